What follows belongs to an exercise in optimizing a design on an open flow for a short achievable clock period and few clock cycles; a production flow would make more cautious choices. At most, simulation tests tie the RTL to the original design; equivalence was not proved. The runs stand in the order in which they began. Some may have run side by side, so a run need not build on the results above it, and the first need not be the original design. Not every run is shown, and edits may drop behaviour that the tests do not exercise. Function not checked in run 3: the RTL went through the layout flow alone. Power figures rest on the tool's default switching activity, not on a simulated workload.

==> flow/design.v <==
module flope #(
    parameter int Width = 1
)(
    input logic clk,
    input logic en,
    input logic[Width-1:0] d,
    output logic[Width-1:0] q
);
    always_ff @(posedge clk) begin
        if (en)
            q <= d; 
    end
endmodule
module floper #(
    parameter int Width = 1,
    parameter logic[Width-1:0] ResetValue = 0
)(
    input logic clk,
    input logic reset,
    input logic en,
    input logic[Width-1:0] d,
    output logic[Width-1:0] q
);
    always_ff @(posedge clk or posedge reset) begin
        if (reset)
            q <= ResetValue;
        else if (en)
            q <= d; 
    end
endmodule
module flopr #(
    parameter int Width = 1,
    parameter logic[Width-1:0] ResetValue = 0
)(
    input logic clk,
    input logic reset,
    input logic[Width-1:0] d,
    output logic[Width-1:0] q
);
    always_ff @(posedge clk or posedge reset) begin
        if (reset)
            q <= ResetValue;
        else
            q <= d; 
    end
endmodule
module mux2 #(
    parameter int Width = 1
)(
    input logic[Width-1:0] a0,
    input logic[Width-1:0] a1,
    input logic sel,
    output logic[Width-1:0] y
);
    assign y = sel ? a1 : a0;
endmodule
module mux4 #(
    parameter int Width = 1
)(
    input logic[Width-1:0] a0,
    input logic[Width-1:0] a1,
    input logic[Width-1:0] a2,
    input logic[Width-1:0] a3,
    input logic[1:0] sel,
    output logic[Width-1:0] y
);
    always_comb
        case (sel)
            2'h0: y = a0;
            2'h1: y = a1;
            2'h2: y = a2;
            2'h3: y = a3;
        endcase
endmodule
module controller(
    input logic[6:0] opcode,
    input logic[2:0] funct3,
    input logic funct75,
    output logic[1:0] rs_valid,
    output logic rd_valid,
    output logic[2:0] imm_sel,
    output logic[1:0] src_sel,
    output logic[3:0] alsu_func,
    output logic[1:0] exec_sel,
    output logic jump_d,
    output logic[2:0] flow_ctrl,
    output logic mem_write,
    output logic mem_read,
    output logic[2:0] mem_size,
    output logic system
);
    logic is_shift;
    logic[17:0] controls;
    assign is_shift = funct3[1:0] == 2'b01;
    assign mem_write = (opcode == 7'b01_000_11);
    assign mem_read = (opcode == 7'b00_000_11);
    assign mem_size = funct3;
    assign {rs_valid, rd_valid, imm_sel, src_sel, alsu_func, exec_sel, jump_d, flow_ctrl} = controls;
    always_comb begin
        system = 0;
        case (opcode)
            7'b00_100_11:
                if (is_shift) controls = {3'b01_1,  3'b000, 2'b10, {funct75, funct3},  2'b00, 4'b0000  };
                else          controls = {3'b01_1,  3'b000, 2'b10, {1'b0, funct3},   2'b00, 4'b0000  };
            7'b01_100_11:       controls = {3'b11_1, 3'b000, 2'b00, {funct75, funct3},  2'b00, 4'b0000  };
            7'b01_101_11:      controls = {3'b00_1,   3'b010, 2'b00,  4'b0000,    2'b01,  4'b0000  };
            7'b00_101_11:    controls = {3'b00_1,   3'b010, 2'b11, 4'b0000,  2'b00, 4'b0000  };
            7'b00_000_11:     controls = {3'b01_1,  3'b000, 2'b10, 4'b0000,  2'b00, 4'b0000  };
            7'b01_000_11:    controls = {3'b11_0,  3'b001, 2'b10, 4'b0000,  2'b00, 4'b0000  };
            7'b11_011_11:      controls = {3'b00_1,   3'b100, 2'b00,  4'b0000,    2'b10,  4'b1000 };
            7'b11_001_11:     controls = {3'b01_1,  3'b000, 2'b10, 4'b0000,  2'b10,  4'b0100 };
            7'b11_000_11:
                case (funct3)
                    3'b000:     controls = {3'b11_0,  3'b101, 2'b00, 4'b1000,  2'b00,    4'b0010 };
                    3'b001:     controls = {3'b11_0,  3'b101, 2'b00, 4'b1000,  2'b00,    4'b0011};
                    3'b100:     controls = {3'b11_0,  3'b101, 2'b00, 4'b0010,  2'b00,    4'b0011};
                    3'b101:     controls = {3'b11_0,  3'b101, 2'b00, 4'b0010,  2'b00,    4'b0010 };
                    3'b110:    controls = {3'b11_0,  3'b101, 2'b00, 4'b0011, 2'b00,    4'b0011};
                    3'b111:    controls = {3'b11_0,  3'b101, 2'b00, 4'b0011, 2'b00,    4'b0010 };
                    default:  controls = {3'b00_0,   3'b000, 2'b00,  4'b0000,    2'b00,    4'b0000  };
                endcase
            7'b00_011_11:     controls = {3'b00_0,   3'b000, 2'b00,  4'b0000,    2'b00,    4'b0000  };
            7'b11_100_11: begin
                system = 1;   controls = {3'b00_0,   3'b000, 2'b00,  4'b0000,    2'b00,    4'b0000  };
            end
            default: begin
                system = 1;   controls = {3'b00_0,   3'b000, 2'b00,  4'b0000,    2'b00,    4'b0000  };
            end
        endcase
    end
endmodule
module decode_stage(
    input logic clk,
    input logic halted,
    input logic[31:0] instr_d,
    input logic[31:0] pc_d,
    output logic[2:0] mem_size_d,
    output logic mem_write_d,
    output logic mem_read_d,
    output logic rd_valid_d,
    output logic[1:0] exec_sel_d,
    output logic[2:0] flow_ctrl_d,
    output logic[3:0] alsu_func_d,
    output logic[1:0] src_sel_d,
    output logic[3:0] fwd_sel_d,
    output logic[4:0] rd_d,
    output logic[31:0] reg_a_d,
    output logic[31:0] reg_b_d,
    output logic[31:0] imm_d,
    output logic[31:0] pc_imm_d,
    output logic jump_d,
    input logic[4:0] rd_w,
    input logic rd_valid_w,
    input logic[31:0] reg_d_w,
    input logic[4:0] rd_e,
    input logic rd_valid_e,
    input logic[4:0] rd_m,
    input logic rd_valid_m,
    input logic mem_read_e,
    output logic stall,
    input logic flush,
    output logic system
);
    logic[4:0] rs1;
    logic[4:0] rs2;
    logic[2:0] imm_sel;
    logic[1:0] rs_valid;
    logic mem_write_pre;
    logic mem_read_pre;
    logic rd_valid_pre;
    logic[2:0] flow_ctrl_pre;
    decomposer decomposer(instr_d, rd_d, rs1, rs2);
    reg_file reg_file(
        .clk(clk),
        .a1(rs1),
        .rd1(reg_a_d),
        .a2(rs2),
        .rd2(reg_b_d),
        .a3(rd_w),
        .wd3(reg_d_w),
        .we3(~halted & rd_valid_w)
    );
    imm_dec imm_dec(instr_d, imm_sel, imm_d);
    pc_imm_adder pc_imm_adder(pc_d, imm_d, pc_imm_d);
    logic system_pre;
    controller controller(
        .opcode(instr_d[6:0]),
        .funct3(instr_d[14:12]),
        .funct75(instr_d[30]),
        .rs_valid(rs_valid),
        .rd_valid(rd_valid_pre),
        .imm_sel(imm_sel),
        .src_sel(src_sel_d),
        .alsu_func(alsu_func_d),
        .exec_sel(exec_sel_d),
        .jump_d(jump_d),
        .flow_ctrl(flow_ctrl_pre),
        .mem_write(mem_write_pre),
        .mem_read(mem_read_pre),
        .mem_size(mem_size_d),
        .system(system_pre)
    );
    hazard_unit hazard_unit(
        .rs1(rs1),
        .rs2(rs2),
        .rs_valid(rs_valid),
        .rd_e(rd_e),
        .rd_valid_e(rd_valid_e),
        .rd_m(rd_m),
        .rd_valid_m(rd_valid_m),
        .mem_read_e(mem_read_e),
        .fwd_sel(fwd_sel_d),
        .stall(stall)
    );
    assign system = system_pre & ~flush;
    mux2 #(6) nop_mask(
        {mem_read_pre, mem_write_pre, rd_valid_pre, flow_ctrl_pre},
        6'd0,
        stall | flush,
        {mem_read_d, mem_write_d, rd_valid_d, flow_ctrl_d}
    );
endmodule
module decomposer(
    input logic[31:0] instr,
    output logic[4:0] rd,
    output logic[4:0] rs1,
    output logic[4:0] rs2
);
    assign rd = instr[11:7];
    assign rs1 = instr[19:15];
    assign rs2 = instr[24:20];
endmodule
module hazard_unit(
    input logic[4:0] rs1,
    input logic[4:0] rs2,
    input logic[1:0] rs_valid,
    input logic[4:0] rd_e,
    input logic rd_valid_e,
    input logic[4:0] rd_m,
    input logic rd_valid_m,
    input logic mem_read_e,
    output logic[3:0] fwd_sel,
    output logic stall
);
    always_comb begin
        fwd_sel = 4'b0000;
        stall = 1'b0;
        if (rd_valid_e & rd_e != 5'd0) begin
            fwd_sel[0] = rs_valid[0] & (rs1 == rd_e);
            fwd_sel[1] = rs_valid[1] & (rs2 == rd_e);
            stall = mem_read_e & (fwd_sel[0] | fwd_sel[1]);
        end
        if (rd_valid_m & rd_m != 5'd0) begin
            fwd_sel[2] = rs_valid[0] & (rs1 == rd_m);
            fwd_sel[3] = rs_valid[1] & (rs2 == rd_m);
        end
    end
endmodule
module imm_dec(
    input logic[31:0] instr,
    input logic[2:0] imm_sel,
    output logic[31:0] imm
);
    logic sign;
    assign sign = instr[31];
    always_comb
        case (imm_sel)
            3'b000: imm = { {20{sign}}, instr[31:20] };                                  
            3'b001: imm = { {20{sign}}, instr[31:25], instr[11:7] };                     
            3'b010: imm = { instr[31:12], 12'h0 };                                       
            3'b100: imm = { {12{sign}}, instr[19:12], instr[20], instr[30:21], 1'b0 };   
            3'b101: imm = { {20{sign}}, instr[7], instr[30:25], instr[11:8], 1'b0 };     
            default: imm = 32'h0;
        endcase
endmodule
module pc_imm_adder(
    input logic[31:0] pc,
    input logic[31:0] imm,
    output logic[31:0] pc_imm
);
    assign pc_imm = pc + imm;
endmodule
module reg_file(
    input logic clk,
    input logic[4:0] a1,
    output logic[31:0] rd1,
    input logic[4:0] a2,
    output logic[31:0] rd2,
    input logic[4:0] a3,
    input logic[31:0] wd3,
    input logic we3
);
    logic[31:0] regs[32];
    always_ff @(posedge clk) begin
        if (we3 && a3 != 5'h0)
            regs[a3] <= wd3;
    end
    assign rd1 = (a1 == 5'h0) ? 32'h0 : ((we3 && a1 == a3) ? wd3 : regs[a1]);
    assign rd2 = (a2 == 5'h0) ? 32'h0 : ((we3 && a2 == a3) ? wd3 : regs[a2]);
endmodule
module alsu(
    input logic[31:0] a,
    input logic[31:0] b,
    input logic[3:0] f,
    output logic[31:0] s,
    output logic zero
);
    logic sub_en;
    logic[31:0] bb, sum, xor_res, or_res, and_res, shift_res;
    logic an, bn, sn, slt;
    assign sub_en = f[3] | f[1];
    assign bb = {32{sub_en}} ^ b;
    assign sum = a + bb + sub_en;
    assign xor_res = a ^ b;
    assign or_res = a | b;
    assign and_res = a & b;
    assign an = a[31];
    assign bn = b[31];
    assign sn = sum[31];
    always_comb
        case ({an, bn})
            2'b00: slt = sn;
            2'b01: slt = f[0];
            2'b10: slt = ~f[0];
            2'b11: slt = sn;
        endcase
    shifter shifter(a, b[4:0], f[3:2], shift_res);    
    always_comb
        case (f[2:0])
            3'b000: s = sum;
            3'b001: s = shift_res;
            3'b010: s = {31'h0, slt};
            3'b011: s = {31'h0, slt};
            3'b100: s = xor_res;
            3'b101: s = shift_res;
            3'b110: s = or_res;
            3'b111: s = and_res;
        endcase
    assign zero = ~|s;
endmodule
module execute_stage(
    input logic[1:0] exec_sel_e,
    input logic[2:0] flow_ctrl_e,
    input logic[3:0] alsu_func_e,
    input logic[1:0] src_sel_e,
    input logic[3:0] fwd_sel_e,
    input logic[31:0] reg_a_e,
    input logic[31:0] reg_b_e,
    input logic[31:0] imm_e,
    input logic[31:0] pc_e,
    input logic[31:0] pc4_e,
    output logic[31:0] exec_res_e,
    output logic[31:0] fwd_b_e,
    output logic[1:0] pc_sel_e,
    output logic[31:0] alsu_res_e,
    input logic[31:0] exec_res_m,
    input logic[31:0] reg_d_w,
    output logic flush
);
    logic[31:0] fwd_a;
    logic[31:0] fwd_b;
    logic[31:0] src_a;
    logic[31:0] src_b;
    logic zero;
    fwd_mux fwd_mux(reg_a_e, reg_b_e, exec_res_m, reg_d_w, fwd_sel_e, fwd_a, fwd_b);
    src_mux src_mux(fwd_a, fwd_b, pc_e, imm_e, src_sel_e, src_a, src_b);
    assign fwd_b_e = fwd_b;
    alsu alsu(src_a, src_b, alsu_func_e, alsu_res_e, zero);
    flow_control flow_control(zero, flow_ctrl_e, pc_sel_e, flush);
    mux4 #(32) exec_mux(alsu_res_e, imm_e, pc4_e, pc4_e, exec_sel_e, exec_res_e);
endmodule
module flow_control(
    input logic zero,
    input logic[2:0] flow_ctrl,
    output logic[1:0] pc_sel_e,
    output logic flush
);
    logic branch_cond, branch_taken;
    assign branch_cond = zero ^ flow_ctrl[0];
    assign branch_taken = branch_cond & flow_ctrl[1];
    assign pc_sel_e = {flow_ctrl[2], branch_taken};
    assign flush = branch_taken | flow_ctrl[2];
endmodule
module fwd_mux(
    input logic[31:0] reg_a,
    input logic[31:0] reg_b,
    input logic[31:0] exec_res_m,
    input logic[31:0] reg_d_w,
    input logic[3:0] fwd_sel,
    output logic[31:0] fwd_a,
    output logic[31:0] fwd_b
);
    assign fwd_a = fwd_sel[0] ? exec_res_m : (fwd_sel[2] ? reg_d_w : reg_a);
    assign fwd_b = fwd_sel[1] ? exec_res_m : (fwd_sel[3] ? reg_d_w : reg_b);
endmodule
module shifter (
    input logic[31:0] a,
    input logic[4:0] shamt,
    input logic[1:0] f,
    output logic[31:0] y
);
    logic[63:0] bc;
    logic[4:0] k;
    logic[47:0] d4;
    logic[39:0] d3;
    logic[35:0] d2;
    logic[33:0] d1;
    logic[32:0] d0;
    always_comb
        case (f)
            2'b00: bc = {a, 32'h0};
            2'b01: bc = {32'h0, a};
            2'b10: bc = {a, 32'h0};
            2'b11: bc = {{32{a[31]}}, a};
        endcase
    assign k = {5{~f[0]}} ^ shamt;
    assign d4 = k[4] ? bc[63:16] : bc[47:0];
    assign d3 = k[3] ? d4[47:8] : d4[39:0];
    assign d2 = k[2] ? d3[39:4] : d3[35:0];
    assign d1 = k[1] ? d2[35:2] : d2[33:0];
    assign d0 = k[0] ? d1[33:1] : d1[32:0];
    assign y = f[0] ? d0[31:0] : d0[32:1];
endmodule
module src_mux(
    input logic[31:0] fwd_a,
    input logic[31:0] fwd_b,
    input logic[31:0] pc,
    input logic[31:0] imm,
    input logic[1:0] src_sel,
    output logic[31:0] src_a,
    output logic[31:0] src_b
);
    assign src_a = src_sel[0] ? pc : fwd_a;
    assign src_b = src_sel[1] ? imm : fwd_b;
endmodule
module fetch_stage #(
    parameter logic[31:0] BootVector = 32'h0000_0000
)(
    input logic clk,
    input logic reset,
    input logic halted,
    output logic[31:0] i_addr,
    input logic[31:0] i_data,
    output logic[31:0] instr_f,
    output logic[31:0] pc_f,
    output logic[31:0] pc4_f,
    input logic[31:0] pc_imm_d,
    input logic[31:0] pc_imm_e,
    input logic[31:0] alsu_res_e,
    input logic jump_d,
    input logic[1:0] pc_sel_e,
    input logic stall,
    input logic flush,
    output logic misaligned_pc
);
    logic[31:0] pc1;
    logic[31:0] pc2;
    logic[31:0] pc3;
    floper #(32, BootVector) pc_reg(clk, reset, ~halted & ~stall, pc1, pc_f);
    pc4_adder pc4_adder(pc_f, pc4_f);
    mux2 #(32) pc_mux_d(pc4_f, pc_imm_d, jump_d, pc3);
    mux4 #(32) pc_mux_e(pc3, pc_imm_e, alsu_res_e, alsu_res_e, pc_sel_e, pc2);
    pc_mask pc_mask(pc2, pc1, misaligned_pc);
    assign i_addr = pc_f;
    mux2 #(32) instr_mux(i_data, 32'b000000000000_00000_000_00000_0010011, flush | jump_d, instr_f);
endmodule
module pc4_adder(
    input logic[31:0] pc,
    output logic[31:0] pc4
);
    assign pc4 = pc + 4;
endmodule
module pc_mask(
    input logic[31:0] pc2,
    output logic[31:0] pc1,
    output logic misaligned_pc
);
    assign pc1 = {pc2[31:2], 2'b0};
    assign misaligned_pc = pc2[1];
endmodule
module halt_ctrl(
    input logic clk,
    input logic reset,
    input logic system,
    input logic misaligned_pc,
    input logic misaligned_addr,
    input logic unhalt,
    output logic halted
);
    logic halt_set;
    always_ff @(posedge clk or posedge reset) begin
        if (reset)
            halted <= 0;
        else begin
            if (unhalt)
                halted <= 0;
            else if (halt_set)
                halted <= 1;
        end
    end
    assign halt_set = system | misaligned_pc | misaligned_addr;
endmodule
module addr_dec(
    input logic[31:0] addr,
    output logic[1:0] byte_offset,
    output logic[31:0] word_addr
);
    assign byte_offset = addr[1:0];
    assign word_addr = {addr[31:2], 2'b00};
endmodule
module dmem_ctrl(
    input logic[31:0] a,
    input logic[31:0] wd,
    output logic[31:0] rd,
    input logic mem_write,
    input logic[2:0] mem_size,
    output logic[31:0] d_addr,
    output logic[31:0] d_wdata,
    output logic[3:0] d_wstrb,
    input logic[31:0] d_rdata,
    output logic misaligned_addr
);
    logic[1:0] byte_offset;
    logic[3:0] lanes;
    addr_dec addr_dec(a, byte_offset, d_addr);
    lane_dec lane_dec(byte_offset, mem_size, lanes);
    write_shifter write_shifter(wd, lanes, d_wdata);
    read_shifter read_shifter(d_rdata, lanes, mem_size[2], rd);
    assign d_wstrb = lanes & {4{mem_write}};
    assign misaligned_addr = (lanes == 4'h0);
endmodule
module lane_dec(
    input logic[1:0] byte_offset,
    input logic[2:0] mem_size,
    output logic[3:0] lanes
);
    always_comb begin
        case (mem_size[1:0])
            2'b00:
                case (byte_offset)
                    2'h0: lanes = 4'b0001;
                    2'h1: lanes = 4'b0010;
                    2'h2: lanes = 4'b0100;
                    2'h3: lanes = 4'b1000;
                endcase
            2'b01:
                case (byte_offset)
                    2'h0: lanes = 4'b0011;
                    2'h2: lanes = 4'b1100;
                    default: lanes = 4'b0000;
                endcase
            2'b10:
                lanes = (byte_offset == 2'h0) ? 4'b1111 : 4'b0000;
            default: lanes = 4'b0000;
        endcase
    end
endmodule
module memory_stage(
    input logic halted,
    output logic[31:0] d_addr,
    output logic[31:0] d_wdata,
    output logic[3:0] d_wstrb,
    input logic[31:0] d_rdata,
    input logic[2:0] mem_size_m,
    input logic mem_write_m,
    input logic mem_read_m,
    input logic[31:0] exec_res_m,
    input logic[31:0] fwd_b_m,
    output logic[31:0] reg_d_m,
    output logic misaligned_addr
);
    logic[31:0] mem_res;
    logic mem_op_m;
    logic misaligned_addr_pre;
    dmem_ctrl dmem_ctrl(
        .a(exec_res_m),
        .wd(fwd_b_m),
        .rd(mem_res),
        .mem_write(~halted & mem_write_m),
        .mem_size(mem_size_m),
        .d_addr(d_addr),
        .d_wdata(d_wdata),
        .d_wstrb(d_wstrb),
        .d_rdata(d_rdata),
        .misaligned_addr(misaligned_addr_pre)
    );
    mux2 #(32) mem_mux(exec_res_m, mem_res, mem_read_m, reg_d_m);
    assign mem_op_m = mem_read_m | mem_write_m;
    assign misaligned_addr = misaligned_addr_pre & mem_op_m;
endmodule
module read_shifter(
    input logic[31:0] rdata,
    input logic[3:0] lanes,
    input logic zeroext,
    output logic[31:0] rd
);
    always_comb
        case (lanes)
            4'b0001: rd = zeroext ? {24'h0, rdata[7:0]}   : {{24{rdata[7]}},  rdata[7:0]};
            4'b0010: rd = zeroext ? {24'h0, rdata[15:8]}  : {{24{rdata[15]}}, rdata[15:8]};
            4'b0100: rd = zeroext ? {24'h0, rdata[23:16]} : {{24{rdata[23]}}, rdata[23:16]};
            4'b1000: rd = zeroext ? {24'h0, rdata[31:24]} : {{24{rdata[31]}}, rdata[31:24]};
            4'b0011: rd = zeroext ? {16'h0, rdata[15:0]}  : {{16{rdata[15]}}, rdata[15:0]};
            4'b1100: rd = zeroext ? {16'h0, rdata[31:16]} : {{16{rdata[31]}}, rdata[31:16]};
            4'b1111: rd = rdata;
            default: rd = 32'h0;
        endcase
endmodule
module write_shifter(
    input logic[31:0] wd,
    input logic[3:0] lanes,
    output logic[31:0] wdata
);
    always_comb
        casez (lanes)
            4'b??10: wdata = { wd[31:16], wd[7:0], wd[7:0] };
            4'b?100: wdata = { wd[15:0], wd[15:0] };
            4'b1000: wdata = { wd[7:0], wd[23:0] };
            default: wdata = wd;
        endcase
endmodule
module de_reg(
    input logic clk,
    input logic reset,
    input logic halted,
    input logic[2:0] mem_size_d,
    input logic mem_write_d,
    input logic mem_read_d,
    input logic rd_valid_d,
    input logic[1:0] exec_sel_d,
    input logic[2:0] flow_ctrl_d,
    input logic[3:0] alsu_func_d,
    input logic[1:0] src_sel_d,
    input logic[3:0] fwd_sel_d,
    input logic[4:0] rd_d,
    input logic[31:0] reg_a_d,
    input logic[31:0] reg_b_d,
    input logic[31:0] imm_d,
    input logic[31:0] pc_imm_d,
    input logic[31:0] pc_d,
    input logic[31:0] pc4_d,
    output logic[2:0] mem_size_e,
    output logic mem_write_e,
    output logic mem_read_e,
    output logic rd_valid_e,
    output logic[1:0] exec_sel_e,
    output logic[2:0] flow_ctrl_e,
    output logic[3:0] alsu_func_e,
    output logic[1:0] src_sel_e,
    output logic[3:0] fwd_sel_e,
    output logic[4:0] rd_e,
    output logic[31:0] reg_a_e,
    output logic[31:0] reg_b_e,
    output logic[31:0] imm_e,
    output logic[31:0] pc_imm_e,
    output logic[31:0] pc_e,
    output logic[31:0] pc4_e
);
    floper #(6) floper(
        clk, reset, ~halted,
        {mem_read_d, mem_write_d, rd_valid_d, flow_ctrl_d},
        {mem_read_e, mem_write_e, rd_valid_e, flow_ctrl_e}
    );
    flope #(212) flope(
        clk, ~halted,
        {mem_size_d, exec_sel_d, alsu_func_d, src_sel_d, fwd_sel_d, rd_d, reg_a_d, reg_b_d, imm_d, pc_imm_d, pc_d, pc4_d},
        {mem_size_e, exec_sel_e, alsu_func_e, src_sel_e, fwd_sel_e, rd_e, reg_a_e, reg_b_e, imm_e, pc_imm_e, pc_e, pc4_e}
    );
endmodule
module em_reg(
    input logic clk,
    input logic reset,
    input logic halted,
    input logic[2:0] mem_size_e,
    input logic mem_write_e,
    input logic mem_read_e,
    input logic rd_valid_e,
    input logic[4:0] rd_e,
    input logic[31:0] exec_res_e,
    input logic[31:0] fwd_b_e,
    output logic[2:0] mem_size_m,
    output logic mem_write_m,
    output logic mem_read_m,
    output logic rd_valid_m,
    output logic[4:0] rd_m,
    output logic[31:0] exec_res_m,
    output logic[31:0] fwd_b_m
);
    floper #(3) floper(
        clk, reset, ~halted,
        {mem_read_e, mem_write_e, rd_valid_e},
        {mem_read_m, mem_write_m, rd_valid_m}
    );
    flope #(72) flope(
        clk, ~halted,
        {mem_size_e, rd_e, exec_res_e, fwd_b_e},
        {mem_size_m, rd_m, exec_res_m, fwd_b_m}
    );
endmodule
module fd_reg(
    input logic clk,
    input logic reset,
    input logic halted,
    input logic stall,
    input logic[31:0] instr_f,
    input logic[31:0] pc_f,
    input logic[31:0] pc4_f,
    output logic[31:0] instr_d,
    output logic[31:0] pc_d,
    output logic[31:0] pc4_d
);
    floper #(32,32'b000000000000_00000_000_00000_0010011) floper(
        clk, reset, ~halted & ~stall,
        instr_f,
        instr_d
    );
    flope #(64) flope(
        clk, ~halted & ~stall,
        {pc_f, pc4_f},
        {pc_d, pc4_d}
    );
endmodule
module mw_reg(
    input logic clk,
    input logic reset,
    input logic halted,
    input logic rd_valid_m,
    input logic[4:0] rd_m,
    input logic[31:0] reg_d_m,
    output logic rd_valid_w,
    output logic[4:0] rd_w,
    output logic[31:0] reg_d_w
);
    floper #(1) floper(
        clk, reset, ~halted,
        rd_valid_m,
        rd_valid_w
    );
    flope #(37) flope(
        clk, ~halted,
        {rd_m, reg_d_m},
        {rd_w, reg_d_w}
    );
endmodule
module riscv #(
    parameter logic[31:0] BootVector = 32'h0000_0000
)(
    input logic clk,
    input logic reset,
    output logic halted,
    input logic unhalt,
    output logic[31:0] i_addr,
    input logic[31:0] i_data,
    output logic[31:0] d_addr,
    output logic[31:0] d_wdata,
    output logic[3:0] d_wstrb,
    input logic[31:0] d_rdata
);
    logic[31:0] instr_f;
    logic[31:0] pc_f;
    logic[31:0] pc4_f;
    logic[31:0] instr_d;
    logic[31:0] pc_d;
    logic[31:0] pc4_d;
    logic[2:0] mem_size_d;
    logic mem_write_d;
    logic mem_read_d;
    logic rd_valid_d;
    logic[1:0] exec_sel_d;
    logic[2:0] flow_ctrl_d;
    logic[3:0] alsu_func_d;
    logic[1:0] src_sel_d;
    logic[3:0] fwd_sel_d;
    logic[4:0] rd_d;
    logic[31:0] reg_a_d;
    logic[31:0] reg_b_d;
    logic[31:0] imm_d;
    logic[31:0] pc_imm_d;
    logic jump_d;
    logic[2:0] mem_size_e;
    logic mem_write_e;
    logic mem_read_e;
    logic rd_valid_e;
    logic[1:0] exec_sel_e;
    logic[2:0] flow_ctrl_e;
    logic[3:0] alsu_func_e;
    logic[1:0] src_sel_e;
    logic[3:0] fwd_sel_e;
    logic[4:0] rd_e;
    logic[31:0] reg_a_e;
    logic[31:0] reg_b_e;
    logic[31:0] imm_e;
    logic[31:0] pc_imm_e;
    logic[31:0] pc_e;
    logic[31:0] pc4_e;
    logic[31:0] exec_res_e;
    logic[31:0] fwd_b_e;
    logic[1:0] pc_sel_e;
    logic[31:0] alsu_res_e;
    logic[2:0] mem_size_m;
    logic mem_write_m;
    logic mem_read_m;
    logic rd_valid_m;
    logic[4:0] rd_m;
    logic[31:0] exec_res_m;
    logic[31:0] fwd_b_m;
    logic[31:0] reg_d_m;
    logic rd_valid_w;
    logic[4:0] rd_w;
    logic[31:0] reg_d_w;
    logic stall;
    logic flush;
    logic system;
    logic misaligned_pc;
    logic misaligned_addr;
    fetch_stage fetch(.*);
    fd_reg fd_reg(.*);
    decode_stage decode(.*);
    de_reg de_reg(.*);
    execute_stage execute(.*);
    em_reg em_reg(.*);
    memory_stage memory(.*);
    mw_reg mw_reg(.*);
    halt_ctrl halt_ctrl(.*);
endmodule
==> flow/run.sh <==
#!/bin/bash
# synth_recipe.tcl (not shown) runs the flow's synth.tcl, then flattens the netlist and writes it again
# the make line also repeats each setting of config.mk as NAME=value (left out here)
make -C /OpenROAD-flow-scripts/flow DESIGN_CONFIG=/design/flow/config.mk WORK_HOME=/design/flow/orfs CLKGATE_MAP_FILE= SYNTH_SCRIPT=/design/flow/synth_recipe.tcl finish
==> flow/config.mk <==
export PLATFORM = sky130hd
export DESIGN_NAME = riscv
export DESIGN_NICKNAME = riscv
export VERILOG_FILES = /design/flow/design.v
export SDC_FILE = /design/flow/constraint.sdc
export NUM_CORES = 4
export LEC_CHECK = 0
export CAP_MARGIN = 20
export CORE_MARGIN = 2
export CORE_UTILIZATION = 40
export SLEW_MARGIN = 20
==> flow/constraint.sdc <==
create_clock -name core_clock -period 10.0 [get_ports {clk}]
set_input_delay 2.0000 -clock core_clock [delete_from_list [all_inputs] [get_ports {clk}]]
set_output_delay 2.0000 -clock core_clock [all_outputs]
set_load 0.01 [all_outputs]
==> impl_metrics.tcl, run 1 <==
set metrics [dict create \
    syn2layout_area_growth_pct 12.58 \
    clkSinkCount 1472 \
    portBuffers 163 \
    die_h_um 446.3 \
    fillers 16960 \
    postSynthAreaPerCell_sq_um 14.85 \
    finalCriticalPeriod_ns 7.958 \
    clock_skew_ns 0.05523 \
    tightestPinTransition_ns 1.176 \
    ys_seq_area_share_pct 56.03 \
    synth_area_leader_cell "edfxtp_1" \
    maxSlewViolCount 0 \
    holdBufCountCts 0 \
    ys_types 111 \
    drt_iter0_drc 7832 \
    crit_buf_inv 3 \
    drc 0 \
    drt_first_pass_iters 9 \
    htreeDepth 4 \
    final-seq-area_sq_um 43880 \
    setup_tns_ns 0 \
    clockRootBuffer "clkbuf_16" \
    setup_viol 0 \
    final_util_pct 45.27 \
    grt_max_degree 100 \
    async_flop_share_pct 4.959 \
    crit_arrival_ns 8.64 \
    multi_input_area_sq_um 32190 \
    dp_hpwl_mm 194.6 \
    synth_most_common_cell "edfxtp_1" \
    wire_per_inst_um 36.61 \
    die_x_um 446.3 \
    grt-ovfl-total 0 \
    dieArea_sq_um 199200 \
    cts_resized 0 \
    crit_path_start_kind "flop" \
    clk_latency_ns 0.84 \
    ys_warn_count 20 \
    synth-edff-count 1399 \
    min_path_type "reg -> reg" \
    fmax_mhz 125.7 \
    setup.worst_path.end_class "flop" \
    yosys-top-cells-count "edfxtp_1, mux4_2, nor2_1" \
    core_sq_um 194600 \
    slowest_stage "a221oi_1" \
    grt_pass1_vias 51540 \
    syn_area_sq_um 78240 \
    finalCritPeriodShare_pct 79.58 \
    slew_headroom_pct 20.91 \
    grt_pass1_wl_mm 406.7 \
    final_nets 5540 \
    routed_wl_mm 293.5 \
    vdd_drop_max_v 0.0001608 \
    maxCapViolCount 0 \
    start_util_pct 40.21 \
    drive_gt1_share_pct 22.74 \
    path_delay_family "compound AO/OA/AOI/OAI gates" \
    crit_chain "buf_4 > or3b_1 > o211ai_4 > inv_2 > buf_4 > nor3_1 > nor3_1 > o32ai_1 > a21oi_1 > a221oi_1 > a21boi_0 > o32ai_1 > nor4b_1 > nand4_1 > nor4_4 > mux2i_1 > nor3_4 > mux2_2 > o221ai_1" \
    postSynthCellCount 5268 \
    rsz0062_at_grt "false" \
    hold_violations 0 \
    antenna_found_initial 9 \
    grt_usage_pct 29.27 \
    tritoncts "built" \
    outcome "timing/DRC/antenna clean" \
    place_inst 7718 \
    postCtsSetupBuffers 0 \
    crit_fanout 65 \
    p_leak_nw 29.36 \
    ys.flop_type "edfxtp_1" \
    rows 162 \
    routed-via-count 52710 \
    layout.cells.non_filler 8017 \
    whs_ns 0.3925 \
    synth_top_cell_area_share_pct 53.69 \
    vias_per_cell 6.574 \
    crit_type "reg -> reg" \
    slowest_delay_ns 1.02 \
    postRouteAntennaNets 0 \
    required_ns 10.69 \
    ys_top_cells_by_area "edfxtp_1, mux4_2, dfrtp_1" \
    synth_seq_cells 1472 \
    clockBufferDepth 3 \
    gp_congestion 1.062 \
    clk_pin_slew_ns 0.07 \
    p_per_area_nw_per_um2 223.8 \
    ioPinCount 168 \
    numCtsBuffers 157 \
]
==> cell usage in the layout (no fill, tap or decap), drive strengths merged, types with 42 or more instances in the layout <==
cell type	count
edfxtp	1399
a22oi	42
nor2	401
a211oi	91
xnor2	98
nand2	247
dfrtp	70
mux2	68
clkdlybuf4s50	163
xor2	44
buf	177
nand2b	58
nand3	66
o221ai	55
mux2i	177
mux4	642
nor3	80
ha	126
inv	139
clkbuf	194
o21ai	194
clkinv	75
a21oi	252
==> cell type report <==
class | count | share of cell area (%)
multi-input combinational | 3235 | 36.54
antenna | 4 | 0.01136
clock buffer | 194 | 4.699
sequential | 1472 | 49.82
timing repair buffer | 340 | 3.538
inverter | 139 | 0.6151
clock inverter | 91 | 1.168
tap | 2542 | 3.611
==> worst reg2reg max path: cells and delay by family (launching register included) <==
family	cells	cell delay (ns)
and+or+nand+nor	7	2.69
muxes	2	0.64
AOI/OAI and AO/OA	7	2.99
DFF	1	0.59
buffers and inverters	3	0.88
==> sequential cells by signal, summed over array words and instances, names as in the netlist, 6 cells and up <==
name and flops:
de_reg.flope.q 206, de_reg.floper.q 6, decode.reg_file.regs 1024, em_reg.flope.q 72, fd_reg.flope.q 60, fd_reg.floper.q 32
fetch.pc_reg.q 30, mw_reg.flope.q 37
==> routing by layer <==
metal | vias to the layer above | track usage (%) | share of wire (%) | wire (um)
met5 | - | 0 | 0.0085 | 25
met2 | 3372 | 45.36 | 46 | 134500
li1 | 21360 | - | - | -
met1 | 27270 | 38.33 | 38 | 110200
met3 | 707 | 5.887 | 9.8 | 28640
met4 | 4 | 17.11 | 6.8 | 20010
==> cell families after synthesis <==
logic type	share of synthesized area, %
buf+inv	3.425
fa+ha+maj	2.066
compound gates	8.995
simple gates	6.104
other cells	0.004793
xor+xnor	1.623
mux	21.75
flops	56.03
==> path summary, 6_finish.rpt <==
kind | from | end | slack [ns] | cells after the start
max in group asynchronous | reset | em_reg.floper.q[2] | 7.65 | 3
worst min register to register | fd_reg.flope.q[29] | de_reg.flope.q[29] | 0.39 | 0
worst max-delay path | de_reg.flope.q[198] | fetch.pc_reg.q[22] | 2.04 | 19
min in group asynchronous | reset | fd_reg.floper.q[7] | 1.73 | 3
worst max register to register | de_reg.flope.q[198] | fetch.pc_reg.q[22] | 2.04 | 19
worst min-delay path | fd_reg.flope.q[29] | de_reg.flope.q[29] | 0.39 | 0
==> power breakdown <==
group          internal (mW)  switching [mW]
registers               7.45           0.582
logic                   2.18            3.63
clock network           3.31            2.56
==> stage by stage <==
step	cell area [sq um]	power, mW	worst slack (ns)
after floorplan	78370	11.49	2.411
after global placement	82680	13.76	2.434
after detailed placement	82740	13.77	2.316
after CTS	87910	19.61	2.255
after global routing	88070	20.30	1.608
final	88080	19.72	2.042
Testbench counts, summed over its fixed seeds: cycles 96,635.
==> run 2, diff against run 1 <==
==> flow/design.v (replaced) <==
module riscv #(
    parameter logic[31:0] BootVector = 32'h0000_0000
)(
    input logic clk,
    input logic reset,
    output logic halted,
    input logic unhalt,
    output logic[31:0] i_addr,
    input logic[31:0] i_data,
    output logic[31:0] d_addr,
    output logic[31:0] d_wdata,
    output logic[3:0] d_wstrb,
    input logic[31:0] d_rdata
);
    localparam int TagW = 8;
    logic adv;
    assign adv = ~halted;
    logic[31:0] pc_f;
    logic[31:0] pc4_f;
    logic[3:0] idx_f;
    logic hit_f, pred_f;
    logic[1:0] ctr_f;
    logic[29:0] ptgt_f;
    logic[31:0] npc_f;
    logic valid_d;
    logic[31:0] ir_d;
    logic[31:0] pc_d;
    logic hit_d, pred_d;
    logic[1:0] ctr_d;
    logic[29:0] ptgt_d;
    logic stall_d;
    logic valid_e;
    logic[31:0] a_e, b_e, s_e;
    logic fa1_e, fa2_e, fb1_e, fb2_e, fs1_e, fs2_e;
    logic sub_e;
    logic[2:0] f3_e;
    logic[2:0] mf3_e;
    logic sra_e;
    logic use_dres_e;
    logic[31:0] dres_e;
    logic[31:0] pc4_e, pc_imm_e;
    logic is_br_e, is_jal_e, is_jalr_e, is_ld_e, is_st_e, wr_e;
    logic[4:0] rd_e;
    logic pred_e, hit_e, tok_e, exc_e;
    logic[1:0] ctr_e;
    logic[29:0] ptgt_e;
    logic[TagW+3:0] pcb_e;
    logic redir_e;
    logic[31:0] tgt_e;
    logic valid_m;
    logic[31:0] res_m, addr_m, wd_m;
    logic[3:0] wstrb_m;
    logic ld_m, wr_m, jalr_m, pred_m, hit_m, exc_m, ctrl_m, taken_m;
    logic[2:0] f3_m;
    logic[4:0] rd_m;
    logic[1:0] ctr_m;
    logic[29:0] ptgt_m, btgt_m;
    logic[TagW+3:0] pcb_m;
    logic redir_m;
    logic[31:0] tgt_m;
    logic wr_w;
    logic[4:0] rd_w;
    logic[31:0] res_w;
    logic kill_fd;
    assign kill_fd = redir_e | redir_m;
    logic[15:0] btb_v;
    logic[TagW-1:0] btb_tag[16];
    logic[29:0] btb_tgt[16];
    logic[1:0] btb_ctr[16];
    assign idx_f = pc_f[5:2];
    assign hit_f = btb_v[idx_f] && (btb_tag[idx_f] == pc_f[TagW+5:6]);
    assign ctr_f = btb_ctr[idx_f];
    assign pred_f = hit_f & ctr_f[1];
    assign ptgt_f = btb_tgt[idx_f];
    assign pc4_f = pc_f + 32'd4;
    assign npc_f = pred_f ? {ptgt_f, 2'b00} : pc4_f;
    assign i_addr = pc_f;
    always_ff @(posedge clk or posedge reset) begin
        if (reset)
            pc_f <= BootVector;
        else if (adv) begin
            if (redir_m)
                pc_f <= tgt_m;
            else if (redir_e)
                pc_f <= tgt_e;
            else if (!stall_d)
                pc_f <= npc_f;
        end
    end
    always_ff @(posedge clk or posedge reset) begin
        if (reset)
            valid_d <= 1'b0;
        else if (adv) begin
            if (kill_fd)
                valid_d <= 1'b0;
            else if (!stall_d)
                valid_d <= 1'b1;
        end
    end
    always_ff @(posedge clk) begin
        if (adv && !stall_d) begin
            ir_d <= i_data;
            pc_d <= pc_f;
            hit_d <= hit_f;
            pred_d <= pred_f;
            ctr_d <= ctr_f;
            ptgt_d <= ptgt_f;
        end
    end
    logic[6:0] opc;
    logic[2:0] f3;
    logic[4:0] rd, rs1, rs2;
    logic is_lui, is_auipc, is_jal, is_jalr, is_br, is_ld, is_st, is_opimm, is_op, is_misc;
    logic illegal;
    logic use_rs1, use_rs2, b_imm, writes;
    logic[31:0] imm_i, imm_s, imm_b, imm_u, imm_j, imm_pc, pc_imm_d, pc4_d;
    logic[31:0] rv1, rv2;
    assign opc = ir_d[6:0];
    assign f3 = ir_d[14:12];
    assign rd = ir_d[11:7];
    assign rs1 = ir_d[19:15];
    assign rs2 = ir_d[24:20];
    assign is_lui   = opc == 7'b0110111;
    assign is_auipc = opc == 7'b0010111;
    assign is_jal   = opc == 7'b1101111;
    assign is_jalr  = opc == 7'b1100111;
    assign is_br    = opc == 7'b1100011;
    assign is_ld    = opc == 7'b0000011;
    assign is_st    = opc == 7'b0100011;
    assign is_opimm = opc == 7'b0010011;
    assign is_op    = opc == 7'b0110011;
    assign is_misc  = opc == 7'b0001111;
    assign illegal = ~(is_lui | is_auipc | is_jal | is_jalr | is_br | is_ld | is_st |
                       is_opimm | is_op | is_misc);
    assign use_rs1 = is_jalr | is_br | is_ld | is_st | is_opimm | is_op;
    assign use_rs2 = is_br | is_st | is_op;
    assign b_imm = is_jalr | is_ld | is_st | is_opimm;
    assign writes = (is_lui | is_auipc | is_jal | is_jalr | is_ld | is_opimm | is_op) & (rd != 5'd0);
    assign imm_i = {{20{ir_d[31]}}, ir_d[31:20]};
    assign imm_s = {{20{ir_d[31]}}, ir_d[31:25], ir_d[11:7]};
    assign imm_b = {{20{ir_d[31]}}, ir_d[7], ir_d[30:25], ir_d[11:8], 1'b0};
    assign imm_u = {ir_d[31:12], 12'h000};
    assign imm_j = {{12{ir_d[31]}}, ir_d[19:12], ir_d[20], ir_d[30:21], 1'b0};
    assign imm_pc = is_br ? imm_b : (is_jal ? imm_j : imm_u);
    assign pc_imm_d = pc_d + imm_pc;
    assign pc4_d = pc_d + 32'd4;
    logic[31:0] regs[32];
    always_ff @(posedge clk) begin
        if (adv && wr_w)
            regs[rd_w] <= res_w;
    end
    assign rv1 = (rs1 == 5'd0) ? 32'h0 : ((wr_w && rd_w == rs1) ? res_w : regs[rs1]);
    assign rv2 = (rs2 == 5'd0) ? 32'h0 : ((wr_w && rd_w == rs2) ? res_w : regs[rs2]);
    logic wr_e_live;
    assign wr_e_live = valid_e & wr_e;
    logic m1e, m2e, m1m, m2m;
    assign m1e = wr_e_live && rd_e == rs1;
    assign m2e = wr_e_live && rd_e == rs2;
    assign m1m = wr_m && rd_m == rs1;
    assign m2m = wr_m && rd_m == rs2;
    assign stall_d = valid_d & is_ld_e & ((use_rs1 & m1e) | (use_rs2 & m2e));
    always_ff @(posedge clk or posedge reset) begin
        if (reset)
            valid_e <= 1'b0;
        else if (adv)
            valid_e <= valid_d & ~stall_d & ~kill_fd;
    end
    always_ff @(posedge clk) begin
        if (adv) begin
            a_e <= rv1;
            b_e <= b_imm ? (is_st ? imm_s : imm_i) : rv2;
            s_e <= rv2;
            fa1_e <= m1e;
            fa2_e <= ~m1e & m1m;
            fb1_e <= ~b_imm & m2e;
            fb2_e <= ~b_imm & ~m2e & m2m;
            fs1_e <= m2e;
            fs2_e <= ~m2e & m2m;
            sub_e <= is_br | (is_op & ir_d[30] & f3 == 3'b000);
            f3_e <= (is_op | is_opimm) ? f3 : 3'b000;
            sra_e <= ir_d[30];
            use_dres_e <= is_lui | is_auipc | is_jal | is_jalr;
            dres_e <= is_lui ? imm_u : (is_auipc ? pc_imm_d : pc4_d);
            pc4_e <= pc4_d;
            pc_imm_e <= pc_imm_d;
            is_br_e <= is_br;
            is_jal_e <= is_jal;
            is_jalr_e <= is_jalr;
            is_ld_e <= is_ld;
            is_st_e <= is_st;
            wr_e <= writes;
            rd_e <= rd;
            mf3_e <= f3;
            pred_e <= pred_d;
            hit_e <= hit_d;
            ctr_e <= ctr_d;
            ptgt_e <= ptgt_d;
            tok_e <= (pc_imm_d[31:2] == ptgt_d) & ~pc_imm_d[1];
            exc_e <= illegal;
            pcb_e <= pc_d[TagW+5:2];
        end
    end
    logic[31:0] fa, fb, fs;
    logic[31:0] sum, alu_res;
    logic eq, lts, ltu, cond, taken;
    assign fa = fa1_e ? res_m : (fa2_e ? res_w : a_e);
    assign fb = fb1_e ? res_m : (fb2_e ? res_w : b_e);
    assign fs = fs1_e ? res_m : (fs2_e ? res_w : s_e);
    assign sum = sub_e ? (fa - fb) : (fa + fb);
    assign eq = (fa == fb);
    assign ltu = (fa < fb);
    assign lts = ({~fa[31], fa[30:0]} < {~fb[31], fb[30:0]});
    logic[63:0] shr64;
    logic[31:0] shr;
    assign shr64 = {{32{sra_e & fa[31]}}, fa} >> fb[4:0];
    assign shr = shr64[31:0];
    always_comb
        case (f3_e)
            3'b000: alu_res = sum;
            3'b001: alu_res = fa << fb[4:0];
            3'b010: alu_res = {31'h0, lts};
            3'b011: alu_res = {31'h0, ltu};
            3'b100: alu_res = fa ^ fb;
            3'b101: alu_res = shr;
            3'b110: alu_res = fa | fb;
            3'b111: alu_res = fa & fb;
        endcase
    always_comb
        case (mf3_e)
            3'b000: cond = eq;
            3'b001: cond = ~eq;
            3'b100: cond = lts;
            3'b101: cond = ~lts;
            3'b110: cond = ltu;
            3'b111: cond = ~ltu;
            default: cond = 1'b0;
        endcase
    assign taken = is_br_e & cond;
    logic ok_e, misp_e;
    assign ok_e = pred_e & tok_e;
    always_comb begin
        if (is_br_e)
            misp_e = cond ? ~ok_e : pred_e;
        else if (is_jal_e)
            misp_e = ~ok_e;
        else if (is_jalr_e)
            misp_e = 1'b0;
        else
            misp_e = pred_e;
    end
    assign redir_e = valid_e & misp_e;
    assign tgt_e = (is_jal_e | taken) ? pc_imm_e : pc4_e;
    logic[3:0] lanes;
    logic mis_mem;
    always_comb begin
        lanes = 4'b0000;
        mis_mem = 1'b0;
        case (mf3_e[1:0])
            2'b00: lanes = 4'b0001 << sum[1:0];
            2'b01: begin
                lanes = sum[1] ? 4'b1100 : 4'b0011;
                mis_mem = sum[0];
            end
            2'b10: begin
                lanes = 4'b1111;
                mis_mem = sum[1] | sum[0];
            end
            default: mis_mem = 1'b1;
        endcase
    end
    logic go_m;
    assign go_m = valid_e & ~redir_m;
    always_ff @(posedge clk or posedge reset) begin
        if (reset) begin
            valid_m <= 1'b0;
            wr_m <= 1'b0;
            wstrb_m <= 4'h0;
        end else if (adv) begin
            valid_m <= go_m;
            wr_m <= go_m & wr_e;
            wstrb_m <= (go_m & is_st_e & ~mis_mem) ? lanes : 4'h0;
        end
    end
    always_ff @(posedge clk) begin
        if (adv) begin
            res_m <= use_dres_e ? dres_e : alu_res;
            addr_m <= sum;
            case (mf3_e[1:0])
                2'b00: wd_m <= {4{fs[7:0]}};
                2'b01: wd_m <= {2{fs[15:0]}};
                default: wd_m <= fs;
            endcase
            ld_m <= is_ld_e;
            f3_m <= mf3_e;
            rd_m <= rd_e;
            jalr_m <= is_jalr_e;
            pred_m <= pred_e;
            hit_m <= hit_e;
            ctr_m <= ctr_e;
            ptgt_m <= ptgt_e;
            pcb_m <= pcb_e;
            ctrl_m <= is_br_e | is_jal_e | is_jalr_e;
            taken_m <= taken | is_jal_e | is_jalr_e;
            btgt_m <= is_jalr_e ? sum[31:2] : pc_imm_e[31:2];
            exc_m <= exc_e | ((is_ld_e | is_st_e) & mis_mem) |
                     ((taken | is_jal_e) & pc_imm_e[1]) | (is_jalr_e & sum[1]);
        end
    end
    assign d_addr = {addr_m[31:2], 2'b00};
    assign d_wdata = wd_m;
    assign d_wstrb = wstrb_m & {4{adv}};
    assign redir_m = valid_m & jalr_m & ~(pred_m & (addr_m[31:2] == ptgt_m) & ~addr_m[1]);
    assign tgt_m = {addr_m[31:1], 1'b0};
    logic[31:0] sh;
    logic[31:0] ld_val;
    assign sh = d_rdata >> {addr_m[1:0], 3'b000};
    always_comb
        case (f3_m)
            3'b000: ld_val = {{24{sh[7]}}, sh[7:0]};
            3'b001: ld_val = {{16{sh[15]}}, sh[15:0]};
            3'b100: ld_val = {24'h0, sh[7:0]};
            3'b101: ld_val = {16'h0, sh[15:0]};
            default: ld_val = d_rdata;
        endcase
    always_ff @(posedge clk or posedge reset) begin
        if (reset)
            wr_w <= 1'b0;
        else if (adv)
            wr_w <= wr_m;
    end
    always_ff @(posedge clk) begin
        if (adv) begin
            res_w <= ld_m ? ld_val : res_m;
            rd_w <= rd_m;
        end
    end
    logic[3:0] idx_m;
    assign idx_m = pcb_m[3:0];
    always_ff @(posedge clk or posedge reset) begin
        if (reset)
            btb_v <= 16'h0;
        else if (adv && valid_m) begin
            if (ctrl_m) begin
                if (taken_m)
                    btb_v[idx_m] <= 1'b1;
            end else if (hit_m)
                btb_v[idx_m] <= 1'b0;
        end
    end
    always_ff @(posedge clk) begin
        if (adv && valid_m && ctrl_m) begin
            if (taken_m) begin
                btb_tag[idx_m] <= pcb_m[TagW+3:4];
                btb_tgt[idx_m] <= btgt_m;
                btb_ctr[idx_m] <= hit_m ? (ctr_m == 2'b11 ? 2'b11 : ctr_m + 2'b01) : 2'b10;
            end else if (hit_m)
                btb_ctr[idx_m] <= (ctr_m == 2'b00) ? 2'b00 : ctr_m - 2'b01;
        end
    end
    always_ff @(posedge clk or posedge reset) begin
        if (reset)
            halted <= 1'b0;
        else if (unhalt)
            halted <= 1'b0;
        else if (valid_m & exc_m)
            halted <= 1'b1;
    end
endmodule
--- a/flow/config.mk
+++ b/flow/config.mk
@@ -6,6 +6,8 @@
 export NUM_CORES = 4
 export LEC_CHECK = 0
+export ABC_CLOCK_PERIOD_IN_PS = 3000
 export CAP_MARGIN = 20
 export CORE_MARGIN = 2
 export CORE_UTILIZATION = 40
+export SETUP_SLACK_MARGIN = 5
 export SLEW_MARGIN = 20
==> run 2 against run 1 <==
Net effect:
- die area up 42%
- clock-buffer cell count rose by 106
- design area increased by 45%
- wire length grew 28%
- critical path depth down 1
- core utilization is 0.92 points higher
==> impl_metrics.tcl, run 2 <==
set metrics [dict create \
    outcome "timing/DRC/antenna clean" \
    synth-edff-count 2249 \
    hp-start "ptgt_e[8]" \
    holdBufCountCts 0 \
    crit_type "reg -> reg" \
    postSynthCellCount 6945 \
    drt_first_pass_iters 6 \
    setup_viol 0 \
    clk_pin_slew_ns 0.06 \
    r2r-start "ir_d[5]" \
    r2r_end "dres_e[28]" \
    largest_register_ffs 1024 \
    synth_seq_cells 2312 \
    final-seq-area_sq_um 69120 \
    clockBufferDepth 4 \
    whs_path_depth 0 \
    grt_max_degree 156 \
    slew_headroom_pct 11.12 \
    hold_violations 0 \
    synth_area_leader_cell "edfxtp_1" \
    tritoncts "built" \
    setup.worst_path.end_class "flop" \
    finalCriticalPeriod_ns 5.017 \
    die_h_um 532.2 \
    postRouteAntennaNets 0 \
    ys_types 95 \
    maxCapViolCount 0 \
    routed-via-count 69270 \
    crit_path_start_kind "flop" \
    gp_congestion 0.9625 \
    antenna_found_initial 20 \
    drive_gt1_share_pct 24.14 \
    ys_warn_count 1 \
    crit_fanout 14 \
    dpl_worst_slack_ns 3.493 \
    design_area_sq_um 127900 \
    synth_top_cell_area_share_pct 60.51 \
    final_util_pct 46.19 \
    numCtsBuffers 247 \
    layout_commonest_cell "edfxtp_1" \
    rows 193 \
    start_util_pct 40.29 \
    syn_area_sq_um 111600 \
    setup_tns_ns 0 \
    portBuffers 165 \
    ys_top_cells_by_area "edfxtp_1, mux4_2, mux2i_1" \
    clock_skew_ns 0.1236 \
    finalWorstSetupSlack_ns 4.983 \
    maxSlewViolCount 0 \
    grt_usage_pct 25.88 \
    dp_hpwl_mm 234.4 \
    yosys-top-cells-count "edfxtp_1, mux4_2, nor2_1" \
    wire_per_inst_um 34.06 \
    synth_most_common_cell "edfxtp_1" \
    hold_path_end "ptgt_m[8]" \
    ioPinCount 168 \
    routed_wl_mm 376.9 \
    dpl_cell_area_sq_um 117900 \
    largest_register "regs" \
    multi_input_area_sq_um 40870 \
    clkSinkCount 2312 \
    ys_seq_area_share_pct 61.90 \
    final_nets 7346 \
    cp-startpoint "ir_d[5]" \
    r2r_cells 18 \
    finalCritPeriodShare_pct 50.17 \
    grt_pass1_wl_mm 523.7 \
    postSynthAreaPerCell_sq_um 16.07 \
    crit_arrival_ns 5.68 \
    core_sq_um 277000 \
    drt_iter0_drc 9498 \
    layout_common_cells "edfxtp_1, mux4_2, nor2_1" \
    drc 0 \
    clk_latency_ns 0.94 \
    htreeDepth 4 \
    clockRootBuffer "clkbuf_16" \
    r2r_setup_slack_ns 4.98 \
    grt_pass1_vias 67830 \
    fmax_mhz 199.3 \
    die_x_um 532.2 \
    rsz0062_at_grt "true" \
    required_ns 10.66 \
    ys.flop_type "edfxtp_1" \
    fillers 23840 \
    async_flop_share_pct 2.509 \
    reg_top3 "regs x1024, btb_tgt x480, btb_tag x128" \
    grt-ovfl-total 0 \
    syn2layout_area_growth_pct 14.64 \
    vias_per_cell 6.260 \
    dieArea_sq_um 283200 \
    min_path_type "reg -> reg" \
    tightestPinTransition_ns 1.333 \
]
run 2: cell types whose count changed in the layout (fill, tap and decap cells not counted), moves of 34 or more:
cell,delta
a21o_1,+39
buf_4,+68
a21oi_1,+46
conb_1,-34
nand2b_1,-43
mux4_2,+186
nor2_1,+121
edfxtp_1,+850
nand2_1,+110
clkbuf_16,+96
mux2i_1,+252
run 2: worst max-delay path by stage:
| stage | endpoint | cells after the start | slack (ns) |
|---|---|---|---|
| after CTS | tok_e | 19 | 5.01 |
| final | dres_e[28] | 18 | 4.98 |
| after floorplan | pc_f[24] | 21 | 5.01 |
| after global routing | tok_e | 19 | 4.89 |
| after detailed placement | pc_f[0] | 17 | 3.49 |
| after global placement | pc_f[1] | 15 | 3.67 |
run 2: timing repair:
item | 4_1_cts | 5_1_grt
setup endpoints to repair | 127 | 89
gates cloned | 0 | 8
gates resized for setup | 91 | 89
pin swaps | 5 | 21
setup buffers | 33 | 43
run 2: area by class of cell:
| class | instances | share of cell area [%] |
|---|---|---|
| clock buffer | 300 | 5.080 |
| inverter | 161 | 0.4851 |
| clock inverter | 155 | 1.433 |
| antenna | 13 | 0.02543 |
| multi-input combinational | 3968 | 31.94 |
| sequential | 2312 | 54.02 |
| timing repair buffer | 452 | 3.389 |
| tap | 3705 | 3.623 |
run 2: cell families (layout without fill, tap and decap cells):
family | after synthesis | in the layout | synth area share [%]
flip-flops | 2312 | 2312 | 61.90
XOR/XNOR | 206 | 206 | 1.682
other | 1 | 15 | 0.003360
multiplexers | 1344 | 1344 | 21.44
adder cells (fa/ha/maj) | 137 | 137 | 1.556
buffers and inverters | 667 | 1068 | 2.443
AND/OR/NAND/NOR | 1268 | 1269 | 5.092
AO/OA/AOI/OAI | 1010 | 1010 | 5.884
run 2: critical path, stage by stage (launching register included):
cell	delay (ns)
edfxtp_1	0.40
buf_12	0.18
nor2b_2	0.19
nand3_1	0.09
or3_4	0.46
clkinv_2	0.13
and2_2	0.24
a21o_1	0.17
ha_1	0.31
and3_1	0.27
and3_1	0.22
a221o_1	0.41
o21ai_0	0.31
a21oi_1	0.20
or3_1	0.36
a21oi_1	0.19
xnor2_1	0.19
mux2i_1	0.11
a21oi_1	0.34
run 2: layer usage:
metal	track usage (%)	vias to the layer above	routed length, um
li1	-	28230	-
met1	35.77	36650	150200
met2	41.01	3764	176400
met3	5.265	624	36310
met4	8.355	8	13930
met5	0	-	59
run 2: metrics by stage:
stage / hold WS [ns] / instances
3_5_place_dp: 0.4045 / 10510
2_1_floorplan: 0.4003 / 6946
5_1_grt: 0.3566 / 11050
4_1_cts: 0.3329 / 11000
6_report: 0.3434 / 11070
3_3_place_gp: 0.4000 / 10510
Testbench counts for the RTL of run 2, summed over its fixed seeds: cycles 74,945.
Power of run 2 is not shown: the default activity estimate is doubtful for this run.
==> run 3, diff against run 2 <==
--- a/flow/design.v
+++ b/flow/design.v
@@ -18,5 +18,4 @@
     logic[31:0] pc_f;
     logic[31:0] pc4_f;
-    logic[3:0] idx_f;
     logic hit_f, pred_f;
     logic[1:0] ctr_f;
@@ -32,15 +31,14 @@
     logic valid_e;
     logic[31:0] a_e, b_e, s_e;
-    logic fa1_e, fa2_e, fb1_e, fb2_e, fs1_e, fs2_e;
+    logic fa1_e, fb1_e, fs1_e;
     logic sub_e;
-    logic[2:0] f3_e;
+    logic[8:0] rsel_e;
     logic[2:0] mf3_e;
     logic sra_e;
-    logic use_dres_e;
     logic[31:0] dres_e;
     logic[31:0] pc4_e, pc_imm_e;
     logic is_br_e, is_jal_e, is_jalr_e, is_ld_e, is_st_e, wr_e;
     logic[4:0] rd_e;
-    logic pred_e, hit_e, tok_e, exc_e;
+    logic pred_e, hit_e, dp_e, tok_e, exc_e;
     logic[1:0] ctr_e;
     logic[29:0] ptgt_e;
@@ -62,5 +60,6 @@
     logic[4:0] rd_w;
     logic[31:0] res_w;
-    logic kill_fd;
+    logic kill_fd, redir_d;
+    logic[31:0] pc_imm_d;
     assign kill_fd = redir_e | redir_m;
     logic[15:0] btb_v;
@@ -68,22 +67,43 @@
     logic[29:0] btb_tgt[16];
     logic[1:0] btb_ctr[16];
-    assign idx_f = pc_f[5:2];
-    assign hit_f = btb_v[idx_f] && (btb_tag[idx_f] == pc_f[TagW+5:6]);
-    assign ctr_f = btb_ctr[idx_f];
+    logic[15:0] oh_f;
+    logic[31:0] pc_nx;
+    logic[TagW-1:0] tag_sel;
+    always_comb begin
+        tag_sel = '0;
+        ctr_f = '0;
+        ptgt_f = '0;
+        hit_f = 1'b0;
+        for (int i = 0; i < 16; i++) begin
+            tag_sel = tag_sel | (btb_tag[i] & {TagW{oh_f[i]}});
+            ctr_f = ctr_f | (btb_ctr[i] & {2{oh_f[i]}});
+            ptgt_f = ptgt_f | (btb_tgt[i] & {30{oh_f[i]}});
+            hit_f = hit_f | (btb_v[i] & oh_f[i]);
+        end
+        hit_f = hit_f & (tag_sel == pc_f[TagW+5:6]);
+    end
     assign pred_f = hit_f & ctr_f[1];
-    assign ptgt_f = btb_tgt[idx_f];
     assign pc4_f = pc_f + 32'd4;
     assign npc_f = pred_f ? {ptgt_f, 2'b00} : pc4_f;
     assign i_addr = pc_f;
+    always_comb begin
+        if (redir_m)
+            pc_nx = tgt_m;
+        else if (redir_e)
+            pc_nx = tgt_e;
+        else if (redir_d)
+            pc_nx = pc_imm_d;
+        else if (!stall_d)
+            pc_nx = npc_f;
+        else
+            pc_nx = pc_f;
+    end
     always_ff @(posedge clk or posedge reset) begin
-        if (reset)
+        if (reset) begin
             pc_f <= BootVector;
-        else if (adv) begin
-            if (redir_m)
-                pc_f <= tgt_m;
-            else if (redir_e)
-                pc_f <= tgt_e;
-            else if (!stall_d)
-                pc_f <= npc_f;
+            oh_f <= 16'h1 << BootVector[5:2];
+        end else if (adv) begin
+            pc_f <= pc_nx;
+            oh_f <= 16'h1 << pc_nx[5:2];
         end
     end
@@ -92,5 +112,5 @@
             valid_d <= 1'b0;
         else if (adv) begin
-            if (kill_fd)
+            if (kill_fd | redir_d)
                 valid_d <= 1'b0;
             else if (!stall_d)
@@ -114,6 +134,8 @@
     logic illegal;
     logic use_rs1, use_rs2, b_imm, writes;
-    logic[31:0] imm_i, imm_s, imm_b, imm_u, imm_j, imm_pc, pc_imm_d, pc4_d;
+    logic[31:0] imm_i, imm_s, imm_b, imm_u, imm_j, imm_pc, pc4_d;
     logic[31:0] rv1, rv2;
+    logic[31:0] ld_val, mres;
+    assign mres = ld_m ? ld_val : res_m;
     assign opc = ir_d[6:0];
     assign f3 = ir_d[14:12];
@@ -160,4 +182,5 @@
     assign m2m = wr_m && rd_m == rs2;
     assign stall_d = valid_d & is_ld_e & ((use_rs1 & m1e) | (use_rs2 & m2e));
+    assign redir_d = valid_d & ~hit_d & (is_jal | (is_br & ir_d[31])) & ~stall_d;
     always_ff @(posedge clk or posedge reset) begin
         if (reset)
@@ -168,17 +191,14 @@
     always_ff @(posedge clk) begin
         if (adv) begin
-            a_e <= rv1;
-            b_e <= b_imm ? (is_st ? imm_s : imm_i) : rv2;
-            s_e <= rv2;
+            a_e <= m1m ? mres : rv1;
+            b_e <= b_imm ? (is_st ? imm_s : imm_i) : (m2m ? mres : rv2);
+            s_e <= m2m ? mres : rv2;
             fa1_e <= m1e;
-            fa2_e <= ~m1e & m1m;
             fb1_e <= ~b_imm & m2e;
-            fb2_e <= ~b_imm & ~m2e & m2m;
             fs1_e <= m2e;
-            fs2_e <= ~m2e & m2m;
             sub_e <= is_br | (is_op & ir_d[30] & f3 == 3'b000);
-            f3_e <= (is_op | is_opimm) ? f3 : 3'b000;
+            rsel_e <= (is_lui | is_auipc | is_jal | is_jalr) ? 9'h100 :
+                      ((is_op | is_opimm) ? {1'b0, 8'h01 << f3} : 9'h001);
             sra_e <= ir_d[30];
-            use_dres_e <= is_lui | is_auipc | is_jal | is_jalr;
             dres_e <= is_lui ? imm_u : (is_auipc ? pc_imm_d : pc4_d);
             pc4_e <= pc4_d;
@@ -192,9 +212,9 @@
             rd_e <= rd;
             mf3_e <= f3;
-            pred_e <= pred_d;
+            pred_e <= pred_d | (~hit_d & (is_jal | (is_br & ir_d[31])));
             hit_e <= hit_d;
             ctr_e <= ctr_d;
             ptgt_e <= ptgt_d;
-            tok_e <= (pc_imm_d[31:2] == ptgt_d) & ~pc_imm_d[1];
+            dp_e <= ~hit_d;
             exc_e <= illegal;
             pcb_e <= pc_d[TagW+5:2];
@@ -204,7 +224,7 @@
     logic[31:0] sum, alu_res;
     logic eq, lts, ltu, cond, taken;
-    assign fa = fa1_e ? res_m : (fa2_e ? res_w : a_e);
-    assign fb = fb1_e ? res_m : (fb2_e ? res_w : b_e);
-    assign fs = fs1_e ? res_m : (fs2_e ? res_w : s_e);
+    assign fa = fa1_e ? res_m : a_e;
+    assign fb = fb1_e ? res_m : b_e;
+    assign fs = fs1_e ? res_m : s_e;
     assign sum = sub_e ? (fa - fb) : (fa + fb);
     assign eq = (fa == fb);
@@ -215,15 +235,15 @@
     assign shr64 = {{32{sra_e & fa[31]}}, fa} >> fb[4:0];
     assign shr = shr64[31:0];
-    always_comb
-        case (f3_e)
-            3'b000: alu_res = sum;
-            3'b001: alu_res = fa << fb[4:0];
-            3'b010: alu_res = {31'h0, lts};
-            3'b011: alu_res = {31'h0, ltu};
-            3'b100: alu_res = fa ^ fb;
-            3'b101: alu_res = shr;
-            3'b110: alu_res = fa | fb;
-            3'b111: alu_res = fa & fb;
-        endcase
+    logic[31:0] shl;
+    assign shl = fa << fb[4:0];
+    assign alu_res = ({32{rsel_e[0]}} & sum) |
+                     ({32{rsel_e[1]}} & shl) |
+                     {31'h0, rsel_e[2] & lts} |
+                     {31'h0, rsel_e[3] & ltu} |
+                     ({32{rsel_e[4]}} & (fa ^ fb)) |
+                     ({32{rsel_e[5]}} & shr) |
+                     ({32{rsel_e[6]}} & (fa | fb)) |
+                     ({32{rsel_e[7]}} & (fa & fb)) |
+                     ({32{rsel_e[8]}} & dres_e);
     always_comb
         case (mf3_e)
@@ -238,4 +258,5 @@
     assign taken = is_br_e & cond;
     logic ok_e, misp_e;
+    assign tok_e = dp_e | ((pc_imm_e[31:2] == ptgt_e) & ~pc_imm_e[1]);
     assign ok_e = pred_e & tok_e;
     always_comb begin
@@ -284,5 +305,5 @@
     always_ff @(posedge clk) begin
         if (adv) begin
-            res_m <= use_dres_e ? dres_e : alu_res;
+            res_m <= alu_res;
             addr_m <= sum;
             case (mf3_e[1:0])
@@ -313,5 +334,4 @@
     assign tgt_m = {addr_m[31:1], 1'b0};
     logic[31:0] sh;
-    logic[31:0] ld_val;
     assign sh = d_rdata >> {addr_m[1:0], 3'b000};
     always_comb
@@ -331,5 +351,5 @@
     always_ff @(posedge clk) begin
         if (adv) begin
-            res_w <= ld_m ? ld_val : res_m;
+            res_w <= mres;
             rd_w <= rd_m;
         end
==> flow/flow/run.sh (new file) <==
#!/bin/bash
set -euo pipefail
MARGIN=${MARGIN:-6.5}
bash standard.sh synth > synth.log 2>&1
bash standard.sh floorplan SETUP_SLACK_MARGIN=$MARGIN > floorplan.log 2>&1
bash standard.sh place SETUP_SLACK_MARGIN=$MARGIN > place.log 2>&1
bash standard.sh cts SETUP_SLACK_MARGIN=$MARGIN > cts.log 2>&1
bash standard.sh route SETUP_SLACK_MARGIN=$MARGIN > route.log 2>&1
bash standard.sh finish SETUP_SLACK_MARGIN=$MARGIN > finish.log 2>&1
==> flow/standard.sh (new file) <==
#!/bin/bash
# synth_recipe.tcl (not shown) runs the flow's synth.tcl, then flattens the netlist and writes it again
# the make line also repeats each setting of config.mk as NAME=value (left out here)
make -C /OpenROAD-flow-scripts/flow DESIGN_CONFIG=/design/flow/config.mk WORK_HOME=/design/flow/orfs CLKGATE_MAP_FILE= SYNTH_SCRIPT=/design/flow/synth_recipe.tcl "${@:-finish}"
--- a/flow/config.mk
+++ b/flow/config.mk
@@ -10,4 +10,3 @@
 export CORE_MARGIN = 2
 export CORE_UTILIZATION = 40
-export SETUP_SLACK_MARGIN = 5
 export SLEW_MARGIN = 20
removed: flow/run.sh
==> run 3 against run 2 <==
Net effect:
- first-iteration DRC count rose by 8.5%
- global-route usage rose by 2.7 points
- clock-buffer cell count rose by 27
- critical path type unchanged
- still clean on timing, DRC and antenna
- worst setup slack improved by 0.19 ns
- final cell count rose by 2.5%
- sequential share of layout area fell by 1.8 points
- worst hold slack improved by 0.058 ns
- synthesized cell count rose by 1.2%
- die area fell by 1.7%
- register-to-register slack improved by 0.19 ns
- largest cell class unchanged
==> impl_metrics.tcl, run 3 <==
set metrics [dict create \
    outcome "timing/DRC/antenna clean" \
    drc 0 \
    tritoncts "built" \
    syn2layout_area_growth_pct 21.81 \
    setup_tns_ns 0 \
    r2r_end "oh_f[5]" \
    required_ns 10.75 \
    synth_compound_area_share_pct 9.004 \
    grt-ovfl-total 0 \
    routed-via-count 73250 \
    r2r-start "oh_f[1]" \
    postSynthAreaPerCell_sq_um 15.60 \
    finalCriticalPeriod_ns 4.829 \
    reg_top3 "regs x1024, btb_tgt x480, btb_tag x128" \
    setup_viol 0 \
    fillers 22590 \
    crit_type "reg -> reg" \
    largest_register "regs" \
    clkSinkCount 2335 \
    maxCapViolCount 0 \
    drt_iter0_drc 10310 \
    synth_area_leader_cell "edfxtp_1" \
    clk_latency_ns 0.89 \
    whs_path_depth 0 \
    rows 192 \
    dp_hpwl_mm 246.1 \
    min_path_type "reg -> reg" \
    maxSlewViolCount 0 \
    drive_gt1_share_pct 32.54 \
    ys_warn_count 1 \
    synth-edff-count 2251 \
    clock_skew_ns 0.05124 \
    place_inst 10440 \
    crit_buf_inv 4 \
    crit_arrival_ns 5.58 \
    synth_mux_area_share_pct 16.56 \
    fmax_mhz 207.1 \
    layout_common_cells "edfxtp_1, mux4_2, nor2_1" \
    slowest_stage "buf_4" \
    start_util_pct 40.14 \
    crit_fanout 33 \
    numCtsBuffers 264 \
    die_x_um 527.6 \
    grt_pass1_wl_mm 560.4 \
    tightestPinTransition_ns 1.184 \
    antenna_found_initial 22 \
    final_nets 7740 \
    portBuffers 165 \
    clockRootBuffer "clkbuf_16" \
    vias_per_cell 6.460 \
    ys_types 94 \
    synth_seq_cells 2335 \
    drt_first_pass_iters 8 \
    async_flop_share_pct 3.169 \
    layout.cells.non_filler 11340 \
    core_sq_um 273100 \
    holdBufCountCts 0 \
    wire_per_inst_um 36.19 \
    synth_top_cell_area_share_pct 61.65 \
    hold_violations 0 \
    slowest_delay_ns 0.67 \
    crit_path_start_kind "flop" \
    grt_usage_pct 28.53 \
    synth_most_common_cell "edfxtp_1" \
    die_h_um 527.6 \
    postRouteAntennaNets 0 \
    clk_pin_slew_ns 0.06 \
    clockBufferDepth 4 \
    synth_fa_ha_area_share_pct 1.584 \
    synth_top_family_by_area "multiplexers" \
    dieArea_sq_um 278300 \
    grt_pass1_vias 70810 \
    postSynthCellCount 7028 \
    hp-start "ptgt_d[9]" \
    hold_path_end "ptgt_e[9]" \
    crit_top_cell "buf_4" \
    synth-xor-area-share_pct 1.677 \
    finalCritPeriodShare_pct 48.29 \
    synth_simple_gate_area_share_pct 5.151 \
    ys_top_cells_by_area "edfxtp_1, mux4_2, mux2i_1" \
    largest_register_ffs 1024 \
    r2r_setup_slack_ns 5.17 \
    ys.flop_type "edfxtp_1" \
    crit_chain "buf_4 > a221oi_1 > nand4_1 > inv_1 > nor3_2 > nand3_2 > buf_4 > inv_4 > mux2_2 > a2111oi_4 > a311o_1 > o211ai_1 > o41ai_2" \
    gp_congestion 0.9729 \
    yosys-top-cells-count "edfxtp_1, mux4_2, nor2_1" \
    htreeDepth 5 \
    ioPinCount 168 \
    ys_seq_area_share_pct 63.52 \
    slew_headroom_pct 21.07 \
    r2r_cells 13 \
    syn_area_sq_um 109600 \
    grt_max_degree 167 \
    setup.worst_path.end_class "flop" \
    layout_commonest_cell "edfxtp_1" \
    rsz0062_at_grt "true" \
    routed_wl_mm 410.4 \
    path_delay_family "compound AO/OA/AOI/OAI gates" \
]
## run 3: cell count changes after synthesis, moves of 27 or more
cell,previous run,this run
o22ai_1,11,76
a221oi_1,23,144
o21a_1,49,6
a22oi_1,19,108
nor2_1,538,409
nand4_1,34,77
o21ai_0,170,254
a22o_1,8,142
mux4_2,828,641
mux2_2,70,121
a211oi_1,73,40
xor2_1,65,92
mux2i_1,427,236
buf_2,58,19
## run 3: worst max-delay path by stage
stage | startpoint | to | slack, ns | depth (start not counted)
3_5_place_dp | fa1_e | oh_f[2] | 3.83 | 15
6_report | oh_f[1] | oh_f[5] | 5.17 | 13
5_1_grt | fb1_e | oh_f[15] | 5.11 | 19
4_1_cts | fb1_e | oh_f[13] | 5.29 | 19
2_1_floorplan | fb1_e | oh_f[15] | 5.72 | 21
3_3_place_gp | fb1_e | oh_f[7] | 3.93 | 16
## run 3: per-layer routing
layer | routed length (um) | global-route usage [%] | share of wire [%]
met5 | 41 | 0 | 0.010
met1 | 153600 | 37.31 | 37
met2 | 193200 | 45.84 | 47
met3 | 40040 | 5.522 | 9.8
met4 | 23410 | 13.60 | 5.7
## run 3: per-stage QoR
stage / setup slack [ns] / area, sq um / utilization [%] / hold WS, ns
after global placement: 3.930 / 115600 / 42.33 / 0.4012
after global routing: 5.107 / 133600 / 48.90 / 0.4026
after CTS: 5.292 / 130600 / 47.80 / 0.3752
after floorplan: 5.717 / 109900 / - / 0.4003
final: 5.171 / 133600 / 48.90 / 0.4011
after detailed placement: 3.828 / 115600 / 42.33 / 0.4045
## run 3: cells by family after synthesis
family,count (synthesis)
AOI/OAI and AO/OA,1443
and+or+nand+nor,1220
muxes,998
other,1
buffers and inverters,684
DFF,2335
adders and majority gates,137
xor gates and xnor gates,210
## run 3: final cells by class
| type | instances | area, sq um | share of cell area, % |
|---|---|---|---|
| inverters | 174 | 728.2 | 0.5452 |
| diodes | 12 | 30.03 | 0.02248 |
| clock buffers | 327 | 7076 | 5.297 |
| multi-input cells | 4015 | 41880 | 31.35 |
| clock inverters | 141 | 1501 | 1.124 |
| repair buffers | 745 | 8095 | 6.061 |
| repair inverters | 1 | 16.27 | 0.01218 |
| flip-flops and latches | 2335 | 69750 | 52.22 |
| well taps | 3589 | 4491 | 3.362 |
## run 3: repair_timing
action                                  in CTS  in global routing
buffers inserted                           268                 85
pin swaps                                  185                168
endpoints found under the setup margin     792                549
gates resized for setup                   1200                365
cloned                                      30                 15
endpoints found under the hold margin        0                  0
## run 3: worst reg2reg max path: stages (launching register included)
cell	delay [ns]
dfrtp_2	0.62
buf_4	0.68
a221oi_1	0.21
nand4_1	0.34
inv_1	0.10
nor3_2	0.42
nand3_2	0.11
buf_4	0.30
inv_4	0.29
mux2_2	0.41
a2111oi_4	0.41
a311o_1	0.28
o211ai_1	0.23
o41ai_2	0.32
Power of run 3 is not shown: the default activity estimate is doubtful for this run.
==> run 4, diff against run 3 <==
==> flow/design.v (replaced) <==
module ksadd #(
    parameter int W = 32
)(
    input logic[W-1:0] a,
    input logic[W-1:0] b,
    input logic cin,
    output logic[W-1:0] s,
    output logic cout
);
    localparam int L = 5;   
    logic[W-1:0] g[L+1];
    logic[W-1:0] p[L+1];
    logic[W-1:0] x;
    assign x = a ^ b;
    assign g[0] = {a[W-1:1] & b[W-1:1], (a[0] & b[0]) | (x[0] & cin)};
    assign p[0] = x;
    for (genvar k = 0; k < L; k++) begin : level
        for (genvar i = 0; i < W; i++) begin : bit_
            if (i >= (1 << k)) begin : op
                assign g[k+1][i] = g[k][i] | (p[k][i] & g[k][i - (1 << k)]);
                assign p[k+1][i] = p[k][i] & p[k][i - (1 << k)];
            end else begin : pass
                assign g[k+1][i] = g[k][i];
                assign p[k+1][i] = p[k][i];
            end
        end
    end
    assign s = x ^ {g[L][W-2:0], cin};
    assign cout = g[L][W-1];
endmodule
module riscv #(
    parameter logic[31:0] BootVector = 32'h0000_0000
)(
    input logic clk,
    input logic reset,
    output logic halted,
    input logic unhalt,
    output logic[31:0] i_addr,
    input logic[31:0] i_data,
    output logic[31:0] d_addr,
    output logic[31:0] d_wdata,
    output logic[3:0] d_wstrb,
    input logic[31:0] d_rdata
);
    localparam int TagW = 8;
    logic[31:0] pc_f;
    logic[15:0] oh_f;
    logic hit_f, pred_f;
    logic[1:0] ctr_f;
    logic[29:0] ptgt_f;
    logic valid_d;
    logic[31:0] ir_d;
    logic[31:0] pc_d;
    logic hit_d, pred_d;
    logic[1:0] ctr_d;
    logic[29:0] ptgt_d;
    logic lui_d, auipc_d, jal_d, jalr_d, br_d, ld_d, st_d, opimm_d, op_d, ill_d;
    logic[31:0] immpc_d, immalu_d;
    logic stall_d, redir_d;
    logic[31:0] pc_imm_d, pc4_d;
    logic valid_e;
    logic[31:0] a_e, b_e, s_e;
    logic fa1_e, fb1_e, fs1_e;
    logic[3:0] cs_e;
    logic[4:0] ss_e, rs_e;
    logic sub_e, sgn_e, breq_e, brinv_e;
    logic[8:0] rsel_e;
    logic[2:0] mf3_e;
    logic sra_e;
    logic[31:0] dres_e;
    logic[31:0] pc4_e, pc_imm_e;
    logic is_br_e, is_jal_e, is_jalr_e, is_ld_e, is_st_e, wr_e;
    logic[4:0] rd_e;
    logic pred_e, hit_e, dp_e, exc_e;
    logic[1:0] ctr_e;
    logic[29:0] ptgt_e;
    logic[TagW+3:0] pcb_e;
    logic redir_e;
    logic valid_m;
    logic[31:0] res_m, addr_m, wd_m;
    logic[3:0] wstrb_m;
    logic ld_m, wr_m, jalr_m, pred_m, hit_m, exc_m, ctrl_m, taken_m;
    logic[2:0] f3_m;
    logic[4:0] rd_m;
    logic[1:0] ctr_m;
    logic[29:0] ptgt_m, pcimm_m;
    logic[TagW+3:0] pcb_m;
    logic redir_m;
    logic[31:0] tgt_m;
    logic wr_w;
    logic[4:0] rd_w;
    logic[31:0] res_w;
    logic[15:0] btb_v;
    logic[TagW-1:0] btb_tag[16];
    logic[29:0] btb_tgt[16];
    logic[1:0] btb_ctr[16];
    logic[TagW-1:0] tag_sel;
    always_comb begin
        tag_sel = '0;
        ctr_f = '0;
        ptgt_f = '0;
        hit_f = 1'b0;
        for (int i = 0; i < 16; i++) begin
            tag_sel = tag_sel | (btb_tag[i] & {TagW{oh_f[i]}});
            ctr_f = ctr_f | (btb_ctr[i] & {2{oh_f[i]}});
            ptgt_f = ptgt_f | (btb_tgt[i] & {30{oh_f[i]}});
            hit_f = hit_f | (btb_v[i] & oh_f[i]);
        end
        hit_f = hit_f & (tag_sel == pc_f[TagW+5:6]);
    end
    assign pred_f = hit_f & ctr_f[1];
    logic[31:0] pc4_f, npc_f;
    logic[15:0] ohnpc_f;
    assign pc4_f = {pc_f[31:2] + 30'd1, pc_f[1:0]};
    assign npc_f = pred_f ? {ptgt_f, 2'b00} : pc4_f;
    assign ohnpc_f = pred_f ? (16'h1 << ptgt_f[3:0]) : {oh_f[14:0], oh_f[15]};
    logic[31:0] ia_n;
    logic[29:0] da_n;
    assign i_addr = ~ia_n;
    logic[31:0] pc_ct, pc_t1, pc_t0, pc_nx;
    logic[15:0] oh_ct, oh_t1, oh_t0, oh_nx;
    logic misp1, misp0, cond;
    logic[31:0] tgt1, tgt0;
    assign pc_ct = redir_d ? dtgt : (stall_d ? pc_f : npc_f);
    assign oh_ct = redir_d ? (16'h1 << dtgt[5:2]) : (stall_d ? oh_f : ohnpc_f);
    logic tok_e, ok_e;
    assign tok_e = dp_e | ((pc_imm_e[31:2] == ptgt_e) & ~pc_imm_e[1]);
    assign ok_e = pred_e & tok_e;
    always_comb begin
        if (is_br_e) begin
            misp1 = ~ok_e;
            misp0 = pred_e;
        end else if (is_jal_e) begin
            misp1 = ~ok_e;
            misp0 = ~ok_e;
        end else if (is_jalr_e) begin
            misp1 = 1'b0;
            misp0 = 1'b0;
        end else begin
            misp1 = pred_e | exc_e;
            misp0 = pred_e | exc_e;
        end
        misp1 = misp1 & valid_e;
        misp0 = misp0 & valid_e;
    end
    assign tgt1 = (is_br_e | is_jal_e) ? pc_imm_e : pc4_e;
    assign tgt0 = is_jal_e ? pc_imm_e : pc4_e;
    assign pc_t1 = redir_m ? tgt_m : (misp1 ? tgt1 : pc_ct);
    assign pc_t0 = redir_m ? tgt_m : (misp0 ? tgt0 : pc_ct);
    assign oh_t1 = redir_m ? (16'h1 << tgt_m[5:2]) : (misp1 ? (16'h1 << tgt1[5:2]) : oh_ct);
    assign oh_t0 = redir_m ? (16'h1 << tgt_m[5:2]) : (misp0 ? (16'h1 << tgt0[5:2]) : oh_ct);
    assign pc_nx = cond ? pc_t1 : pc_t0;
    assign oh_nx = cond ? oh_t1 : oh_t0;
    assign redir_e = cond ? misp1 : misp0;
    logic kill_fd;
    assign kill_fd = redir_e | redir_m;
    always_ff @(posedge clk or posedge reset) begin
        if (reset) begin
            pc_f <= BootVector;
            ia_n <= ~BootVector;
            oh_f <= 16'h1 << BootVector[5:2];
        end else if (!halted) begin
            pc_f <= pc_nx;
            ia_n <= ~pc_nx;
            oh_f <= oh_nx;
        end
    end
    always_ff @(posedge clk or posedge reset) begin
        if (reset)
            valid_d <= 1'b0;
        else if (halted | kill_fd | redir_d)
            valid_d <= 1'b0;
        else if (!stall_d)
            valid_d <= 1'b1;
    end
    logic[6:0] opc_f;
    logic lui_f, auipc_f, jal_f, jalr_f, br_f, ld_f, st_f, opimm_f, op_f, misc_f;
    assign opc_f = i_data[6:0];
    assign lui_f   = opc_f == 7'b0110111;
    assign auipc_f = opc_f == 7'b0010111;
    assign jal_f   = opc_f == 7'b1101111;
    assign jalr_f  = opc_f == 7'b1100111;
    assign br_f    = opc_f == 7'b1100011;
    assign ld_f    = opc_f == 7'b0000011;
    assign st_f    = opc_f == 7'b0100011;
    assign opimm_f = opc_f == 7'b0010011;
    assign op_f    = opc_f == 7'b0110011;
    assign misc_f  = opc_f == 7'b0001111;
    always_ff @(posedge clk) begin
        if (!stall_d) begin
            ir_d <= i_data;
            pc_d <= pc_f;
            hit_d <= hit_f;
            pred_d <= pred_f;
            ctr_d <= ctr_f;
            ptgt_d <= ptgt_f;
            lui_d <= lui_f;
            auipc_d <= auipc_f;
            jal_d <= jal_f;
            jalr_d <= jalr_f;
            br_d <= br_f;
            ld_d <= ld_f;
            st_d <= st_f;
            opimm_d <= opimm_f;
            op_d <= op_f;
            ill_d <= ~(lui_f | auipc_f | jal_f | jalr_f | br_f | ld_f | st_f | opimm_f | op_f | misc_f);
            immpc_d <= br_f ? {{20{i_data[31]}}, i_data[7], i_data[30:25], i_data[11:8], 1'b0} :
                       (jal_f ? {{12{i_data[31]}}, i_data[19:12], i_data[20], i_data[30:21], 1'b0} :
                        {i_data[31:12], 12'h000});
            immalu_d <= st_f ? {{20{i_data[31]}}, i_data[31:25], i_data[11:7]} :
                        {{20{i_data[31]}}, i_data[31:20]};
        end
    end
    logic[2:0] f3;
    logic[4:0] rd, rs1, rs2;
    logic use_rs1, use_rs2, b_imm, writes;
    logic[31:0] rv1, rv2;
    assign f3 = ir_d[14:12];
    assign rd = ir_d[11:7];
    assign rs1 = ir_d[19:15];
    assign rs2 = ir_d[24:20];
    assign use_rs1 = jalr_d | br_d | ld_d | st_d | opimm_d | op_d;
    assign use_rs2 = br_d | st_d | op_d;
    assign b_imm = jalr_d | ld_d | st_d | opimm_d;
    assign writes = (lui_d | auipc_d | jal_d | jalr_d | ld_d | opimm_d | op_d) & (rd != 5'd0);
    ksadd #(32) pc_imm_add(.a(pc_d), .b(immpc_d), .cin(1'b0), .s(pc_imm_d), .cout());
    assign pc4_d = {pc_d[31:2] + 30'd1, pc_d[1:0]};
    logic[31:0] regs[32];
    always_ff @(posedge clk) begin
        if (wr_w)
            regs[rd_w] <= res_w;
    end
    assign rv1 = (rs1 == 5'd0) ? 32'h0 : ((wr_w && rd_w == rs1) ? res_w : regs[rs1]);
    assign rv2 = (rs2 == 5'd0) ? 32'h0 : ((wr_w && rd_w == rs2) ? res_w : regs[rs2]);
    logic[31:0] ld_val, mres;
    assign mres = ld_m ? ld_val : res_m;
    logic wr_e_live;
    assign wr_e_live = valid_e & wr_e;
    logic m1e, m2e, m1m, m2m;
    assign m1e = wr_e_live && rd_e == rs1;
    assign m2e = wr_e_live && rd_e == rs2;
    assign m1m = wr_m && rd_m == rs1;
    assign m2m = wr_m && rd_m == rs2;
    assign stall_d = valid_d & is_ld_e & ((use_rs1 & m1e) | (use_rs2 & m2e));
    logic sub_d, fb1_d;
    logic[4:0] ssel;
    assign ssel = {m1e & fb1_d & ~sub_d, ~m1e & fb1_d & sub_d, ~m1e & fb1_d & ~sub_d,
                   m1e & ~fb1_d, ~m1e & ~fb1_d};
    assign sub_d = br_d | ((op_d | opimm_d) & f3[2:1] == 2'b01) | (op_d & ir_d[30] & f3 == 3'b000);
    assign fb1_d = ~b_imm & m2e;
    logic auipc_e, fuse;
    logic[31:0] jt, dtgt;
    ksadd #(32) jt_add(.a(dres_e), .b(immalu_d), .cin(1'b0), .s(jt), .cout());
    assign fuse = jalr_d & auipc_e & m1e;
    assign dtgt = fuse ? {jt[31:1], 1'b0} : pc_imm_d;
    logic dpred;
    assign dpred = ~hit_d & (jal_d | (br_d & ir_d[31]) | fuse);
    assign redir_d = valid_d & dpred & ~stall_d;
    always_ff @(posedge clk or posedge reset) begin
        if (reset)
            valid_e <= 1'b0;
        else
            valid_e <= valid_d & ~stall_d & ~kill_fd;
    end
    always_ff @(posedge clk) begin
        begin
            a_e <= m1m ? mres : rv1;
            b_e <= (b_imm ? immalu_d : (m2m ? mres : rv2)) ^ {32{sub_d}};
            s_e <= m2m ? mres : rv2;
            fa1_e <= m1e;
            fb1_e <= fb1_d;
            fs1_e <= m2e;
            sub_e <= sub_d;
            cs_e <= {m1e & fb1_d, ~m1e & fb1_d, m1e & ~fb1_d, ~m1e & ~fb1_d};
            ss_e <= ssel;
            rs_e <= ssel & {5{~(lui_d | auipc_d | jal_d | jalr_d) & ~((op_d | opimm_d) & f3 != 3'b000)}};
            sgn_e <= br_d ? ~f3[1] : ~f3[0];
            breq_e <= ~f3[2];
            brinv_e <= f3[0];
            rsel_e <= (lui_d | auipc_d | jal_d | jalr_d) ? 9'h100 :
                      ((op_d | opimm_d) ? {1'b0, 8'h01 << f3} : 9'h001);
            sra_e <= ir_d[30];
            dres_e <= lui_d ? immpc_d : (auipc_d ? pc_imm_d : pc4_d);
            pc4_e <= pc4_d;
            pc_imm_e <= pc_imm_d;
            is_br_e <= br_d & (f3[2:1] != 2'b01);
            is_jal_e <= jal_d;
            is_jalr_e <= jalr_d;
            is_ld_e <= ld_d;
            is_st_e <= st_d;
            wr_e <= writes;
            rd_e <= rd;
            mf3_e <= f3;
            pred_e <= pred_d | dpred;
            hit_e <= hit_d;
            dp_e <= ~hit_d;
            ctr_e <= ctr_d;
            ptgt_e <= (~hit_d & fuse) ? jt[31:2] : ptgt_d;
            auipc_e <= auipc_d;
            exc_e <= ill_d;
            pcb_e <= pc_d[TagW+5:2];
        end
    end
    logic[31:0] s00, s10, s01a, s01s;
    logic c01s;
    ksadd #(32) add00(.a(a_e), .b(b_e), .cin(sub_e), .s(s00), .cout());
    ksadd #(32) add10(.a(res_m), .b(b_e), .cin(sub_e), .s(s10), .cout());
    ksadd #(32) add01a(.a(a_e), .b(res_m), .cin(1'b0), .s(s01a), .cout());
    ksadd #(32) add01s(.a(a_e), .b(~res_m), .cin(1'b1), .s(s01s), .cout(c01s));
    logic k00, k10;
    ksadd #(32) cmp00(.a(a_e), .b(b_e), .cin(1'b1), .s(), .cout(k00));
    ksadd #(32) cmp10(.a(res_m), .b(b_e), .cin(1'b1), .s(), .cout(k10));
    logic lt00, lt10, lt01;
    assign lt00 = (sgn_e & (a_e[31] ^ ~b_e[31])) ? a_e[31] : ~k00;
    assign lt10 = (sgn_e & (res_m[31] ^ ~b_e[31])) ? res_m[31] : ~k10;
    assign lt01 = (sgn_e & (a_e[31] ^ res_m[31])) ? a_e[31] : ~c01s;
    logic eq00, eq10, eq01;
    assign eq00 = &(a_e ^ b_e);
    assign eq10 = &(res_m ^ b_e);
    assign eq01 = (a_e == res_m);
    logic cd00, cd10, cd01, cd11;
    assign cd00 = (breq_e ? eq00 : lt00) ^ brinv_e;
    assign cd10 = (breq_e ? eq10 : lt10) ^ brinv_e;
    assign cd01 = (breq_e ? eq01 : lt01) ^ brinv_e;
    assign cd11 = breq_e ^ brinv_e;
    assign cond = (cs_e[0] & cd00) | (cs_e[1] & cd10) | (cs_e[2] & cd01) | (cs_e[3] & cd11);
    logic[31:0] sum;
    logic lt;
    assign sum = ({32{ss_e[0]}} & s00) | ({32{ss_e[1]}} & s10) | ({32{ss_e[2]}} & s01a) |
                 ({32{ss_e[3]}} & s01s) | ({32{ss_e[4]}} & {res_m[30:0], 1'b0});
    assign lt = (cs_e[0] & lt00) | (cs_e[1] & lt10) | (cs_e[2] & lt01);
    logic[31:0] fa, fb, fs;
    assign fa = fa1_e ? res_m : a_e;
    assign fb = fb1_e ? res_m : b_e;
    assign fs = fs1_e ? res_m : s_e;
    logic[63:0] shr64;
    logic[31:0] shr, shl;
    assign shr64 = {{32{sra_e & fa[31]}}, fa} >> fb[4:0];
    assign shr = shr64[31:0];
    assign shl = fa << fb[4:0];
    logic[31:0] alu_res;
    assign alu_res = ({32{rs_e[0]}} & s00) | ({32{rs_e[1]}} & s10) | ({32{rs_e[2]}} & s01a) |
                     ({32{rs_e[3]}} & s01s) | ({32{rs_e[4]}} & {res_m[30:0], 1'b0}) |
                     ({32{rsel_e[1]}} & shl) |
                     {31'h0, (rsel_e[2] | rsel_e[3]) & lt} |
                     ({32{rsel_e[4]}} & (fa ^ fb)) |
                     ({32{rsel_e[5]}} & shr) |
                     ({32{rsel_e[6]}} & (fa | fb)) |
                     ({32{rsel_e[7]}} & (fa & fb)) |
                     ({32{rsel_e[8]}} & dres_e);
    logic taken;
    assign taken = is_br_e & cond;
    logic[3:0] lanes;
    logic mis_mem;
    always_comb begin
        lanes = 4'b0000;
        mis_mem = 1'b0;
        case (mf3_e[1:0])
            2'b00: lanes = 4'b0001 << sum[1:0];
            2'b01: begin
                lanes = sum[1] ? 4'b1100 : 4'b0011;
                mis_mem = sum[0];
            end
            2'b10: begin
                lanes = 4'b1111;
                mis_mem = sum[1] | sum[0];
            end
            default: mis_mem = 1'b1;
        endcase
    end
    logic go_m;
    assign go_m = valid_e & ~redir_m;
    always_ff @(posedge clk or posedge reset) begin
        if (reset) begin
            valid_m <= 1'b0;
            wr_m <= 1'b0;
            wstrb_m <= 4'h0;
        end else begin
            valid_m <= go_m;
            wr_m <= go_m & wr_e;
            wstrb_m <= (go_m & is_st_e & ~mis_mem) ? lanes : 4'h0;
        end
    end
    always_ff @(posedge clk) begin
        begin
            res_m <= alu_res;
            addr_m <= sum;
            da_n <= ~sum[31:2];
            case (mf3_e[1:0])
                2'b00: wd_m <= {4{fs[7:0]}};
                2'b01: wd_m <= {2{fs[15:0]}};
                default: wd_m <= fs;
            endcase
            ld_m <= is_ld_e;
            f3_m <= mf3_e;
            rd_m <= rd_e;
            jalr_m <= is_jalr_e;
            pred_m <= pred_e;
            hit_m <= hit_e;
            ctr_m <= ctr_e;
            ptgt_m <= ptgt_e;
            pcb_m <= pcb_e;
            pcimm_m <= pc_imm_e[31:2];
            ctrl_m <= is_br_e | is_jal_e | is_jalr_e;
            taken_m <= taken | is_jal_e | is_jalr_e;
            exc_m <= ((is_ld_e | is_st_e) & mis_mem) |
                     ((taken | is_jal_e) & pc_imm_e[1]) | (is_jalr_e & sum[1]);
        end
    end
    assign d_addr = {~da_n, 2'b00};
    assign d_wdata = wd_m;
    assign d_wstrb = wstrb_m;
    assign redir_m = valid_m & (exc_m | (jalr_m & ~(pred_m & (addr_m[31:2] == ptgt_m) & ~addr_m[1])));
    assign tgt_m = {addr_m[31:1], 1'b0};
    logic[31:0] sh;
    assign sh = d_rdata >> {addr_m[1:0], 3'b000};
    always_comb
        case (f3_m)
            3'b000: ld_val = {{24{sh[7]}}, sh[7:0]};
            3'b001: ld_val = {{16{sh[15]}}, sh[15:0]};
            3'b100: ld_val = {24'h0, sh[7:0]};
            3'b101: ld_val = {16'h0, sh[15:0]};
            default: ld_val = d_rdata;
        endcase
    always_ff @(posedge clk or posedge reset) begin
        if (reset)
            wr_w <= 1'b0;
        else
            wr_w <= wr_m & ~exc_m;
    end
    always_ff @(posedge clk) begin
        begin
            res_w <= mres;
            rd_w <= rd_m;
        end
    end
    logic[3:0] idx_m;
    logic[29:0] btgt_m;
    assign idx_m = pcb_m[3:0];
    assign btgt_m = jalr_m ? addr_m[31:2] : pcimm_m;
    always_ff @(posedge clk or posedge reset) begin
        if (reset)
            btb_v <= 16'h0;
        else if (valid_m) begin
            if (ctrl_m) begin
                if (taken_m)
                    btb_v[idx_m] <= 1'b1;
            end else if (hit_m)
                btb_v[idx_m] <= 1'b0;
        end
    end
    always_ff @(posedge clk) begin
        if (valid_m && ctrl_m) begin
            if (taken_m) begin
                btb_tag[idx_m] <= pcb_m[TagW+3:4];
                btb_tgt[idx_m] <= btgt_m;
                btb_ctr[idx_m] <= hit_m ? (ctr_m == 2'b11 ? 2'b11 : ctr_m + 2'b01) : 2'b10;
            end else if (hit_m)
                btb_ctr[idx_m] <= (ctr_m == 2'b00) ? 2'b00 : ctr_m - 2'b01;
        end
    end
    logic halt_set;
    assign halt_set = (valid_e & exc_e & ~redir_m) | (valid_m & exc_m);
    always_ff @(posedge clk or posedge reset) begin
        if (reset)
            halted <= 1'b0;
        else if (unhalt)
            halted <= 1'b0;
        else if (halt_set)
            halted <= 1'b1;
    end
endmodule
==> flow/flow/run.sh (replaced) <==
#!/bin/bash
set -euo pipefail
MARGIN=${MARGIN:-6.5}
EXTRA=(SETUP_SLACK_MARGIN=$MARGIN "BUFFER_PORTS_ARGS=-buffer_cell sky130_fd_sc_hd__buf_6")
bash standard.sh synth > synth.log 2>&1
bash standard.sh floorplan "${EXTRA[@]}" > floorplan.log 2>&1
bash standard.sh place "${EXTRA[@]}" > place.log 2>&1
bash standard.sh cts "${EXTRA[@]}" > cts.log 2>&1
bash standard.sh route "${EXTRA[@]}" > route.log 2>&1
bash standard.sh finish "${EXTRA[@]}" > finish.log 2>&1
==> run 4 against run 3 <==
Net effect:
- critical path depth rose by 1
- synthesized cell count is 27% higher
- design area grew 8.8%
- critical path type unchanged
- highest routed layer unchanged
==> impl_metrics.tcl, run 4 <==
set metrics [dict create \
    synth_top_cell_area_share_pct 45.11 \
    htreeDepth 5 \
    slowest_delay_ns 0.54 \
    crit_type "reg -> reg" \
    maxSlewViolCount 0 \
    vdd_drop_max_v 0.0001539 \
    layout_commonest_cell "edfxtp_1" \
    ys_seq_area_share_pct 56.43 \
    required_ns 10.79 \
    fmax_mhz 255.8 \
    setup.worst_path.end_class "flop" \
    cp-startpoint "pc_imm_e[15]" \
    ioPinCount 168 \
    final_nets 9780 \
    clk_latency_ns 0.91 \
    reg_top3 "regs x1024, btb_tgt x480, btb_tag x128" \
    layout_common_cells "edfxtp_1, mux4_2, nand2_1" \
    dieArea_sq_um 303900 \
    postRouteAntennaNets 0 \
    synth-edff-count 1800 \
    drc 0 \
    yosys-top-cells-count "edfxtp_1, mux4_2, nand2_1" \
    drt_first_pass_iters 10 \
    rsz0062_at_grt "true" \
    dpl_cell_area_sq_um 126500 \
    r2r_cells 14 \
    crit_path_start_kind "flop" \
    syn2layout_area_growth_pct 21.29 \
    drive_gt1_share_pct 29.60 \
    setup_tns_ns 0 \
    largest_register_ffs 1024 \
    r2r_setup_slack_ns 6.09 \
    synth_seq_cells 2449 \
    rows 200 \
    clockRootBuffer "clkbuf_16" \
    synth_area_leader_cell "edfxtp_1" \
    hold_violations 0 \
    antenna_found_initial 60 \
    core_sq_um 297500 \
    grt-ovfl-total 0 \
    min_path_type "reg -> reg" \
    clockBufferDepth 4 \
    crit_path_end "ia_n[20]" \
    outcome "timing/DRC/antenna clean" \
    portBuffers 165 \
    clock_skew_ns 0.08128 \
    p_per_area_nw_per_um2 278.9 \
    clkSinkCount 2449 \
    syn_area_sq_um 119800 \
    vias_per_cell 6.574 \
    postSynthAreaPerCell_sq_um 13.40 \
    drt_iter0_drc 13650 \
    finalCriticalPeriod_ns 3.909 \
    async_flop_share_pct 4.328 \
    wire_per_inst_um 35.78 \
    holdBufCountCts 0 \
    grt_pass1_vias 85090 \
    crit_fanout 24 \
    grt_usage_pct 30.92 \
    routed_wl_mm 488.2 \
    start_util_pct 40.27 \
    design_area_sq_um 145300 \
    tritoncts "built" \
    clk_pin_slew_ns 0.06 \
    finalWorstSetupSlack_ns 6.091 \
    power.total_mw 40.53 \
    slowest_stage "dfxtp_1" \
    postSynthCellCount 8940 \
    grt_max_degree 66 \
    p_leak_nw 50.97 \
    gp_congestion 1.016 \
    r2r_end "ia_n[20]" \
    grt_pass1_wl_mm 665.9 \
    dpl_worst_slack_ns 4.215 \
    die_h_um 551.3 \
    ys_top_cells_by_area "edfxtp_1, mux4_2, dfxtp_1" \
    setup_viol 0 \
    crit_chain "xnor2_1 > nand4_1 > nor4_1 > a41oi_4 > o2111a_1 > buf_4 > nand2_2 > nor4_4 > buf_4 > buf_6 > buf_6 > a221oi_2 > o31ai_4 > a21boi_2" \
    dp_hpwl_mm 309.5 \
    ys.flop_type "edfxtp_1" \
    crit_arrival_ns 4.70 \
    routed-via-count 89700 \
    r2r-start "pc_imm_e[15]" \
    finalCritPeriodShare_pct 39.09 \
    numCtsBuffers 274 \
    slew_headroom_pct 18.69 \
    die_x_um 551.3 \
    maxCapViolCount 0 \
    tightestPinTransition_ns 1.215 \
    ys_types 124 \
    largest_register "regs" \
    ys_warn_count 4 \
    synth_most_common_cell "edfxtp_1" \
]
## run 4: cell types whose count changed in the layout (fill, tap and decap cells not counted), sizes merged, moves of 49 or more
cell | before | now
a21oi | 334 | 431
a22oi | 108 | 157
buf | 655 | 785
clkdlybuf4s50 | 62 | 0
dfxtp | 10 | 543
edfxtp | 2251 | 1800
ha | 134 | 258
inv | 181 | 356
mux2i | 236 | 361
nand2 | 356 | 609
nand3 | 91 | 149
nor2 | 410 | 489
nor3 | 60 | 114
xnor2 | 118 | 200
## run 4: worst max-delay path: cells and delay by family, from the launching register on
| kind | cells | cell delay [ns] |
|---|---|---|
| AO/OA/AOI/OAI | 5 | 1.23 |
| XOR/XNOR | 1 | 0.17 |
| buffers and inverters | 4 | 0.74 |
| flip-flops | 1 | 0.54 |
| AND/OR/NAND/NOR | 4 | 1.07 |
## run 4: kinds of logic after synthesis
family,after synthesis,share of synthesized area (%)
other cells,1,0.003130
xor+xnor,329,2.405
mux,1111,16.12
flops,2449,56.43
simple gates,1862,7.394
buf+inv,924,3.038
compound gates,1997,11.77
fa+ha+maj,267,2.836
## run 4: how the worst min path moves through the flow
stage               startpoint       end  slack (ns)  depth (start not counted)
floorplan             ctr_e[0]  ctr_m[0]        0.31                          0
global placement         hit_e     hit_m        0.31                          0
detailed placement       hit_e     hit_m        0.31                          0
CTS                      hit_e     hit_m        0.33                          0
global route          pcb_e[1]  pcb_m[1]        0.33                          0
finish                   hit_e     hit_m        0.33                          0
## run 4: power by group
part / internal [mW] / total [mW] / switching, mW
clock: 5.96 / 10.3 / 4.35
sequential: 13.1 / 15.2 / 2.11
combinational: 5.77 / 15.0 / 9.27
## run 4: through the flow
step / hold WS, ns / instances / utilization, %
final: 0.3261 / 13650 / 48.84
after detailed placement: 0.3128 / 12670 / 42.52
after global placement: 0.3144 / 12670 / 42.51
after floorplan: 0.3096 / 8941 / -
after CTS: 0.3261 / 13440 / 47.60
after global routing: 0.3326 / 13630 / 48.82
## run 4: area by class of cell
| class | instances | area, sq um |
|---|---|---|
| antenna | 37 | 92.59 |
| clock buffer | 362 | 7550 |
| clock inverter | 136 | 1485 |
| fill | 25190 | 152200 |
| inverter | 345 | 1361 |
| multi-input combinational | 5571 | 53290 |
| sequential | 2449 | 67950 |
| tap | 3939 | 4928 |
| timing repair buffer | 806 | 8663 |
## run 4: routing by layer
| layer | track usage (%) | part of all wire (%) | up-vias | wire (um) |
|---|---|---|---|---|
| li1 | - | - | 36290 | - |
| met1 | 42.35 | 39 | 46080 | 189200 |
| met2 | 46.38 | 44 | 6032 | 213800 |
| met3 | 6.266 | 11 | 1276 | 53910 |
| met4 | 16.47 | 6.4 | 18 | 31140 |
| met5 | 0 | 0.026 | - | 125 |
## run 4: repair_timing
action                     CTS  global route
setup buffers              252           157
resized for setup          744           431
setup endpoints to repair  373           220
pin swaps                  173           165
gates cloned                19            10
Testbench counts for the RTL of run 4, summed over its fixed seeds: cycles 73,438.
==> run 5, diff against run 4 <==
--- a/flow/design.v
+++ b/flow/design.v
@@ -58,4 +58,9 @@
     logic[31:0] immpc_d, immalu_d;
     logic stall_d, redir_d;
+    logic frz, hold_fd;
+    logic[2:0] f3;
+    logic[4:0] rd, rs1, rs2;
+    logic use_rs1, use_rs2, b_imm, writes;
+    logic he1_d, he2_d, hm1_d, hm2_d, sd;
     logic[31:0] pc_imm_d, pc4_d;
     logic valid_e;
@@ -76,5 +81,4 @@
     logic[29:0] ptgt_e;
     logic[TagW+3:0] pcb_e;
-    logic redir_e;
     logic valid_m;
     logic[31:0] res_m, addr_m, wd_m;
@@ -87,5 +91,7 @@
     logic[TagW+3:0] pcb_m;
     logic redir_m;
-    logic[31:0] tgt_m;
+    logic[31:0] tgt_m, tgt1_m, tgt0_m;
+    logic[15:0] ohtgt_m, oh1_m, oh0_m;
+    logic cond_m, misp1_m, misp0_m, br_m, jal_m, excr_m, pcimm1_m;
     logic wr_w;
     logic[4:0] rd_w;
@@ -95,17 +101,13 @@
     logic[29:0] btb_tgt[16];
     logic[1:0] btb_ctr[16];
-    logic[TagW-1:0] tag_sel;
     always_comb begin
-        tag_sel = '0;
         ctr_f = '0;
         ptgt_f = '0;
         hit_f = 1'b0;
         for (int i = 0; i < 16; i++) begin
-            tag_sel = tag_sel | (btb_tag[i] & {TagW{oh_f[i]}});
             ctr_f = ctr_f | (btb_ctr[i] & {2{oh_f[i]}});
             ptgt_f = ptgt_f | (btb_tgt[i] & {30{oh_f[i]}});
-            hit_f = hit_f | (btb_v[i] & oh_f[i]);
+            hit_f = hit_f | (btb_v[i] & oh_f[i] & (btb_tag[i] == pc_f[TagW+5:6]));
         end
-        hit_f = hit_f & (tag_sel == pc_f[TagW+5:6]);
     end
     assign pred_f = hit_f & ctr_f[1];
@@ -115,13 +117,12 @@
     assign npc_f = pred_f ? {ptgt_f, 2'b00} : pc4_f;
     assign ohnpc_f = pred_f ? (16'h1 << ptgt_f[3:0]) : {oh_f[14:0], oh_f[15]};
-    logic[31:0] ia_n;
     logic[29:0] da_n;
-    assign i_addr = ~ia_n;
-    logic[31:0] pc_ct, pc_t1, pc_t0, pc_nx;
-    logic[15:0] oh_ct, oh_t1, oh_t0, oh_nx;
+    assign i_addr = pc_f;
+    logic[31:0] pc_ct, pc_nx;
+    logic[15:0] oh_ct, oh_nx;
     logic misp1, misp0, cond;
     logic[31:0] tgt1, tgt0;
-    assign pc_ct = redir_d ? dtgt : (stall_d ? pc_f : npc_f);
-    assign oh_ct = redir_d ? (16'h1 << dtgt[5:2]) : (stall_d ? oh_f : ohnpc_f);
+    assign pc_ct = redir_d ? dtgt : (hold_fd ? pc_f : npc_f);
+    assign oh_ct = redir_d ? (16'h1 << dtgt[5:2]) : (hold_fd ? oh_f : ohnpc_f);
     logic tok_e, ok_e;
     assign tok_e = dp_e | ((pc_imm_e[31:2] == ptgt_e) & ~pc_imm_e[1]);
@@ -138,6 +139,6 @@
             misp0 = 1'b0;
         end else begin
-            misp1 = pred_e | exc_e;
-            misp0 = pred_e | exc_e;
+            misp1 = pred_e;
+            misp0 = pred_e;
         end
         misp1 = misp1 & valid_e;
@@ -146,21 +147,14 @@
     assign tgt1 = (is_br_e | is_jal_e) ? pc_imm_e : pc4_e;
     assign tgt0 = is_jal_e ? pc_imm_e : pc4_e;
-    assign pc_t1 = redir_m ? tgt_m : (misp1 ? tgt1 : pc_ct);
-    assign pc_t0 = redir_m ? tgt_m : (misp0 ? tgt0 : pc_ct);
-    assign oh_t1 = redir_m ? (16'h1 << tgt_m[5:2]) : (misp1 ? (16'h1 << tgt1[5:2]) : oh_ct);
-    assign oh_t0 = redir_m ? (16'h1 << tgt_m[5:2]) : (misp0 ? (16'h1 << tgt0[5:2]) : oh_ct);
-    assign pc_nx = cond ? pc_t1 : pc_t0;
-    assign oh_nx = cond ? oh_t1 : oh_t0;
-    assign redir_e = cond ? misp1 : misp0;
+    assign pc_nx = redir_m ? tgt_m : pc_ct;
+    assign oh_nx = redir_m ? ohtgt_m : oh_ct;
     logic kill_fd;
-    assign kill_fd = redir_e | redir_m;
+    assign kill_fd = redir_m;
     always_ff @(posedge clk or posedge reset) begin
         if (reset) begin
             pc_f <= BootVector;
-            ia_n <= ~BootVector;
             oh_f <= 16'h1 << BootVector[5:2];
-        end else if (!halted) begin
+        end else if (!halted | redir_m) begin
             pc_f <= pc_nx;
-            ia_n <= ~pc_nx;
             oh_f <= oh_nx;
         end
@@ -169,7 +163,7 @@
         if (reset)
             valid_d <= 1'b0;
-        else if (halted | kill_fd | redir_d)
+        else if (kill_fd | redir_d)
             valid_d <= 1'b0;
-        else if (!stall_d)
+        else if (!hold_fd)
             valid_d <= 1'b1;
     end
@@ -188,5 +182,5 @@
     assign misc_f  = opc_f == 7'b0001111;
     always_ff @(posedge clk) begin
-        if (!stall_d) begin
+        if (!hold_fd) begin
             ir_d <= i_data;
             pc_d <= pc_f;
@@ -210,9 +204,10 @@
             immalu_d <= st_f ? {{20{i_data[31]}}, i_data[31:25], i_data[11:7]} :
                         {{20{i_data[31]}}, i_data[31:20]};
+            he1_d <= writes && rd == i_data[19:15];
+            he2_d <= writes && rd == i_data[24:20];
+            hm1_d <= wr_e && rd_e == i_data[19:15];
+            hm2_d <= wr_e && rd_e == i_data[24:20];
         end
     end
-    logic[2:0] f3;
-    logic[4:0] rd, rs1, rs2;
-    logic use_rs1, use_rs2, b_imm, writes;
     logic[31:0] rv1, rv2;
     assign f3 = ir_d[14:12];
@@ -238,9 +233,17 @@
     assign wr_e_live = valid_e & wr_e;
     logic m1e, m2e, m1m, m2m;
-    assign m1e = wr_e_live && rd_e == rs1;
-    assign m2e = wr_e_live && rd_e == rs2;
-    assign m1m = wr_m && rd_m == rs1;
-    assign m2m = wr_m && rd_m == rs2;
+    assign m1e = he1_d & valid_e;
+    assign m2e = he2_d & valid_e;
+    assign m1m = (sd ? he1_d : hm1_d) & wr_m;
+    assign m2m = (sd ? he2_d : hm2_d) & wr_m;
+    always_ff @(posedge clk or posedge reset) begin
+        if (reset)
+            sd <= 1'b0;
+        else
+            sd <= stall_d;
+    end
     assign stall_d = valid_d & is_ld_e & ((use_rs1 & m1e) | (use_rs2 & m2e));
+    assign frz = halted | (valid_e & exc_e);
+    assign hold_fd = stall_d | frz;
     logic sub_d, fb1_d;
     logic[4:0] ssel;
@@ -256,10 +259,10 @@
     logic dpred;
     assign dpred = ~hit_d & (jal_d | (br_d & ir_d[31]) | fuse);
-    assign redir_d = valid_d & dpred & ~stall_d;
+    assign redir_d = valid_d & dpred & ~hold_fd;
     always_ff @(posedge clk or posedge reset) begin
         if (reset)
             valid_e <= 1'b0;
         else
-            valid_e <= valid_d & ~stall_d & ~kill_fd;
+            valid_e <= valid_d & ~hold_fd & ~kill_fd;
     end
     always_ff @(posedge clk) begin
@@ -349,6 +352,4 @@
                      ({32{rsel_e[7]}} & (fa & fb)) |
                      ({32{rsel_e[8]}} & dres_e);
-    logic taken;
-    assign taken = is_br_e & cond;
     logic[3:0] lanes;
     logic mis_mem;
@@ -385,4 +386,13 @@
         begin
             res_m <= alu_res;
+            cond_m <= cond;
+            misp1_m <= misp1;
+            misp0_m <= misp0;
+            tgt1_m <= tgt1;
+            tgt0_m <= tgt0;
+            oh1_m <= 16'h1 << tgt1[5:2];
+            oh0_m <= 16'h1 << tgt0[5:2];
+            br_m <= is_br_e;
+            pcimm1_m <= pc_imm_e[1];
             addr_m <= sum;
             da_n <= ~sum[31:2];
@@ -403,7 +413,6 @@
             pcimm_m <= pc_imm_e[31:2];
             ctrl_m <= is_br_e | is_jal_e | is_jalr_e;
-            taken_m <= taken | is_jal_e | is_jalr_e;
-            exc_m <= ((is_ld_e | is_st_e) & mis_mem) |
-                     ((taken | is_jal_e) & pc_imm_e[1]) | (is_jalr_e & sum[1]);
+            jal_m <= is_jal_e | is_jalr_e;
+            excr_m <= ((is_ld_e | is_st_e) & mis_mem) | (is_jal_e & pc_imm_e[1]) | (is_jalr_e & sum[1]);
         end
     end
@@ -411,6 +420,11 @@
     assign d_wdata = wd_m;
     assign d_wstrb = wstrb_m;
-    assign redir_m = valid_m & (exc_m | (jalr_m & ~(pred_m & (addr_m[31:2] == ptgt_m) & ~addr_m[1])));
-    assign tgt_m = {addr_m[31:1], 1'b0};
+    logic rq_m;
+    assign taken_m = (br_m & cond_m) | jal_m;
+    assign exc_m = excr_m | (br_m & cond_m & pcimm1_m);
+    assign rq_m = valid_m & (cond_m ? misp1_m : misp0_m);
+    assign redir_m = rq_m | (valid_m & (exc_m | (jalr_m & ~(pred_m & (addr_m[31:2] == ptgt_m) & ~addr_m[1]))));
+    assign tgt_m = rq_m ? (cond_m ? tgt1_m : tgt0_m) : {addr_m[31:1], 1'b0};
+    assign ohtgt_m = rq_m ? (cond_m ? oh1_m : oh0_m) : (16'h1 << addr_m[5:2]);
     logic[31:0] sh;
     assign sh = d_rdata >> {addr_m[1:0], 3'b000};
==> run 5 against run 4 <==
Net effect:
- via count is 5.6% lower
- register-to-register slack better by 0.28 ns
- synthesized cell count is 0.27% lower
- area after synthesis is 0.33% higher
- sequential share of layout area is 2.4 points higher
- clock skew is 0.0014 ns lower
- critical endpoint is now i_addr[12]
- highest routed layer unchanged
==> impl_metrics.tcl, run 5 <==
set metrics [dict create \
    synth-edff-count 1804 \
    clock_skew_ns 0.07993 \
    ioPinCount 168 \
    htreeDepth 5 \
    grt-ovfl-total 0 \
    synth_area_leader_cell "edfxtp_1" \
    postRouteAntennaNets 0 \
    vias_per_cell 6.313 \
    clk_pin_slew_ns 0.06 \
    fmax_mhz 275.4 \
    slowest_stage "dfrtp_2" \
    layout_common_cells "edfxtp_1, mux4_2, nand2_1" \
    dp_hpwl_mm 293.4 \
    ys_types 103 \
    ys_seq_area_share_pct 57.34 \
    maxSlewViolCount 0 \
    die_x_um 552.2 \
    clkSinkCount 2522 \
    drt_iter0_drc 11440 \
    rsz0062_at_grt "true" \
    postSynthAreaPerCell_sq_um 13.48 \
    ys.flop_type "edfxtp_1" \
    crit_fanout 3 \
    place_inst 12670 \
    postSynthCellCount 8916 \
    finalCriticalPeriod_ns 3.632 \
    die_h_um 552.2 \
    ys_top_cells_by_area "edfxtp_1, mux4_2, dfxtp_1" \
    maxCapViolCount 0 \
    grt_usage_pct 28.65 \
    grt_max_degree 83 \
    final_nets 9541 \
    clockBufferDepth 4 \
    syn_area_sq_um 120200 \
    drt_first_pass_iters 10 \
    setup_tns_ns 0 \
    synth_top_cell_area_share_pct 45.07 \
    core_sq_um 299500 \
    min_path_type "reg -> reg" \
    yosys-top-cells-count "edfxtp_1, dfxtp_1, mux4_2" \
    whs_ns 0.3226 \
    slowest_delay_ns 0.47 \
    gp_congestion 1.014 \
    rows 201 \
    layout_commonest_cell "edfxtp_1" \
    drive_gt1_share_pct 25.30 \
    tightestPinTransition_ns 1.146 \
    clockRootBuffer "clkbuf_16" \
    drc 0 \
    largest_register "regs" \
    holdBufCountCts 0 \
    grt_pass1_wl_mm 625.5 \
    synth_most_common_cell "edfxtp_1" \
    finalCritPeriodShare_pct 36.32 \
    grt_pass1_vias 81680 \
    slew_headroom_pct 23.51 \
    crit_chain "buf_12 > buf_6" \
    synth_seq_cells 2522 \
    antenna_found_initial 21 \
    setup_viol 0 \
    reg_top3 "regs x1024, btb_tgt x480, btb_tag x128" \
    required_ns 8.00 \
    numCtsBuffers 279 \
    layout.cells.non_filler 13410 \
    clk_latency_ns 0.90 \
    start_util_pct 40.13 \
    syn2layout_area_growth_pct 17.19 \
    crit_path_start_kind "flop" \
    setup.worst_path.end_class "output pin" \
    routed_wl_mm 454.3 \
    routed-via-count 84640 \
    async_flop_share_pct 2.974 \
    largest_register_ffs 1024 \
    hold_violations 0 \
    ys_warn_count 4 \
    tritoncts "built" \
    outcome "timing/DRC/antenna clean" \
    crit_arrival_ns 1.63 \
    wire_per_inst_um 33.88 \
    portBuffers 165 \
    dieArea_sq_um 304900 \
    crit_type "reg -> out" \
]
## run 5: timing repair
action	CTS	global route
gates resized for setup	401	269
cloned	13	7
hold endpoints to repair	0	0
buffers inserted	122	77
pin swaps	44	88
endpoints found under the setup margin	789	186
## run 5: worst paths after layout
check                      startpoint    endpoint  slack, ns  cells past startpoint
max in group asynchronous       reset    pc_f[29]       7.40                      3
min in group asynchronous       reset     oh_f[8]       1.22                      2
setup / recovery             pc_f[12]  i_addr[12]       6.37                      2
setup reg to reg                fa1_e    res_m[0]       6.37                     11
hold reg to reg              ctr_e[1]    ctr_m[1]       0.32                      0
hold / removal               ctr_e[1]    ctr_m[1]       0.32                      0
## run 5: stage by stage
step,instance area [sq um],worst slack (ns),utilization [%]
3_5_place_dp,126800,5.161,42.34
6_report,140900,6.368,47.03
3_3_place_gp,126800,5.130,42.34
4_1_cts,138900,6.323,46.36
2_1_floorplan,120400,6.246,-
5_1_grt,140900,6.361,47.03
## run 5: worst max-delay path: cells and delay by family (launching register included)
kind / cells / cell delay, ns
flip-flops: 1 / 0.47
buffers and inverters: 2 / 0.27
## run 5: layout make-up
type,count,area [sq um]
clock buffers,360,7629
fillers,26020,158700
repair buffers,571,6023
well taps,3958,4952
clock inverters,145,1506
multi-input cells,5519,50300
inverters,314,1227
flip-flops and latches,2522,69180
repair inverters,1,8.758
diodes,18,45.04
## run 5: cell families after synthesis
family,share of synthesized area [%]
AOI/OAI and AO/OA,10.16
xor gates and xnor gates,3.410
adders and majority gates,2.819
buffers and inverters,2.911
DFF,57.34
muxes,16.17
other,0.003120
and+or+nand+nor,7.189
## run 5: metal layers
layer / part of all wire (%) / vias up / routed length [um] / GRT usage [%]
met5: 0.012 / - / 53 / 0
met4: 5.6 / 8 / 25600 / 13.66
met3: 9.8 / 927 / 44360 / 5.153
met1: 38 / 43450 / 174800 / 38.21
met2: 46 / 5121 / 209400 / 45.30
li1: - / 35140 / - / -
Testbench counts for the RTL of run 5, summed over its fixed seeds: cycles 74,527.
Power of run 5 is not shown: the default activity estimate is doubtful for this run.
==> run 6, diff against run 5 <==
--- a/flow/design.v
+++ b/flow/design.v
@@ -45,4 +45,5 @@
     localparam int TagW = 8;
     logic[31:0] pc_f;
+    logic[31:0] pc_ct, pc_nx;
     logic[15:0] oh_f;
     logic hit_f, pred_f;
@@ -117,7 +118,16 @@
     assign npc_f = pred_f ? {ptgt_f, 2'b00} : pc4_f;
     assign ohnpc_f = pred_f ? (16'h1 << ptgt_f[3:0]) : {oh_f[14:0], oh_f[15]};
+    logic[31:0] ia;
     logic[29:0] da_n;
-    assign i_addr = pc_f;
-    logic[31:0] pc_ct, pc_nx;
+    logic boot;
+    assign i_addr = ia;
+    always_ff @(posedge clk)
+        ia <= pc_nx;
+    always_ff @(posedge clk or posedge reset) begin
+        if (reset)
+            boot <= 1'b1;
+        else
+            boot <= 1'b0;
+    end
     logic[15:0] oh_ct, oh_nx;
     logic misp1, misp0, cond;
@@ -244,5 +254,5 @@
     end
     assign stall_d = valid_d & is_ld_e & ((use_rs1 & m1e) | (use_rs2 & m2e));
-    assign frz = halted | (valid_e & exc_e);
+    assign frz = halted | (valid_e & exc_e) | boot;
     assign hold_fd = stall_d | frz;
     logic sub_d, fb1_d;
==> run 6 against run 5 <==
Net effect:
- still clean
- design area up 0.70%
- area after synthesis is 0.89% higher
- global-route usage is 0.69 points lower
- synthesized cell count increased by 1.0%
- critical path depth grew 10
- final cell count grew 0.31%
- first-iteration DRC count decreased by 4.2%
- clock skew is 0.012 ns lower
- clock-buffer cell count decreased by 2
- worst setup slack improved by 0.068 ns
- maximum frequency grew 1.9%
- non-clock buffer count decreased by 70
- largest cell class unchanged
==> impl_metrics.tcl, run 6 <==
set metrics [dict create \
    ys_types 100 \
    required_ns 10.78 \
    clockBufferDepth 4 \
    layout_commonest_cell "edfxtp_1" \
    clockRootBuffer "clkbuf_16" \
    tritoncts "built" \
    postSynthCellCount 9007 \
    crit_path_start_kind "flop" \
    grt_pass1_wl_mm 616.7 \
    wire_per_inst_um 33.16 \
    vias_per_cell 6.277 \
    crit_buf_inv 3 \
    tightestPinTransition_ns 1.225 \
    grt_usage_pct 27.95 \
    slew_headroom_pct 18.12 \
    layout_common_cells "edfxtp_1, mux4_2, nand2_1" \
    postRouteAntennaNets 0 \
    slowest_stage "nor4b_1" \
    finalCriticalPeriod_ns 3.563 \
    final-seq-area_sq_um 69820 \
    min_path_type "reg -> reg" \
    synth_seq_cells 2555 \
    m1WireLength_mm 175.8 \
    dp_hpwl_mm 294.1 \
    synth_area_leader_cell "edfxtp_1" \
    outcome "timing/DRC/antenna clean" \
    die_x_um 554.6 \
    final_nets 9551 \
    ys_top_cells_by_area "edfxtp_1, mux4_2, dfxtp_1" \
    crit_arrival_ns 4.34 \
    ys.flop_type "edfxtp_1" \
    die_h_um 554.6 \
    core_sq_um 302300 \
    wl_met2_mm 204.4 \
    wl_met3_mm 41.74 \
    crit_fanout 9 \
    syn_area_sq_um 121300 \
    yosys-top-cells-count "edfxtp_1, dfxtp_1, mux4_2" \
    setup_viol 0 \
    top_layer_used "met5" \
    drc 0 \
    dieArea_sq_um 307600 \
    crit_type "reg -> reg" \
    htreeDepth 5 \
    clk_pin_slew_ns 0.06 \
    clk_latency_ns 0.91 \
    finalCritPeriodShare_pct 35.63 \
    hold_violations 0 \
    clock_skew_ns 0.06748 \
    routed_wl_mm 446.1 \
    rows 202 \
    setup.worst_path.end_class "flop" \
    antenna_found_initial 28 \
    start_util_pct 40.12 \
    gp_congestion 1.013 \
    syn2layout_area_growth_pct 16.97 \
    async_flop_share_pct 2.975 \
    drt_first_pass_iters 9 \
    routed-via-count 84420 \
    rsz0062_at_grt "true" \
    synth-edff-count 1804 \
    largest_register_ffs 1024 \
    numCtsBuffers 284 \
    synth_top_cell_area_share_pct 44.67 \
    path_delay_family "simple AND/OR/NAND/NOR gates" \
    largest_register "regs" \
    maxSlewViolCount 0 \
    grt_pass1_vias 81090 \
    portBuffers 165 \
    postSynthAreaPerCell_sq_um 13.46 \
    ys_seq_area_share_pct 57.38 \
    reg_top3 "regs x1024, btb_tgt x480, btb_tag x128" \
    synth_most_common_cell "edfxtp_1" \
    setup_tns_ns 0 \
    drt_iter0_drc 10960 \
    fmax_mhz 280.6 \
    clkSinkCount 2555 \
    crit_chain "buf_4 > inv_1 > ha_1 > inv_4 > nand4_1 > nor4b_1 > o211ai_1 > a21oi_1 > nor2_1 > xnor2_1 > nand2_1 > and3_1" \
    grt_max_degree 87 \
    drive_gt1_share_pct 24.19 \
    slowest_delay_ns 0.51 \
    maxCapViolCount 0 \
    ioPinCount 168 \
    multi_input_area_sq_um 50820 \
    grt-ovfl-total 0 \
    ys_warn_count 4 \
    fillers 26180 \
]
run 6: changes by cell type after synthesis, sizes merged, moves of 21 or more:
cell and change:
o21ai +31, a221oi +36, a22o +25, dfxtp +32, o22ai +32, xnor2 -29, a211oi +21, a22oi -40
nand2 -45, and3 -25
run 6: cell families after synthesis:
kind of cell | after synthesis | synth area share (%)
flops | 2555 | 57.38
fa+ha+maj | 266 | 2.794
simple gates | 1838 | 6.874
compound gates | 1876 | 10.58
xor+xnor | 445 | 3.214
buf+inv | 890 | 2.921
mux | 1136 | 16.23
other cells | 1 | 0.003092
run 6: cell type report:
cell class / instances / area share [%]
Clock buffer: 358 / 5.448
Tap cell: 3978 / 3.509
Sequential cell: 2555 / 49.22
Timing Repair inverter: 2 / 0.01235
Antenna cell: 21 / 0.03705
Clock inverter: 161 / 1.215
Timing Repair Buffer: 501 / 3.876
Inverter: 308 / 0.8512
Multi-Input combinational cell: 5566 / 35.83
run 6: final timing paths:
check                      slack (ns)       from                         end  depth (start not counted)
max                              6.44  res_m[21]                    da_n[26]                         12
min                              0.33   ctr_e[0]                    ctr_m[0]                          0
max in group asynchronous        7.53      reset                  wstrb_m[0]                          3
min in group asynchronous        1.14      reset  asynchronous set/reset pin                          2
min reg2reg                      0.33   ctr_e[0]                    ctr_m[0]                          0
max reg2reg                      6.44  res_m[21]                    da_n[26]                         12
run 6: worst register-to-register path, stage by stage, from the launching register on:
cell and delay [ns]:
dfxtp_1 0.30, buf_4 0.21, inv_1 0.07, ha_1 0.48, inv_4 0.22, nand4_1 0.27
nor4b_1 0.51, o211ai_1 0.31, a21oi_1 0.41, nor2_1 0.13, xnor2_1 0.22, nand2_1 0.10
and3_1 0.22
run 6: metal layers:
layer / track usage, % / vias to the layer above
met3: 5.371 / 882
met5: 0 / -
li1: - / 35440
met4: 12.99 / 12
met1: 37.67 / 43490
met2: 43.62 / 4598
run 6: per-stage QoR:
step | instance area, sq um | instances | hold WS (ns) | setup slack, ns | util [%]
global placement | 127900 | 12770 | 0.3130 | 5.109 | 42.32
finish | 141900 | 13450 | 0.3272 | 6.437 | 46.93
global route | 141800 | 13440 | 0.3318 | 6.349 | 46.92
detailed placement | 127900 | 12770 | 0.3121 | 5.138 | 42.32
floorplan | 121400 | 9009 | 0.3096 | 6.278 | -
CTS | 139800 | 13370 | 0.3287 | 6.422 | 46.24
run 6: timing repair:
| action | 4_1_cts | 5_1_grt |
|---|---|---|
| gates resized for setup | 359 | 274 |
| pin swaps | 42 | 61 |
| endpoints found under the setup margin | 378 | 178 |
| gates cloned | 14 | 12 |
| hold buffers | 0 | 0 |
| setup buffers | 61 | 50 |
Testbench counts for the RTL of run 6, summed over its fixed seeds: cycles 74,559.
Power of run 6 is not shown: the default activity estimate is doubtful for this run.
==> run 7, diff against run 6 <==
--- a/flow/flow/run.sh
+++ b/flow/flow/run.sh
@@ -1,5 +1,5 @@
 #!/bin/bash
 set -euo pipefail
-MARGIN=${MARGIN:-6.5}
+MARGIN=${MARGIN:-7}
 EXTRA=(SETUP_SLACK_MARGIN=$MARGIN "BUFFER_PORTS_ARGS=-buffer_cell sky130_fd_sc_hd__buf_6")
 bash standard.sh synth > synth.log 2>&1
--- a/flow/config.mk
+++ b/flow/config.mk
@@ -9,4 +9,5 @@
 export CAP_MARGIN = 20
 export CORE_MARGIN = 2
-export CORE_UTILIZATION = 40
+export CORE_UTILIZATION = 55
+export PLACE_DENSITY = 0.62
 export SLEW_MARGIN = 20
==> run 7 against run 6 <==
Net effect:
- still clean on timing, DRC and antenna
- worst setup slack got worse by 0.046 ns
- non-clock buffer count increased by 599
- design area increased by 8.3%
- final cell count decreased by 3.9%
- highest routed layer unchanged
==> impl_metrics.tcl, run 7 <==
set metrics [dict create \
    routed_wl_mm 485.6 \
    clockBufferDepth 4 \
    rsz0062_at_grt "true" \
    holdBufCountCts 0 \
    synth_seq_cells 2555 \
    grt-ovfl-total 0 \
    die_h_um 473.6 \
    postSynthAreaPerCell_sq_um 13.46 \
    finalCriticalPeriod_ns 3.609 \
    fillers 14780 \
    layout_common_cells "edfxtp_1, mux4_2, nand2_1" \
    synth_top_cell_area_share_pct 44.67 \
    tritoncts "built" \
    grt_max_degree 77 \
    r2r_cells 10 \
    grt_usage_pct 42.01 \
    synth_most_common_cell "edfxtp_1" \
    ys_types 100 \
    numCtsBuffers 286 \
    slowest_stage "dfxtp_1" \
    crit_arrival_ns 4.38 \
    whs_path_depth 0 \
    wire_per_inst_um 37.56 \
    drt_first_pass_iters 10 \
    drc 0 \
    whs_ns 0.2924 \
    clk_pin_slew_ns 0.06 \
    ys_top_cells_by_area "edfxtp_1, mux4_2, dfxtp_1" \
    crit_top_cell "a221o_1" \
    hold_violations 0 \
    ioPinCount 168 \
    setup_tns_ns 0 \
    synth_area_leader_cell "edfxtp_1" \
    largest_register "regs" \
    final-seq-area_sq_um 70000 \
    clock_skew_ns 0.07772 \
    setup.worst_path.end_class "flop" \
    final_nets 10160 \
    dieArea_sq_um 224300 \
    rows 172 \
    required_ns 10.77 \
    crit_chain "ha_1 > nand2b_1 > o21ai_0 > nand2_1 > nand4_1 > a221o_1 > a221o_1 > a31o_2 > a221o_1 > a221o_1" \
    crit_path_start_kind "flop" \
    vias_per_cell 7.082 \
    dp_hpwl_mm 291.1 \
    slew_headroom_pct 5.735 \
    antenna_found_initial 43 \
    syn_area_sq_um 121300 \
    clk_latency_ns 0.96 \
    outcome "timing/DRC/antenna clean" \
    clkSinkCount 2555 \
    ys_warn_count 4 \
    htreeDepth 5 \
    clockRootBuffer "clkbuf_16" \
    die_x_um 473.6 \
    setup_viol 0 \
    fmax_mhz 277.1 \
    yosys-top-cells-count "edfxtp_1, dfxtp_1, mux4_2" \
    multi_input_area_sq_um 56390 \
    maxCapViolCount 0 \
    crit_fanout 9 \
    drive_gt1_share_pct 36.62 \
    start_util_pct 55.25 \
    core_sq_um 219500 \
    layout_commonest_cell "edfxtp_1" \
    largest_register_ffs 1024 \
    grt_pass1_vias 86990 \
    grt_pass1_wl_mm 662.6 \
    drt_iter0_drc 13780 \
    maxSlewViolCount 0 \
    portBuffers 165 \
    min_path_type "reg -> reg" \
    slowest_delay_ns 0.61 \
    crit_type "reg -> reg" \
    final_util_pct 69.99 \
    routed-via-count 91550 \
    postSynthCellCount 9007 \
    tightestPinTransition_ns 1.396 \
    ys.flop_type "edfxtp_1" \
    synth-edff-count 1804 \
    postRouteAntennaNets 0 \
    finalCritPeriodShare_pct 36.09 \
    syn2layout_area_growth_pct 26.68 \
    ys_seq_area_share_pct 57.38 \
    gp_congestion 1.017 \
    async_flop_share_pct 2.975 \
    reg_top3 "regs x1024, btb_tgt x480, btb_tag x128" \
]
## run 7: cell count changes in the layout (fill, tap and decap cells not counted), moves of 56 or more
cell and delta:
o21ai_0 -71, dfxtp_1 -88, dfxtp_2 +63, inv_1 -65, buf_6 +131, ha_4 +57, ha_1 -68, buf_4 +299
buf_12 +71, a21oi_2 +113, inv_2 +56, a21oi_1 -141
## run 7: kinds of logic after synthesis
family                   share of synthesized area, %
flip-flops                                      57.38
AO/OA/AOI/OAI                                   10.58
AND/OR/NAND/NOR                                 6.874
multiplexers                                    16.23
buffers and inverters                           2.921
XOR/XNOR                                        3.214
adder cells (fa/ha/maj)                         2.794
other                                        0.003092
## run 7: path summary, 6_finish.rpt
| path | slack [ns] | end | startpoint |
|---|---|---|---|
| max | 6.39 | res_m[30] | b_e[30] |
| min | 0.29 | rd_w[0] | rd_m[0] |
| max reg2reg | 6.39 | res_m[30] | b_e[30] |
| min reg2reg | 0.29 | rd_w[0] | rd_m[0] |
| max in group asynchronous | 7.35 | oh_f[15] | reset |
| min in group asynchronous | 1.13 | oh_f[6] | reset |
## run 7: stage by stage
stage / setup slack (ns) / std cells / instance area (sq um)
finish: 6.391 / 12930 / 153600
global route: 6.325 / 12920 / 153600
CTS: 6.472 / 12660 / 148100
detailed placement: 4.939 / 11660 / 126700
global placement: 4.924 / 11660 / 126700
floorplan: 6.278 / 9009 / 121700
## run 7: critical path: cells and delay by family, from the launching register on
| family | cells | cell delay (ns) |
|---|---|---|
| AND/OR/NAND/NOR | 3 | 0.83 |
| adder cells (fa/ha/maj) | 1 | 0.49 |
| flip-flops | 1 | 0.61 |
| AO/OA/AOI/OAI | 6 | 1.54 |
## run 7: area by class of cell
cell class / instances / area share, %
clock buffers: 368 / 5.128
diodes: 23 / 0.03746
flip-flops and latches: 2555 / 45.56
inverters: 308 / 0.8087
repair inverters: 3 / 0.01710
well taps: 2871 / 2.338
repair buffers: 1100 / 8.567
clock inverters: 130 / 0.8340
multi-input cells: 5569 / 36.71
## run 7: timing repair
action / in CTS / in global routing
endpoints found under the setup margin: 1207 / 497
pin swaps: 329 / 358
endpoints found under the hold margin: 0 / 0
cloned: 76 / 15
buffers inserted: 423 / 227
gates resized for setup: 1424 / 695
## run 7: per-layer routing
layer	up-vias	part of all wire (%)	global-route usage, %
li1	36730	-	-
met4	22	7.3	25.92
met5	-	0.082	0.6273
met2	6740	44	62.61
met3	1561	11	9.258
met1	46500	37	56.37
Power of run 7 is not shown: the default activity estimate is doubtful for this run.
==> run 8, diff against run 7 <==
--- a/flow/design.v
+++ b/flow/design.v
@@ -69,5 +69,5 @@
     logic fa1_e, fb1_e, fs1_e;
     logic[3:0] cs_e;
-    logic[4:0] ss_e, rs_e;
+    logic[4:0] rs_e;
     logic sub_e, sgn_e, breq_e, brinv_e;
     logic[8:0] rsel_e;
@@ -286,5 +286,4 @@
             sub_e <= sub_d;
             cs_e <= {m1e & fb1_d, ~m1e & fb1_d, m1e & ~fb1_d, ~m1e & ~fb1_d};
-            ss_e <= ssel;
             rs_e <= ssel & {5{~(lui_d | auipc_d | jal_d | jalr_d) & ~((op_d | opimm_d) & f3 != 3'b000)}};
             sgn_e <= br_d ? ~f3[1] : ~f3[0];
@@ -340,6 +339,5 @@
     logic[31:0] sum;
     logic lt;
-    assign sum = ({32{ss_e[0]}} & s00) | ({32{ss_e[1]}} & s10) | ({32{ss_e[2]}} & s01a) |
-                 ({32{ss_e[3]}} & s01s) | ({32{ss_e[4]}} & {res_m[30:0], 1'b0});
+    assign sum = fa1_e ? s10 : s00;
     assign lt = (cs_e[0] & lt00) | (cs_e[1] & lt10) | (cs_e[2] & lt01);
     logic[31:0] fa, fb, fs;
--- a/flow/flow/run.sh
+++ b/flow/flow/run.sh
@@ -1,5 +1,5 @@
 #!/bin/bash
 set -euo pipefail
-MARGIN=${MARGIN:-7}
+MARGIN=${MARGIN:-6.5}
 EXTRA=(SETUP_SLACK_MARGIN=$MARGIN "BUFFER_PORTS_ARGS=-buffer_cell sky130_fd_sc_hd__buf_6")
 bash standard.sh synth > synth.log 2>&1
--- a/flow/config.mk
+++ b/flow/config.mk
@@ -9,5 +9,4 @@
 export CAP_MARGIN = 20
 export CORE_MARGIN = 2
-export CORE_UTILIZATION = 55
-export PLACE_DENSITY = 0.62
+export CORE_UTILIZATION = 40
 export SLEW_MARGIN = 20
==> run 8 against run 7 <==
Net effect:
- die area is 36% higher
- maximum frequency is 2.0% higher
- wire length is 12% lower
- critical endpoint is now d_wstrb[0]
- critical path type is now reg -> out
- worst hold slack better by 0.029 ns
- critical path depth is 9 lower
- clock skew is 0.020 ns lower
- global-route usage is 15 points lower
- sequential share of layout area is 4.5 points higher
- flip-flop and latch count is 3 lower
- still clean on timing, DRC and antenna
==> impl_metrics.tcl, run 8 <==
set metrics [dict create \
    start_util_pct 40.12 \
    die_h_um 551.7 \
    rsz0062_at_grt "true" \
    drive_gt1_share_pct 23.19 \
    routed-via-count 82140 \
    crit_buf_inv 1 \
    grt_pass1_wl_mm 597.1 \
    largest_register_ffs 1024 \
    maxCapViolCount 0 \
    synth_top_cell_area_share_pct 45.15 \
    ys.flop_type "edfxtp_1" \
    gp_congestion 0.9989 \
    use_met1_pct 36.61 \
    synth_simple_gate_area_share_pct 6.546 \
    reg_top3 "regs x1024, btb_tgt x480, btb_tag x128" \
    clk_pin_slew_ns 0.06 \
    clockRootBuffer "clkbuf_16" \
    ys_warn_count 4 \
    drt_first_pass_iters 10 \
    synth_fa_ha_area_share_pct 2.824 \
    synth-edff-count 1804 \
    clk_latency_ns 0.92 \
    crit_path_end "d_wstrb[0]" \
    whs_path_depth 0 \
    r2r_setup_slack_ns 6.47 \
    clock_skew_ns 0.05812 \
    crit_type "reg -> out" \
    synth_mux_area_share_pct 16.71 \
    synth_most_common_cell "edfxtp_1" \
    core_sq_um 299000 \
    slowest_delay_ns 0.49 \
    syn_area_sq_um 120000 \
    grt_usage_pct 27.39 \
    path_delay_family "flip-flops" \
    finalCritPeriodShare_pct 35.39 \
    worst-path-stages 1 \
    setup_viol 0 \
    synth-xor-area-share_pct 2.993 \
    wire_per_inst_um 32.51 \
    routed_wl_mm 429.2 \
    crit_path_start_kind "flop" \
    r2r_end "res_m[0]" \
    numCtsBuffers 281 \
    r2r_cells 11 \
    vias_per_cell 6.222 \
    outcome "timing/DRC/antenna clean" \
    syn2layout_area_growth_pct 16.08 \
    drt_iter0_drc 10820 \
    crit_chain "buf_6" \
    slew_headroom_pct 25.27 \
    r2r-start "res_m[13]" \
    holdBufCountCts 0 \
    setup_tns_ns 0 \
    clkSinkCount 2552 \
    layout_common_cells "edfxtp_1, mux4_2, dfxtp_1" \
    multi_input_area_sq_um 49040 \
    die_x_um 551.7 \
    ys_top_cells_by_area "edfxtp_1, mux4_2, dfxtp_1" \
    top_usage_layer "met2" \
    tightestPinTransition_ns 1.119 \
    min_path_type "reg -> reg" \
    fillers 26060 \
    htreeDepth 5 \
    grt-ovfl-total 0 \
    async_flop_share_pct 2.978 \
    crit_arrival_ns 1.54 \
    postRouteAntennaNets 0 \
    ioPinCount 168 \
    required_ns 8.00 \
    hold_violations 0 \
    layout_commonest_cell "edfxtp_1" \
    dp_hpwl_mm 275.9 \
    antenna_found_initial 38 \
    grtUsageMet2_pct 42.99 \
    ys_seq_area_share_pct 57.95 \
    grt_pass1_vias 79720 \
    slowest_stage "dfrtp_2" \
    synth_top_family_by_area "multiplexers" \
    cp-startpoint "wstrb_m[0]" \
    grt_max_degree 74 \
    crit_fanout 1 \
    final_nets 9305 \
    tritoncts "built" \
    setup.worst_path.end_class "output pin" \
    ys_types 97 \
    yosys-top-cells-count "edfxtp_1, dfxtp_1, mux4_2" \
    synth_seq_cells 2552 \
    drc 0 \
    fmax_mhz 282.6 \
    synth_area_leader_cell "edfxtp_1" \
    synth_compound_area_share_pct 10.15 \
    finalCriticalPeriod_ns 3.539 \
    postSynthCellCount 8768 \
    largest_register "regs" \
    rows 201 \
    dieArea_sq_um 304300 \
    postSynthAreaPerCell_sq_um 13.68 \
    maxSlewViolCount 0 \
    use_met3_pct 4.925 \
    clockBufferDepth 4 \
    final-seq-area_sq_um 69760 \
    portBuffers 165 \
]
## run 8: cell families (layout without fill, tap and decap cells)
group                      Yosys count  after routing
DFF                               2552           2552
adders and majority gates          266            266
and+or+nand+nor                   1697           1699
buffers and inverters              862           1287
muxes                             1176           1176
AOI/OAI and AO/OA                 1804           1804
other                                1             50
xor gates and xnor gates           410            410
## run 8: per-stage QoR
| step | std cells | hold WS, ns | setup slack (ns) | utilization [%] | instance area (sq um) |
|---|---|---|---|---|---|
| final | 13200 | 0.3210 | 6.461 | 46.57 | 139300 |
| after global routing | 13200 | 0.3253 | 6.403 | 46.57 | 139300 |
| after CTS | 13090 | 0.3145 | 6.424 | 46.06 | 137700 |
| after detailed placement | 12520 | 0.3121 | 5.145 | 42.33 | 126600 |
| after global placement | 12520 | 0.3150 | 5.187 | 42.33 | 126600 |
| after floorplan | 8770 | 0.3096 | 6.382 | - | 120100 |
## run 8: worst min path at each step
| stage | from | end | slack [ns] |
|---|---|---|---|
| 2_1_floorplan | ctr_e[0] | ctr_m[0] | 0.31 |
| 3_3_place_gp | rd_m[1] | rd_w[1] | 0.31 |
| 3_5_place_dp | hit_e | hit_m | 0.31 |
| 4_1_cts | ill_d | exc_e | 0.31 |
| 5_1_grt | pcb_e[5] | pcb_m[5] | 0.33 |
| 6_report | ill_d | exc_e | 0.32 |
## run 8: final cells by class
class | count | share of cell area [%]
timing repair inverter | 2 | 0.01258
tap | 3958 | 3.556
antenna | 47 | 0.08445
clock inverter | 147 | 1.028
timing repair buffer | 461 | 3.610
clock buffer | 361 | 5.533
multi-input combinational | 5358 | 35.21
sequential | 2552 | 50.09
inverter | 316 | 0.8760
## run 8: timing repair
action | in CTS | in global routing
resized for setup | 315 | 149
buffers inserted | 57 | 52
gates cloned | 9 | 9
pin swaps | 36 | 45
endpoints found under the setup margin | 400 | 213
hold endpoints to repair | 0 | 0
## run 8: metal layers
layer  part of all wire [%]  routed length [um]
met1                     39              169000
met5                  0.024                 105
met4                    5.5               23520
met2                     46              197600
met3                    9.1               38950
Testbench counts for the RTL of run 8, summed over its fixed seeds: cycles 74,559.
Power of run 8 is not shown: the default activity estimate is doubtful for this run.
==> run 9, diff against run 8 <==
--- a/flow/config.mk
+++ b/flow/config.mk
@@ -9,4 +9,5 @@
 export CAP_MARGIN = 20
 export CORE_MARGIN = 2
-export CORE_UTILIZATION = 40
+export CORE_UTILIZATION = 55
+export PLACE_DENSITY = 0.62
 export SLEW_MARGIN = 20
==> run 9 against run 8 <==
Net effect:
- wire length fell by 0.42%
- core utilization up 17 points
- sequential share of layout area is 0.49 points higher
- via count increased by 1.4%
- non-clock buffer count grew 3
- critical path depth is 10 higher
- clock-buffer cell count up 43
- final cell count down 8.5%
- maximum frequency shrank 1.2%
- global-route usage grew 10 points
- design area decreased by 0.92%
- worst hold slack gained 0.0056 ns
- largest cell class unchanged
==> impl_metrics.tcl, run 9 <==
set metrics [dict create \
    clock_skew_ns 0.07549 \
    numCtsBuffers 290 \
    async_flop_share_pct 2.978 \
    postRouteAntennaNets 0 \
    clockRootBuffer "clkbuf_16" \
    clockBufferDepth 4 \
    layout_commonest_cell "edfxtp_1" \
    dpl_cell_area_sq_um 125200 \
    maxCapViolCount 0 \
    yosys-top-cells-count "edfxtp_1, dfxtp_1, mux4_2" \
    top_layer_used "met5" \
    ys_types 97 \
    syn_area_sq_um 120000 \
    rsz0062_at_grt "true" \
    grt_usage_pct 37.57 \
    die_h_um 471.1 \
    grt-ovfl-total 0 \
    synth-edff-count 1804 \
    setup.worst_path.end_class "flop" \
    synth_seq_cells 2552 \
    maxSlewViolCount 0 \
    setup_viol 0 \
    ys_top_cells_by_area "edfxtp_1, mux4_2, dfxtp_1" \
    hold_path_end "pcb_m[7]" \
    final_nets 9316 \
    fillers 16090 \
    outcome "timing/DRC/antenna clean" \
    gp_congestion 0.9893 \
    crit_top_cell "a22o_1" \
    hold_violations 0 \
    hp-start "pcb_e[7]" \
    synth_area_leader_cell "edfxtp_1" \
    finalWorstSetupSlack_ns 6.419 \
    start_util_pct 55.30 \
    largest_register_ffs 1024 \
    grt_pass1_vias 79170 \
    holdBufCountCts 0 \
    drive_gt1_share_pct 23.20 \
    r2r_setup_slack_ns 6.42 \
    crit_arrival_ns 4.35 \
    fmax_mhz 279.3 \
    required_ns 10.77 \
    ys_seq_area_share_pct 57.95 \
    finalCritPeriodShare_pct 35.81 \
    clkSinkCount 2552 \
    synth_most_common_cell "edfxtp_1" \
    crit_chain "ha_2 > and3_1 > nand2_1 > a21oi_1 > o21ai_1 > a21o_1 > a311o_1 > a22o_1 > a221o_1 > a211o_1 > a22o_1" \
    rows 171 \
    ys.flop_type "edfxtp_1" \
    slowest_delay_ns 0.42 \
    ioPinCount 168 \
    slew_headroom_pct 24.27 \
    drt_first_pass_iters 10 \
    core_sq_um 217000 \
    finalCriticalPeriod_ns 3.581 \
    portBuffers 165 \
    crit_path_start_kind "flop" \
    routed_wl_mm 427.4 \
    r2r_end "cond_m" \
    design_area_sq_um 138000 \
    dpl_worst_slack_ns 4.615 \
    final_util_pct 63.60 \
    tightestPinTransition_ns 1.134 \
    setup_tns_ns 0 \
    routed-via-count 83260 \
    postSynthCellCount 8768 \
    slowest_stage "ha_2" \
    wire_per_inst_um 35.39 \
    path_delay_family "compound AO/OA/AOI/OAI gates" \
    largest_register "regs" \
    crit_type "reg -> reg" \
    ys_warn_count 4 \
    dp_hpwl_mm 272.1 \
    wl_met3_mm 43.95 \
    dieArea_sq_um 221900 \
    synth_top_cell_area_share_pct 45.15 \
    layout_common_cells "edfxtp_1, mux4_2, dfxtp_1" \
    clk_latency_ns 0.97 \
    crit_fanout 8 \
    whs_path_depth 0 \
    r2r_cells 11 \
    wl_met2_mm 194.1 \
    vias_per_cell 6.894 \
    min_path_type "reg -> reg" \
    multi_input_area_sq_um 49100 \
    clk_pin_slew_ns 0.07 \
    drc 0 \
    drt_iter0_drc 12200 \
    crit_buf_inv 0 \
    postSynthAreaPerCell_sq_um 13.68 \
    tritoncts "built" \
    grt_pass1_wl_mm 591.5 \
    antenna_found_initial 37 \
    die_x_um 471.1 \
    final-seq-area_sq_um 69790 \
    reg_top3 "regs x1024, btb_tgt x480, btb_tag x128" \
    m1WireLength_mm 167.0 \
    r2r-start "res_m[7]" \
    htreeDepth 5 \
    grt_max_degree 109 \
    syn2layout_area_growth_pct 15.01 \
]
## run 9: cell counts after synthesis
Identical to the previous run, type by type.
## run 9: final cells by class
type / count / area share (%)
antenna: 33 / 0.05985
clock buffer: 404 / 5.958
clock inverter: 95 / 0.6565
inverter: 316 / 0.8932
multi-input combinational: 5358 / 35.58
sequential: 2552 / 50.58
tap: 2854 / 2.588
timing repair buffer: 464 / 3.681
timing repair inverter: 1 / 0.006347
## run 9: what timing repair did
action | 4_1_cts | 5_1_grt
pin swaps | 26 | 39
gates resized for setup | 369 | 183
setup endpoints to repair | 681 | 298
setup buffers | 47 | 58
gates cloned | 10 | 9
endpoints found under the hold margin | 0 | 0
## run 9: logic make-up after synthesis
kind of cell | count (synthesis) | share of synthesized area (%)
AOI/OAI and AO/OA | 1804 | 10.15
xor gates and xnor gates | 410 | 2.993
adders and majority gates | 266 | 2.824
buffers and inverters | 862 | 2.825
DFF | 2552 | 57.95
muxes | 1176 | 16.71
other | 1 | 0.003126
and+or+nand+nor | 1697 | 6.546
## run 9: how the worst max path moves through the flow
stage          startpoint     endpoint  slack [ns]  cells past startpoint
2_1_floorplan   i_data[4]  immpc_d[20]        6.38                      8
3_3_place_gp   addr_m[26]     pc_f[25]        4.59                     10
3_5_place_dp   addr_m[26]     pc_f[25]        4.61                     10
4_1_cts            halted       halted        6.42                      1
5_1_grt           b_e[29]       cond_m        6.39                     10
6_report         res_m[7]       cond_m        6.42                     11
## run 9: per-stage QoR
step | hold slack [ns] | instances
finish | 0.3265 | 12080
CTS | 0.3266 | 11980
floorplan | 0.3096 | 8770
global placement | 0.3128 | 11420
detailed placement | 0.3121 | 11420
global route | 0.3317 | 12070
## run 9: per-layer routing
metal | vias up | GRT usage, %
met5 | - | 0
met4 | 16 | 17.66
met3 | 904 | 7.503
met2 | 5159 | 56.86
met1 | 42570 | 52.61
li1 | 34610 | -
Power of run 9 is not shown: the default activity estimate is doubtful for this run.
==> run 10, diff against run 9 <==
--- a/flow/design.v
+++ b/flow/design.v
@@ -345,9 +345,10 @@
     assign fb = fb1_e ? res_m : b_e;
     assign fs = fs1_e ? res_m : s_e;
-    logic[63:0] shr64;
+    logic[63:0] shr64b, shr64r;
     logic[31:0] shr, shl;
-    assign shr64 = {{32{sra_e & fa[31]}}, fa} >> fb[4:0];
-    assign shr = shr64[31:0];
-    assign shl = fa << fb[4:0];
+    assign shr64b = {{32{sra_e & fa[31]}}, fa} >> b_e[4:0];
+    assign shr64r = {{32{sra_e & fa[31]}}, fa} >> res_m[4:0];
+    assign shr = fb1_e ? shr64r[31:0] : shr64b[31:0];
+    assign shl = fb1_e ? (fa << res_m[4:0]) : (fa << b_e[4:0]);
     logic[31:0] alu_res;
     assign alu_res = ({32{rs_e[0]}} & s00) | ({32{rs_e[1]}} & s10) | ({32{rs_e[2]}} & s01a) |
--- a/flow/config.mk
+++ b/flow/config.mk
@@ -9,5 +9,4 @@
 export CAP_MARGIN = 20
 export CORE_MARGIN = 2
-export CORE_UTILIZATION = 55
-export PLACE_DENSITY = 0.62
+export CORE_UTILIZATION = 40
 export SLEW_MARGIN = 20
==> run 10 against run 9 <==
Net effect:
- still clean on timing, DRC and antenna
- global-route usage is 9.1 points lower
- via count about the same
- maximum frequency decreased by 0.43%
- non-clock buffer count is 10 higher
- clock skew shrank 0.0065 ns
- flip-flop and latch count is the same
- final cell count grew 9.5%
- critical endpoint is now res_m[25]
==> impl_metrics.tcl, run 10 <==
set metrics [dict create \
    maxCapViolCount 0 \
    grt_pass1_wl_mm 617.2 \
    grt_usage_pct 28.52 \
    synth_top_cell_area_share_pct 45.18 \
    routed_wl_mm 446.0 \
    drt_first_pass_iters 8 \
    synth_seq_cells 2552 \
    grt_max_degree 87 \
    dp_hpwl_mm 291.6 \
    tritoncts "built" \
    setup_viol 0 \
    die_h_um 551.5 \
    final_nets 9351 \
    antenna_found_initial 24 \
    r2r_setup_slack_ns 6.40 \
    ys.flop_type "edfxtp_1" \
    clkSinkCount 2552 \
    yosys-top-cells-count "edfxtp_1, dfxtp_1, mux4_2" \
    holdBufCountCts 0 \
    die_x_um 551.5 \
    finalCritPeriodShare_pct 35.96 \
    place_inst 12560 \
    crit_chain "ha_2 > and3_1 > a221o_2 > a221o_2 > a211oi_4 > o21ai_4 > a311o_1 > a21oi_2 > xnor2_2 > a221o_1 > a211o_1" \
    slowest_stage "dfxtp_2" \
    crit_top_cell "a221o_2" \
    postSynthCellCount 8818 \
    wire_per_inst_um 33.73 \
    routed-via-count 83200 \
    ys_seq_area_share_pct 57.99 \
    reg_top3 "regs x1024, btb_tgt x480, btb_tag x128" \
    crit_arrival_ns 4.36 \
    r2r_cells 11 \
    htreeDepth 5 \
    syn2layout_area_growth_pct 16.30 \
    r2r_end "res_m[25]" \
    crit_path_end "res_m[25]" \
    largest_register_ffs 1024 \
    synth_most_common_cell "edfxtp_1" \
    cp-startpoint "a_e[4]" \
    postSynthAreaPerCell_sq_um 13.60 \
    synth_area_leader_cell "edfxtp_1" \
    dieArea_sq_um 304200 \
    min_path_type "reg -> reg" \
    syn_area_sq_um 119900 \
    clockBufferDepth 4 \
    setup_tns_ns 0 \
    crit_fanout 7 \
    r2r-start "a_e[4]" \
    crit_type "reg -> reg" \
    tightestPinTransition_ns 1.221 \
    synth-edff-count 1804 \
    layout_common_cells "edfxtp_1, mux4_2, nand2_1, dfxtp_1, nor2_1" \
    maxSlewViolCount 0 \
    portBuffers 165 \
    clk_latency_ns 0.92 \
    ys_types 94 \
    rsz0062_at_grt "true" \
    hold_violations 0 \
    numCtsBuffers 280 \
    outcome "timing/DRC/antenna clean" \
    drt_iter0_drc 11100 \
    clk_pin_slew_ns 0.06 \
    slowest_delay_ns 0.47 \
    layout_commonest_cell "edfxtp_1" \
    core_sq_um 299000 \
    largest_register "regs" \
    fmax_mhz 278.1 \
    ys_warn_count 4 \
    ioPinCount 168 \
    rows 201 \
    gp_congestion 0.9750 \
    grt_pass1_vias 80490 \
    crit_path_start_kind "flop" \
    slew_headroom_pct 18.32 \
    grt-ovfl-total 0 \
    setup.worst_path.end_class "flop" \
    ys_top_cells_by_area "edfxtp_1, mux4_2, dfxtp_1" \
    postRouteAntennaNets 0 \
    required_ns 10.76 \
    finalCriticalPeriod_ns 3.596 \
    drive_gt1_share_pct 23.77 \
    start_util_pct 40.10 \
    layout.cells.non_filler 13220 \
    async_flop_share_pct 2.978 \
    clock_skew_ns 0.06895 \
    clockRootBuffer "clkbuf_16" \
    vias_per_cell 6.292 \
    drc 0 \
]
## run 10: cell count changes after synthesis, moves of 19 or more
cell	change
a211oi_1	+31
a21o_1	-19
a21oi_1	+33
a22oi_1	+22
a31o_2	+21
clkbuf_1	+43
nor2_1	+30
o21ai_0	+76
o21ai_1	-86
o22ai_1	-40
## run 10: through the flow
stage                     worst slack, ns  cell area, sq um  utilization (%)  hold slack (ns)
after floorplan                     6.280            120000                -           0.3096
after global placement              5.066            126600            42.32           0.3135
after detailed placement            5.162            126600            42.35           0.3121
after CTS                           6.432            138000            46.15           0.2726
after global routing                6.340            139400            46.63           0.2804
final                               6.404            139500            46.64           0.2731
## run 10: how the worst min path moves through the flow
stage | from | to | slack (ns) | cells after the start
finish | hit_e | hit_m | 0.27 | 0
CTS | hit_e | hit_m | 0.27 | 0
floorplan | ctr_e[0] | ctr_m[0] | 0.31 | 0
global route | hit_e | hit_m | 0.28 | 0
global placement | pcb_e[6] | pcb_m[6] | 0.31 | 0
detailed placement | hit_e | hit_m | 0.31 | 0
## run 10: timing repair
item	CTS	global route
gates resized for setup	371	205
pin swaps	33	38
gates cloned	10	4
setup endpoints to repair	787	332
buffers inserted	65	53
## run 10: area by class of cell
cell class                      instances  area, sq um
Multi-Input combinational cell       5382        49100
Antenna cell                           30        75.07
Sequential cell                      2552        69820
Inverter                              325         1262
Clock buffer                          356         7621
Timing Repair inverter                  3        26.28
Clock inverter                        143         1508
Fill cell                           25940       159600
Tap cell                             3958         4952
Timing Repair Buffer                  474         5089
## run 10: routing by layer
layer | track usage, % | wire [um] | up-vias
met4 | 13.44 | 24480 | 16
met2 | 44.36 | 202800 | 4783
met3 | 5.814 | 43070 | 960
li1 | - | - | 34670
met1 | 38.33 | 175500 | 42770
met5 | 0 | 99 | -
## run 10: critical path, delay by kind of cell (launching register included)
| family | cells | cell delay, ns |
|---|---|---|
| AOI/OAI and AO/OA | 8 | 2.32 |
| DFF | 1 | 0.47 |
| adders and majority gates | 1 | 0.37 |
| and+or+nand+nor | 1 | 0.20 |
| xor gates and xnor gates | 1 | 0.13 |
## run 10: cells by family (layout without fill, tap and decap cells)
family,count (synthesis),after routing,share of synthesized area (%)
other cells,1,33,0.003127
simple gates,1723,1724,6.534
xor+xnor,411,411,3.002
mux,1164,1164,16.59
buf+inv,887,1301,2.823
flops,2552,2552,57.99
fa+ha+maj,266,266,2.826
compound gates,1814,1814,10.23
Testbench counts for the RTL of run 10, summed over its fixed seeds: cycles 74,559.
Power of run 10 is not shown: the default activity estimate is doubtful for this run.

port drivers added, routing unchanged:
Ports are ideal in the flow. The routed layouts listed here were re-timed in OpenROAD.
Step 1: set_driving_cell puts a clkbuf_16 on clk and a buf_2 on each other input, an assumption about the parent block.
Step 2 moves the port delays by t, midway between the first and last clock arrival at a register: inputs arrive t later, outputs are due t later. That takes back most of the time a late clock gives input paths.
Three values: ideal, step 1, step 2; two values: the first two.
| run | t (ns) | setup WS [ns] | worst data-port slew with drivers (ns) | pins driven straight from the clock port |
|---|---|---|---|---|
| run 1 | 0.900 | 2.042 / 2.042 / 2.042 | 0.06 | 1 |
| run 2 | 0.972 | 4.983 / 4.983 / 4.983 | 0.10 | 1 |
| run 3 | 0.964 | 5.171 / 5.171 / 5.171 | 0.19 | 1 |
| run 4 | 0.970 | 6.091 / 6.063 / 5.671 | 0.24 | 1 |
| run 5 | 0.969 | 6.368 / 6.269 / 5.581 | 0.27 | 1 |
| run 6 | 0.971 | 6.437 / 6.375 / 5.733 | 0.23 | 1 |
| run 7 | 1.015 | 6.391 / 6.389 / 5.759 | 0.24 | 1 |
| run 8 | 0.986 | 6.461 / 6.364 / 5.643 | 0.27 | 1 |
| run 9 | 1.019 | 6.419 / 6.383 / 5.515 | 0.25 | 1 |
| run 10 | 0.989 | 6.404 / 6.362 / 5.653 | 0.28 | 1 |
After both steps every run listed still meets setup and hold. For run 9, which loses most, drivers alone change the setup slack by -0.036 ns; drivers and shift together by -0.904 ns.
